From an optimization exercise on the open Yosys and OpenROAD flow, aimed at small area; shortcuts taken in it are not production practice. RTL that was checked went through simulation tests only; none was proved equivalent to the original. The runs stand in the order in which they began. Some may have run side by side, so a run need not build on the results above it, and the first need not be the original design. Not every run is shown, and edits may drop behaviour that the tests do not exercise. No functional check of the RTL was part of runs 3 and 4. The flow treats the clock pin as an ideal source, which a real chip does not have. Power figures rest on the tool's default switching activity, not on a simulated workload.

--- design/flow/design.v ---
module window_gen #(
    parameter int DATA_W = 8,
    parameter int IMG_W  = 32
)(
    input  logic                 clk,
    input  logic                 rst_n,        
    input  logic                 pixel_vld,    
    input  logic [DATA_W-1:0]    pixel_in,     
    output logic [DATA_W-1:0]    w00, w01, w02,   
    output logic [DATA_W-1:0]    w10, w11, w12,   
    output logic [DATA_W-1:0]    w20, w21, w22    
);
    logic [DATA_W-1:0] linebuf1 [0:IMG_W-1];  
    logic [DATA_W-1:0] linebuf2 [0:IMG_W-1];  
    logic [$clog2(IMG_W)-1:0] col;
    logic [DATA_W-1:0] shift2 [0:2];  
    logic [DATA_W-1:0] shift1 [0:2];  
    logic [DATA_W-1:0] shift0 [0:2];  
    always_ff @(posedge clk or negedge rst_n) begin
        if (!rst_n) begin
            col <= '0;
            for (int i = 0; i < 3; i++) begin
                shift2[i] <= '0;
                shift1[i] <= '0;
                shift0[i] <= '0;
            end
        end else if (pixel_vld) begin
            shift2[2] <= shift2[1];
            shift2[1] <= shift2[0];
            shift2[0] <= pixel_in;
            shift1[2] <= shift1[1];
            shift1[1] <= shift1[0];
            shift1[0] <= linebuf1[col];
            shift0[2] <= shift0[1];
            shift0[1] <= shift0[0];
            shift0[0] <= linebuf2[col];
            linebuf2[col] <= linebuf1[col];
            linebuf1[col] <= pixel_in;
            /*verilator lint_off WIDTHEXPAND*/
            col <= (col == IMG_W-1) ? '0 : col + 1;
            /*verilator lint_on WIDTHEXPAND*/
        end
    end
    assign { w00, w01, w02 } = { shift0[2], shift0[1], shift0[0] };
    assign { w10, w11, w12 } = { shift1[2], shift1[1], shift1[0] };
    assign { w20, w21, w22 } = { shift2[2], shift2[1], shift2[0] };
endmodule
module gaussian_blur (
  input  logic        clk,
  input  logic        rst_n,
  input  logic [7:0]  pixel_in,
  input  logic        pixel_vld,
  output logic [7:0]  pixel_out,
  output logic        pixel_vld_out
);
  localparam int IMG_W = 32;
  localparam int IMG_H = 24;
  logic [7:0] w00, w01, w02;
  logic [7:0] w10, w11, w12;
  logic [7:0] w20, w21, w22;
  /*verilator lint_off WIDTHEXPAND*/
  window_gen #(
    .DATA_W(8),
    .IMG_W (IMG_W)
  ) win0 (
    .clk       (clk),
    .rst_n     (rst_n),
    .pixel_in  (pixel_in),
    .pixel_vld (pixel_vld),
    .w00       (w00), .w01(w01), .w02(w02),
    .w10       (w10), .w11(w11), .w12(w12),
    .w20       (w20), .w21(w21), .w22(w22)
  );
  /*verilator lint_on WIDTHEXPAND*/
  logic [15:0] mac_sum;
  always_comb begin
    mac_sum = {{8{1'b0}}, w00}       + ({{8{1'b0}}, w01} << 1) + {{8{1'b0}}, w02}
            + ({{8{1'b0}}, w10} << 1) + ({{8{1'b0}}, w11} << 2) + ({{8{1'b0}}, w12} << 1)
            + {{8{1'b0}}, w20}       + ({{8{1'b0}}, w21} << 1) + {{8{1'b0}}, w22};
  end
  logic [1:0] vld_pipe;
  always_ff @(posedge clk or negedge rst_n) begin
    if (!rst_n)
      vld_pipe <= 2'b0;
    else
      vld_pipe <= {vld_pipe[0], pixel_vld};
  end
  logic [1:0] row0_pipe;
  always_ff @(posedge clk or negedge rst_n) begin
    if (!rst_n)
      row0_pipe <= 2'b0;
    else
      row0_pipe <= {row0_pipe[0], (row_cnt == 0)};
  end
  logic [$clog2(IMG_W)-1:0] col_cnt;
  logic [$clog2(IMG_H)-1:0] row_cnt;
  always_ff @(posedge clk or negedge rst_n) begin
    if (!rst_n) begin
      col_cnt <= '0;
      row_cnt <= '0;
    end else if (pixel_vld) begin
      /*verilator lint_off WIDTHEXPAND*/
      if (col_cnt == IMG_W-1) begin
        col_cnt <= '0;
        row_cnt <= (row_cnt == IMG_H-1) ? '0 : row_cnt + 1;
      end else begin
        col_cnt <= col_cnt + 1;
      end
      /*verilator lint_on WIDTHEXPAND*/
    end
  end
  always_ff @(posedge clk or negedge rst_n) begin
    if (!rst_n) begin
      pixel_out     <= '0;
      pixel_vld_out <= 1'b0;
    end else begin
      /*verilator lint_off WIDTHTRUNC*/
      if (row0_pipe[1]) begin
        pixel_out <= mac_sum[9:2];    
      end else begin
        pixel_out <= mac_sum[11:4];   
      end
      /*verilator lint_on WIDTHTRUNC*/
      pixel_vld_out <= vld_pipe[1];
    end
  end
endmodule
--- design/flow/run.sh ---
#!/bin/bash
# synth_recipe.tcl (not shown) runs the flow's synth.tcl, then flattens the netlist and writes it again
# the make line also repeats each setting of config.mk as NAME=value (left out here)
make -C /OpenROAD-flow-scripts/flow DESIGN_CONFIG=/design/flow/config.mk WORK_HOME=/design/flow/orfs CLKGATE_MAP_FILE= SYNTH_SCRIPT=/design/flow/synth_recipe.tcl finish
--- design/flow/config.mk ---
export PLATFORM = sky130hd
export DESIGN_NAME = gaussian_blur
export DESIGN_NICKNAME = gaussian_blur
export VERILOG_FILES = /design/flow/design.v
export SDC_FILE = /design/flow/constraint.sdc
export NUM_CORES = 4
export LEC_CHECK = 0
export CAP_MARGIN = 20
export CORE_MARGIN = 2
export CORE_UTILIZATION = 40
export SLEW_MARGIN = 20
--- design/flow/constraint.sdc ---
create_clock -name core_clock -period 5.0 [get_ports {clk}]
set_input_delay 1.0000 -clock core_clock [delete_from_list [all_inputs] [get_ports {clk}]]
set_output_delay 1.0000 -clock core_clock [all_outputs]
set_load 0.01 [all_outputs]
==> metrics.cfg, run 1 <==
[outcome]
status = complete, no violations

[finish]
antenna_cells = 0
syn_to_final_growth_pct = 15.54
layout-drive-gt1-share_pct = 18.03
layout.nets = 1855

[yosys]
ys_seq_area_share_pct = 69.69
ys_types = 78
yosysWarnings = 7
ys.flop_type = edfxtp_1
synth_area_mm2 = 0.02565
async_flop_share_pct = 16.34
syn_inst = 1672
ys_ff_latch = 612
syn_area_per_cell_um2 = 15.34
synth_edf_count = 512

[timing]
fin_setup_tns_ns = 0
setup-violations-final = 0
maxSlewViolCount = 0
hold_viol_final = 0
worstMarginPinSlew_ns = 1.151
finalCritPeriodShare_pct = 89.01
skew_ns = 0.02659
rsz0062_at_grt = false
fmax_mhz = 224.7
max_slew_margin_pct = 22.90
min_period_ns = 4.450

[route]
routed.top_layer = met4
dr.pass1.iters = 6
drc = 0
wl_met2_um = 35810
num_vias = 16140
post_drt_wl_per_cell_um = 29.95
drt-total-wl_um = 79680
detail-route-antenna-nets = 0
met1Wirelength_um = 30800
viasPerCell = 6.066
wl_met3_um = 9054
first_iter_violations = 2440

[clocking]
clockBufferDepth = 3
clk_latency_ns = 0.61
ctsHtreeMaxLevel = 3
clk_pin_slew_ns = 0.06
clkSinkCount = 612
cts_buffers = 66
cts_setup_buffers = 0
cts-root-buf = clkbuf_16
cts_resized = 0
cts_tree = done
cts_hold_buf = 0

[critical_path]
crit_required_ns = 5.48
cp-start-kind = register
crit_chain = inv_1 > fa_1 > inv_1 > fa_1 > fa_1 > inv_1 > fa_1 > inv_1 > ha_1 > fa_1 > a21o_1 > a21oi_1 > nor4b_1 > a211o_1 > mux2_2
cp.arrival_ns = 4.93
path_common_cell = fa_1
crit_fanout = 3
endpoint_kind = register
reg2reg_depth = 15
critPathKind = reg2reg
worst_path_largest_cell_delay_ns = 0.54
slowest_stage = fa_1

[global_routing]
grt_first_pass_wirelength_um = 114600
antenna_found_initial = 3
overflow = 0
grt_usage_pct = 24.15
grt_pass1_vias = 15820
grt_max_degree = 66

[place]
globalplace.congestion = 0.9125
port_buffers = 19
dp_hpwl_um = 50380

[min_path]
hold_class = in2async

[floorplan]
io_pins = 20
die_h_um = 257.2
num_rows = 92
core_area_mm2 = 0.06320
fp.dieW_um = 257.2
initial_core_util_pct = 40.59
die_area_mm2 = 0.06617

[run]
maxCapViolations = 0

==> sequential cells by signal, indices dropped and copies added, names as in the netlist, 5 cells and up <==
register / flops
col_cnt: 5
win0.linebuf1: 256
row_cnt: 5
win0.shift1: 24
win0.linebuf2: 256
win0.shift2: 24
win0.col: 5
pixel_out: 8
win0.shift0: 24
==> area by class of cell <==
| cell class | instances | area, um^2 |
|---|---|---|
| Fill cell | 5428 | 33560 |
| Sequential cell | 612 | 17890 |
| Multi-Input combinational cell | 864 | 7112 |
| Clock buffer | 80 | 1782 |
| Tap cell | 846 | 1059 |
| Timing Repair Buffer | 117 | 958.4 |
| Clock inverter | 35 | 440.4 |
| Inverter | 106 | 397.9 |
==> stage by stage <==
stage / util [%] / hold slack, ns / instance area, um^2 / std cells / setup WS, ns
after CTS: 46.90 / 0.2761 / 29640 / 2660 / 0.5126
after detailed placement: 43.38 / 0.3370 / 27410 / 2545 / 0.5500
after global placement: 43.37 / 0.3321 / 27410 / 2545 / 0.6190
after global routing: 46.90 / 0.2808 / 29640 / 2660 / 0.3739
after floorplan: - / 0.3312 / 25650 / 1672 / 0.7950
final: 46.90 / 0.2984 / 29640 / 2660 / 0.5496
==> worst max-delay path: cells and delay by family (launching register included) <==
kind,cells,cell delay [ns]
compound gates,3,0.71
fa+ha+maj,6,2.71
buf+inv,4,0.21
flops,1,0.35
mux,1,0.27
simple gates,1,0.09
==> cell usage after synthesis (all sizes together) (5+ instances only) <==
cell	number	area, um^2
nand2	103	389.1
a222oi	6	60.06
nor3b	6	50.05
o32ai	5	43.79
a32oi	23	201.4
clkbuf	34	127.6
nor2	57	226.5
nand4	6	37.54
ha	25	312.8
mux2	65	735.7
nor2b	11	68.82
nor4	10	68.81
buf	56	354.1
a221oi	12	111.4
xnor2	5	43.79
a32o	11	110.1
dfrtp	100	2502
nand3	38	190.2
nand2b	9	58.81
nor3	29	145.1
o21ai	63	315.3
and2	8	50.05
a31oi	12	75.07
a21oi	26	130.1
inv	106	397.9
o22ai	34	212.7
and3	11	68.82
a22o	18	157.7
edfxtp	512	15370
a22oi	73	548.0
and4bb	5	62.56
a2111oi	9	98.84
fa	52	1041
mux2i	65	650.6
==> placed cells by master (no fill, tap or decap), drive strengths merged, types with 57 or more instances in the layout <==
master    n
inv     110
nor2     57
mux2     65
nand2   103
edfxtp  512
buf     100
clkbuf   80
a22oi    73
mux2i    65
dfrtp   100
o21ai    63
==> per-layer routing <==
layer | track usage, % | up-vias
met5 | 0 | -
met2 | 37.04 | 1146
met3 | 5.693 | 207
met4 | 10.84 | 0
met1 | 32.80 | 8165
li1 | - | 6618
==> logic make-up (layout without fill, tap and decap cells) <==
logic type | Yosys count | in the layout | share of synthesized area (%)
XOR/XNOR | 5 | 5 | 0.1707
AND/OR/NAND/NOR | 315 | 315 | 6.273
adder cells (fa/ha/maj) | 77 | 77 | 5.278
multiplexers | 134 | 134 | 5.756
flip-flops | 612 | 612 | 69.69
buffers and inverters | 196 | 338 | 3.429
AO/OA/AOI/OAI | 333 | 333 | 9.399
==> final timing paths <==
path / from / to / slack (ns)
max: win0.shift0[1][2] / pixel_out[5] / 0.55
min: rst_n / win0.shift2[2][5] / 0.30
max reg2reg: win0.shift0[1][2] / pixel_out[5] / 0.55
min reg2reg: vld_pipe[0] / vld_pipe[1] / 0.35
max in group asynchronous: rst_n / win0.shift1[1][2] / 3.70
min in group core_clock: vld_pipe[0] / vld_pipe[1] / 0.35
Power of run 1 is not shown: the default activity estimate is doubtful for this run.
==> run 2: changes to the inputs <==
==> design/flow/design.v (replaced) <==
module window_gen #(
    parameter int DATA_W = 8,
    parameter int IMG_W  = 32
)(
    input  logic              clk,
    input  logic              pixel_vld,
    input  logic [DATA_W-1:0] pixel_in,
    output logic [DATA_W-1:0] tap0,
    output logic [DATA_W-1:0] tap32,
    output logic [DATA_W-1:0] tap64
);
    logic [DATA_W-1:0] sr [0:2*IMG_W];
    always_ff @(posedge clk) begin
        if (pixel_vld) begin
            sr[0] <= pixel_in;
            for (int i = 1; i <= 2*IMG_W; i++)
                sr[i] <= sr[i-1];
        end
    end
    assign tap0  = sr[0];
    assign tap32 = sr[IMG_W];
    assign tap64 = sr[2*IMG_W];
endmodule
module gaussian_blur (
  input  logic        clk,
  input  logic        rst_n,
  input  logic [7:0]  pixel_in,
  input  logic        pixel_vld,
  output logic [7:0]  pixel_out,
  output logic        pixel_vld_out
);
  localparam int IMG_W = 32;
  localparam int IMG_H = 24;
  logic [7:0] tap0, tap32, tap64;
  logic [9:0] v0;           
  logic [9:0] v1, v2;       
  window_gen #(.DATA_W(8), .IMG_W(IMG_W)) win0 (
    .clk      (clk),
    .pixel_vld(pixel_vld),
    .pixel_in (pixel_in),
    .tap0     (tap0),
    .tap32    (tap32),
    .tap64    (tap64)
  );
  assign v0 = {2'b00, tap64} + {1'b0, tap32, 1'b0} + {2'b00, tap0};
  always_ff @(posedge clk) begin
    if (pixel_vld) begin
      v1 <= v0;
      v2 <= v1;
    end
  end
  logic [11:0] sum;
  assign sum = {2'b00, v2} + {1'b0, v1, 1'b0} + {2'b00, v0};
  logic [1:0] vld_pipe;
  always_ff @(posedge clk or negedge rst_n) begin
    if (!rst_n) begin
      vld_pipe      <= 2'b0;
      pixel_vld_out <= 1'b0;
    end else begin
      vld_pipe      <= {vld_pipe[0], pixel_vld};
      pixel_vld_out <= vld_pipe[1];
    end
  end
  logic [$clog2(IMG_W)-1:0] col_cnt;
  logic [$clog2(IMG_H)-1:0] row_cnt;
  always_ff @(posedge clk or negedge rst_n) begin
    if (!rst_n) begin
      col_cnt <= '0;
      row_cnt <= '0;
    end else if (vld_pipe[1]) begin
      col_cnt <= col_cnt + 1'b1;
      if (&col_cnt)
        row_cnt <= (row_cnt == IMG_H-1) ? '0 : row_cnt + 1'b1;
    end
  end
  always_ff @(posedge clk) begin
    if (row_cnt == 0)
      pixel_out <= sum[9:2];
    else
      pixel_out <= sum[11:4];
  end
endmodule
==> metrics.cfg, run 2 <==
[outcome]
status = complete, no violations

[route]
drt-total-wl_um = 23080
drc = 0
first_iter_violations = 580
detail-route-antenna-nets = 0
post_drt_wl_per_cell_um = 15.37
viasPerCell = 4.552
num_vias = 6833
dr.pass1.iters = 4

[floorplan]
num_rows = 78
initial_core_util_pct = 40.59
die_h_um = 218.6
fp.dieW_um = 218.6
core_area_mm2 = 0.04538
die_area_mm2 = 0.04778
io_pins = 20

[yosys]
netlist_top_cells_count = edfxtp_1 (540), inv_1 (52), ha_1 (21), fa_1 (18), o21ai_0 (15)
ys_types = 47
ys_ff_latch = 561
syn_area_per_cell_um2 = 23.53
synth_area_leaders = edfxtp_1 (88%), fa_1 (2.0%), dfrtp_1 (1.8%)
yosysWarnings = 3
synth_area_mm2 = 0.01842
ys.flop_type = edfxtp_1
synth_edf_count = 540
ys_seq_area_share_pct = 90.67
yosysTopAreaCellShare_pct = 88.03
async_flop_share_pct = 2.317
synth_most_common_cell = edfxtp_1
synth_top_cell_by_area = edfxtp_1
syn_inst = 783

[pwr]
intPower_uw = 8351
switching_share_pct = 23.44
power_frac_seq_pct = 52.1
comb_power_share_pct = 13.3
p_leak_uw = 0.007325
power.switching_uw = 2557
clockPowerShare_pct = 34.6
ir_drop_v = 0.0003057
p_per_area_mw_per_mm2 = 517.8

[finish]
seq_area_mm2 = 0.01670
layout-drive-gt1-share_pct = 10.11
reg_top3 = win0.sr x520, v1 x10, v2 x10
layout_common_cells = edfxtp_1 (540), clkbuf_16 (53), inv_1 (52)
top_register = win0.sr
fill_cells = 3718
layout.nets = 911
final_util_pct = 46.42
largest_reg_flops = 520
syn_to_final_growth_pct = 14.37
multiInputGateArea_mm2 = 0.001479
fin_cells = 1501
layout_commonest_cell = edfxtp_1
final_cell_area_mm2 = 0.02107

[clocking]
clockBufferDepth = 3
cts_setup_buffers = 0
clk_latency_ns = 0.59
cts_hold_buf = 0
clk_pin_slew_ns = 0.06
cts_tree = done
cts-root-buf = clkbuf_16
clkSinkCount = 561
cts_buffers = 53
ctsHtreeMaxLevel = 2
cts_resized = 0

[timing]
worstMarginPinSlew_ns = 0.8066
rsz0062_at_grt = false
hold_viol_final = 0
min_period_ns = 4.485
fin_ws_ns = 0.5151
finalCritPeriodShare_pct = 89.70
fmax_mhz = 223.0
skew_ns = 0.03402
maxSlewViolCount = 0
fin_setup_tns_ns = 0
setup-violations-final = 0
max_slew_margin_pct = 46.23

[critical_path]
crit_required_ns = 5.44
path_common_cell = inv_1
crit_chain = inv_1 > fa_1 > inv_1 > ha_1 > inv_1 > fa_1 > nor2b_1 > o21ai_1 > a21boi_0 > o31ai_1 > o21ai_0 > fa_1 > inv_1 > ha_1 > a21oi_1 > nand2_1 > o21ai_0 > mux2i_1 > a211oi_2
slowest_stage = fa_1
critPathKind = reg2reg
endpoint_kind = register
crit_fanout = 8
worst_path_largest_cell_delay_ns = 0.53
cp.arrival_ns = 4.92
cp-start-kind = register

[global_routing]
antenna_found_initial = 1
overflow = 0
grt_max_degree = 109
use_met2_pct = 11.95
use_met1_pct = 15.70
busiest_layer = met1
grt_first_pass_wirelength_um = 36150
grt_usage_pct = 9.770
grt_use_met3_pct = 2.477
grt_pass1_vias = 6626

[place]
port_buffers = 19
globalplace.congestion = 0.7246
pre_cts_ws_ns = 0.5130
place_inst = 1406
placed_cell_area_mm2 = 0.01943
dp_hpwl_um = 11700

[min_path]
hold_class = reg2reg

[run]
maxCapViolations = 0

## run 2: cell families (layout without fill, tap and decap cells)
kind of cell               after synthesis  count (layout)  synth area share [%]
DFF                                    561             561                 90.67
buffers and inverters                   57             174                 1.304
AOI/OAI and AO/OA                       53              53                 2.017
and+or+nand+nor                         52              52                 1.589
adders and majority gates               39              39                 3.383
xor gates and xnor gates                16              16                0.7608
muxes                                    5               5                0.2785
other                                    0               1                     0
## run 2: per-stage QoR
step                hold WS (ns)  power (uW)
floorplan                 0.3312        6820
global placement          0.3344        7194
detailed placement        0.3472        7237
CTS                       0.3597       11090
global route              0.3635       11460
finish                    0.3554       10910
## run 2: area by class of cell
cell class	instances	share of cell area (%)
well taps	600	3.563
flip-flops and latches	561	79.27
inverters	52	0.9265
diodes	1	0.01188
multi-input cells	165	7.020
clock buffers	66	6.527
clock inverters	28	1.253
repair buffers	28	1.425
## run 2: final timing paths
| check | cells past startpoint | endpoint | slack (ns) | start |
|---|---|---|---|---|
| worst max-delay path | 19 | pixel_out[6] | 0.52 | win0.sr[0][1] |
| worst min register to register | 0 | vld_pipe[1] | 0.36 | vld_pipe[0] |
| worst min-delay path | 0 | vld_pipe[1] | 0.36 | vld_pipe[0] |
| min in group asynchronous | 1 | col_cnt[4] | 0.79 | rst_n |
| max in group asynchronous | 1 | row_cnt[1] | 3.81 | rst_n |
| worst max register to register | 19 | pixel_out[6] | 0.52 | win0.sr[0][1] |
## run 2: power groups by stage
stage	clock (uW)	sequential, uW	combinational, uW
3_5_place_dp	0	5780	1460
2_1_floorplan	0	5740	1080
3_3_place_gp	0	5770	1420
6_report	3780	5680	1450
5_1_grt	4110	5710	1640
4_1_cts	3930	5690	1460
## run 2: critical path: cells and delay by family, from the launching register on
| family | cells | cell delay, ns |
|---|---|---|
| buf+inv | 4 | 0.22 |
| simple gates | 2 | 0.14 |
| fa+ha+maj | 5 | 1.83 |
| compound gates | 7 | 1.53 |
| flops | 1 | 0.35 |
| mux | 1 | 0.25 |
## run 2: layer usage
metal  wire, um  vias to the layer above
li1           -                     3175
met1      12380                     3492
met2       8866                      110
met3       1070                       56
met4        762                        0
met5          0                        -
==> run 3: changes to the inputs <==
--- a/design/flow/design.v
+++ b/design/flow/design.v
@@ -42,7 +42,26 @@
     .tap32    (tap32),
     .tap64    (tap64)
   );
-  assign v0 = {2'b00, tap64} + {1'b0, tap32, 1'b0} + {2'b00, tap0};
+  logic [8:0] cs_s;         
+  logic [9:0] cs_c;         
+  assign cs_s[0] = tap64[0] ^ tap0[0];
+  assign cs_c[0] = 1'b0;
+  assign cs_c[1] = tap64[0] & tap0[0];
+  for (genvar i = 1; i < 8; i++) begin : g_csa0
+    assign cs_s[i]   = tap64[i] ^ tap0[i] ^ tap32[i-1];
+    assign cs_c[i+1] = (tap64[i] & tap0[i]) | (tap64[i] & tap32[i-1]) | (tap0[i] & tap32[i-1]);
+  end
+  assign cs_s[8] = tap32[7];
+  assign cs_c[9] = 1'b0;
+  logic [10:0] rc0;
+  assign rc0[0] = 1'b0;
+  for (genvar i = 0; i < 10; i++) begin : g_cpa0
+    logic a, b;
+    assign a = (i < 9) ? cs_s[i] : 1'b0;
+    assign b = cs_c[i];
+    assign v0[i]    = a ^ b ^ rc0[i];
+    assign rc0[i+1] = (a & b) | (a & rc0[i]) | (b & rc0[i]);
+  end
   always_ff @(posedge clk) begin
     if (pixel_vld) begin
       v1 <= v0;
@@ -50,7 +69,26 @@
     end
   end
   logic [11:0] sum;
-  assign sum = {2'b00, v2} + {1'b0, v1, 1'b0} + {2'b00, v0};
+  logic [10:0] ss_s;
+  logic [11:0] ss_c;
+  assign ss_s[0] = v2[0] ^ v0[0];
+  assign ss_c[0] = 1'b0;
+  assign ss_c[1] = v2[0] & v0[0];
+  for (genvar i = 1; i < 10; i++) begin : g_csa1
+    assign ss_s[i]   = v2[i] ^ v0[i] ^ v1[i-1];
+    assign ss_c[i+1] = (v2[i] & v0[i]) | (v2[i] & v1[i-1]) | (v0[i] & v1[i-1]);
+  end
+  assign ss_s[10] = v1[9];
+  assign ss_c[11] = 1'b0;
+  logic [12:0] rc1;
+  assign rc1[0] = 1'b0;
+  for (genvar i = 0; i < 12; i++) begin : g_cpa1
+    logic a, b;
+    assign a = (i < 11) ? ss_s[i] : 1'b0;
+    assign b = ss_c[i];
+    assign sum[i]   = a ^ b ^ rc1[i];
+    assign rc1[i+1] = (a & b) | (a & rc1[i]) | (b & rc1[i]);
+  end
   logic [1:0] vld_pipe;
   always_ff @(posedge clk or negedge rst_n) begin
     if (!rst_n) begin
--- a/design/flow/config.mk
+++ b/design/flow/config.mk
@@ -8,4 +8,5 @@
 export CAP_MARGIN = 20
 export CORE_MARGIN = 2
 export CORE_UTILIZATION = 40
+export CTS_BUF_LIST = sky130_fd_sc_hd__clkbuf_8
 export SLEW_MARGIN = 20
==> metrics.cfg, run 3 <==
[yosys]
ys.flop_type = edfxtp_1
ys_types = 20
yosysTopAreaCellShare_pct = 90.49
synth_edf_count = 540
synth_area_leaders = edfxtp_1 (90%), fa_1 (3.6%), dfrtp_1 (1.8%)
synth_most_common_cell = edfxtp_1
yosysWarnings = 3
async_flop_share_pct = 2.317
syn_area_per_cell_um2 = 25.78
syn_inst = 695
synth_area_mm2 = 0.01792
ys_seq_area_share_pct = 93.20
ys_ff_latch = 561
netlist_top_cells_count = edfxtp_1 (540), inv_1 (61), fa_1 (32), dfrtp_1 (13), mux2_2 (9)
synth_top_cell_by_area = edfxtp_1

[route]
dr.pass1.iters = 4
detail-route-antenna-nets = 0
drc = 0
viasPerCell = 4.302
num_vias = 6303
drt-total-wl_um = 22340
first_iter_violations = 564
post_drt_wl_per_cell_um = 15.25

[finish]
reg_top3 = win0.sr x520, v1 x10, v2 x10
final_cell_area_mm2 = 0.02060
largest_reg_flops = 520
layout_commonest_cell = edfxtp_1
layout.nets = 863
syn_to_final_growth_pct = 14.95
fill_cells = 3638
layout_common_cells = edfxtp_1 (540), clkbuf_8 (88), inv_1 (80)
top_register = win0.sr
antenna_cells = 0
layout-drive-gt1-share_pct = 17.87
final_util_pct = 46.58

[floorplan]
core_area_mm2 = 0.04422
io_pins = 20
die_h_um = 215.7
die_area_mm2 = 0.04651
fp.dieW_um = 215.7
initial_core_util_pct = 40.52
num_rows = 77

[pwr]
p_leak_uw = 0.007259
total_power_uw = 10040
p_per_area_mw_per_mm2 = 487.6
ir_drop_v = 0.0002765

[timing]
hold_ws_ns = 0.3463
maxSlewViolCount = 0
max_slew_margin_pct = 30.80
worstMarginPinSlew_ns = 1.038
min_period_ns = 5.626
setup-violations-final = 3
skew_ns = 0.02843
fmax_mhz = 177.7
fin_ws_ns = -0.6262
hold_viol_final = 0
rsz0062_at_grt = true
finalCritPeriodShare_pct = 112.5

[critical_path]
reg2reg_depth = 22
r2r_start = win0.sr[0][1]
crit_fanout = 2
ff2ff_setup_slack_ns = -0.63
crit_required_ns = 5.52
cp.arrival_ns = 6.14
cp-start-kind = register
reg2reg_to = pixel_out[7]
endpoint_kind = register
startpoint = win0.sr[0][1]
crit_end = pixel_out[7]
critPathKind = reg2reg

[global_routing]
grt_max_degree = 133
overflow = 0
grt_first_pass_wirelength_um = 35280
antenna_found_initial = 1
use_met2_pct = 11.46
grt_usage_pct = 9.837
grt_pass1_vias = 6450
busiest_layer = met1
use_met1_pct = 15.59
grt_use_met3_pct = 3.749

[place]
dp_hpwl_um = 10270
pre_cts_ws_ns = -0.7373
port_buffers = 19
placed_cell_area_mm2 = 0.01902
globalplace.congestion = 0.6593

[clocking]
cts_buffers = 85
clkSinkCount = 561
clk_pin_slew_ns = 0.06
clockBufferDepth = 3
clk_latency_ns = 0.65
cts_tree = done
ctsHtreeMaxLevel = 3
cts-root-buf = clkbuf_8

[outcome]
status = complete, but fails checks
check.faults = setup timing

[run]
maxCapViolations = 0

[min_path]
hold_class = reg2reg

## run 3: changes by cell type in the layout (fill, tap and decap cells not counted), sizes merged, moves of 10 or more
cell    before  now
inv         53   94
xnor2       13    3
ha          21    5
clkbuf      66   88
o21ai       16    1
nand2       14    3
fa          18   32
a21oi       12    2
## run 3: how the worst min path moves through the flow
stage / startpoint / to / slack, ns / depth (start not counted)
after global routing: vld_pipe[0] / vld_pipe[1] / 0.36 / 0
after global placement: vld_pipe[0] / vld_pipe[1] / 0.33 / 0
after floorplan: vld_pipe[0] / vld_pipe[1] / 0.33 / 0
final: vld_pipe[0] / vld_pipe[1] / 0.35 / 0
after detailed placement: vld_pipe[0] / vld_pipe[1] / 0.34 / 0
after CTS: vld_pipe[0] / vld_pipe[1] / 0.35 / 0
## run 3: repair_timing
action	CTS	global route
buffers inserted	2	1
hold endpoints to repair	0	0
pin swaps	7	1
endpoints found under the setup margin	4	4
gates resized for setup	0	11
hold buffers	0	0
## run 3: final cells by class
class	count	area [um^2]	area share (%)
Clock buffer	88	1211	5.880
Clock inverter	57	339.1	1.646
Inverter	61	229.0	1.112
Multi-Input combinational cell	73	1027	4.987
Sequential cell	561	16700	81.08
Tap cell	592	740.7	3.596
Timing Repair Buffer	33	350.3	1.701
## run 3: logic make-up (layout without fill, tap and decap cells)
group,after synthesis,count (layout),share of synthesized area [%]
compound gates,4,4,0.1466
xor+xnor,5,5,0.2444
fa+ha+maj,37,37,3.924
buf+inv,61,239,1.278
flops,561,561,93.20
mux,11,11,0.6773
simple gates,16,16,0.5306
## run 3: metal layers
metal | vias up | part of all wire, %
li1 | 2904 | -
met1 | 3225 | 54
met2 | 117 | 38
met3 | 57 | 4.8
met4 | 0 | 2.9
met5 | - | 0
## run 3: where the power goes
group / total [uW] / internal (uW) / switching, uW / leakage [uW]
combinational: 901 / 429 / 471 / 0.000837
clock: 3460 / 1790 / 1670 / 0.000907
sequential: 5690 / 5560 / 133 / 0.00552
total: 10000 / 7770 / 2270 / 0.00726
## run 3: through the flow
| stage | TNS (ns) | cells |
|---|---|---|
| floorplan | -1.374 | 695 |
| global placement | -1.886 | 1317 |
| detailed placement | -2.105 | 1317 |
| CTS | -1.727 | 1464 |
| global route | -2.296 | 1465 |
| finish | -1.598 | 1465 |
## run 3: critical path, cell delays in order, from the launching register on
cell and delay [ns]:
edfxtp_1 0.35, inv_2 0.04, fa_1 0.53, inv_1 0.04, ha_2 0.17, inv_2 0.05, fa_2 0.18, inv_2 0.04
fa_2 0.53, inv_2 0.04, fa_1 0.49, inv_2 0.04, fa_2 0.38, fa_2 0.34, fa_2 0.35, fa_2 0.35
fa_2 0.34, inv_2 0.06, fa_2 0.18, inv_2 0.04, fa_2 0.33, fa_1 0.37, mux2_2 0.27
==> run 4: changes to the inputs <==
--- a/design/flow/config.mk
+++ b/design/flow/config.mk
@@ -8,5 +8,4 @@
 export CAP_MARGIN = 20
 export CORE_MARGIN = 2
 export CORE_UTILIZATION = 40
-export CTS_BUF_LIST = sky130_fd_sc_hd__clkbuf_8
 export SLEW_MARGIN = 20
==> metrics.cfg, run 4 <==
[critical_path]
critPathKind = reg2reg
reg2reg_to = pixel_out[7]
crit_fanout = 2
r2r_start = win0.sr[32][0]
cp.arrival_ns = 6.06
cp-start-kind = register
endpoint_kind = register
reg2reg_depth = 20
ff2ff_setup_slack_ns = -0.61
crit_required_ns = 5.45

[finish]
final_util_pct = 46.95
final_cell_area_mm2 = 0.02076
layout_commonest_cell = edfxtp_1
layout_common_cells = edfxtp_1 (540), clkbuf_16 (54), inv_1 (53)
reg_top3 = win0.sr x520, v1 x10, v2 x10
layout.nets = 830
top_register = win0.sr
fill_cells = 3595
syn_to_final_growth_pct = 15.86
largest_reg_flops = 520
antenna_cells = 0
layout-drive-gt1-share_pct = 14.95

[clocking]
clockBufferDepth = 3
ctsHtreeMaxLevel = 2
cts_buffers = 53
clk_latency_ns = 0.57
cts_hold_buf = 0
cts_tree = done
cts-root-buf = clkbuf_16
clk_pin_slew_ns = 0.06
clkSinkCount = 561

[timing]
fin_setup_tns_ns = -1.656
max_slew_margin_pct = 32.97
min_period_ns = 5.613
maxSlewViolCount = 0
skew_ns = 0.02162
finalCritPeriodShare_pct = 112.3
rsz0062_at_grt = true
setup-violations-final = 4
fin_ws_ns = -0.6127
hold_viol_final = 0
worstMarginPinSlew_ns = 1.006
fmax_mhz = 178.2

[floorplan]
core_area_mm2 = 0.04422
fp.dieW_um = 215.7
die_area_mm2 = 0.04651
io_pins = 20
num_rows = 77
die_h_um = 215.7
initial_core_util_pct = 40.52

[global_routing]
grt_pass1_vias = 6098
grt_usage_pct = 9.186
grt_max_degree = 133
antenna_found_initial = 2
grt_first_pass_wirelength_um = 33890
overflow = 0

[yosys]
synth_edf_count = 540
syn_inst = 695
ys_ff_latch = 561
yosysTopAreaCellShare_pct = 90.49
ys_types = 20
synth_most_common_cell = edfxtp_1
netlist_top_cells_count = edfxtp_1 (540), inv_1 (61), fa_1 (32), dfrtp_1 (13), mux2_2 (9)
synth_area_mm2 = 0.01792
ys_seq_area_share_pct = 93.20
synth_area_leaders = edfxtp_1 (90%), fa_1 (3.6%), dfrtp_1 (1.8%)
syn_area_per_cell_um2 = 25.78
synth_top_cell_by_area = edfxtp_1
ys.flop_type = edfxtp_1
yosysWarnings = 3
async_flop_share_pct = 2.317

[route]
first_iter_violations = 514
post_drt_wl_per_cell_um = 15.07
detail-route-antenna-nets = 0
dr.pass1.iters = 6
drc = 0
num_vias = 6178
viasPerCell = 4.366
drt-total-wl_um = 21320

[place]
dp_hpwl_um = 10270
placed_cell_area_mm2 = 0.01902
globalplace.congestion = 0.6593
pre_cts_ws_ns = -0.7373
port_buffers = 19

[min_path]
hold_class = reg2reg
hold_path_end = vld_pipe[1]
whs_path_depth = 0
hp-start = vld_pipe[0]

[run]
maxCapViolations = 0

[pwr]
total_power_uw = 10490
p_per_area_mw_per_mm2 = 505.3
p_leak_uw = 0.007193
ir_drop_v = 0.0003777

[outcome]
check.faults = setup timing
status = complete, but fails checks

## run 4: cell counts after synthesis
Identical to the previous run, type by type.
## run 4: worst max-delay path by stage
stage | from | endpoint | slack (ns) | cells past startpoint
CTS | win0.sr[32][0] | pixel_out[7] | -0.63 | 20
global placement | win0.sr[32][0] | pixel_out[7] | -0.66 | 20
finish | win0.sr[32][0] | pixel_out[7] | -0.61 | 20
global route | win0.sr[0][1] | pixel_out[7] | -0.80 | 22
floorplan | win0.sr[0][1] | pixel_out[7] | -0.52 | 20
detailed placement | win0.sr[32][0] | pixel_out[7] | -0.74 | 20
## run 4: metrics by stage
step,cells,hold slack [ns]
2_1_floorplan,695,0.3312
3_3_place_gp,1317,0.3317
3_5_place_dp,1317,0.3356
4_1_cts,1415,0.3498
5_1_grt,1415,0.3643
6_report,1415,0.3465
## run 4: layer usage
metal | up-vias | track usage (%) | part of all wire [%]
met1 | 3196 | 15.32 | 55
li1 | 2837 | - | -
met4 | 0 | 3.448 | 2.3
met5 | - | 0 | 0
met2 | 101 | 11.13 | 38
met3 | 44 | 2.565 | 4.8
## run 4: kinds of logic after synthesis
group,Yosys count,share of synthesized area [%]
flops,561,93.20
buf+inv,61,1.278
fa+ha+maj,37,3.924
simple gates,16,0.5306
mux,11,0.6773
xor+xnor,5,0.2444
compound gates,4,0.1466
## run 4: layout make-up
type                       count  area, um^2  share of cell area (%)
clock buffer                  65        1413                   6.804
clock inverter                31       316.6                   1.525
inverter                      61       229.0                   1.103
multi-input combinational     73        1020                   4.911
sequential                   561       16700                   80.44
tap                          592       740.7                   3.568
timing repair buffer          32       342.8                   1.651
## run 4: what timing repair did
item,in CTS,in global routing
setup buffers,2,0
setup endpoints to repair,4,4
pin swaps,7,2
resized for setup,1,4
## run 4: power by group
part	internal (uW)	total [uW]	switching [uW]
sequential	5550	5690	133
clock	2270	3910	1640
combinational	426	894	468
## run 4: critical path, stage by stage, from the launching register on
cell and delay, ns:
edfxtp_1 0.40, inv_2 0.07, fa_1 0.42, inv_1 0.07
ha_2 0.17, inv_2 0.03, fa_1 0.47, fa_1 0.51
inv_2 0.04, fa_2 0.33, fa_2 0.35, fa_2 0.34
fa_2 0.35, fa_2 0.35, fa_2 0.34, inv_2 0.06
fa_2 0.18, inv_2 0.04, fa_2 0.33, fa_1 0.37
mux2_2 0.26
==> run 5: changes to the inputs <==
--- a/design/flow/design.v
+++ b/design/flow/design.v
@@ -42,26 +42,7 @@
     .tap32    (tap32),
     .tap64    (tap64)
   );
-  logic [8:0] cs_s;         
-  logic [9:0] cs_c;         
-  assign cs_s[0] = tap64[0] ^ tap0[0];
-  assign cs_c[0] = 1'b0;
-  assign cs_c[1] = tap64[0] & tap0[0];
-  for (genvar i = 1; i < 8; i++) begin : g_csa0
-    assign cs_s[i]   = tap64[i] ^ tap0[i] ^ tap32[i-1];
-    assign cs_c[i+1] = (tap64[i] & tap0[i]) | (tap64[i] & tap32[i-1]) | (tap0[i] & tap32[i-1]);
-  end
-  assign cs_s[8] = tap32[7];
-  assign cs_c[9] = 1'b0;
-  logic [10:0] rc0;
-  assign rc0[0] = 1'b0;
-  for (genvar i = 0; i < 10; i++) begin : g_cpa0
-    logic a, b;
-    assign a = (i < 9) ? cs_s[i] : 1'b0;
-    assign b = cs_c[i];
-    assign v0[i]    = a ^ b ^ rc0[i];
-    assign rc0[i+1] = (a & b) | (a & rc0[i]) | (b & rc0[i]);
-  end
+  assign v0 = {2'b00, tap64} + {1'b0, tap32, 1'b0} + {2'b00, tap0};
   always_ff @(posedge clk) begin
     if (pixel_vld) begin
       v1 <= v0;
@@ -69,26 +50,7 @@
     end
   end
   logic [11:0] sum;
-  logic [10:0] ss_s;
-  logic [11:0] ss_c;
-  assign ss_s[0] = v2[0] ^ v0[0];
-  assign ss_c[0] = 1'b0;
-  assign ss_c[1] = v2[0] & v0[0];
-  for (genvar i = 1; i < 10; i++) begin : g_csa1
-    assign ss_s[i]   = v2[i] ^ v0[i] ^ v1[i-1];
-    assign ss_c[i+1] = (v2[i] & v0[i]) | (v2[i] & v1[i-1]) | (v0[i] & v1[i-1]);
-  end
-  assign ss_s[10] = v1[9];
-  assign ss_c[11] = 1'b0;
-  logic [12:0] rc1;
-  assign rc1[0] = 1'b0;
-  for (genvar i = 0; i < 12; i++) begin : g_cpa1
-    logic a, b;
-    assign a = (i < 11) ? ss_s[i] : 1'b0;
-    assign b = ss_c[i];
-    assign sum[i]   = a ^ b ^ rc1[i];
-    assign rc1[i+1] = (a & b) | (a & rc1[i]) | (b & rc1[i]);
-  end
+  assign sum = {2'b00, v2} + {1'b0, v1, 1'b0} + {2'b00, v0};
   logic [1:0] vld_pipe;
   always_ff @(posedge clk or negedge rst_n) begin
     if (!rst_n) begin
--- a/design/flow/config.mk
+++ b/design/flow/config.mk
@@ -8,4 +8,7 @@
 export CAP_MARGIN = 20
 export CORE_MARGIN = 2
 export CORE_UTILIZATION = 40
+export CTS_BUF_LIST = sky130_fd_sc_hd__clkbuf_8
+export CTS_CLUSTER_DIAMETER = 60
+export CTS_CLUSTER_SIZE = 20
 export SLEW_MARGIN = 20
==> metrics.cfg, run 5 <==
[outcome]
status = complete, no violations

[floorplan]
io_pins = 20
die_area_mm2 = 0.04778
core_area_mm2 = 0.04538
num_rows = 78
die_h_um = 218.6
initial_core_util_pct = 40.59
fp.dieW_um = 218.6

[finish]
fill_cells = 3805
layout_common_cells = edfxtp_1 (540), inv_1 (55), clkbuf_8 (38)
seq_area_mm2 = 0.01670
fin_cells = 1464
syn_to_final_growth_pct = 9.319
top_register = win0.sr
layout_commonest_cell = edfxtp_1
layout.nets = 896
largest_reg_flops = 520
layout-drive-gt1-share_pct = 8.343
reg_top3 = win0.sr x520, v1 x10, v2 x10
final_cell_area_mm2 = 0.02014
final_util_pct = 44.37
multiInputGateArea_mm2 = 0.001479

[route]
num_vias = 6706
post_drt_wl_per_cell_um = 15.45
drc = 0
dr.pass1.iters = 4
drt-total-wl_um = 22630
first_iter_violations = 703
detail-route-antenna-nets = 0
viasPerCell = 4.581

[timing]
fin_setup_tns_ns = 0
hold_ws_ns = 0.3666
max_slew_margin_pct = 44.92
setup-violations-final = 0
min_period_ns = 4.500
rsz0062_at_grt = false
finalCritPeriodShare_pct = 90.01
skew_ns = 0.03424
fmax_mhz = 222.2
hold_viol_final = 0
maxSlewViolCount = 0
worstMarginPinSlew_ns = 0.8262

[clocking]
ctsHtreeMaxLevel = 2
cts_resized = 0
cts_setup_buffers = 0
clkSinkCount = 561
clk_pin_slew_ns = 0.11
cts_hold_buf = 0
clockBufferDepth = 3
cts_buffers = 38
clk_latency_ns = 0.59
cts_tree = done
cts-root-buf = clkbuf_8

[critical_path]
crit_fanout = 8
crit_required_ns = 5.45
cp-start-kind = register
cp.arrival_ns = 4.95
critPathKind = reg2reg
endpoint_kind = register

[yosys]
ys_ff_latch = 561
synth_fa_ha_area_share_pct = 3.383
synth_area_mm2 = 0.01842
synth_top_family_by_area = adder cells
synth_edf_count = 540
syn_inst = 783
async_flop_share_pct = 2.317
yosysTopAreaCellShare_pct = 88.03
syn_area_per_cell_um2 = 23.53
synthXorXnorAreaFrac_pct = 0.7608
yosysWarnings = 3
ys_types = 47
synth_most_common_cell = edfxtp_1
synth_top_cell_by_area = edfxtp_1
synthSimpleGateAreaFrac_pct = 1.589
muxShareOfSynthArea_pct = 0.2785
ys.flop_type = edfxtp_1
synth_compound_area_share_pct = 2.017
synth_area_leaders = edfxtp_1 (88%), fa_1 (2.0%), dfrtp_1 (1.8%)
ys_seq_area_share_pct = 90.67
netlist_top_cells_count = edfxtp_1 (540), inv_1 (52), ha_1 (21), fa_1 (18), o21ai_0 (15)

[pwr]
p_leak_uw = 0.006899
p_per_area_mw_per_mm2 = 463.6
power_frac_seq_pct = 60.8
switching_share_pct = 25.08
comb_power_share_pct = 15.5
power.switching_uw = 2341
intPower_uw = 6994
ir_drop_v = 0.0002508
clockPowerShare_pct = 23.8

[global_routing]
grt_pass1_vias = 6421
grt_first_pass_wirelength_um = 35070
grt_max_degree = 109
overflow = 0
antenna_found_initial = 0
grt_usage_pct = 9.369

[place]
placed_cell_area_mm2 = 0.01943
globalplace.congestion = 0.7246
place_inst = 1406
dp_hpwl_um = 11700
port_buffers = 19

[min_path]
hold_class = reg2reg

[run]
maxCapViolations = 0

run 5: cell types whose count changed after synthesis, moves of 4 or more:
cell     previous run  this run
fa_1               32        18
xnor2_1             3        13
o21a_1              0         4
mux2_2              9         1
a21oi_1             2        12
ha_1                5        21
nor2_1              3        11
inv_1              61        52
o21ai_0             1        15
nand2_1             3        14
run 5: stage by stage:
stage / power [uW] / setup slack [ns]
global route: 9859 / 0.01765
floorplan: 6820 / 0.9196
detailed placement: 7237 / 0.5130
finish: 9335 / 0.4996
CTS: 9506 / 0.4442
global placement: 7194 / 0.6378
run 5: routing by layer:
| layer | track usage [%] | share of wire [%] | vias to the layer above |
|---|---|---|---|
| li1 | - | - | 3112 |
| met1 | 15.44 | 55 | 3474 |
| met2 | 11.90 | 39 | 79 |
| met3 | 2.450 | 4.1 | 41 |
| met4 | 2.857 | 1.9 | 0 |
| met5 | 0 | 0 | - |
run 5: layout make-up:
class | instances | area share (%)
diodes | 1 | 0.01243
repair buffers | 28 | 1.491
well taps | 600 | 3.728
clock inverters | 19 | 0.9196
flip-flops and latches | 561 | 82.94
clock buffers | 38 | 2.597
inverters | 52 | 0.9693
multi-input cells | 165 | 7.344
run 5: power by group through the flow:
stage / registers [uW] / clock network [uW] / logic [uW]
finish: 5670 / 2220 / 1450
detailed placement: 5780 / 0 / 1460
global placement: 5770 / 0 / 1420
floorplan: 5740 / 0 / 1080
CTS: 5680 / 2360 / 1470
global route: 5710 / 2520 / 1640
run 5: logic make-up after synthesis:
family,count (synthesis)
simple gates,52
buf+inv,57
mux,5
flops,561
fa+ha+maj,39
compound gates,53
xor+xnor,16
run 5: worst max-delay path, stage by stage, from the launching register on:
cell and delay (ns):
edfxtp_1 0.37, inv_1 0.06, fa_1 0.53, inv_1 0.05, ha_1 0.21, inv_1 0.07, fa_1 0.19, nor2b_1 0.05
o21ai_1 0.14, a21boi_0 0.19, o31ai_1 0.44, o21ai_0 0.21, fa_1 0.51, inv_1 0.04, ha_1 0.39, a21oi_1 0.29
nand2_1 0.09, o21ai_0 0.21, mux2i_1 0.25, a211oi_2 0.06
run 5: final timing paths:
kind                          startpoint      endpoint  slack [ns]  cells past startpoint
max                        win0.sr[0][1]  pixel_out[6]        0.50                     19
min                          vld_pipe[0]   vld_pipe[1]        0.37                      0
max reg2reg                win0.sr[0][1]  pixel_out[6]        0.50                     19
min reg2reg                  vld_pipe[0]   vld_pipe[1]        0.37                      0
max in group asynchronous          rst_n    row_cnt[1]        3.83                      1
min in group asynchronous          rst_n    col_cnt[3]        0.78                      1
==> run 6: changes to the inputs <==
--- a/design/flow/config.mk
+++ b/design/flow/config.mk
@@ -7,7 +7,7 @@
 export LEC_CHECK = 0
 export CAP_MARGIN = 20
 export CORE_MARGIN = 2
-export CORE_UTILIZATION = 40
+export CORE_UTILIZATION = 70
 export CTS_BUF_LIST = sky130_fd_sc_hd__clkbuf_8
 export CTS_CLUSTER_DIAMETER = 60
 export CTS_CLUSTER_SIZE = 20
==> metrics.cfg, run 6 <==
[route]
viasPerCell = 5.608
num_vias = 6668
drc = 0
drt-total-wl_um = 21790
dr.pass1.iters = 5
post_drt_wl_per_cell_um = 18.33
detail-route-antenna-nets = 0
first_iter_violations = 766

[outcome]
status = complete, no violations

[yosys]
ys_seq_area_share_pct = 90.67
yosysWarnings = 3
muxShareOfSynthArea_pct = 0.2785
synth_top_cell_by_area = edfxtp_1
synth_compound_area_share_pct = 2.017
syn_area_per_cell_um2 = 23.53
synth_most_common_cell = edfxtp_1
ys.flop_type = edfxtp_1
ys_types = 47
synth_top_family_by_area = adder cells
ys_ff_latch = 561
yosysTopAreaCellShare_pct = 88.03
synth_fa_ha_area_share_pct = 3.383
synthSimpleGateAreaFrac_pct = 1.589
synth_edf_count = 540
netlist_top_cells_count = edfxtp_1 (540), inv_1 (52), ha_1 (21), fa_1 (18), o21ai_0 (15)
synth_area_leaders = edfxtp_1 (88%), fa_1 (2.0%), dfrtp_1 (1.8%)
syn_inst = 783
synth_area_mm2 = 0.01842
async_flop_share_pct = 2.317
synthXorXnorAreaFrac_pct = 0.7608

[pwr]
ir_drop_v = 0.0003272
power_frac_seq_pct = 61.5
power.switching_uw = 2271
intPower_uw = 6952
comb_power_share_pct = 16.2
clockPowerShare_pct = 22.3
p_leak_uw = 0.006850
switching_share_pct = 24.63
p_per_area_mw_per_mm2 = 468.0

[clocking]
clk_pin_slew_ns = 0.11
cts_buffers = 36
clockBufferDepth = 3
cts_setup_buffers = 0
ctsHtreeMaxLevel = 2
cts_hold_buf = 0
cts_tree = done
cts-root-buf = clkbuf_8
cts_resized = 0
clkSinkCount = 561
clk_latency_ns = 0.56

[finish]
reg_top3 = win0.sr x520, v1 x10, v2 x10
top_register = win0.sr
fill_cells = 1342
layout.nets = 890
final_cell_area_mm2 = 0.01971
syn_to_final_growth_pct = 6.976
layout_commonest_cell = edfxtp_1
layout_common_cells = edfxtp_1 (540), inv_1 (56), clkbuf_8 (37)
layout-drive-gt1-share_pct = 7.494
antenna_cells = 0
largest_reg_flops = 520

[place]
placed_cell_area_mm2 = 0.01906
globalplace.congestion = 0.7838
port_buffers = 19
dp_hpwl_um = 11230

[floorplan]
fp.dieW_um = 166.2
io_pins = 20
core_area_mm2 = 0.02591
die_h_um = 166.2
num_rows = 59
die_area_mm2 = 0.02763
initial_core_util_pct = 71.09

[timing]
rsz0062_at_grt = false
maxSlewViolCount = 0
fmax_mhz = 214.7
max_slew_margin_pct = 46.67
hold_ws_ns = 0.3715
setup-violations-final = 0
finalCritPeriodShare_pct = 93.15
hold_viol_final = 0
min_period_ns = 4.658
worstMarginPinSlew_ns = 0.7999
fin_setup_tns_ns = 0
skew_ns = 0.01961

[critical_path]
crit_buf_inv = 4
crit_fanout = 8
endpoint_kind = register
slowest_stage = fa_1
crit_chain = inv_1 > fa_1 > inv_1 > ha_1 > inv_1 > fa_1 > nor2b_1 > o21ai_1 > a21boi_0 > o31ai_1 > o21ai_0 > fa_1 > inv_1 > ha_1 > a21oi_1 > nand2_1 > o21ai_0 > mux2i_1 > a211oi_2
cp-start-kind = register
worst_path_largest_cell_delay_ns = 0.54
cp_top_family = adder cells
crit_required_ns = 5.44
path_common_cell = inv_1
cp.arrival_ns = 5.10
critPathKind = reg2reg

[run]
maxCapViolations = 0

[global_routing]
grt_usage_pct = 15.91
grt_first_pass_wirelength_um = 34470
overflow = 0
grt_max_degree = 130
grt_pass1_vias = 6487
antenna_found_initial = 0

[min_path]
hold_class = reg2reg

## run 6: cell types whose count changed in the layout (fill, tap and decap cells not counted)
cell / before / now
buf_4: 6 / 2
clkinv_1: 3 / 1
inv_8: 3 / 1
clkbuf_8: 38 / 37
clkinv_8: 2 / 1
diode_2: 1 / 0
inv_1: 55 / 56
inv_16: 1 / 0
inv_6: 2 / 3
## run 6: per-layer routing
layer / up-vias / global-route usage, % / part of all wire [%]
met1: 3398 / 26.57 / 51
met2: 131 / 21.92 / 43
met4: 0 / 5.585 / 2.4
met3: 42 / 2.884 / 4.0
li1: 3097 / - / -
met5: - / 0 / 0
## run 6: worst paths after layout
path                          startpoint           end  slack (ns)  depth (start not counted)
max                        win0.sr[0][1]  pixel_out[6]        0.34                         19
min                          vld_pipe[0]   vld_pipe[1]        0.37                          0
max reg2reg                win0.sr[0][1]  pixel_out[6]        0.34                         19
min reg2reg                  vld_pipe[0]   vld_pipe[1]        0.37                          0
max in group asynchronous          rst_n    row_cnt[1]        3.80                          1
min in group asynchronous          rst_n   vld_pipe[0]        0.81                          1
## run 6: cell type report
cell class | count | area [um^2] | area share [%]
Multi-Input combinational cell | 165 | 1479 | 7.505
Timing Repair Buffer | 24 | 270.3 | 1.372
Tap cell | 335 | 419.2 | 2.127
Clock buffer | 37 | 509.2 | 2.584
Clock inverter | 15 | 131.4 | 0.6667
Inverter | 52 | 195.2 | 0.9905
Sequential cell | 561 | 16700 | 84.75
## run 6: cells by family after synthesis
kind of cell             Yosys count
XOR/XNOR                          16
multiplexers                       5
AO/OA/AOI/OAI                     53
AND/OR/NAND/NOR                   52
flip-flops                       561
adder cells (fa/ha/maj)           39
buffers and inverters             57
## run 6: through the flow
stage                     std cells  utilization [%]  worst slack [ns]  power (uW)
after floorplan                 783                -            0.9196        6820
after global placement         1137            73.58            0.6694        7137
after detailed placement       1137            73.58            0.4082        7243
after CTS                      1189            76.05            0.3909        9306
after global routing           1189            76.05           0.03482        9677
final                          1189            76.05            0.3423        9223
## run 6: power groups by stage
stage               clock network (uW)  registers, uW  logic [uW]
floorplan                            0           5740        1080
global placement                     0           5760        1370
detailed placement                   0           5770        1470
CTS                               2150           5680        1480
global route                      2320           5700        1650
finish                            2050           5670        1500
==> run 7: changes to the inputs <==
==> design/flow/design.v (replaced) <==
module window_gen #(
    parameter int DATA_W = 8,
    parameter int IMG_W  = 32
)(
    input  logic              clk,
    input  logic              pixel_vld,
    input  logic [DATA_W-1:0] pixel_in,
    output logic [DATA_W-1:0] tap32,
    output logic [DATA_W-1:0] tap64
);
    logic [DATA_W-1:0] sr [0:2*IMG_W-1];
    always_ff @(posedge clk) begin
        if (pixel_vld) begin
            sr[0] <= pixel_in;
            for (int i = 1; i < 2*IMG_W; i++)
                sr[i] <= sr[i-1];
        end
    end
    assign tap32 = sr[IMG_W-1];
    assign tap64 = sr[2*IMG_W-1];
endmodule
module gaussian_blur (
  input  logic        clk,
  input  logic        rst_n,
  input  logic [7:0]  pixel_in,
  input  logic        pixel_vld,
  output logic [7:0]  pixel_out,
  output logic        pixel_vld_out
);
  localparam int IMG_W = 32;
  localparam int IMG_H = 24;
  logic [7:0] tap32, tap64;
  window_gen #(.DATA_W(8), .IMG_W(IMG_W)) win0 (
    .clk      (clk),
    .pixel_vld(pixel_vld),
    .pixel_in (pixel_in),
    .tap32    (tap32),
    .tap64    (tap64)
  );
  logic [8:0]  cs_s;
  logic [9:0]  cs_c;
  logic [10:0] rc0;
  logic [9:0]  vin;
  assign cs_s[0] = tap64[0] ^ pixel_in[0];
  assign cs_c[0] = 1'b0;
  assign cs_c[1] = tap64[0] & pixel_in[0];
  for (genvar i = 1; i < 8; i++) begin : g_csa0
    assign {cs_c[i+1], cs_s[i]} = tap64[i] + pixel_in[i] + tap32[i-1];
  end
  assign cs_s[8] = tap32[7];
  assign cs_c[9] = 1'b0;
  assign rc0[0] = 1'b0;
  for (genvar i = 0; i < 10; i++) begin : g_cpa0
    logic a;
    assign a = (i < 9) ? cs_s[i] : 1'b0;
    assign {rc0[i+1], vin[i]} = a + cs_c[i] + rc0[i];
  end
  logic [9:0] v0, v1, v2;
  always_ff @(posedge clk) begin
    if (pixel_vld) begin
      v0 <= vin;
      v1 <= v0;
      v2 <= v1;
    end
  end
  logic [11:0] sum;
  logic [10:0] ss_s;
  logic [11:0] ss_c;
  logic [12:0] rc1;
  assign ss_s[0] = v2[0] ^ v0[0];
  assign ss_c[0] = 1'b0;
  assign ss_c[1] = v2[0] & v0[0];
  for (genvar i = 1; i < 10; i++) begin : g_csa1
    assign {ss_c[i+1], ss_s[i]} = v2[i] + v0[i] + v1[i-1];
  end
  assign ss_s[10] = v1[9];
  assign ss_c[11] = 1'b0;
  assign rc1[0] = 1'b0;
  for (genvar i = 0; i < 12; i++) begin : g_cpa1
    logic a;
    assign a = (i < 11) ? ss_s[i] : 1'b0;
    assign {rc1[i+1], sum[i]} = a + ss_c[i] + rc1[i];
  end
  logic [1:0] vld_pipe;
  always_ff @(posedge clk or negedge rst_n) begin
    if (!rst_n) begin
      vld_pipe      <= 2'b0;
      pixel_vld_out <= 1'b0;
    end else begin
      vld_pipe      <= {vld_pipe[0], pixel_vld};
      pixel_vld_out <= vld_pipe[1];
    end
  end
  logic [$clog2(IMG_W)-1:0] col_cnt;
  logic [$clog2(IMG_H)-1:0] row_cnt;
  always_ff @(posedge clk or negedge rst_n) begin
    if (!rst_n) begin
      col_cnt <= '0;
      row_cnt <= '0;
    end else if (vld_pipe[1]) begin
      col_cnt <= col_cnt + 1'b1;
      if (&col_cnt)
        row_cnt <= (row_cnt == 5'(IMG_H-1)) ? '0 : row_cnt + 1'b1;
    end
  end
  always_ff @(posedge clk) begin
    if (row_cnt == 0)
      pixel_out <= sum[9:2];
    else
      pixel_out <= sum[11:4];
  end
endmodule
--- a/design/flow/config.mk
+++ b/design/flow/config.mk
@@ -7,7 +7,7 @@
 export LEC_CHECK = 0
 export CAP_MARGIN = 20
 export CORE_MARGIN = 2
-export CORE_UTILIZATION = 70
+export CORE_UTILIZATION = 40
 export CTS_BUF_LIST = sky130_fd_sc_hd__clkbuf_8
 export CTS_CLUSTER_DIAMETER = 60
 export CTS_CLUSTER_SIZE = 20
==> metrics.cfg, run 7 <==
[outcome]
status = complete, no violations

[clocking]
clk_pin_slew_ns = 0.12
cts-root-buf = clkbuf_8
cts_buffers = 36
ctsHtreeMaxLevel = 2
clk_latency_ns = 0.59
cts_tree = done
clkSinkCount = 563
clockBufferDepth = 3

[finish]
fin_cells = 1316
layout_common_cells = edfxtp_1 (542), clkbuf_8 (37), fa_1 (23)
layout_commonest_cell = edfxtp_1
largest_reg_flops = 512
final_util_pct = 44.30
top_register = win0.sr
layout.nets = 757
layout-drive-gt1-share_pct = 10.77
antenna_cells = 0
syn_to_final_growth_pct = 9.574

[critical_path]
reg2reg_to = pixel_out[6]
slowest_stage = fa_1
path_common_cell = fa_1
cp.arrival_ns = 5.16
cp-start-kind = primary input
worst_path_largest_cell_delay_ns = 0.49
crit_required_ns = 5.32
crit_chain = clkdlybuf4s50_1 > fa_1 > ha_1 > inv_1 > fa_1 > inv_1 > fa_1 > fa_2 > fa_1 > fa_1 > fa_1 > fa_1
critPathKind = in2reg
r2r_start = v0[1]
ff2ff_setup_slack_ns = 0.19
endpoint_kind = register
cp_top_family = adder cells
reg2reg_depth = 12
crit_fanout = 2
crit_buf_inv = 3

[pwr]
p_leak_uw = 0.006408
p_per_area_mw_per_mm2 = 430.5
total_power_uw = 8397
ir_drop_v = 0.0002409

[timing]
skew_ns = 0.02286
maxSlewViolCount = 0
fin_ws_ns = 0.1601
hold_viol_final = 0
setup-violations-final = 0
rsz0062_at_grt = false
worstMarginPinSlew_ns = 0.7390
min_period_ns = 4.840
max_slew_margin_pct = 50.73
fin_setup_tns_ns = 0
finalCritPeriodShare_pct = 96.80
fmax_mhz = 206.6

[global_routing]
antenna_found_initial = 3
grt_usage_pct = 8.909
grt_max_degree = 121
grt_pass1_vias = 5743
grt_first_pass_wirelength_um = 32590
overflow = 0

[yosys]
synth_area_leaders = edfxtp_1 (91%), fa_1 (3.6%), dfrtp_1 (1.8%)
syn_inst = 646
ys_ff_latch = 563
netlist_top_cells_count = edfxtp_1 (542), fa_1 (32), dfrtp_1 (13), mux2_2 (11)
ys_seq_area_share_pct = 94.17
synth_most_common_cell = edfxtp_1
async_flop_share_pct = 2.309
yosysWarnings = 3
ys.flop_type = edfxtp_1
synth_edf_count = 542
synth_area_mm2 = 0.01780
ys_types = 20
synth_top_cell_by_area = edfxtp_1
syn_area_per_cell_um2 = 27.55
yosysTopAreaCellShare_pct = 91.44

[floorplan]
initial_core_util_pct = 40.43
num_rows = 77
die_h_um = 214.9
io_pins = 20
core_area_mm2 = 0.04403
fp.dieW_um = 214.9
die_area_mm2 = 0.04620

[route]
num_vias = 5858
viasPerCell = 4.451
post_drt_wl_per_cell_um = 15.67
detail-route-antenna-nets = 0
drt-total-wl_um = 20620
dr.pass1.iters = 4
first_iter_violations = 717
drc = 0

[place]
place_inst = 1261
port_buffers = 19
dp_hpwl_um = 9792
globalplace.congestion = 0.6632
pre_cts_ws_ns = -0.5276

[min_path]
hold_path_end = vld_pipe[1]
whs_path_depth = 0
hold_class = reg2reg
hp-start = vld_pipe[0]

[run]
maxCapViolations = 0

==> run 7: through the flow <==
| step | hold slack [ns] | area [um^2] |
|---|---|---|
| floorplan | 0.3312 | 17820 |
| CTS | 0.3733 | 19490 |
| finish | 0.3688 | 19500 |
| global route | 0.3855 | 19500 |
| detailed placement | 0.3404 | 18840 |
| global placement | 0.3329 | 18840 |
==> run 7: power by group <==
group          switching [uW]  internal (uW)  total [uW]
registers                 141           5560        5700
clock network            1340            765        2110
logic                     294            301         595
total                    1780           6620        8400
==> run 7: routing by layer <==
metal | wire length (um) | up-vias | GRT usage (%)
li1 | - | 2663 | -
met1 | 11330 | 3069 | 15.24
met2 | 7677 | 89 | 10.64
met3 | 1173 | 37 | 2.350
met4 | 441 | 0 | 2.986
met5 | 0 | - | 0
==> run 7: worst reg2reg max path: stages, from the launching register on <==
cell,delay [ns]
edfxtp_1,0.43
fa_1,0.48
and3_4,0.16
fa_2,0.39
fa_2,0.37
fa_2,0.34
fa_2,0.35
fa_2,0.38
fa_2,0.39
fa_2,0.35
fa_2,0.35
fa_1,0.44
mux2_2,0.26
==> run 7: timing repair <==
item                       in CTS  in global routing
cloned                          0                  0
buffers inserted                1                  1
pin swaps                       4                  3
gates resized for setup         1                  1
setup endpoints to repair       2                  3
hold buffers                    0                  0
==> run 7: worst max path at each step <==
| stage | from | to | slack (ns) | depth (start not counted) |
|---|---|---|---|---|
| after floorplan | v0[1] | pixel_out[6] | 0.04 | 12 |
| after global placement | pixel_in[1] | v0[8] | -0.53 | 12 |
| after detailed placement | pixel_in[1] | v0[8] | -0.53 | 12 |
| after CTS | v0[1] | pixel_out[6] | 0.05 | 12 |
| after global routing | v0[1] | pixel_out[6] | 0.02 | 12 |
| final | pixel_in[1] | v0[8] | 0.16 | 12 |
==> run 7: area by class of cell <==
cell class | count | area (um^2)
Inverter | 8 | 30.03
Timing Repair Buffer | 26 | 297.8
Multi-Input combinational cell | 74 | 1031
Clock inverter | 16 | 133.9
Fill cell | 3670 | 24520
Clock buffer | 37 | 509.2
Tap cell | 592 | 740.7
Sequential cell | 563 | 16760
==> run 7: cell families after synthesis <==
family	after synthesis	synth area share, %
buffers and inverters	9	0.1968
AO/OA/AOI/OAI	7	0.2320
adder cells (fa/ha/maj)	37	3.950
multiplexers	11	0.6959
XOR/XNOR	5	0.2461
AND/OR/NAND/NOR	14	0.5132
flip-flops	563	94.17
==> run 8: changes to the inputs <==
==> design/flow/flow/run.sh (new file) <==
#!/bin/bash
# Own layout flow: the standard ORFS flow with small port buffers and a
# lean clock tree (no dummy clock loads). Tool output goes to standard.log.
set -euo pipefail
export BUFFER_PORTS_ARGS="-buffer_cell sky130_fd_sc_hd__buf_1"
export CTS_ARGS="-sink_clustering_enable -repair_clock_nets -dont_use_dummy_load -buf_list sky130_fd_sc_hd__clkbuf_4 -sink_clustering_size 10 -sink_clustering_max_diameter 40"
bash standard.sh > standard.log 2>&1
==> design/flow/standard.sh (new file) <==
#!/bin/bash
# synth_recipe.tcl (not shown) runs the flow's synth.tcl, then flattens the netlist and writes it again
# the make line also repeats each setting of config.mk as NAME=value (left out here)
make -C /OpenROAD-flow-scripts/flow DESIGN_CONFIG=/design/flow/config.mk WORK_HOME=/design/flow/orfs CLKGATE_MAP_FILE= SYNTH_SCRIPT=/design/flow/synth_recipe.tcl "${@:-finish}"
--- a/design/flow/config.mk
+++ b/design/flow/config.mk
@@ -8,7 +8,4 @@
 export CAP_MARGIN = 20
 export CORE_MARGIN = 2
 export CORE_UTILIZATION = 40
-export CTS_BUF_LIST = sky130_fd_sc_hd__clkbuf_8
-export CTS_CLUSTER_DIAMETER = 60
-export CTS_CLUSTER_SIZE = 20
 export SLEW_MARGIN = 20
removed: design/flow/run.sh
==> metrics.cfg, run 8 <==
[yosys]
ys_ff_latch = 563
synth_area_mm2 = 0.01780
yosysWarnings = 3
synth_most_common_cell = edfxtp_1
synth_top_cell_by_area = edfxtp_1
async_flop_share_pct = 2.309
synth_area_leaders = edfxtp_1 (91%), fa_1 (3.6%), dfrtp_1 (1.8%)
ys.flop_type = edfxtp_1
syn_area_per_cell_um2 = 27.55
ys_types = 20
synth_edf_count = 542
netlist_top_cells_count = edfxtp_1 (542), fa_1 (32), dfrtp_1 (13), mux2_2 (11)
ys_seq_area_share_pct = 94.17
syn_inst = 646
yosysTopAreaCellShare_pct = 91.44

[timing]
max_slew_margin_pct = 40.60
fmax_mhz = 207.5
setup-violations-final = 0
hold_viol_final = 0
min_period_ns = 4.820
maxSlewViolCount = 0
finalCritPeriodShare_pct = 96.41
rsz0062_at_grt = false
skew_ns = 0.06731
hold_ws_ns = 0.2851
worstMarginPinSlew_ns = 0.8909

[pwr]
total_power_uw = 8187
p_per_area_mw_per_mm2 = 425.4
ir_drop_v = 0.0002434
comb_power_share_pct = 6.7
clockPowerShare_pct = 23.7
power_frac_seq_pct = 69.6
intPower_uw = 6443
switching_share_pct = 21.31
power.switching_uw = 1744
p_leak_uw = 0.006324

[finish]
layout_common_cells = edfxtp_1 (542), clkbuf_4 (69), fa_1 (24)
layout_commonest_cell = edfxtp_1
largest_reg_flops = 512
seq_area_mm2 = 0.01676
layout.nets = 788
fin_cells = 1332
fill_cells = 3712
syn_to_final_growth_pct = 8.126
layout-drive-gt1-share_pct = 13.01
top_register = win0.sr
multiInputGateArea_mm2 = 0.001028

[floorplan]
die_h_um = 214.9
num_rows = 77
io_pins = 20
core_area_mm2 = 0.04403
fp.dieW_um = 214.9
die_area_mm2 = 0.04620
initial_core_util_pct = 40.43

[route]
post_drt_wl_per_cell_um = 15.88
detail-route-antenna-nets = 0
num_vias = 5987
drt-total-wl_um = 21160
viasPerCell = 4.495
first_iter_violations = 641
dr.pass1.iters = 4
drc = 0

[global_routing]
grt_max_degree = 122
antenna_found_initial = 2
grt_first_pass_wirelength_um = 33100
overflow = 0
grt_pass1_vias = 5968
grt_usage_pct = 9.298

[run]
maxCapViolations = 0

[place]
port_buffers = 19
place_inst = 1261
dp_hpwl_um = 10110
globalplace.congestion = 0.6728

[clocking]
clkSinkCount = 563
cts_tree = done
clk_pin_slew_ns = 0.11
clockBufferDepth = 3
cts_hold_buf = 0
ctsHtreeMaxLevel = 3
cts_buffers = 68
clk_latency_ns = 0.72
cts-root-buf = clkbuf_4

[outcome]
status = complete, no violations

[critical_path]
ff2ff_setup_slack_ns = 0.18
cp.arrival_ns = 5.43
critPathKind = reg2reg
r2r_start = v1[0]
reg2reg_to = pixel_out[6]
crit_required_ns = 5.61
reg2reg_depth = 12
crit_fanout = 2
endpoint_kind = register
startpoint = v1[0]
cp-start-kind = register

[min_path]
hold_class = in2async

-- run 8: changes by cell type in the layout (fill, tap and decap cells not counted), sizes merged --
cell / delta
buf: +16
clkbuf: +32
clkinv: -7
clkdlybuf4s50: -18
clkinvlp: -2
diode: +2
bufinv: -1
inv: -6
-- run 8: cell type report --
class | instances | area share [%]
inverters | 8 | 0.1560
multi-input cells | 74 | 5.344
flip-flops and latches | 563 | 87.09
clock buffers | 68 | 2.652
repair buffers | 25 | 0.8841
well taps | 592 | 3.849
diodes | 2 | 0.02600
-- run 8: worst max-delay path by stage --
stage | end | slack (ns) | depth (start not counted)
2_1_floorplan | pixel_out[6] | 0.04 | 12
3_3_place_gp | v0[8] | -0.16 | 12
3_5_place_dp | v0[8] | -0.19 | 12
4_1_cts | pixel_out[6] | 0.05 | 12
5_1_grt | pixel_out[6] | 0.004 | 12
6_report | pixel_out[6] | 0.18 | 12
-- run 8: per-layer routing --
metal  vias to the layer above  GRT usage [%]  share of wire (%)
met5                         -              0                  0
met4                         0          4.653                3.0
met3                        55          3.015                5.3
met2                       126          10.80                 37
met1                      3063          15.15                 55
li1                       2743              -                  -
-- run 8: power groups by stage --
stage	Clock (uW)	Combinational, uW	Sequential [uW]
6_report	1940	552	5700
5_1_grt	2250	641	5740
4_1_cts	2080	574	5700
3_5_place_dp	0	574	5800
3_3_place_gp	0	554	5800
2_1_floorplan	0	335	5760
-- run 8: critical path, cell delays in order, from the launching register on --
cell and delay, ns:
edfxtp_1 0.43, fa_1 0.48, and3_4 0.17, fa_2 0.34, fa_2 0.37, fa_2 0.38, fa_2 0.39, fa_2 0.34
fa_2 0.36, fa_2 0.39, fa_2 0.35, fa_1 0.45, mux2_2 0.27
-- run 8: metrics by stage --
stage	TNS [ns]	instance area [um^2]	setup WS, ns	util (%)
after floorplan	0	17820	0.03811	-
final	0	19250	0.1797	43.71
after detailed placement	-0.4668	18720	-0.1913	42.51
after CTS	0	19240	0.04514	43.70
after global placement	-0.2785	18720	-0.1647	42.51
after global routing	0	19240	0.004219	43.71
-- run 8: cell families (layout without fill, tap and decap cells) --
family                     after synthesis  after routing  synth area share [%]
xor gates and xnor gates                 5              5                0.2461
DFF                                    563            563                 94.17
buffers and inverters                    9            101                0.1968
and+or+nand+nor                         14             14                0.5132
adders and majority gates               37             37                 3.950
muxes                                   11             11                0.6959
AOI/OAI and AO/OA                        7              7                0.2320
other                                    0              2                     0
-- run 8: what timing repair did --
action / CTS / global route
resized for setup: 1 / 0
pin swaps: 3 / 6
setup endpoints to repair: 2 / 2
cloned: 0 / 0
buffers inserted: 1 / 0
==> run 9: changes to the inputs <==
==> design/flow/flow/run.sh (replaced) <==
#!/bin/bash
# Own layout flow: the standard ORFS flow with small port buffers and a
# lean clock tree (no dummy clock loads). Tool output goes to standard.log.
set -euo pipefail
export BUFFER_PORTS_ARGS="-buffer_cell sky130_fd_sc_hd__buf_1"
export CTS_ARGS="-sink_clustering_enable -repair_clock_nets -dont_use_dummy_load -buf_list sky130_fd_sc_hd__clkbuf_8 -sink_clustering_size 24 -sink_clustering_max_diameter 60"
bash standard.sh > standard.log 2>&1
--- a/design/flow/config.mk
+++ b/design/flow/config.mk
@@ -7,5 +7,5 @@
 export LEC_CHECK = 0
 export CAP_MARGIN = 20
 export CORE_MARGIN = 2
-export CORE_UTILIZATION = 40
+export CORE_UTILIZATION = 70
 export SLEW_MARGIN = 20
==> metrics.cfg, run 9 <==
[yosys]
async_flop_share_pct = 2.309
ys_types = 20
netlist_top_cells_count = edfxtp_1 (542), fa_1 (32), dfrtp_1 (13), mux2_2 (11)
ys_ff_latch = 563
synth_edf_count = 542
synth_compound_area_share_pct = 0.2320
synth_area_leaders = edfxtp_1 (91%), fa_1 (3.6%), dfrtp_1 (1.8%)
ys.flop_type = edfxtp_1
synth_most_common_cell = edfxtp_1
synth_area_mm2 = 0.01780
synthSimpleGateAreaFrac_pct = 0.5131
yosysTopAreaCellShare_pct = 91.44
synth_top_family_by_area = adder cells
synth_top_cell_by_area = edfxtp_1
muxShareOfSynthArea_pct = 0.6959
synth_fa_ha_area_share_pct = 3.951
syn_area_per_cell_um2 = 27.55
yosysWarnings = 3
ys_seq_area_share_pct = 94.17
synthXorXnorAreaFrac_pct = 0.2460
syn_inst = 646

[critical_path]
crit_fanout = 2
cp-start-kind = register
critPathKind = reg2reg
endpoint_kind = register
cp.arrival_ns = 5.25
crit_required_ns = 5.41

[pwr]
total_power_uw = 8101
p_leak_uw = 0.006317
ir_drop_v = 0.0002817
p_per_area_mw_per_mm2 = 426.8

[clocking]
clk_pin_slew_ns = 0.09
clkSinkCount = 563
cts_tree = done
clockBufferDepth = 3
cts_setup_buffers = 0
ctsHtreeMaxLevel = 2
cts-root-buf = clkbuf_8
cts_buffers = 36
clk_latency_ns = 0.55

[timing]
setup-violations-final = 0
finalCritPeriodShare_pct = 96.74
rsz0062_at_grt = false
maxSlewViolCount = 0
max_slew_margin_pct = 38.03
min_period_ns = 4.837
fmax_mhz = 206.7
hold_viol_final = 0
hold_ws_ns = 0.3509
skew_ns = 0.04261
fin_setup_tns_ns = 0
worstMarginPinSlew_ns = 0.9295

[finish]
layout-drive-gt1-share_pct = 10.21
top_register = win0.sr
antenna_cells = 0
layout_commonest_cell = edfxtp_1
syn_to_final_growth_pct = 6.622
layout_common_cells = edfxtp_1 (542), clkbuf_8 (36), fa_1 (24)
layout.nets = 765
largest_reg_flops = 512

[global_routing]
grt_pass1_vias = 5736
grt_first_pass_wirelength_um = 31310
grt_use_met3_pct = 2.844
grt_usage_pct = 15.59
antenna_found_initial = 0
busiest_layer = met1
overflow = 0
use_met2_pct = 21.17
use_met1_pct = 26.95
grt_max_degree = 100

[floorplan]
num_rows = 58
die_h_um = 163.5
io_pins = 20
core_area_mm2 = 0.02511
initial_core_util_pct = 70.89
fp.dieW_um = 163.5
die_area_mm2 = 0.02672

[run]
maxCapViolations = 0

[route]
first_iter_violations = 552
dr.pass1.iters = 6
drt-total-wl_um = 20250
detail-route-antenna-nets = 0
drc = 0
viasPerCell = 5.646
post_drt_wl_per_cell_um = 19.38
num_vias = 5900

[place]
dp_hpwl_um = 10260
port_buffers = 19
globalplace.congestion = 0.7255

[min_path]
hold_class = reg2reg

[outcome]
status = complete, no violations

==> run 9: cell counts after synthesis <==
No cell type changed its count.
==> run 9: path summary, 6_finish.rpt <==
kind	from	endpoint	slack, ns	cells past startpoint
max	v1[0]	pixel_out[6]	0.16	12
max reg2reg	v1[0]	pixel_out[6]	0.16	12
min	vld_pipe[0]	vld_pipe[1]	0.35	0
min in group asynchronous	rst_n	col_cnt[2]	0.47	1
max in group asynchronous	rst_n	vld_pipe[1]	4.09	1
min reg2reg	vld_pipe[0]	vld_pipe[1]	0.35	0
==> run 9: logic make-up (layout without fill, tap and decap cells) <==
logic type | after synthesis | count (layout)
DFF | 563 | 563
muxes | 11 | 11
adders and majority gates | 37 | 37
AOI/OAI and AO/OA | 7 | 7
xor gates and xnor gates | 5 | 5
and+or+nand+nor | 14 | 14
buffers and inverters | 9 | 78
==> run 9: what timing repair did <==
| item | CTS | global route |
|---|---|---|
| hold buffers | 0 | 0 |
| gates resized for setup | 1 | 0 |
| pin swaps | 6 | 6 |
| endpoints found under the setup margin | 2 | 2 |
==> run 9: layout make-up <==
type	count	area, um^2
clock buffer	36	495.5
fill	1318	6131
inverter	8	30.03
multi-input combinational	74	1028
sequential	563	16760
tap	330	412.9
timing repair buffer	34	250.2
==> run 9: critical path, stage by stage (launching register included) <==
cell and delay [ns]:
edfxtp_1 0.43, fa_1 0.50, and3_4 0.17, fa_2 0.39, fa_2 0.37, fa_2 0.39, fa_2 0.34, fa_2 0.35
fa_2 0.37, fa_2 0.35, fa_2 0.35, fa_1 0.44, mux2_2 0.27
==> run 9: layer usage <==
layer / vias up / wire [um]
met5: - / 0
met4: 0 / 338
met3: 32 / 830
met2: 111 / 8585
met1: 3092 / 10490
li1: 2665 / -
==> run 9: metrics by stage <==
stage | util (%) | cells | setup slack (ns) | instance area (um^2)
after floorplan | - | 646 | 0.03811 | 17820
after global placement | 73.59 | 1009 | -0.1512 | 18480
after detailed placement | 73.59 | 1009 | -0.2044 | 18480
after CTS | 75.58 | 1045 | 0.007540 | 18980
after global routing | 75.58 | 1045 | 0.03527 | 18980
final | 75.58 | 1045 | 0.1632 | 18980
==> run 9: power breakdown <==
part | switching, uW | leakage, uW | internal [uW]
registers | 142 | 0.00553 | 5560
clock network | 1180 | 0.000259 | 654
logic | 301 | 0.000523 | 263
total | 1630 | 0.00632 | 6470
==> run 10: changes to the inputs <==
==> design/flow/flow/run.sh (replaced) <==
#!/bin/bash
# Own layout flow: the standard ORFS flow with small port buffers and a
# lean clock tree (no dummy clock loads). Tool output goes to standard.log.
set -euo pipefail
export BUFFER_PORTS_ARGS="-buffer_cell sky130_fd_sc_hd__buf_1"
export CTS_ARGS="-sink_clustering_enable -repair_clock_nets -dont_use_dummy_load -buf_list sky130_fd_sc_hd__clkbuf_16 -sink_clustering_size 32 -sink_clustering_max_diameter 60"
bash standard.sh > standard.log 2>&1
==> metrics.cfg, run 10 <==
[route]
wl_met3_um = 673
wl_met2_um = 9251
routed.top_layer = met4
first_iter_violations = 525
dr.pass1.iters = 4
drt-total-wl_um = 21010
post_drt_wl_per_cell_um = 20.11
num_vias = 5920
met1Wirelength_um = 10620
drc = 0
detail-route-antenna-nets = 0
viasPerCell = 5.665

[floorplan]
initial_core_util_pct = 70.89
num_rows = 58
io_pins = 20
fp.dieW_um = 163.5
core_area_mm2 = 0.02511
die_area_mm2 = 0.02672
die_h_um = 163.5

[critical_path]
crit_required_ns = 5.38
critPathKind = reg2reg
reg2reg_depth = 12
cp.arrival_ns = 5.21
crit_fanout = 2
endpoint_kind = register
cp-start-kind = register

[clocking]
clk_pin_slew_ns = 0.06
clkSinkCount = 563
cts-root-buf = clkbuf_16
ctsHtreeMaxLevel = 2
clk_latency_ns = 0.52
cts_buffers = 36
cts_tree = done
cts_hold_buf = 0
clockBufferDepth = 3

[run]
maxCapViolations = 0

[global_routing]
overflow = 0
grt_first_pass_wirelength_um = 32600
grt_max_degree = 100
grt_usage_pct = 16.27
antenna_found_initial = 0
grt_pass1_vias = 5884

[pwr]
p_leak_uw = 0.006502
p_per_area_mw_per_mm2 = 456.4
ir_drop_v = 0.0003226

[yosys]
ys_ff_latch = 563
muxShareOfSynthArea_pct = 0.6959
yosysTopAreaCellShare_pct = 91.44
synth_fa_ha_area_share_pct = 3.951
synth_area_leaders = edfxtp_1 (91%), fa_1 (3.6%), dfrtp_1 (1.8%)
ys_types = 20
synth_compound_area_share_pct = 0.2320
yosysWarnings = 3
syn_inst = 646
ys.flop_type = edfxtp_1
synth_edf_count = 542
async_flop_share_pct = 2.309
ys_seq_area_share_pct = 94.17
synth_top_cell_by_area = edfxtp_1
synth_area_mm2 = 0.01780
synth_top_family_by_area = adder cells
synthXorXnorAreaFrac_pct = 0.2460
netlist_top_cells_count = edfxtp_1 (542), fa_1 (32), dfrtp_1 (13), mux2_2 (11)
syn_area_per_cell_um2 = 27.55
synthSimpleGateAreaFrac_pct = 0.5131
synth_most_common_cell = edfxtp_1

[timing]
rsz0062_at_grt = false
skew_ns = 0.03068
worstMarginPinSlew_ns = 0.9243
fmax_mhz = 207.2
hold_viol_final = 0
min_period_ns = 4.827
maxSlewViolCount = 0
max_slew_margin_pct = 38.38
finalCritPeriodShare_pct = 96.54
setup-violations-final = 0
fin_setup_tns_ns = 0
hold_ws_ns = 0.3486

[finish]
layout.nets = 765
top_register = win0.sr
layout-drive-gt1-share_pct = 10.21
fin_cells = 1045
antenna_cells = 0
layout_common_cells = edfxtp_1 (542), clkbuf_16 (36), fa_1 (24)
largest_reg_flops = 512
layout_commonest_cell = edfxtp_1
final_util_pct = 77.20
syn_to_final_growth_pct = 8.899

[place]
globalplace.congestion = 0.7255
dp_hpwl_um = 10260
port_buffers = 19
place_inst = 1009

[min_path]
whs_path_depth = 0
hold_class = reg2reg

[outcome]
status = complete, no violations

[run 10: cell counts after synthesis]
Identical to the previous run, type by type.
[run 10: cell families (layout without fill, tap and decap cells)]
| logic type | count (synthesis) | count (layout) |
|---|---|---|
| flip-flops | 563 | 563 |
| adder cells (fa/ha/maj) | 37 | 37 |
| AND/OR/NAND/NOR | 14 | 14 |
| multiplexers | 11 | 11 |
| buffers and inverters | 9 | 78 |
| AO/OA/AOI/OAI | 7 | 7 |
| XOR/XNOR | 5 | 5 |
[run 10: layout make-up]
class | count | area (um^2)
Tap cell | 330 | 412.9
Sequential cell | 563 | 16760
Clock buffer | 36 | 900.9
Timing Repair Buffer | 34 | 250.2
Fill cell | 1273 | 5725
Inverter | 8 | 30.03
Multi-Input combinational cell | 74 | 1028
[run 10: final timing paths]
| check | slack [ns] | startpoint | endpoint |
|---|---|---|---|
| setup / recovery | 0.17 | v1[0] | pixel_out[6] |
| hold reg to reg | 0.35 | vld_pipe[0] | vld_pipe[1] |
| min in group asynchronous | 0.51 | rst_n | col_cnt[4] |
| setup reg to reg | 0.17 | v1[0] | pixel_out[6] |
| hold / removal | 0.35 | vld_pipe[0] | vld_pipe[1] |
| max in group asynchronous | 4.04 | rst_n | col_cnt[0] |
[run 10: worst max-delay path, stage by stage (launching register included)]
cell      delay [ns]
edfxtp_1        0.42
fa_1            0.50
and3_4          0.17
fa_2            0.39
fa_2            0.35
fa_2            0.36
fa_2            0.39
fa_2            0.35
fa_2            0.38
fa_2            0.35
fa_2            0.35
fa_1            0.44
mux2_2          0.27
[run 10: repair_timing]
action,CTS,global route
setup buffers,0,0
setup endpoints to repair,2,2
resized for setup,1,0
pin swaps,6,7
[run 10: metrics by stage]
step	total power, uW	area (um^2)	setup WS, ns
finish	8846	19380	0.1730
global placement	6337	18480	-0.1512
floorplan	6099	17820	0.03811
global route	9192	19380	0.04013
detailed placement	6381	18480	-0.2044
CTS	8961	19380	0.01338
[run 10: power breakdown]
part | switching (uW) | internal [uW]
registers | 148 | 5560
logic | 305 | 265
clock network | 1290 | 1280
total | 1740 | 7100
[run 10: metal layers]
metal | global-route usage, % | vias to the layer above
li1 | - | 2667
met1 | 26.82 | 3114
met2 | 23.42 | 102
met3 | 2.692 | 37
met4 | 4.785 | 0
met5 | 0 | -
==> run 11: changes to the inputs <==
==> design/flow/flow/run.sh (replaced) <==
#!/bin/bash
# Own layout flow: the standard ORFS flow with small port buffers and a
# lean clock tree (no dummy clock loads). Tool output goes to standard.log.
set -euo pipefail
export BUFFER_PORTS_ARGS="-buffer_cell sky130_fd_sc_hd__buf_1"
export CTS_ARGS="-sink_clustering_enable -repair_clock_nets -dont_use_dummy_load -buf_list sky130_fd_sc_hd__clkbuf_8 -sink_clustering_size 20 -sink_clustering_max_diameter 60"
bash standard.sh > standard.log 2>&1
==> design/flow/config.mk (replaced) <==
export PLATFORM = sky130hd
export DESIGN_NAME = gaussian_blur
export DESIGN_NICKNAME = gaussian_blur
export VERILOG_FILES = /design/flow/design.v
export SDC_FILE = /design/flow/constraint.sdc
export NUM_CORES = 4
export LEC_CHECK = 0
export CAP_MARGIN = 0
export CORE_MARGIN = 2
export CORE_UTILIZATION = 40
export SLEW_MARGIN = 0
==> metrics.cfg, run 11 <==
[pwr]
p_leak_uw = 0.006262
ir_drop_v = 0.0001818
p_per_area_mw_per_mm2 = 422.5

[timing]
skew_ns = 0.04069
max_slew_margin_pct = 40.74
setup-violations-final = 0
finalCritPeriodShare_pct = 96.19
worstMarginPinSlew_ns = 0.8889
hold_ws_ns = 0.3813
maxSlewViolCount = 0
fin_ws_ns = 0.1905
hold_viol_final = 0
rsz0062_at_grt = false
fmax_mhz = 207.9
min_period_ns = 4.809

[yosys]
synth_top_cell_by_area = edfxtp_1
ys.flop_type = edfxtp_1
netlist_top_cells_count = edfxtp_1 (542), fa_1 (32), dfrtp_1 (13), mux2_2 (11)
yosysTopAreaCellShare_pct = 91.44
syn_inst = 646
ys_ff_latch = 563
synth_most_common_cell = edfxtp_1
synth_area_mm2 = 0.01780
synth_area_leaders = edfxtp_1 (91%), fa_1 (3.6%), dfrtp_1 (1.8%)
syn_area_per_cell_um2 = 27.55
ys_types = 20
ys_seq_area_share_pct = 94.17
async_flop_share_pct = 2.309
yosysWarnings = 3
synth_edf_count = 542

[clocking]
clockBufferDepth = 3
cts_buffers = 35
clk_latency_ns = 0.58
ctsHtreeMaxLevel = 2
clkSinkCount = 563
cts_hold_buf = 0
clk_pin_slew_ns = 0.11
cts_tree = done
cts-root-buf = clkbuf_8

[place]
globalplace.congestion = 0.6728
dp_hpwl_um = 10110
port_buffers = 19
pre_cts_ws_ns = -0.1913

[finish]
layout_common_cells = edfxtp_1 (542), clkbuf_8 (35), fa_1 (24)
layout.nets = 755
syn_to_final_growth_pct = 7.936
layout_commonest_cell = edfxtp_1
largest_reg_flops = 512
layout-drive-gt1-share_pct = 8.936
multiInputGateArea_mm2 = 0.001028
fill_cells = 3678
seq_area_mm2 = 0.01676
antenna_cells = 0
top_register = win0.sr

[route]
num_vias = 5827
drt-total-wl_um = 20480
dr.pass1.iters = 4
wl_met2_um = 7673
viasPerCell = 4.493
first_iter_violations = 630
detail-route-antenna-nets = 0
drc = 0
routed.top_layer = met4
met1Wirelength_um = 11560
wl_met3_um = 799
post_drt_wl_per_cell_um = 15.79

[global_routing]
grt_usage_pct = 8.861
grt_first_pass_wirelength_um = 32040
grt_max_degree = 122
overflow = 0
grt_pass1_vias = 5706
antenna_found_initial = 1

[run]
maxCapViolations = 0

[floorplan]
core_area_mm2 = 0.04403
io_pins = 20
die_area_mm2 = 0.04620
die_h_um = 214.9
initial_core_util_pct = 40.43
num_rows = 77
fp.dieW_um = 214.9

[critical_path]
startpoint = v0[1]
crit_fanout = 2
crit_required_ns = 5.46
cp.arrival_ns = 5.27
cp-start-kind = register
endpoint_kind = register
critPathKind = reg2reg
r2r_start = v0[1]

[outcome]
status = complete, no violations

[min_path]
hp-start = win0.sr[44][3]
hold_class = reg2reg

[run 11: cell counts after synthesis]
No cell type changed its count.
[run 11: worst paths after layout]
kind / cells after the start / end / slack (ns)
setup / recovery: 12 / pixel_out[6] / 0.19
hold / removal: 0 / win0.sr[45][3] / 0.38
setup reg to reg: 12 / pixel_out[6] / 0.19
hold reg to reg: 0 / win0.sr[45][3] / 0.38
max in group asynchronous: 1 / col_cnt[1] / 4.09
min in group asynchronous: 1 / row_cnt[2] / 0.45
[run 11: metal layers]
metal,vias up,GRT usage [%]
li1,2635,-
met1,3069,14.98
met2,86,10.86
met3,37,2.166
met4,0,3.079
met5,-,0
[run 11: per-stage QoR]
step	instance area [um^2]	utilization, %	setup TNS (ns)	std cells	total power, uW
floorplan	17820	-	0	646	6099
global placement	18720	42.51	-0.2785	1261	6353
detailed placement	18720	42.51	-0.4668	1261	6374
CTS	19210	43.64	0	1297	8276
global route	19210	43.64	0	1297	8532
finish	19210	43.64	0	1297	8118
[run 11: layout make-up]
class	instances	area share, %
sequential	563	87.24
timing repair buffer	25	0.8857
inverter	8	0.1563
multi-input combinational	74	5.353
tap	592	3.855
clock buffer	35	2.507
[run 11: power by group]
group / switching [uW] / internal [uW]
Clock: 1240 / 637
Sequential: 141 / 5560
Combinational: 294 / 255
Total: 1670 / 6450
[run 11: cells by family (layout without fill, tap and decap cells)]
kind of cell / count (synthesis) / after routing / synth area share [%]
flops: 563 / 563 / 94.17
compound gates: 7 / 7 / 0.2320
fa+ha+maj: 37 / 37 / 3.950
mux: 11 / 11 / 0.6959
buf+inv: 9 / 68 / 0.1968
simple gates: 14 / 14 / 0.5132
xor+xnor: 5 / 5 / 0.2461
[run 11: timing repair]
| item | 4_1_cts | 5_1_grt |
|---|---|---|
| pin swaps | 3 | 6 |
| buffers inserted | 1 | 0 |
| resized for setup | 1 | 0 |
| endpoints found under the setup margin | 2 | 2 |
[run 11: worst max-delay path, cell delays in order, from the launching register on]
cell      delay (ns)
edfxtp_1        0.43
fa_1            0.50
and3_4          0.17
fa_2            0.34
fa_2            0.37
fa_2            0.38
fa_2            0.39
fa_2            0.34
fa_2            0.36
fa_2            0.39
fa_2            0.35
fa_1            0.45
mux2_2          0.27
==> run 12: changes to the inputs <==
==> design/flow/flow/run.sh (replaced) <==
#!/bin/bash
# Own layout flow: the standard ORFS flow with smaller port buffers and a
# leaner clock tree (no dummy clock loads). Each tool's output goes to its own
# log in the work folder.
set -euo pipefail
export BUFFER_PORTS_ARGS="-buffer_cell sky130_fd_sc_hd__buf_1"
export CTS_ARGS="-sink_clustering_enable -repair_clock_nets -buf_list sky130_fd_sc_hd__clkbuf_8 -sink_clustering_size 20 -sink_clustering_max_diameter 60 -dont_use_dummy_load"
bash standard.sh > standard.log 2>&1
--- a/design/flow/config.mk
+++ b/design/flow/config.mk
@@ -5,7 +5,10 @@
 export SDC_FILE = /design/flow/constraint.sdc
 export NUM_CORES = 4
 export LEC_CHECK = 0
-export CAP_MARGIN = 0
+export CAP_MARGIN = 20
 export CORE_MARGIN = 2
 export CORE_UTILIZATION = 40
-export SLEW_MARGIN = 0
+export CTS_BUF_LIST = sky130_fd_sc_hd__clkbuf_8
+export CTS_CLUSTER_DIAMETER = 60
+export CTS_CLUSTER_SIZE = 20
+export SLEW_MARGIN = 20
==> metrics.cfg, run 12 <==
[critical_path]
ff2ff_setup_slack_ns = 0.19
reg2reg_to = pixel_out[6]
r2r_start = v0[1]
endpoint_kind = register
critPathKind = reg2reg
reg2reg_depth = 12
cp.arrival_ns = 5.27
crit_fanout = 2
crit_required_ns = 5.46
cp-start-kind = register

[clocking]
clk_latency_ns = 0.58
clkSinkCount = 563
cts_buffers = 35
ctsHtreeMaxLevel = 2
cts-root-buf = clkbuf_8
clockBufferDepth = 3
clk_pin_slew_ns = 0.11
cts_tree = done

[yosys]
synth_area_mm2 = 0.01780
syn_inst = 646
synth_edf_count = 542
ys.flop_type = edfxtp_1
ys_types = 20
synth_most_common_cell = edfxtp_1
muxShareOfSynthArea_pct = 0.6959
async_flop_share_pct = 2.309
ys_seq_area_share_pct = 94.17
synth_top_family_by_area = adder cells
synth_compound_area_share_pct = 0.2320
yosysTopAreaCellShare_pct = 91.44
netlist_top_cells_count = edfxtp_1 (542), fa_1 (32), dfrtp_1 (13), mux2_2 (11)
yosysWarnings = 3
synth_fa_ha_area_share_pct = 3.951
synth_top_cell_by_area = edfxtp_1
ys_ff_latch = 563
synthXorXnorAreaFrac_pct = 0.2460
syn_area_per_cell_um2 = 27.55
synth_area_leaders = edfxtp_1 (91%), fa_1 (3.6%), dfrtp_1 (1.8%)
synthSimpleGateAreaFrac_pct = 0.5131

[global_routing]
grt_max_degree = 122
antenna_found_initial = 1
grt_pass1_vias = 5706
grt_first_pass_wirelength_um = 32040
overflow = 0
grt_usage_pct = 8.861

[place]
dp_hpwl_um = 10110
globalplace.congestion = 0.6728
port_buffers = 19
place_inst = 1261

[finish]
syn_to_final_growth_pct = 7.936
layout.nets = 755
top_register = win0.sr
layout_common_cells = edfxtp_1 (542), clkbuf_8 (35), fa_1 (24)
layout-drive-gt1-share_pct = 8.936
largest_reg_flops = 512
layout_commonest_cell = edfxtp_1
antenna_cells = 0
fin_cells = 1297

[route]
dr.pass1.iters = 4
drc = 0
detail-route-antenna-nets = 0
drt-total-wl_um = 20480
post_drt_wl_per_cell_um = 15.79
viasPerCell = 4.493
first_iter_violations = 630
num_vias = 5827

[timing]
hold_viol_final = 0
finalCritPeriodShare_pct = 96.19
min_period_ns = 4.809
hold_ws_ns = 0.3813
skew_ns = 0.04069
rsz0062_at_grt = false
max_slew_margin_pct = 40.74
worstMarginPinSlew_ns = 0.8889
fmax_mhz = 207.9
maxSlewViolCount = 0
setup-violations-final = 0

[floorplan]
fp.dieW_um = 214.9
die_h_um = 214.9
num_rows = 77
io_pins = 20
initial_core_util_pct = 40.43
die_area_mm2 = 0.04620
core_area_mm2 = 0.04403

[pwr]
p_leak_uw = 0.006262
ir_drop_v = 0.0001818
p_per_area_mw_per_mm2 = 422.5
total_power_uw = 8118

[min_path]
hold_class = reg2reg
whs_path_depth = 0
hold_path_end = win0.sr[45][3]
hp-start = win0.sr[44][3]

[outcome]
status = complete, no violations

[run]
maxCapViolations = 0

[run 12: area by class of cell]
class / count / area, um^2
clock buffers: 35 / 481.7
repair buffers: 25 / 170.2
well taps: 592 / 740.7
fillers: 3678 / 24820
multi-input cells: 74 / 1028
inverters: 8 / 30.03
flip-flops and latches: 563 / 16760
[run 12: power by group]
group / leakage (uW) / internal [uW] / switching, uW
clock: 0.000252 / 637 / 1240
combinational: 0.000476 / 255 / 294
sequential: 0.00553 / 5560 / 141
[run 12: critical path, cell delays in order (launching register included)]
cell and delay (ns):
edfxtp_1 0.43, fa_1 0.50, and3_4 0.17, fa_2 0.34, fa_2 0.37, fa_2 0.38
fa_2 0.39, fa_2 0.34, fa_2 0.36, fa_2 0.39, fa_2 0.35, fa_1 0.45
mux2_2 0.27
[run 12: how the worst max path moves through the flow]
stage	to	cells past startpoint	start	slack [ns]
6_report	pixel_out[6]	12	v0[1]	0.19
5_1_grt	pixel_out[6]	12	v0[1]	0.03
4_1_cts	pixel_out[6]	12	v1[0]	0.05
3_5_place_dp	v0[8]	12	pixel_in[1]	-0.19
3_3_place_gp	v0[8]	12	pixel_in[1]	-0.16
2_1_floorplan	pixel_out[6]	12	v0[1]	0.04
[run 12: what timing repair did]
item,CTS,global route
pin swaps,3,6
hold buffers,0,0
endpoints found under the setup margin,2,2
buffers inserted,1,0
gates resized for setup,1,0
[run 12: stage by stage]
stage                     utilization, %  setup slack (ns)  area (um^2)  setup TNS, ns
after floorplan                        -           0.03811        17820              0
after global placement             42.51           -0.1647        18720        -0.2785
after detailed placement           42.51           -0.1913        18720        -0.4668
after CTS                          43.64           0.04785        19210              0
after global routing               43.64           0.02544        19210              0
final                              43.64            0.1905        19210              0
[run 12: logic make-up after synthesis]
| kind of cell | Yosys count |
|---|---|
| compound gates | 7 |
| xor+xnor | 5 |
| fa+ha+maj | 37 |
| buf+inv | 9 |
| flops | 563 |
| mux | 11 |
| simple gates | 14 |
[run 12: per-layer routing]
layer / GRT usage [%] / wire length [um] / share of wire (%)
met5: 0 / 0 / 0
met3: 2.166 / 799 / 3.9
met1: 14.98 / 11560 / 56
met4: 3.079 / 449 / 2.2
met2: 10.86 / 7673 / 37
==> run 13: changes to the inputs <==
==> design/flow/flow/run.sh (replaced) <==
#!/bin/bash
# Own layout flow: the standard ORFS flow with small port buffers and a
# lean clock tree (no dummy clock loads). Tool output goes to standard.log.
set -euo pipefail
export BUFFER_PORTS_ARGS="-buffer_cell sky130_fd_sc_hd__buf_1"
export CTS_ARGS="-sink_clustering_enable -repair_clock_nets -dont_use_dummy_load -buf_list sky130_fd_sc_hd__clkbuf_16 -sink_clustering_size 30 -sink_clustering_max_diameter 70"
bash standard.sh > standard.log 2>&1
--- a/design/flow/config.mk
+++ b/design/flow/config.mk
@@ -8,7 +8,4 @@
 export CAP_MARGIN = 20
 export CORE_MARGIN = 2
 export CORE_UTILIZATION = 40
-export CTS_BUF_LIST = sky130_fd_sc_hd__clkbuf_8
-export CTS_CLUSTER_DIAMETER = 60
-export CTS_CLUSTER_SIZE = 20
 export SLEW_MARGIN = 20
==> metrics.cfg, run 13 <==
[outcome]
status = complete, no violations

[clocking]
clk_latency_ns = 0.55
cts_tree = done
clkSinkCount = 563
cts-root-buf = clkbuf_16
clockBufferDepth = 3
clk_pin_slew_ns = 0.10
cts_buffers = 26
cts_hold_buf = 0
ctsHtreeMaxLevel = 1

[critical_path]
path_common_cell = fa_2
cp_top_family = adder cells
slowest_stage = fa_1
crit_chain = fa_1 > and3_4 > fa_2 > fa_2 > fa_2 > fa_2 > fa_2 > fa_2 > fa_2 > fa_2 > fa_1 > mux2_2
cp.arrival_ns = 5.29
crit_required_ns = 5.48
ff2ff_setup_slack_ns = 0.19
worst_path_largest_cell_delay_ns = 0.50
crit_fanout = 2
cp-start-kind = register
endpoint_kind = register
crit_buf_inv = 0
critPathKind = reg2reg

[yosys]
ys_ff_latch = 563
synth_area_mm2 = 0.01780
syn_inst = 646
synth_top_cell_by_area = edfxtp_1
ys_types = 20
yosysWarnings = 3
async_flop_share_pct = 2.309
synth_edf_count = 542
syn_area_per_cell_um2 = 27.55
synth_most_common_cell = edfxtp_1
synth_area_leaders = edfxtp_1 (91%), fa_1 (3.6%), dfrtp_1 (1.8%)
netlist_top_cells_count = edfxtp_1 (542), fa_1 (32), dfrtp_1 (13), mux2_2 (11)
ys_seq_area_share_pct = 94.17
yosysTopAreaCellShare_pct = 91.44
ys.flop_type = edfxtp_1

[timing]
min_period_ns = 4.814
finalCritPeriodShare_pct = 96.28
rsz0062_at_grt = false
setup-violations-final = 0
hold_viol_final = 0
hold_ws_ns = 0.3615
fmax_mhz = 207.7
fin_ws_ns = 0.1862
skew_ns = 0.04051
max_slew_margin_pct = 40.42
worstMarginPinSlew_ns = 0.8937
maxSlewViolCount = 0

[finish]
layout_commonest_cell = edfxtp_1
fin_cells = 1289
layout-drive-gt1-share_pct = 7.759
layout.nets = 746
layout_common_cells = edfxtp_1 (542), clkbuf_16 (26), fa_1 (24)
largest_reg_flops = 512
syn_to_final_growth_pct = 8.899
top_register = win0.sr

[place]
place_inst = 1261
globalplace.congestion = 0.6728
port_buffers = 19
dp_hpwl_um = 10110
pre_cts_ws_ns = -0.1913

[floorplan]
die_h_um = 214.9
core_area_mm2 = 0.04403
io_pins = 20
num_rows = 77
initial_core_util_pct = 40.43
fp.dieW_um = 214.9
die_area_mm2 = 0.04620

[min_path]
hold_class = reg2reg

[route]
first_iter_violations = 722
dr.pass1.iters = 5
drc = 0
num_vias = 5775
viasPerCell = 4.480
detail-route-antenna-nets = 0
post_drt_wl_per_cell_um = 15.82
drt-total-wl_um = 20390

[global_routing]
antenna_found_initial = 1
grt_pass1_vias = 5610
grt_first_pass_wirelength_um = 31820
grt_usage_pct = 8.681
overflow = 0
grt_max_degree = 122

[pwr]
total_power_uw = 8440
p_leak_uw = 0.006331
p_per_area_mw_per_mm2 = 435.4
ir_drop_v = 0.0002941

[run]
maxCapViolations = 0

[run 13: cell types whose count changed in the layout (fill, tap and decap cells not counted), sizes merged]
cell | previous run | this run
clkbuf | 36 | 27
diode | 0 | 1
[run 13: layout make-up]
class	count	area [um^2]
inverters	8	30.03
repair buffers	25	170.2
well taps	592	740.7
clock buffers	26	650.6
fillers	3667	24640
diodes	1	2.502
flip-flops and latches	563	16760
multi-input cells	74	1028
[run 13: layer usage]
| metal | wire [um] | track usage (%) | share of wire (%) | up-vias |
|---|---|---|---|---|
| met5 | 0 | 0 | 0 | - |
| met4 | 422 | 2.222 | 2.1 | 0 |
| met3 | 1029 | 2.067 | 5.0 | 32 |
| met2 | 7724 | 10.94 | 38 | 88 |
| met1 | 11210 | 14.78 | 55 | 3025 |
| li1 | - | - | - | 2630 |
[run 13: final timing paths]
| path | from | endpoint | cells past startpoint |
|---|---|---|---|
| min in group asynchronous | rst_n | row_cnt[3] | 1 |
| worst min-delay path | vld_pipe[0] | vld_pipe[1] | 0 |
| worst max-delay path | v0[1] | pixel_out[6] | 12 |
| max in group asynchronous | rst_n | col_cnt[1] | 1 |
| worst min register to register | vld_pipe[0] | vld_pipe[1] | 0 |
| worst max register to register | v0[1] | pixel_out[6] | 12 |
[run 13: kinds of logic after synthesis]
family	count (synthesis)	share of synthesized area [%]
xor+xnor	5	0.2461
compound gates	7	0.2320
fa+ha+maj	37	3.950
mux	11	0.6959
flops	563	94.17
simple gates	14	0.5132
buf+inv	9	0.1968
[run 13: report_power, final]
group          leakage, uW  internal (uW)  switching (uW)  total [uW]
registers          0.00553           5560             140        5700
clock network     0.000320            930            1260        2190
logic             0.000476            256             296         552
total              0.00633           6740            1700        8440
[run 13: worst reg2reg max path, delay by kind of cell, from the launching register on]
| kind | cells | cell delay [ns] |
|---|---|---|
| adders and majority gates | 10 | 3.87 |
| DFF | 1 | 0.43 |
| muxes | 1 | 0.27 |
| and+or+nand+nor | 1 | 0.17 |
[run 13: through the flow]
step | TNS, ns | utilization [%] | cell area [um^2]
5_1_grt | 0 | 44.02 | 19380
2_1_floorplan | 0 | - | 17820
3_5_place_dp | -0.4668 | 42.51 | 18720
6_report | 0 | 44.03 | 19380
4_1_cts | 0 | 44.02 | 19380
3_3_place_gp | -0.2785 | 42.51 | 18720
[run 13: what timing repair did]
action                                 4_1_cts  5_1_grt
setup endpoints to repair                    2        2
endpoints found under the hold margin        0        0
pin swaps                                    3        6
resized for setup                            1        0
buffers inserted                             1        0
==> run 14: changes to the inputs <==
==> design/flow/flow/run.sh (replaced) <==
#!/bin/bash
# Own layout flow: the standard ORFS flow with small port buffers and a
# lean clock tree (no dummy clock loads). Tool output goes to standard.log.
set -euo pipefail
export BUFFER_PORTS_ARGS="-buffer_cell sky130_fd_sc_hd__buf_1"
export CTS_ARGS="-sink_clustering_enable -repair_clock_nets -dont_use_dummy_load -buf_list sky130_fd_sc_hd__clkbuf_8 -sink_clustering_size 22 -sink_clustering_max_diameter 60"
bash standard.sh > standard.log 2>&1
==> metrics.cfg, run 14 <==
[outcome]
status = complete, no violations

[yosys]
netlist_top_cells_count = edfxtp_1 (542), fa_1 (32), dfrtp_1 (13), mux2_2 (11)
synth_area_leaders = edfxtp_1 (91%), fa_1 (3.6%), dfrtp_1 (1.8%)
syn_inst = 646
synth_fa_ha_area_share_pct = 3.951
synth_top_family_by_area = adder cells
async_flop_share_pct = 2.309
synthXorXnorAreaFrac_pct = 0.2460
synth_most_common_cell = edfxtp_1
muxShareOfSynthArea_pct = 0.6959
ys_types = 20
synth_area_mm2 = 0.01780
ys.flop_type = edfxtp_1
synthSimpleGateAreaFrac_pct = 0.5131
synth_compound_area_share_pct = 0.2320
synth_top_cell_by_area = edfxtp_1
ys_ff_latch = 563
synth_edf_count = 542
syn_area_per_cell_um2 = 27.55
yosysWarnings = 3
ys_seq_area_share_pct = 94.17
yosysTopAreaCellShare_pct = 91.44

[pwr]
ir_drop_v = 0.0002156
power.switching_uw = 1655
p_per_area_mw_per_mm2 = 418.8
intPower_uw = 6369
p_leak_uw = 0.006234
power_frac_seq_pct = 71.0
clockPowerShare_pct = 22.1
comb_power_share_pct = 6.9
switching_share_pct = 20.63

[critical_path]
endpoint_kind = register
crit_fanout = 2
cp.arrival_ns = 5.28
critPathKind = reg2reg
crit_required_ns = 5.50
cp-start-kind = register

[timing]
worstMarginPinSlew_ns = 0.8830
skew_ns = 0.03900
fin_ws_ns = 0.2199
rsz0062_at_grt = false
finalCritPeriodShare_pct = 95.60
hold_viol_final = 0
maxSlewViolCount = 0
fmax_mhz = 209.2
max_slew_margin_pct = 41.13
setup-violations-final = 0
min_period_ns = 4.780
hold_ws_ns = 0.3830

[floorplan]
io_pins = 20
initial_core_util_pct = 40.43
die_area_mm2 = 0.04620
core_area_mm2 = 0.04403
fp.dieW_um = 214.9
die_h_um = 214.9
num_rows = 77

[finish]
fill_cells = 3681
top_register = win0.sr
syn_to_final_growth_pct = 7.641
final_util_pct = 43.52
layout.nets = 751
layout_common_cells = edfxtp_1 (542), clkbuf_8 (31), fa_1 (24)
largest_reg_flops = 512
layout-drive-gt1-share_pct = 8.417
layout_commonest_cell = edfxtp_1

[clocking]
clkSinkCount = 563
cts_buffers = 31
cts_hold_buf = 0
cts-root-buf = clkbuf_8
clockBufferDepth = 3
cts_tree = done
ctsHtreeMaxLevel = 1
clk_pin_slew_ns = 0.10
clk_latency_ns = 0.64

[global_routing]
grt_max_degree = 122
grt_usage_pct = 8.703
overflow = 0
antenna_found_initial = 1
grt_first_pass_wirelength_um = 31850
grt_pass1_vias = 5622

[route]
first_iter_violations = 731
viasPerCell = 4.486
drt-total-wl_um = 20250
dr.pass1.iters = 5
detail-route-antenna-nets = 0
post_drt_wl_per_cell_um = 15.65
drc = 0
num_vias = 5805

[place]
dp_hpwl_um = 10110
pre_cts_ws_ns = -0.1913
port_buffers = 19
globalplace.congestion = 0.6728

[run]
maxCapViolations = 0

[min_path]
hold_class = reg2reg

## run 14: cell counts after synthesis
Identical to the previous run, type by type.
## run 14: power by group through the flow
stage	clock network, uW	registers (uW)	logic, uW
after detailed placement	0	5800	574
after global routing	2050	5740	639
final	1780	5700	550
after floorplan	0	5760	335
after global placement	0	5800	554
after CTS	1890	5700	574
## run 14: final cells by class
cell class	count	area, um^2	share of cell area (%)
Sequential cell	563	16760	87.48
Multi-Input combinational cell	74	1028	5.368
Tap cell	592	740.7	3.866
Clock buffer	31	426.7	2.227
Timing Repair Buffer	25	170.2	0.8881
Inverter	8	30.03	0.1567
Antenna cell	1	2.502	0.01306
## run 14: timing repair
item                                    in CTS  in global routing
setup buffers                                1                  0
resized for setup                            1                  0
pin swaps                                    3                  7
endpoints found under the setup margin       2                  2
## run 14: cells by family (layout without fill, tap and decap cells)
logic type / count (synthesis) / after routing
adders and majority gates: 37 / 37
xor gates and xnor gates: 5 / 5
other: 0 / 1
buffers and inverters: 9 / 64
DFF: 563 / 563
and+or+nand+nor: 14 / 14
AOI/OAI and AO/OA: 7 / 7
muxes: 11 / 11
## run 14: through the flow
step	instance area [um^2]	power [uW]	TNS, ns	instances
after floorplan	17820	6099	0	646
after global placement	18720	6353	-0.2785	1261
after detailed placement	18720	6374	-0.4668	1261
after CTS	19160	8171	0	1293
after global routing	19160	8420	0	1293
final	19160	8024	0	1294
## run 14: worst max-delay path, cell delays in order, from the launching register on
cell and delay [ns]:
edfxtp_1 0.43, fa_1 0.50, and3_4 0.17, fa_2 0.34
fa_2 0.37, fa_2 0.36, fa_2 0.34, fa_2 0.34
fa_2 0.36, fa_2 0.39, fa_2 0.35, fa_1 0.45
mux2_2 0.27
## run 14: routing by layer
layer	track usage (%)	up-vias	share of wire, %
met4	2.546	0	2.5
met1	14.90	3045	55
met2	10.76	92	38
met5	0	-	0
met3	2.038	40	4.8
li1	-	2628	-
## run 14: path summary, 6_finish.rpt
kind | from | end | slack (ns) | cells past startpoint
worst max-delay path | v0[1] | pixel_out[6] | 0.22 | 12
worst min-delay path | vld_pipe[0] | vld_pipe[1] | 0.38 | 0
worst max register to register | v0[1] | pixel_out[6] | 0.22 | 12
worst min register to register | vld_pipe[0] | vld_pipe[1] | 0.38 | 0
max in group asynchronous | rst_n | col_cnt[3] | 4.16 | 1
min in group asynchronous | rst_n | row_cnt[4] | 0.39 | 1
==> run 15: changes to the inputs <==
==> design/flow/flow/run.sh (replaced) <==
#!/bin/bash
# Own layout flow: the standard ORFS flow with small port buffers and a
# lean clock tree (no dummy clock loads, a clock slew target for CTS repair).
# Tool output goes to standard.log.
set -euo pipefail
export BUFFER_PORTS_ARGS="-buffer_cell sky130_fd_sc_hd__buf_1"
export CTS_ARGS="-sink_clustering_enable -repair_clock_nets -dont_use_dummy_load -buf_list sky130_fd_sc_hd__clkbuf_16 -sink_clustering_size 36 -sink_clustering_max_diameter 90"
export PRE_CTS_TCL="$PWD/flow/pre_cts.tcl"
bash standard.sh > standard.log 2>&1
==> design/flow/flow/pre_cts.tcl (new file) <==
set_max_transition 0.100 -clock_path [all_clocks]
==> metrics.cfg, run 15 <==
[outcome]
status = complete, no violations

[timing]
fin_setup_tns_ns = 0
max_slew_margin_pct = 40.19
setup-violations-final = 0
hold_viol_final = 0
finalCritPeriodShare_pct = 96.67
skew_ns = 0.02374
rsz0062_at_grt = false
fmax_mhz = 206.9
min_period_ns = 4.834
worstMarginPinSlew_ns = 0.8971
hold_ws_ns = 0.3705
maxSlewViolCount = 0

[critical_path]
startpoint = v0[1]
crit_required_ns = 5.44
cp.arrival_ns = 5.27
endpoint_kind = register
critPathKind = reg2reg
crit_fanout = 2
r2r_start = v0[1]
cp-start-kind = register

[finish]
final_util_pct = 43.62
layout_common_cells = edfxtp_1 (542), fa_1 (24), clkbuf_16 (19)
layout.nets = 739
largest_reg_flops = 512
syn_to_final_growth_pct = 7.901
antenna_cells = 0
layout-drive-gt1-share_pct = 6.821
layout_commonest_cell = edfxtp_1
final_cell_area_mm2 = 0.01921
top_register = win0.sr

[clocking]
clkSinkCount = 563
clk_latency_ns = 0.54
cts_tree = done
cts_hold_buf = 0
clk_pin_slew_ns = 0.12
cts_buffers = 19

[yosys]
syn_inst = 646
ys_ff_latch = 563
async_flop_share_pct = 2.309
synth_area_leaders = edfxtp_1 (91%), fa_1 (3.6%), dfrtp_1 (1.8%)
synth_most_common_cell = edfxtp_1
ys_types = 20
ys_seq_area_share_pct = 94.17
synth_top_cell_by_area = edfxtp_1
synth_edf_count = 542
yosysTopAreaCellShare_pct = 91.44
ys.flop_type = edfxtp_1
netlist_top_cells_count = edfxtp_1 (542), fa_1 (32), dfrtp_1 (13), mux2_2 (11)
yosysWarnings = 3
synth_area_mm2 = 0.01780
syn_area_per_cell_um2 = 27.55

[floorplan]
initial_core_util_pct = 40.43
fp.dieW_um = 214.9
die_h_um = 214.9
die_area_mm2 = 0.04620
core_area_mm2 = 0.04403
io_pins = 20
num_rows = 77

[pwr]
p_leak_uw = 0.006245
p_per_area_mw_per_mm2 = 424.3
total_power_uw = 8149
ir_drop_v = 0.0002794

[global_routing]
antenna_found_initial = 1
use_met1_pct = 14.79
use_met2_pct = 10.78
grt_first_pass_wirelength_um = 31330
grt_usage_pct = 8.496
grt_pass1_vias = 5515
busiest_layer = met1
grt_use_met3_pct = 1.472
overflow = 0
grt_max_degree = 122

[route]
drc = 0
viasPerCell = 4.507
detail-route-antenna-nets = 0
post_drt_wl_per_cell_um = 15.73
drt-total-wl_um = 20150
num_vias = 5773
dr.pass1.iters = 4
first_iter_violations = 693

[place]
placed_cell_area_mm2 = 0.01872
port_buffers = 19
dp_hpwl_um = 10110
globalplace.congestion = 0.6728

[min_path]
hp-start = vld_pipe[0]
hold_class = reg2reg

[run]
maxCapViolations = 0

==> run 15: worst max-delay path, stage by stage (launching register included) <==
cell and delay [ns]:
edfxtp_1 0.44, fa_1 0.50, and3_4 0.17, fa_2 0.34, fa_2 0.37, fa_2 0.38, fa_2 0.39, fa_2 0.34
fa_2 0.36, fa_2 0.39, fa_2 0.35, fa_1 0.45, mux2_2 0.27
==> run 15: final timing paths <==
check                      depth (start not counted)            to  slack (ns)
max                                               12  pixel_out[6]        0.17
min                                                0   vld_pipe[1]        0.37
max reg2reg                                       12  pixel_out[6]        0.17
min reg2reg                                        0   vld_pipe[1]        0.37
max in group asynchronous                          1    col_cnt[1]        4.10
min in group asynchronous                          1    row_cnt[4]        0.46
==> run 15: cells by family after synthesis <==
logic type / share of synthesized area, %
adder cells (fa/ha/maj): 3.950
AND/OR/NAND/NOR: 0.5132
flip-flops: 94.17
buffers and inverters: 0.1968
AO/OA/AOI/OAI: 0.2320
multiplexers: 0.6959
XOR/XNOR: 0.2461
==> run 15: final cells by class <==
cell class	count	area (um^2)
Clock buffer	19	475.5
Timing Repair Buffer	25	170.2
Tap cell	592	740.7
Multi-Input combinational cell	74	1028
Inverter	8	30.03
Sequential cell	563	16760
Fill cell	3681	24820
==> run 15: report_power, final <==
| part | switching [uW] | internal [uW] | leakage [uW] | total (uW) |
|---|---|---|---|---|
| registers | 143 | 5560 | 0.00553 | 5700 |
| logic | 296 | 256 | 0.000476 | 553 |
| clock network | 1200 | 696 | 0.000234 | 1900 |
| total | 1640 | 6510 | 0.00624 | 8150 |
==> run 15: what timing repair did <==
action	4_1_cts	5_1_grt
cloned	0	0
buffers inserted	1	0
pin swaps	3	6
setup endpoints to repair	2	2
gates resized for setup	1	0
==> run 15: metrics by stage <==
stage,worst slack (ns),std cells
CTS,0.04641,1281
global route,0.003181,1281
global placement,-0.1647,1261
finish,0.1664,1281
detailed placement,-0.1913,1261
floorplan,0.03811,646
==> run 15: routing by layer <==
layer  vias up  part of all wire, %
li1       2610                    -
met1      3073                   57
met2        62                   38
met3        28                  3.0
met4         0                  2.1
met5         -                    0
==> run 16: changes to the inputs <==
==> design/flow/flow/run.sh (replaced) <==
#!/bin/bash
# Own layout flow: the standard ORFS flow with small port buffers and a
# lean clock tree (no dummy clock loads). Tool output goes to standard.log.
set -euo pipefail
export BUFFER_PORTS_ARGS="-buffer_cell sky130_fd_sc_hd__buf_1"
export CTS_ARGS="-sink_clustering_enable -repair_clock_nets -dont_use_dummy_load -buf_list sky130_fd_sc_hd__clkbuf_8 -sink_clustering_size 22 -sink_clustering_max_diameter 45"
bash standard.sh > standard.log 2>&1
removed: design/flow/flow/pre_cts.tcl
==> metrics.cfg, run 16 <==
[global_routing]
overflow = 0
antenna_found_initial = 1
grt_max_degree = 122
grt_usage_pct = 8.989
grt_first_pass_wirelength_um = 32460
grt_pass1_vias = 5733

[place]
globalplace.congestion = 0.6728
port_buffers = 19
dp_hpwl_um = 10110

[clocking]
cts_hold_buf = 0
cts_tree = done
ctsHtreeMaxLevel = 2
clkSinkCount = 563
clockBufferDepth = 3
cts-root-buf = clkbuf_8
cts_buffers = 44
clk_pin_slew_ns = 0.08
clk_latency_ns = 0.59

[pwr]
switching_share_pct = 20.74
clockPowerShare_pct = 25.0
power.switching_uw = 1728
ir_drop_v = 0.0002434
p_leak_uw = 0.006327
comb_power_share_pct = 6.6
p_per_area_mw_per_mm2 = 430.8
intPower_uw = 6603
total_power_uw = 8331
power_frac_seq_pct = 68.4

[finish]
syn_to_final_growth_pct = 8.646
layout_common_cells = edfxtp_1 (542), clkbuf_8 (44), fa_1 (24)
layout-drive-gt1-share_pct = 10.08
top_register = win0.sr
layout.nets = 764
largest_reg_flops = 512
layout_commonest_cell = edfxtp_1

[yosys]
synth_area_leaders = edfxtp_1 (91%), fa_1 (3.6%), dfrtp_1 (1.8%)
netlist_top_cells_count = edfxtp_1 (542), fa_1 (32), dfrtp_1 (13), mux2_2 (11)
synth_area_mm2 = 0.01780
syn_area_per_cell_um2 = 27.55
async_flop_share_pct = 2.309
ys_ff_latch = 563
ys.flop_type = edfxtp_1
yosysWarnings = 3
synth_edf_count = 542
synth_top_cell_by_area = edfxtp_1
ys_seq_area_share_pct = 94.17
yosysTopAreaCellShare_pct = 91.44
syn_inst = 646
synth_most_common_cell = edfxtp_1
ys_types = 20

[critical_path]
crit_fanout = 2
r2r_start = v0[1]
cp.arrival_ns = 5.27
startpoint = v0[1]
critPathKind = reg2reg
crit_required_ns = 5.47
endpoint_kind = register
cp-start-kind = register

[route]
viasPerCell = 4.516
detail-route-antenna-nets = 0
first_iter_violations = 752
post_drt_wl_per_cell_um = 15.93
dr.pass1.iters = 5
num_vias = 5902
drc = 0
drt-total-wl_um = 20820

[timing]
worstMarginPinSlew_ns = 0.9055
finalCritPeriodShare_pct = 95.89
fin_setup_tns_ns = 0
maxSlewViolCount = 0
max_slew_margin_pct = 39.64
fmax_mhz = 208.6
rsz0062_at_grt = false
skew_ns = 0.06580
setup-violations-final = 0
hold_viol_final = 0
min_period_ns = 4.794

[floorplan]
fp.dieW_um = 214.9
core_area_mm2 = 0.04403
num_rows = 77
io_pins = 20
die_h_um = 214.9
die_area_mm2 = 0.04620
initial_core_util_pct = 40.43

[min_path]
hold_class = reg2reg
hp-start = vld_pipe[0]

[run]
maxCapViolations = 0

[outcome]
status = complete, no violations

run 16: cell types whose count changed in the layout (fill, tap and decap cells not counted):
| cell | before | now |
|---|---|---|
| diode_2 | 0 | 1 |
| clkbuf_16 | 19 | 0 |
| clkbuf_8 | 0 | 44 |
run 16: cell type report:
class                      instances  area, um^2
fill                            3674       24690
sequential                       563       16760
multi-input combinational         74        1028
tap                              592       740.7
clock buffer                      44       605.6
timing repair buffer              25       170.2
inverter                           8       30.03
antenna                            1       2.502
run 16: metal layers:
| metal | global-route usage [%] | routed length [um] | up-vias |
|---|---|---|---|
| met5 | 0 | 0 | - |
| met4 | 3.565 | 564 | 0 |
| met2 | 10.73 | 7828 | 102 |
| li1 | - | - | 2656 |
| met1 | 15.06 | 11340 | 3097 |
| met3 | 2.505 | 1082 | 47 |
run 16: cells by family after synthesis:
group	Yosys count	synth area share [%]
and+or+nand+nor	14	0.5132
buffers and inverters	9	0.1968
muxes	11	0.6959
xor gates and xnor gates	5	0.2461
AOI/OAI and AO/OA	7	0.2320
adders and majority gates	37	3.950
DFF	563	94.17
run 16: path summary, 6_finish.rpt:
path	depth (start not counted)	slack (ns)	end
max in group asynchronous	1	4.13	vld_pipe[0]
max reg2reg	12	0.21	pixel_out[6]
min	0	0.35	vld_pipe[1]
max	12	0.21	pixel_out[6]
min reg2reg	0	0.35	vld_pipe[1]
min in group asynchronous	1	0.43	row_cnt[3]
run 16: power groups by stage:
stage | clock network, uW | registers [uW] | logic [uW]
5_1_grt | 2380 | 5740 | 641
3_3_place_gp | 0 | 5800 | 554
2_1_floorplan | 0 | 5760 | 335
4_1_cts | 2200 | 5700 | 574
3_5_place_dp | 0 | 5800 | 574
6_report | 2080 | 5700 | 552
run 16: timing repair:
| item | 4_1_cts | 5_1_grt |
|---|---|---|
| pin swaps | 3 | 6 |
| gates resized for setup | 1 | 0 |
| buffers inserted | 1 | 0 |
| setup endpoints to repair | 2 | 2 |
run 16: per-stage QoR:
step	utilization, %	cells	setup WS [ns]	hold slack [ns]	area (um^2)
floorplan	-	646	0.03811	0.3312	17820
global placement	42.51	1261	-0.1647	0.3324	18720
detailed placement	42.51	1261	-0.1913	0.3456	18720
CTS	43.92	1306	0.05905	0.3616	19340
global route	43.92	1306	0.01985	0.3700	19340
finish	43.92	1307	0.2056	0.3546	19340
run 16: critical path, stage by stage (launching register included):
cell	delay, ns
edfxtp_1	0.42
fa_1	0.50
and3_4	0.17
fa_2	0.34
fa_2	0.37
fa_2	0.37
fa_2	0.39
fa_2	0.34
fa_2	0.36
fa_2	0.39
fa_2	0.34
fa_1	0.45
mux2_2	0.27
==> run 17: changes to the inputs <==
==> design/flow/flow/run.sh (replaced) <==
#!/bin/bash
# Own layout flow: the standard ORFS flow with small port buffers and a
# lean clock tree (no dummy clock loads). Tool output goes to standard.log.
set -euo pipefail
export BUFFER_PORTS_ARGS="-buffer_cell sky130_fd_sc_hd__buf_1"
export CTS_ARGS="-sink_clustering_enable -repair_clock_nets -dont_use_dummy_load -buf_list sky130_fd_sc_hd__clkbuf_8 -sink_clustering_size 22 -sink_clustering_max_diameter 60"
bash standard.sh > standard.log 2>&1
--- a/design/flow/config.mk
+++ b/design/flow/config.mk
@@ -8,4 +8,5 @@
 export CAP_MARGIN = 20
 export CORE_MARGIN = 2
 export CORE_UTILIZATION = 40
+export PLACE_DENSITY = 0.75
 export SLEW_MARGIN = 20
==> metrics.cfg, run 17 <==
[pwr]
total_power_uw = 8042
power_frac_seq_pct = 70.9
clockPowerShare_pct = 21.8
power.switching_uw = 1661
comb_power_share_pct = 7.3
p_leak_uw = 0.006262
ir_drop_v = 0.0002423
switching_share_pct = 20.65
p_per_area_mw_per_mm2 = 418.8
intPower_uw = 6381

[global_routing]
grt_max_degree = 89
antenna_found_initial = 0
overflow = 0
grt_first_pass_wirelength_um = 31170
grt_usage_pct = 8.530
grt_pass1_vias = 5606

[yosys]
synth_edf_count = 542
ys_ff_latch = 563
ys.flop_type = edfxtp_1
async_flop_share_pct = 2.309
yosysWarnings = 3
ys_seq_area_share_pct = 94.17
netlist_top_cells_count = edfxtp_1 (542), fa_1 (32), dfrtp_1 (13), mux2_2 (11)
synth_top_cell_by_area = edfxtp_1
synth_area_leaders = edfxtp_1 (91%), fa_1 (3.6%), dfrtp_1 (1.8%)
syn_area_per_cell_um2 = 27.55
yosysTopAreaCellShare_pct = 91.44
syn_inst = 646
synth_area_mm2 = 0.01780
ys_types = 20
synth_most_common_cell = edfxtp_1

[critical_path]
worst_path_largest_cell_delay_ns = 0.50
cp-start-kind = register
crit_required_ns = 5.50
path_common_cell = fa_2
crit_chain = fa_1 > and3_4 > fa_2 > fa_2 > fa_2 > fa_2 > fa_2 > fa_2 > fa_2 > fa_2 > fa_1 > mux2_4
slowest_stage = fa_1
crit_fanout = 2
ff2ff_setup_slack_ns = 0.15
cp.arrival_ns = 5.35
critPathKind = reg2reg
endpoint_kind = register

[timing]
maxSlewViolCount = 0
min_period_ns = 4.846
skew_ns = 0.1041
max_slew_margin_pct = 31.67
hold_viol_final = 0
fin_setup_tns_ns = 0
fmax_mhz = 206.3
hold_ws_ns = 0.3703
rsz0062_at_grt = false
worstMarginPinSlew_ns = 1.025
setup-violations-final = 0
finalCritPeriodShare_pct = 96.92

[floorplan]
fp.dieW_um = 214.9
core_area_mm2 = 0.04403
initial_core_util_pct = 40.43
io_pins = 20
die_area_mm2 = 0.04620
die_h_um = 214.9
num_rows = 77

[finish]
seq_area_mm2 = 0.01676
syn_to_final_growth_pct = 7.887
fill_cells = 3619
layout_common_cells = edfxtp_1 (542), clkbuf_8 (31), fa_1 (24)
multiInputGateArea_mm2 = 0.001032
antenna_cells = 0
layout_commonest_cell = edfxtp_1
top_register = win0.sr
layout-drive-gt1-share_pct = 8.936
largest_reg_flops = 512
fin_cells = 1297
final_util_pct = 43.62
layout.nets = 755

[route]
detail-route-antenna-nets = 0
dr.pass1.iters = 4
num_vias = 5801
viasPerCell = 4.473
post_drt_wl_per_cell_um = 15.51
first_iter_violations = 563
drt-total-wl_um = 20120
drc = 0

[clocking]
cts_buffers = 31
cts_tree = done
clockBufferDepth = 3
clk_latency_ns = 0.66
clkSinkCount = 563
clk_pin_slew_ns = 0.12
cts-root-buf = clkbuf_8
ctsHtreeMaxLevel = 1

[run]
maxCapViolations = 0

[place]
globalplace.congestion = 0.6915
port_buffers = 19
dp_hpwl_um = 10470
place_inst = 1266

[min_path]
hold_class = reg2reg

[outcome]
status = complete, no violations

-- run 17: cell count changes in the layout (fill, tap and decap cells not counted) --
cell      change
clkbuf_8     -13
mux2_2        -1
buf_4         +3
mux2_4        +1
buf_12        +1
diode_2       -1
-- run 17: stage by stage --
stage / setup slack (ns) / area (um^2)
after floorplan: 0.03811 / 17820
after global placement: -0.1909 / 18770
after detailed placement: -0.1811 / 18770
after CTS: 0.02407 / 19200
after global routing: 0.0005222 / 19200
final: 0.1538 / 19200
-- run 17: power by group through the flow --
stage | clock (uW) | combinational [uW] | sequential [uW]
3_3_place_gp | 0 | 568 | 5800
6_report | 1750 | 588 | 5700
4_1_cts | 1850 | 599 | 5700
2_1_floorplan | 0 | 335 | 5760
3_5_place_dp | 0 | 599 | 5800
5_1_grt | 2000 | 675 | 5730
-- run 17: critical path, delay by kind of cell, from the launching register on --
| family | cells | cell delay, ns |
|---|---|---|
| muxes | 1 | 0.29 |
| adders and majority gates | 10 | 3.86 |
| DFF | 1 | 0.44 |
| and+or+nand+nor | 1 | 0.16 |
-- run 17: timing repair --
| action | in CTS | in global routing |
|---|---|---|
| pin swaps | 4 | 8 |
| hold endpoints to repair | 0 | 0 |
| setup buffers | 0 | 0 |
| setup endpoints to repair | 2 | 1 |
| hold buffers | 0 | 0 |
| gates resized for setup | 1 | 1 |
-- run 17: cell type report --
class                           instances  area share, %
Tap cell                              592          3.857
Inverter                                8         0.1564
Timing Repair Buffer                   29          1.108
Sequential cell                       563          87.28
Multi-Input combinational cell         74          5.375
Clock buffer                           31          2.222
-- run 17: final timing paths --
kind / end / depth (start not counted) / from
worst max-delay path: pixel_out[6] / 12 / v0[1]
worst min-delay path: vld_pipe[1] / 0 / vld_pipe[0]
worst max register to register: pixel_out[6] / 12 / v0[1]
worst min register to register: vld_pipe[1] / 0 / vld_pipe[0]
max in group asynchronous: col_cnt[2] / 1 / rst_n
min in group asynchronous: row_cnt[4] / 1 / rst_n
-- run 17: kinds of logic after synthesis --
group                    Yosys count  synth area share (%)
buffers and inverters              9                0.1968
multiplexers                      11                0.6959
AO/OA/AOI/OAI                      7                0.2320
flip-flops                       563                 94.17
adder cells (fa/ha/maj)           37                 3.950
AND/OR/NAND/NOR                   14                0.5132
XOR/XNOR                           5                0.2461
-- run 17: layer usage --
metal / GRT usage [%] / vias up / wire length, um
met5: 0 / - / 0
met4: 2.639 / 0 / 506
met3: 2.038 / 35 / 1017
met2: 10.88 / 97 / 7706
met1: 14.21 / 3034 / 10890
li1: - / 2635 / -
==> run 18: changes to the inputs <==
==> design/flow/flow/run.sh (replaced) <==
#!/bin/bash
# Own layout flow: the standard ORFS flow with small port buffers and a
# lean clock tree (no dummy clock loads). Tool output goes to standard.log.
set -euo pipefail
export BUFFER_PORTS_ARGS="-buffer_cell sky130_fd_sc_hd__buf_1"
export CTS_ARGS="-sink_clustering_enable -repair_clock_nets -dont_use_dummy_load -buf_list {sky130_fd_sc_hd__clkbuf_8 sky130_fd_sc_hd__clkbuf_16} -sink_clustering_size 22 -sink_clustering_max_diameter 60"
bash standard.sh > standard.log 2>&1
--- a/design/flow/config.mk
+++ b/design/flow/config.mk
@@ -8,5 +8,4 @@
 export CAP_MARGIN = 20
 export CORE_MARGIN = 2
 export CORE_UTILIZATION = 40
-export PLACE_DENSITY = 0.75
 export SLEW_MARGIN = 20
==> metrics.cfg, run 18 <==
[outcome]
status = complete, no violations

[timing]
finalCritPeriodShare_pct = 95.39
max_slew_margin_pct = 40.06
hold_viol_final = 0
fin_ws_ns = 0.2304
rsz0062_at_grt = false
fmax_mhz = 209.7
worstMarginPinSlew_ns = 0.8991
hold_ws_ns = 0.3724
maxSlewViolCount = 0
skew_ns = 0.02572
setup-violations-final = 0
min_period_ns = 4.770

[clocking]
clockBufferDepth = 3
clkSinkCount = 563
cts_tree = done
cts_hold_buf = 0
clk_latency_ns = 0.58
ctsHtreeMaxLevel = 1
clk_pin_slew_ns = 0.07
cts_buffers = 31
cts-root-buf = clkbuf_16

[min_path]
hold_class = reg2reg
whs_path_depth = 0

[critical_path]
ff2ff_setup_slack_ns = 0.23
cp.arrival_ns = 5.21
worst_path_largest_cell_delay_ns = 0.50
path_common_cell = fa_2
endpoint_kind = register
reg2reg_depth = 12
critPathKind = reg2reg
crit_fanout = 2
cp-start-kind = register
crit_required_ns = 5.45
slowest_stage = fa_1
crit_chain = fa_1 > and3_4 > fa_2 > fa_2 > fa_2 > fa_2 > fa_2 > fa_2 > fa_2 > fa_2 > fa_1 > mux2_2

[floorplan]
core_area_mm2 = 0.04403
die_h_um = 214.9
initial_core_util_pct = 40.43
num_rows = 77
fp.dieW_um = 214.9
die_area_mm2 = 0.04620
io_pins = 20

[yosys]
syn_inst = 646
ys_seq_area_share_pct = 94.17
yosysTopAreaCellShare_pct = 91.44
synth_area_leaders = edfxtp_1 (91%), fa_1 (3.6%), dfrtp_1 (1.8%)
ys_ff_latch = 563
synth_edf_count = 542
async_flop_share_pct = 2.309
synth_top_cell_by_area = edfxtp_1
syn_area_per_cell_um2 = 27.55
ys_types = 20
synth_most_common_cell = edfxtp_1
ys.flop_type = edfxtp_1
synth_area_mm2 = 0.01780
netlist_top_cells_count = edfxtp_1 (542), fa_1 (32), dfrtp_1 (13), mux2_2 (11)
yosysWarnings = 3

[finish]
final_cell_area_mm2 = 0.01951
top_register = win0.sr
syn_to_final_growth_pct = 9.602
fin_cells = 1294
largest_reg_flops = 512
layout.nets = 751
layout-drive-gt1-share_pct = 8.417
fill_cells = 3644
seq_area_mm2 = 0.01676
final_util_pct = 44.31
layout_common_cells = edfxtp_1 (542), clkbuf_16 (31), fa_1 (24)
multiInputGateArea_mm2 = 0.001028
layout_commonest_cell = edfxtp_1

[run]
maxCapViolations = 0

[pwr]
p_per_area_mw_per_mm2 = 442.8
ir_drop_v = 0.0002427
p_leak_uw = 0.006393

[place]
pre_cts_ws_ns = -0.1913
place_inst = 1261
port_buffers = 19
dp_hpwl_um = 10110
placed_cell_area_mm2 = 0.01872
globalplace.congestion = 0.6728

[route]
detail-route-antenna-nets = 0
drc = 0
dr.pass1.iters = 4
first_iter_violations = 758
viasPerCell = 4.511
num_vias = 5837
post_drt_wl_per_cell_um = 15.86
drt-total-wl_um = 20520

[global_routing]
antenna_found_initial = 1
overflow = 0
grt_usage_pct = 8.782
grt_first_pass_wirelength_um = 32060
grt_max_degree = 122
grt_pass1_vias = 5607

==> run 18: what timing repair did <==
action,4_1_cts,5_1_grt
pin swaps,3,7
endpoints found under the setup margin,2,2
gates resized for setup,1,0
endpoints found under the hold margin,0,0
buffers inserted,1,0
==> run 18: final cells by class <==
class | count | share of cell area (%)
Clock buffer | 31 | 3.976
Inverter | 8 | 0.1539
Timing Repair Buffer | 25 | 0.8722
Antenna cell | 1 | 0.01283
Sequential cell | 563 | 85.92
Tap cell | 592 | 3.797
Multi-Input combinational cell | 74 | 5.272
==> run 18: metrics by stage <==
step                      TNS, ns  total power [uW]
after floorplan                 0              6099
after global placement    -0.2785              6353
after detailed placement  -0.4668              6374
after CTS                       0              8782
after global routing            0              9044
final                           0              8639
==> run 18: final timing paths <==
kind	from	endpoint
max	v0[1]	pixel_out[6]
min in group asynchronous	rst_n	row_cnt[4]
max in group asynchronous	rst_n	col_cnt[4]
max reg2reg	v0[1]	pixel_out[6]
min	vld_pipe[0]	vld_pipe[1]
min reg2reg	vld_pipe[0]	vld_pipe[1]
==> run 18: kinds of logic after synthesis <==
family | Yosys count | synth area share, %
xor gates and xnor gates | 5 | 0.2461
muxes | 11 | 0.6959
buffers and inverters | 9 | 0.1968
DFF | 563 | 94.17
adders and majority gates | 37 | 3.950
AOI/OAI and AO/OA | 7 | 0.2320
and+or+nand+nor | 14 | 0.5132
==> run 18: power breakdown <==
group          total, uW  internal (uW)  switching [uW]
logic                551            255             296
clock network       2390           1100            1290
registers           5700           5560             142
==> run 18: routing by layer <==
layer | routed length [um] | vias up | track usage (%)
li1 | - | 2643 | -
met1 | 11180 | 3075 | 15.11
met2 | 7821 | 88 | 10.88
met3 | 1050 | 31 | 2.067
met4 | 471 | 0 | 2.315
met5 | 0 | - | 0
==> run 18: worst max-delay path, delay by kind of cell (launching register included) <==
| family | cells | cell delay, ns |
|---|---|---|
| mux | 1 | 0.27 |
| fa+ha+maj | 10 | 3.80 |
| simple gates | 1 | 0.17 |
| flops | 1 | 0.42 |
==> run 19: changes to the inputs <==
==> design/flow/flow/run.sh (replaced) <==
#!/bin/bash
# Own layout flow: the standard ORFS flow with small port buffers and a
# lean clock tree (no dummy clock loads). Tool output goes to standard.log.
set -euo pipefail
export BUFFER_PORTS_ARGS="-buffer_cell sky130_fd_sc_hd__buf_1"
export CTS_ARGS="-sink_clustering_enable -repair_clock_nets -dont_use_dummy_load -buf_list sky130_fd_sc_hd__clkbuf_8 -sink_clustering_size 21 -sink_clustering_max_diameter 60"
bash standard.sh > standard.log 2>&1
==> metrics.cfg, run 19 <==
[min_path]
whs_path_depth = 0
hold_class = reg2reg
hp-start = win0.sr[23][0]

[critical_path]
crit_fanout = 2
cp_top_family = adder cells
endpoint_kind = register
crit_buf_inv = 0
slowest_stage = fa_1
worst_path_largest_cell_delay_ns = 0.50
reg2reg_depth = 12
startpoint = v0[1]
crit_chain = fa_1 > and3_4 > fa_2 > fa_2 > fa_2 > fa_2 > fa_2 > fa_2 > fa_2 > fa_2 > fa_1 > mux2_2
path_depth = 12
r2r_start = v0[1]
critPathKind = reg2reg
ff2ff_setup_slack_ns = 0.19
crit_required_ns = 5.45
path_common_cell = fa_2
cp.arrival_ns = 5.26
cp-start-kind = register

[floorplan]
num_rows = 77
core_area_mm2 = 0.04403
fp.dieW_um = 214.9
die_h_um = 214.9
io_pins = 20
initial_core_util_pct = 40.43
die_area_mm2 = 0.04620

[global_routing]
grt_first_pass_wirelength_um = 32090
grt_max_degree = 122
antenna_found_initial = 1
grt_pass1_vias = 5664
grt_usage_pct = 8.880
overflow = 0

[yosys]
ys_seq_area_share_pct = 94.17
synth_top_family_by_area = adder cells
yosysWarnings = 3
synth_edf_count = 542
yosysTopAreaCellShare_pct = 91.44
synth_fa_ha_area_share_pct = 3.951
syn_inst = 646
synth_area_leaders = edfxtp_1 (91%), fa_1 (3.6%), dfrtp_1 (1.8%)
synth_compound_area_share_pct = 0.2320
syn_area_per_cell_um2 = 27.55
synth_area_mm2 = 0.01780
synthXorXnorAreaFrac_pct = 0.2460
ys.flop_type = edfxtp_1
muxShareOfSynthArea_pct = 0.6959
netlist_top_cells_count = edfxtp_1 (542), fa_1 (32), dfrtp_1 (13), mux2_2 (11)
synthSimpleGateAreaFrac_pct = 0.5131
ys_types = 20
synth_most_common_cell = edfxtp_1
async_flop_share_pct = 2.309
ys_ff_latch = 563
synth_top_cell_by_area = edfxtp_1

[finish]
fill_cells = 3680
final_util_pct = 43.61
fin_cells = 1297
top_register = win0.sr
layout_commonest_cell = edfxtp_1
layout-drive-gt1-share_pct = 8.807
layout_common_cells = edfxtp_1 (542), clkbuf_8 (34), fa_1 (24)
largest_reg_flops = 512
syn_to_final_growth_pct = 7.873
layout.nets = 754
final_cell_area_mm2 = 0.01920

[pwr]
power.switching_uw = 1671
p_leak_uw = 0.006255
comb_power_share_pct = 6.8
ir_drop_v = 0.0001842
power_frac_seq_pct = 70.3
p_per_area_mw_per_mm2 = 421.9
switching_share_pct = 20.62
clockPowerShare_pct = 22.9
intPower_uw = 6430

[route]
drc = 0
detail-route-antenna-nets = 0
viasPerCell = 4.467
drt-total-wl_um = 20360
first_iter_violations = 663
num_vias = 5794
post_drt_wl_per_cell_um = 15.70
dr.pass1.iters = 4

[timing]
hold_viol_final = 0
skew_ns = 0.05291
min_period_ns = 4.813
rsz0062_at_grt = false
setup-violations-final = 0
max_slew_margin_pct = 40.78
worstMarginPinSlew_ns = 0.8883
hold_ws_ns = 0.3806
fmax_mhz = 207.8
maxSlewViolCount = 0
fin_setup_tns_ns = 0
finalCritPeriodShare_pct = 96.25

[outcome]
status = complete, no violations

[clocking]
cts_hold_buf = 0
clk_pin_slew_ns = 0.11
cts_tree = done
cts_buffers = 34
clkSinkCount = 563
cts-root-buf = clkbuf_8
clk_latency_ns = 0.57
clockBufferDepth = 3
ctsHtreeMaxLevel = 2

[place]
placed_cell_area_mm2 = 0.01872
dp_hpwl_um = 10110
place_inst = 1261
port_buffers = 19
globalplace.congestion = 0.6728

[run]
maxCapViolations = 0

-- run 19: cell counts after synthesis --
No cell type changed its count.
-- run 19: metal layers --
metal	vias up	global-route usage [%]	share of wire [%]
li1	2639	-	-
met1	3015	15.00	54
met2	94	10.78	37
met3	46	2.293	5.8
met4	0	3.148	2.5
met5	-	0	0
-- run 19: what timing repair did --
item,CTS,global route
resized for setup,1,0
buffers inserted,1,0
pin swaps,3,6
setup endpoints to repair,2,2
-- run 19: final cells by class --
class	count	area, um^2	area share [%]
inverters	8	30.03	0.1564
well taps	592	740.7	3.858
multi-input cells	74	1028	5.356
diodes	1	2.502	0.01303
flip-flops and latches	563	16760	87.29
repair buffers	25	170.2	0.8862
clock buffers	34	467.9	2.437
-- run 19: metrics by stage --
step           power, uW  setup WS [ns]
6_report            8101         0.1874
5_1_grt             8518        0.01140
4_1_cts             8258        0.04834
3_5_place_dp        6374        -0.1913
3_3_place_gp        6353        -0.1647
2_1_floorplan       6099        0.03811
-- run 19: worst paths after layout --
kind,endpoint
setup / recovery,pixel_out[6]
hold / removal,win0.sr[24][0]
setup reg to reg,pixel_out[6]
hold reg to reg,win0.sr[24][0]
max in group asynchronous,col_cnt[0]
min in group asynchronous,row_cnt[3]
-- run 19: power groups by stage --
stage	clock [uW]	sequential, uW	combinational (uW)
2_1_floorplan	0	5760	335
3_3_place_gp	0	5800	554
3_5_place_dp	0	5800	574
4_1_cts	1980	5700	572
5_1_grt	2140	5740	640
6_report	1860	5700	548
-- run 19: cells by family after synthesis --
group / Yosys count
buffers and inverters: 9
adder cells (fa/ha/maj): 37
AND/OR/NAND/NOR: 14
flip-flops: 563
multiplexers: 11
AO/OA/AOI/OAI: 7
XOR/XNOR: 5
-- run 19: worst reg2reg max path, cell delays in order (launching register included) --
cell and delay [ns]:
edfxtp_1 0.43, fa_1 0.50, and3_4 0.17, fa_2 0.34
fa_2 0.37, fa_2 0.38, fa_2 0.39, fa_2 0.34
fa_2 0.36, fa_2 0.39, fa_2 0.35, fa_1 0.45
mux2_2 0.27
==> run 20: changes to the inputs <==
==> design/flow/flow/run.sh (replaced) <==
#!/bin/bash
# Own layout flow: the standard ORFS flow with small port buffers and a
# lean clock tree (no dummy clock loads). Tool output goes to standard.log.
set -euo pipefail
export BUFFER_PORTS_ARGS="-buffer_cell sky130_fd_sc_hd__buf_1"
export CTS_ARGS="-sink_clustering_enable -repair_clock_nets -dont_use_dummy_load -buf_list sky130_fd_sc_hd__clkbuf_8 -sink_clustering_size 20 -sink_clustering_max_diameter 60"
bash standard.sh > standard.log 2>&1
--- a/design/flow/config.mk
+++ b/design/flow/config.mk
@@ -8,4 +8,6 @@
 export CAP_MARGIN = 20
 export CORE_MARGIN = 2
 export CORE_UTILIZATION = 40
+export GPL_ROUTABILITY_DRIVEN = 0
+export GPL_TIMING_DRIVEN = 0
 export SLEW_MARGIN = 20
==> metrics.cfg, run 20 <==
[pwr]
ir_drop_v = 0.0002718
p_per_area_mw_per_mm2 = 419.0
total_power_uw = 8162
p_leak_uw = 0.006390

[route]
drc = 0
viasPerCell = 4.517
detail-route-antenna-nets = 0
drt-total-wl_um = 21030
num_vias = 5917
post_drt_wl_per_cell_um = 16.05
dr.pass1.iters = 4
first_iter_violations = 620

[finish]
fill_cells = 3645
layout_commonest_cell = edfxtp_1
largest_reg_flops = 512
layout-drive-gt1-share_pct = 10.58
syn_to_final_growth_pct = 9.454
top_register = win0.sr
layout.nets = 768
antenna_cells = 0
final_cell_area_mm2 = 0.01948
layout_common_cells = edfxtp_1 (542), clkbuf_8 (35), fa_1 (24)

[yosys]
synth_top_cell_by_area = edfxtp_1
ys_seq_area_share_pct = 94.17
ys_ff_latch = 563
netlist_top_cells_count = edfxtp_1 (542), fa_1 (32), dfrtp_1 (13), mux2_2 (11)
ys_types = 20
yosysTopAreaCellShare_pct = 91.44
syn_area_per_cell_um2 = 27.55
synth_most_common_cell = edfxtp_1
async_flop_share_pct = 2.309
synth_area_mm2 = 0.01780
synth_area_leaders = edfxtp_1 (91%), fa_1 (3.6%), dfrtp_1 (1.8%)
ys.flop_type = edfxtp_1
syn_inst = 646
synth_edf_count = 542
yosysWarnings = 3

[critical_path]
r2r_start = v1[0]
endpoint_kind = register
ff2ff_setup_slack_ns = 0.17
crit_required_ns = 5.46
reg2reg_depth = 12
cp.arrival_ns = 5.29
critPathKind = reg2reg
reg2reg_to = pixel_out[6]
cp-start-kind = register
crit_fanout = 2

[floorplan]
io_pins = 20
core_area_mm2 = 0.04403
initial_core_util_pct = 40.43
fp.dieW_um = 214.9
die_h_um = 214.9
num_rows = 77
die_area_mm2 = 0.04620

[global_routing]
grt_pass1_vias = 5913
grt_usage_pct = 9.185
overflow = 0
grt_max_degree = 38
grt_first_pass_wirelength_um = 33180
antenna_found_initial = 3

[clocking]
clk_latency_ns = 0.59
clkSinkCount = 563
cts_buffers = 35
cts_tree = done
cts-root-buf = clkbuf_8
cts_hold_buf = 0
clockBufferDepth = 3
clk_pin_slew_ns = 0.11
ctsHtreeMaxLevel = 2

[timing]
rsz0062_at_grt = false
finalCritPeriodShare_pct = 96.65
max_slew_margin_pct = 53.67
min_period_ns = 4.832
fin_setup_tns_ns = 0
maxSlewViolCount = 0
skew_ns = 0.06181
fmax_mhz = 206.9
worstMarginPinSlew_ns = 0.6949
hold_viol_final = 0
setup-violations-final = 0

[run]
maxCapViolations = 0

[min_path]
hp-start = vld_pipe[0]
hold_class = reg2reg
hold_path_end = vld_pipe[1]
whs_path_depth = 0

[place]
port_buffers = 19
dp_hpwl_um = 11890
placed_cell_area_mm2 = 0.01899

[outcome]
status = complete, no violations

-- run 20: cell count changes in the layout (fill, tap and decap cells not counted), sizes merged --
cell | previous run | this run
diode | 1 | 0
buf | 24 | 37
clkbuf | 35 | 36
-- run 20: metrics by stage --
step | setup WS (ns) | instances | hold WS [ns] | utilization (%)
after detailed placement | -0.2282 | 1274 | 0.3358 | 43.13
after CTS | 0.04551 | 1310 | 0.3624 | 44.24
after global routing | 0.0009472 | 1310 | 0.3824 | 44.25
after global placement | -17.01 | 1257 | 0.3318 | 42.32
final | 0.1677 | 1310 | 0.3587 | 44.25
after floorplan | 0.03811 | 646 | 0.3312 | -
-- run 20: report_power, final --
group / leakage (uW) / total [uW] / internal (uW) / switching [uW]
sequential: 0.00553 / 5690 / 5550 / 133
clock: 0.000252 / 1880 / 637 / 1240
combinational: 0.000604 / 598 / 279 / 319
-- run 20: per-layer routing --
| layer | up-vias | share of wire [%] | track usage, % |
|---|---|---|---|
| met5 | - | 0 | 0 |
| met4 | 0 | 3.2 | 3.819 |
| met3 | 47 | 4.5 | 2.052 |
| met2 | 92 | 37 | 11.04 |
| met1 | 3103 | 55 | 15.59 |
| li1 | 2675 | - | - |
-- run 20: worst max path at each step --
stage | start | to | cells after the start
floorplan | v0[1] | pixel_out[6] | 12
global placement | pixel_vld | vld_pipe[0] | 1
detailed placement | pixel_in[1] | v0[8] | 12
CTS | v0[1] | pixel_out[6] | 12
global route | v1[0] | pixel_out[6] | 12
finish | v1[0] | pixel_out[6] | 12
-- run 20: critical path, stage by stage, from the launching register on --
cell      delay (ns)
edfxtp_1        0.43
fa_1            0.46
and3_4          0.16
fa_2            0.38
fa_2            0.34
fa_2            0.36
fa_2            0.40
fa_2            0.35
fa_2            0.35
fa_2            0.38
fa_2            0.39
fa_1            0.44
mux2_2          0.28
-- run 20: layout make-up --
type	count	area (um^2)	share of cell area, %
Clock buffer	35	481.7	2.473
Timing Repair Buffer	37	435.4	2.235
Tap cell	592	740.7	3.802
Buffer	1	5.005	0.02569
Multi-Input combinational cell	74	1028	5.279
Sequential cell	563	16760	86.03
Inverter	8	30.03	0.1541
-- run 20: kinds of logic after synthesis --
group,Yosys count,synth area share (%)
multiplexers,11,0.6959
AO/OA/AOI/OAI,7,0.2320
adder cells (fa/ha/maj),37,3.950
buffers and inverters,9,0.1968
AND/OR/NAND/NOR,14,0.5132
flip-flops,563,94.17
XOR/XNOR,5,0.2461
-- run 20: repair_timing --
action                                  4_1_cts  5_1_grt
setup buffers                                 1        0
endpoints found under the setup margin        2        2
resized for setup                             0        1
pin swaps                                     3        4
hold endpoints to repair                      0        0
==> run 21: changes to the inputs <==
--- a/design/flow/config.mk
+++ b/design/flow/config.mk
@@ -7,7 +7,5 @@
 export LEC_CHECK = 0
 export CAP_MARGIN = 20
 export CORE_MARGIN = 2
-export CORE_UTILIZATION = 40
-export GPL_ROUTABILITY_DRIVEN = 0
-export GPL_TIMING_DRIVEN = 0
+export CORE_UTILIZATION = 55
 export SLEW_MARGIN = 20
==> metrics.cfg, run 21 <==
[clocking]
clk_pin_slew_ns = 0.11
clkSinkCount = 563
clockBufferDepth = 3
ctsHtreeMaxLevel = 2
cts-root-buf = clkbuf_8
clk_latency_ns = 0.57
cts_setup_buffers = 0
cts_buffers = 35
cts_tree = done

[yosys]
muxShareOfSynthArea_pct = 0.6959
ys_ff_latch = 563
synth_area_mm2 = 0.01780
yosysWarnings = 3
syn_area_per_cell_um2 = 27.55
yosysTopAreaCellShare_pct = 91.44
syn_inst = 646
async_flop_share_pct = 2.309
synth_compound_area_share_pct = 0.2320
synth_most_common_cell = edfxtp_1
netlist_top_cells_count = edfxtp_1 (542), fa_1 (32), dfrtp_1 (13), mux2_2 (11)
synth_fa_ha_area_share_pct = 3.951
synth_area_leaders = edfxtp_1 (91%), fa_1 (3.6%), dfrtp_1 (1.8%)
synth_top_family_by_area = adder cells
synth_top_cell_by_area = edfxtp_1
synth_edf_count = 542
ys.flop_type = edfxtp_1
synthXorXnorAreaFrac_pct = 0.2460
ys_seq_area_share_pct = 94.17
ys_types = 20
synthSimpleGateAreaFrac_pct = 0.5131

[timing]
hold_viol_final = 0
maxSlewViolCount = 0
finalCritPeriodShare_pct = 97.28
setup-violations-final = 0
worstMarginPinSlew_ns = 0.9022
max_slew_margin_pct = 39.85
rsz0062_at_grt = false
fmax_mhz = 205.6
min_period_ns = 4.864
skew_ns = 0.06368

[min_path]
hold_class = reg2reg
whs_path_depth = 0

[run]
maxCapViolations = 0

[route]
post_drt_wl_per_cell_um = 18.18
dr.pass1.iters = 4
num_vias = 5806
viasPerCell = 5.221
drc = 0
first_iter_violations = 455
drt-total-wl_um = 20220
detail-route-antenna-nets = 0

[global_routing]
grt_first_pass_wirelength_um = 32040
grt_max_degree = 107
grt_pass1_vias = 5817
overflow = 0
antenna_found_initial = 1
grt_usage_pct = 12.37

[critical_path]
path_common_cell = fa_2
worst_path_largest_cell_delay_ns = 0.50
crit_required_ns = 5.42
endpoint_kind = register
slowest_stage = fa_1
critPathKind = reg2reg
cp-start-kind = register
crit_chain = fa_1 > and3_4 > fa_2 > fa_2 > fa_2 > fa_2 > fa_2 > fa_2 > fa_2 > fa_2 > fa_1 > mux2_2
crit_fanout = 2
cp.arrival_ns = 5.29
reg2reg_depth = 12

[place]
globalplace.congestion = 0.7282
placed_cell_area_mm2 = 0.01854
dp_hpwl_um = 10240
port_buffers = 19
place_inst = 1077

[floorplan]
io_pins = 20
core_area_mm2 = 0.03172
num_rows = 65
die_area_mm2 = 0.03382
die_h_um = 183.9
fp.dieW_um = 183.9
initial_core_util_pct = 56.12

[finish]
fill_cells = 2160
layout_common_cells = edfxtp_1 (542), clkbuf_8 (35), fa_1 (24)
fin_cells = 1112
layout_commonest_cell = edfxtp_1
multiInputGateArea_mm2 = 0.001028
layout.nets = 760
antenna_cells = 0
seq_area_mm2 = 0.01676
largest_reg_flops = 512
final_cell_area_mm2 = 0.01902
syn_to_final_growth_pct = 6.882
layout-drive-gt1-share_pct = 9.577
top_register = win0.sr

[pwr]
p_leak_uw = 0.006291
p_per_area_mw_per_mm2 = 426.4
ir_drop_v = 0.0003171

[outcome]
status = complete, no violations

## run 21: cell counts after synthesis
Identical to the previous run, type by type.
## run 21: cells by family after synthesis
family | after synthesis
DFF | 563
adders and majority gates | 37
and+or+nand+nor | 14
muxes | 11
buffers and inverters | 9
AOI/OAI and AO/OA | 7
xor gates and xnor gates | 5
## run 21: cell type report
class / count / share of cell area, %
clock buffer: 35 / 2.532
inverter: 8 / 0.1578
multi-input combinational: 74 / 5.406
sequential: 563 / 88.10
tap: 402 / 2.644
timing repair buffer: 30 / 1.158
## run 21: through the flow
stage	hold WS [ns]	TNS, ns	util (%)	power (uW)	setup WS [ns]
2_1_floorplan	0.3312	0	-	6099	0.03811
3_3_place_gp	0.3343	-0.2620	58.45	6356	-0.1521
4_1_cts	0.3716	0	59.98	8258	0.04006
3_5_place_dp	0.3465	-0.5164	58.45	6390	-0.1864
6_report	0.3654	0	59.98	8112	0.1359
5_1_grt	0.3886	0	59.98	8523	0.01252
## run 21: where the power goes
part | total, uW | internal, uW | switching [uW]
clock network | 1850 | 637 | 1210
logic | 565 | 262 | 304
registers | 5700 | 5560 | 143
## run 21: critical path, delay by kind of cell, from the launching register on
| family | cells | cell delay, ns |
|---|---|---|
| adders and majority gates | 10 | 3.89 |
| DFF | 1 | 0.43 |
| muxes | 1 | 0.26 |
| and+or+nand+nor | 1 | 0.17 |
## run 21: timing repair
action | CTS | global route
resized for setup | 1 | 0
setup endpoints to repair | 2 | 1
pin swaps | 4 | 2
hold buffers | 0 | 0
## run 21: final timing paths
path	from	endpoint	slack, ns
setup / recovery	v1[0]	pixel_out[6]	0.14
hold / removal	vld_pipe[0]	vld_pipe[1]	0.37
setup reg to reg	v1[0]	pixel_out[6]	0.14
hold reg to reg	vld_pipe[0]	vld_pipe[1]	0.37
max in group asynchronous	rst_n	col_cnt[2]	4.06
min in group asynchronous	rst_n	col_cnt[4]	0.49
## run 21: metal layers
| metal | GRT usage (%) | part of all wire, % | up-vias |
|---|---|---|---|
| met2 | 16.60 | 41 | 86 |
| met3 | 2.516 | 4.3 | 34 |
| met4 | 4.416 | 2.4 | 0 |
| li1 | - | - | 2647 |
| met1 | 20.34 | 52 | 3039 |
| met5 | 0 | 0 | - |
==> run 22: changes to the inputs <==
==> design/flow/flow/run.sh (replaced) <==
#!/bin/bash
# Own layout flow: the standard ORFS flow with small port buffers and a
# lean clock tree (no dummy clock loads). Tool output goes to standard.log.
set -euo pipefail
export BUFFER_PORTS_ARGS="-buffer_cell sky130_fd_sc_hd__buf_1"
export CTS_ARGS="-sink_clustering_enable -repair_clock_nets -dont_use_dummy_load -buf_list sky130_fd_sc_hd__clkbuf_8 -sink_clustering_size 22 -sink_clustering_max_diameter 50 -balance_levels"
bash standard.sh > standard.log 2>&1
--- a/design/flow/config.mk
+++ b/design/flow/config.mk
@@ -7,5 +7,5 @@
 export LEC_CHECK = 0
 export CAP_MARGIN = 20
 export CORE_MARGIN = 2
-export CORE_UTILIZATION = 55
+export CORE_UTILIZATION = 40
 export SLEW_MARGIN = 20
==> metrics.cfg, run 22 <==
[timing]
max_slew_margin_pct = 40.84
min_period_ns = 4.767
maxSlewViolCount = 0
rsz0062_at_grt = false
skew_ns = 0.05989
fin_setup_tns_ns = 0
hold_viol_final = 0
fmax_mhz = 209.8
finalCritPeriodShare_pct = 95.34
setup-violations-final = 0
worstMarginPinSlew_ns = 0.8875

[finish]
final_util_pct = 43.76
largest_reg_flops = 512
syn_to_final_growth_pct = 8.245
fin_cells = 1301
top_register = win0.sr
layout.nets = 759
antenna_cells = 0
layout_common_cells = edfxtp_1 (542), clkbuf_8 (39), fa_1 (24)
layout_commonest_cell = edfxtp_1
layout-drive-gt1-share_pct = 9.450

[critical_path]
crit_end = pixel_out[6]
cp_top_family = adder cells
crit_chain = fa_1 > and3_4 > fa_2 > fa_2 > fa_2 > fa_2 > fa_2 > fa_2 > fa_2 > fa_2 > fa_1 > mux2_2
slowest_stage = fa_1
critPathKind = reg2reg
startpoint = v0[1]
reg2reg_depth = 12
reg2reg_to = pixel_out[6]
crit_required_ns = 5.44
path_common_cell = fa_2
cp.arrival_ns = 5.20
endpoint_kind = register
cp-start-kind = register
crit_fanout = 2
path_depth = 12
worst_path_largest_cell_delay_ns = 0.50
ff2ff_setup_slack_ns = 0.23
crit_buf_inv = 0
r2r_start = v0[1]

[global_routing]
grt_max_degree = 122
antenna_found_initial = 1
grt_usage_pct = 8.918
overflow = 0
grt_pass1_vias = 5739
grt_first_pass_wirelength_um = 32310

[run]
maxCapViolations = 0

[yosys]
syn_area_per_cell_um2 = 27.55
ys_types = 20
synth_area_leaders = edfxtp_1 (91%), fa_1 (3.6%), dfrtp_1 (1.8%)
synth_most_common_cell = edfxtp_1
syn_inst = 646
synth_top_cell_by_area = edfxtp_1
yosysTopAreaCellShare_pct = 91.44
async_flop_share_pct = 2.309
ys.flop_type = edfxtp_1
synth_area_mm2 = 0.01780
ys_ff_latch = 563
ys_seq_area_share_pct = 94.17
synth_edf_count = 542
yosysWarnings = 3
netlist_top_cells_count = edfxtp_1 (542), fa_1 (32), dfrtp_1 (13), mux2_2 (11)

[min_path]
hp-start = win0.sr[13][6]
hold_class = reg2reg

[clocking]
cts_buffers = 39
clockBufferDepth = 3
cts_tree = done
cts_hold_buf = 0
clk_latency_ns = 0.58
cts-root-buf = clkbuf_8
clkSinkCount = 563
clk_pin_slew_ns = 0.11
ctsHtreeMaxLevel = 2

[floorplan]
initial_core_util_pct = 40.43
num_rows = 77
fp.dieW_um = 214.9
io_pins = 20
core_area_mm2 = 0.04403
die_area_mm2 = 0.04620
die_h_um = 214.9

[route]
dr.pass1.iters = 4
drc = 0
viasPerCell = 4.513
first_iter_violations = 796
post_drt_wl_per_cell_um = 15.89
detail-route-antenna-nets = 0
num_vias = 5871
drt-total-wl_um = 20680

[pwr]
ir_drop_v = 0.0002173
p_leak_uw = 0.006291
p_per_area_mw_per_mm2 = 426.1

[place]
port_buffers = 19
dp_hpwl_um = 10110
place_inst = 1261
globalplace.congestion = 0.6728

[outcome]
status = complete, no violations

==> run 22: cell counts after synthesis <==
Identical to the previous run, type by type.
==> run 22: area by class of cell <==
cell class / count / area [um^2]
Sequential cell: 563 / 16760
Clock buffer: 39 / 536.8
Inverter: 8 / 30.03
Tap cell: 592 / 740.7
Fill cell: 3678 / 24760
Multi-Input combinational cell: 74 / 1028
Timing Repair Buffer: 25 / 170.2
==> run 22: worst register-to-register path, delay by kind of cell, from the launching register on <==
family / cells / cell delay, ns
AND/OR/NAND/NOR: 1 / 0.17
adder cells (fa/ha/maj): 10 / 3.79
flip-flops: 1 / 0.42
multiplexers: 1 / 0.27
==> run 22: report_power, final <==
group	leakage [uW]	switching [uW]	internal (uW)	total, uW
combinational	0.000476	295	255	550
clock	0.000280	1260	705	1960
sequential	0.00553	141	5560	5700
total	0.00629	1690	6520	8210
==> run 22: how the worst min path moves through the flow <==
| stage | to | slack (ns) | cells after the start |
|---|---|---|---|
| 3_5_place_dp | vld_pipe[1] | 0.35 | 0 |
| 3_3_place_gp | vld_pipe[1] | 0.33 | 0 |
| 5_1_grt | win0.sr[14][6] | 0.36 | 0 |
| 4_1_cts | win0.sr[16][6] | 0.36 | 0 |
| 6_report | win0.sr[14][6] | 0.36 | 0 |
| 2_1_floorplan | vld_pipe[1] | 0.33 | 0 |
==> run 22: metal layers <==
metal	global-route usage (%)	share of wire, %
met1	14.81	55
met5	0	0
met2	10.99	38
met3	2.279	5.0
met4	3.449	2.7
==> run 22: logic make-up (layout without fill, tap and decap cells) <==
group | Yosys count | in the layout | share of synthesized area, %
compound gates | 7 | 7 | 0.2320
xor+xnor | 5 | 5 | 0.2461
fa+ha+maj | 37 | 37 | 3.950
buf+inv | 9 | 72 | 0.1968
flops | 563 | 563 | 94.17
mux | 11 | 11 | 0.6959
simple gates | 14 | 14 | 0.5132
==> run 22: stage by stage <==
| stage | cell area, um^2 | power, uW | worst slack, ns | hold slack (ns) |
|---|---|---|---|---|
| after floorplan | 17820 | 6099 | 0.03811 | 0.3312 |
| after global placement | 18720 | 6353 | -0.1647 | 0.3324 |
| after detailed placement | 18720 | 6374 | -0.1913 | 0.3456 |
| after CTS | 19270 | 8375 | 0.03456 | 0.3572 |
| after global routing | 19270 | 8623 | 0.06343 | 0.3576 |
| final | 19270 | 8209 | 0.2331 | 0.3564 |
==> run 22: repair_timing <==
action | CTS | global route
pin swaps | 3 | 7
resized for setup | 1 | 0
setup buffers | 1 | 0
endpoints found under the setup margin | 2 | 2
==> run 23: changes to the inputs <==
==> design/flow/flow/run.sh (replaced) <==
#!/bin/bash
# Own layout flow: the standard ORFS flow with small port buffers and a
# lean clock tree (no dummy clock loads). Tool output goes to standard.log.
set -euo pipefail
export BUFFER_PORTS_ARGS="-buffer_cell sky130_fd_sc_hd__buf_1"
export CTS_ARGS="-sink_clustering_enable -repair_clock_nets -dont_use_dummy_load -buf_list sky130_fd_sc_hd__clkbuf_8 -sink_clustering_size 22 -sink_clustering_max_diameter 55"
bash standard.sh > standard.log 2>&1
==> metrics.cfg, run 23 <==
[timing]
setup-violations-final = 0
fin_setup_tns_ns = 0
finalCritPeriodShare_pct = 96.02
max_slew_margin_pct = 40.33
skew_ns = 0.03929
rsz0062_at_grt = false
worstMarginPinSlew_ns = 0.8951
hold_viol_final = 0
min_period_ns = 4.801
maxSlewViolCount = 0
fmax_mhz = 208.3
fin_ws_ns = 0.1989

[clocking]
clk_latency_ns = 0.58
cts_buffers = 36
cts_tree = done
cts_hold_buf = 0
clkSinkCount = 563
clk_pin_slew_ns = 0.11
clockBufferDepth = 3
cts-root-buf = clkbuf_8
ctsHtreeMaxLevel = 2

[pwr]
switching_share_pct = 20.60
intPower_uw = 6465
power_frac_seq_pct = 70.0
power.switching_uw = 1678
total_power_uw = 8143
p_per_area_mw_per_mm2 = 423.6
clockPowerShare_pct = 23.3
ir_drop_v = 0.0001775
comb_power_share_pct = 6.8
p_leak_uw = 0.006270

[global_routing]
overflow = 0
grt_use_met3_pct = 2.208
grt_first_pass_wirelength_um = 32130
use_met2_pct = 10.72
grt_pass1_vias = 5676
use_met1_pct = 15.06
busiest_layer = met1
grt_max_degree = 122
antenna_found_initial = 1
grt_usage_pct = 8.898

[finish]
layout.nets = 756
fill_cells = 3682
layout-drive-gt1-share_pct = 9.065
top_register = win0.sr
syn_to_final_growth_pct = 8.013
largest_reg_flops = 512
layout_commonest_cell = edfxtp_1
fin_cells = 1298
layout_common_cells = edfxtp_1 (542), clkbuf_8 (36), fa_1 (24)
antenna_cells = 0
final_cell_area_mm2 = 0.01923

[yosys]
synth_area_leaders = edfxtp_1 (91%), fa_1 (3.6%), dfrtp_1 (1.8%)
yosysTopAreaCellShare_pct = 91.44
ys_ff_latch = 563
syn_area_per_cell_um2 = 27.55
synth_edf_count = 542
ys_types = 20
netlist_top_cells_count = edfxtp_1 (542), fa_1 (32), dfrtp_1 (13), mux2_2 (11)
synth_area_mm2 = 0.01780
ys_seq_area_share_pct = 94.17
ys.flop_type = edfxtp_1
synth_top_cell_by_area = edfxtp_1
async_flop_share_pct = 2.309
syn_inst = 646
yosysWarnings = 3
synth_most_common_cell = edfxtp_1

[critical_path]
ff2ff_setup_slack_ns = 0.20
crit_fanout = 1
cp-start-kind = register
crit_chain = fa_1 > and3_4 > fa_2 > fa_2 > fa_2 > fa_2 > fa_2 > fa_2 > fa_2 > fa_2 > fa_1 > mux2_2
endpoint_kind = register
worst_path_largest_cell_delay_ns = 0.49
slowest_stage = fa_1
path_common_cell = fa_2
cp.arrival_ns = 5.27
critPathKind = reg2reg
crit_required_ns = 5.47

[route]
first_iter_violations = 736
detail-route-antenna-nets = 0
viasPerCell = 4.498
drc = 0
drt-total-wl_um = 20500
dr.pass1.iters = 4
num_vias = 5838
post_drt_wl_per_cell_um = 15.80

[place]
pre_cts_ws_ns = -0.1913
placed_cell_area_mm2 = 0.01872
place_inst = 1261
port_buffers = 19
dp_hpwl_um = 10110
globalplace.congestion = 0.6728

[floorplan]
die_area_mm2 = 0.04620
die_h_um = 214.9
initial_core_util_pct = 40.43
io_pins = 20
num_rows = 77
core_area_mm2 = 0.04403
fp.dieW_um = 214.9

[min_path]
hold_class = reg2reg

[outcome]
status = complete, no violations

[run]
maxCapViolations = 0

-- run 23: cell counts after synthesis --
Identical to the previous run, type by type.
-- run 23: repair_timing --
action / CTS / global route
endpoints found under the setup margin: 2 / 2
hold endpoints to repair: 0 / 0
buffers inserted: 1 / 0
resized for setup: 1 / 0
pin swaps: 3 / 6
-- run 23: cell families after synthesis --
group / count (synthesis) / synth area share [%]
DFF: 563 / 94.17
and+or+nand+nor: 14 / 0.5132
adders and majority gates: 37 / 3.950
xor gates and xnor gates: 5 / 0.2461
AOI/OAI and AO/OA: 7 / 0.2320
buffers and inverters: 9 / 0.1968
muxes: 11 / 0.6959
-- run 23: power by group through the flow --
stage	combinational (uW)	clock, uW	sequential, uW
floorplan	335	0	5760
global placement	554	0	5800
detailed placement	574	0	5800
CTS	574	2020	5700
global route	641	2180	5740
finish	551	1900	5700
-- run 23: worst max-delay path: cells and delay by family, from the launching register on --
family | cells | cell delay [ns]
adder cells (fa/ha/maj) | 10 | 3.86
flip-flops | 1 | 0.41
multiplexers | 1 | 0.27
AND/OR/NAND/NOR | 1 | 0.17
-- run 23: layer usage --
| metal | vias to the layer above | share of wire (%) |
|---|---|---|
| met3 | 40 | 4.5 |
| met5 | - | 0 |
| li1 | 2637 | - |
| met1 | 3075 | 56 |
| met2 | 86 | 37 |
| met4 | 0 | 2.4 |
-- run 23: cell type report --
type                       count  area, um^2  share of cell area, %
clock buffer                  36       495.5                  2.577
inverter                       8       30.03                 0.1562
multi-input combinational     74        1028                  5.350
sequential                   563       16760                  87.18
tap                          592       740.7                  3.853
timing repair buffer          25       170.2                 0.8851
-- run 23: metrics by stage --
| stage | util [%] | hold WS, ns |
|---|---|---|
| 6_report | 43.67 | 0.3796 |
| 2_1_floorplan | - | 0.3312 |
| 4_1_cts | 43.67 | 0.3858 |
| 5_1_grt | 43.67 | 0.3951 |
| 3_5_place_dp | 42.51 | 0.3456 |
| 3_3_place_gp | 42.51 | 0.3324 |
-- run 23: worst paths after layout --
kind                             start            to  cells past startpoint
max                              v2[1]  pixel_out[6]                     12
min                        vld_pipe[0]   vld_pipe[1]                      0
max reg2reg                      v2[1]  pixel_out[6]                     12
min reg2reg                vld_pipe[0]   vld_pipe[1]                      0
max in group asynchronous        rst_n    col_cnt[4]                      1
min in group asynchronous        rst_n    col_cnt[1]                      1
==> run 24: changes to the inputs <==
==> design/flow/flow/run.sh (replaced) <==
#!/bin/bash
# Own layout flow: the standard ORFS flow with small port buffers and a
# lean clock tree (no dummy clock loads). Tool output goes to standard.log.
set -euo pipefail
export BUFFER_PORTS_ARGS="-buffer_cell sky130_fd_sc_hd__buf_1"
export CTS_ARGS="-sink_clustering_enable -repair_clock_nets -dont_use_dummy_load -buf_list sky130_fd_sc_hd__clkbuf_8 -sink_clustering_size 22 -sink_clustering_max_diameter 50"
bash standard.sh > standard.log 2>&1
==> metrics.cfg, run 24 <==
[yosys]
syn_area_per_cell_um2 = 27.55
synth_edf_count = 542
synth_area_leaders = edfxtp_1 (91%), fa_1 (3.6%), dfrtp_1 (1.8%)
ys_types = 20
yosysTopAreaCellShare_pct = 91.44
synth_most_common_cell = edfxtp_1
syn_inst = 646
synth_area_mm2 = 0.01780
ys.flop_type = edfxtp_1
async_flop_share_pct = 2.309
yosysWarnings = 3
ys_ff_latch = 563
synth_top_cell_by_area = edfxtp_1
ys_seq_area_share_pct = 94.17
netlist_top_cells_count = edfxtp_1 (542), fa_1 (32), dfrtp_1 (13), mux2_2 (11)

[critical_path]
cp_top_family = adder cells
worst_path_largest_cell_delay_ns = 0.50
crit_chain = fa_1 > and3_4 > fa_2 > fa_2 > fa_2 > fa_2 > fa_2 > fa_2 > fa_2 > fa_2 > fa_1 > mux2_2
crit_end = pixel_out[6]
reg2reg_to = pixel_out[6]
cp.arrival_ns = 5.20
crit_required_ns = 5.44
startpoint = v0[1]
slowest_stage = fa_1
endpoint_kind = register
reg2reg_depth = 12
cp-start-kind = register
path_common_cell = fa_2
crit_buf_inv = 0
r2r_start = v0[1]
critPathKind = reg2reg
path_depth = 12
crit_fanout = 2
ff2ff_setup_slack_ns = 0.23

[finish]
layout_commonest_cell = edfxtp_1
fin_cells = 1301
layout_common_cells = edfxtp_1 (542), clkbuf_8 (39), fa_1 (24)
syn_to_final_growth_pct = 8.245
layout-drive-gt1-share_pct = 9.450
antenna_cells = 0
top_register = win0.sr
layout.nets = 759
largest_reg_flops = 512

[timing]
skew_ns = 0.05989
setup-violations-final = 0
max_slew_margin_pct = 40.84
finalCritPeriodShare_pct = 95.34
rsz0062_at_grt = false
fin_ws_ns = 0.2331
min_period_ns = 4.767
fmax_mhz = 209.8
hold_viol_final = 0
worstMarginPinSlew_ns = 0.8875
maxSlewViolCount = 0

[clocking]
clk_latency_ns = 0.58
ctsHtreeMaxLevel = 2
clkSinkCount = 563
cts-root-buf = clkbuf_8
cts_buffers = 39
cts_hold_buf = 0
clk_pin_slew_ns = 0.11
cts_tree = done
clockBufferDepth = 3

[floorplan]
core_area_mm2 = 0.04403
num_rows = 77
fp.dieW_um = 214.9
io_pins = 20
initial_core_util_pct = 40.43
die_area_mm2 = 0.04620
die_h_um = 214.9

[route]
num_vias = 5871
detail-route-antenna-nets = 0
drc = 0
viasPerCell = 4.513
drt-total-wl_um = 20680
dr.pass1.iters = 4
first_iter_violations = 796
post_drt_wl_per_cell_um = 15.89

[global_routing]
grt_max_degree = 122
overflow = 0
grt_usage_pct = 8.918
antenna_found_initial = 1
grt_first_pass_wirelength_um = 32310
grt_pass1_vias = 5739

[pwr]
total_power_uw = 8209
p_leak_uw = 0.006291
ir_drop_v = 0.0002173
p_per_area_mw_per_mm2 = 426.1

[place]
globalplace.congestion = 0.6728
dp_hpwl_um = 10110
place_inst = 1261
pre_cts_ws_ns = -0.1913
port_buffers = 19

[min_path]
hold_class = reg2reg

[outcome]
status = complete, no violations

[run]
maxCapViolations = 0

-- run 24: worst min-delay path by stage --
stage / startpoint / slack (ns) / to / cells past startpoint
finish: win0.sr[13][6] / 0.36 / win0.sr[14][6] / 0
detailed placement: vld_pipe[0] / 0.35 / vld_pipe[1] / 0
global placement: vld_pipe[0] / 0.33 / vld_pipe[1] / 0
CTS: win0.sr[15][6] / 0.36 / win0.sr[16][6] / 0
floorplan: vld_pipe[0] / 0.33 / vld_pipe[1] / 0
global route: win0.sr[13][6] / 0.36 / win0.sr[14][6] / 0
-- run 24: cells by family (layout without fill, tap and decap cells) --
group	Yosys count	in the layout	share of synthesized area, %
XOR/XNOR	5	5	0.2461
AO/OA/AOI/OAI	7	7	0.2320
multiplexers	11	11	0.6959
buffers and inverters	9	72	0.1968
flip-flops	563	563	94.17
adder cells (fa/ha/maj)	37	37	3.950
AND/OR/NAND/NOR	14	14	0.5132
-- run 24: power breakdown --
part           internal (uW)  total [uW]  switching, uW
logic                    255         550            295
registers               5560        5700            141
clock network            705        1960           1260
-- run 24: stage by stage --
stage	util, %	setup TNS (ns)	hold slack [ns]	cell area (um^2)
6_report	43.76	0	0.3564	19270
5_1_grt	43.76	0	0.3576	19270
4_1_cts	43.76	0	0.3572	19270
3_5_place_dp	42.51	-0.4668	0.3456	18720
3_3_place_gp	42.51	-0.2785	0.3324	18720
2_1_floorplan	-	0	0.3312	17820
-- run 24: final cells by class --
cell class	count	area (um^2)
Fill cell	3678	24760
Multi-Input combinational cell	74	1028
Tap cell	592	740.7
Inverter	8	30.03
Sequential cell	563	16760
Timing Repair Buffer	25	170.2
Clock buffer	39	536.8
-- run 24: worst register-to-register path, stage by stage (launching register included) --
cell and delay [ns]:
edfxtp_1 0.42, fa_1 0.50, and3_4 0.17, fa_2 0.34
fa_2 0.37, fa_2 0.36, fa_2 0.34, fa_2 0.34
fa_2 0.36, fa_2 0.39, fa_2 0.34, fa_1 0.45
mux2_2 0.27
-- run 24: repair_timing --
item | in CTS | in global routing
resized for setup | 1 | 0
pin swaps | 3 | 7
buffers inserted | 1 | 0
setup endpoints to repair | 2 | 2
-- run 24: layer usage --
metal	vias up	wire, um	GRT usage (%)
met5	-	0	0
met4	0	559	3.449
met2	94	7769	10.99
met3	45	1039	2.279
li1	2644	-	-
met1	3088	11310	14.81
==> run 25: changes to the inputs <==
==> design/flow/flow/run.sh (replaced) <==
#!/bin/bash
# Own layout flow: the standard ORFS flow with small port buffers and a
# lean clock tree (no dummy clock loads). Tool output goes to standard.log.
set -euo pipefail
export BUFFER_PORTS_ARGS="-buffer_cell sky130_fd_sc_hd__buf_1"
export CTS_ARGS="-sink_clustering_enable -repair_clock_nets -dont_use_dummy_load -buf_list sky130_fd_sc_hd__clkbuf_8 -sink_clustering_size 20 -sink_clustering_max_diameter 60"
export REMOVE_ABC_BUFFERS=1
bash standard.sh > standard.log 2>&1
==> metrics.cfg, run 25 <==
[outcome]
status = complete, no violations

[pwr]
ir_drop_v = 0.0002297
p_per_area_mw_per_mm2 = 424.2
total_power_uw = 8164
p_leak_uw = 0.006279

[min_path]
hold_class = reg2reg
hp-start = win0.sr[12][3]
whs_path_depth = 0

[timing]
rsz0062_at_grt = false
worstMarginPinSlew_ns = 0.8678
fmax_mhz = 208.4
finalCritPeriodShare_pct = 95.95
maxSlewViolCount = 0
fin_setup_tns_ns = 0
max_slew_margin_pct = 42.15
skew_ns = 0.05545
min_period_ns = 4.798
hold_viol_final = 0
setup-violations-final = 0
fin_ws_ns = 0.2025

[yosys]
netlist_top_cells_count = edfxtp_1 (542), fa_1 (32), dfrtp_1 (13), mux2_2 (11)
synth_top_cell_by_area = edfxtp_1
synth_area_mm2 = 0.01780
ys.flop_type = edfxtp_1
synth_edf_count = 542
synth_area_leaders = edfxtp_1 (91%), fa_1 (3.6%), dfrtp_1 (1.8%)
yosysWarnings = 3
ys_ff_latch = 563
async_flop_share_pct = 2.309
synth_most_common_cell = edfxtp_1
ys_types = 20
ys_seq_area_share_pct = 94.17
syn_inst = 646
yosysTopAreaCellShare_pct = 91.44
syn_area_per_cell_um2 = 27.55

[route]
post_drt_wl_per_cell_um = 15.92
viasPerCell = 4.504
drc = 0
drt-total-wl_um = 20680
num_vias = 5851
dr.pass1.iters = 4
detail-route-antenna-nets = 0
first_iter_violations = 573

[clocking]
clk_latency_ns = 0.58
cts-root-buf = clkbuf_8
clockBufferDepth = 3
cts_buffers = 36
cts_tree = done
cts_hold_buf = 0
clkSinkCount = 563
clk_pin_slew_ns = 0.12
ctsHtreeMaxLevel = 2

[place]
port_buffers = 19
dp_hpwl_um = 10080
pre_cts_ws_ns = -0.6211
globalplace.congestion = 0.6652
placed_cell_area_mm2 = 0.01873

[critical_path]
cp-start-kind = register
crit_fanout = 2
crit_required_ns = 5.45
critPathKind = reg2reg
cp.arrival_ns = 5.25
startpoint = v1[0]
reg2reg_depth = 12
r2r_start = v1[0]
endpoint_kind = register

[global_routing]
grt_usage_pct = 8.972
grt_first_pass_wirelength_um = 32710
grt_max_degree = 112
grt_pass1_vias = 5729
antenna_found_initial = 0
overflow = 0

[floorplan]
die_area_mm2 = 0.04620
num_rows = 77
fp.dieW_um = 214.9
core_area_mm2 = 0.04403
initial_core_util_pct = 40.43
die_h_um = 214.9
io_pins = 20

[finish]
final_util_pct = 43.71
layout_commonest_cell = edfxtp_1
antenna_cells = 0
layout_common_cells = edfxtp_1 (542), clkbuf_8 (36), fa_1 (24)
top_register = win0.sr
final_cell_area_mm2 = 0.01925
layout-drive-gt1-share_pct = 9.194
syn_to_final_growth_pct = 8.126
layout.nets = 757
largest_reg_flops = 512

[run]
maxCapViolations = 0

run 25: cell types whose count changed in the layout (fill, tap and decap cells not counted), sizes merged:
cell    change
buf         +1
clkbuf      -3
run 25: stage by stage:
| step | hold WS, ns | cells |
|---|---|---|
| 6_report | 0.3587 | 1299 |
| 3_5_place_dp | 0.3602 | 1263 |
| 4_1_cts | 0.3592 | 1299 |
| 5_1_grt | 0.3642 | 1299 |
| 3_3_place_gp | 0.3314 | 1263 |
| 2_1_floorplan | 0.3312 | 645 |
run 25: report_power, final:
group / leakage, uW / internal (uW) / total (uW) / switching, uW
Clock: 0.000259 / 654 / 1900 / 1250
Combinational: 0.000485 / 256 / 563 / 306
Sequential: 0.00553 / 5560 / 5700 / 144
Total: 0.00628 / 6470 / 8160 / 1700
run 25: final timing paths:
check,end,slack (ns)
worst max-delay path,pixel_out[6],0.20
worst min-delay path,win0.sr[13][3],0.36
worst max register to register,pixel_out[6],0.20
worst min register to register,win0.sr[13][3],0.36
max in group asynchronous,col_cnt[4],4.08
min in group asynchronous,vld_pipe[0],0.45
run 25: repair_timing:
action	CTS	global route
pin swaps	3	4
buffers inserted	0	0
gates resized for setup	9	0
hold endpoints to repair	0	0
setup endpoints to repair	3	1
run 25: cells by family (layout without fill, tap and decap cells):
kind of cell	after synthesis	in the layout	synth area share, %
simple gates	14	14	0.5132
mux	11	11	0.6959
fa+ha+maj	37	37	3.950
xor+xnor	5	5	0.2461
flops	563	563	94.17
compound gates	7	7	0.2320
buf+inv	9	70	0.1968
run 25: critical path: stages, from the launching register on:
cell and delay (ns):
edfxtp_1 0.42, fa_1 0.47, and3_4 0.17, fa_2 0.38
fa_2 0.34, fa_2 0.35, fa_2 0.40, fa_2 0.39
fa_2 0.35, fa_2 0.37, fa_2 0.35, fa_1 0.44
mux2_2 0.26
run 25: cell type report:
cell class	count	area [um^2]
inverter	8	30.03
clock buffer	36	495.5
multi-input combinational	74	1028
tap	592	740.7
fill	3658	24780
timing repair buffer	26	190.2
sequential	563	16760
run 25: metal layers:
metal	track usage, %	share of wire [%]
met5	0	0
met1	15.15	55
met3	2.010	4.3
met4	3.333	2.6
met2	11.06	38
==> run 26: changes to the inputs <==
==> design/flow/flow/run.sh (replaced) <==
#!/bin/bash
# Own layout flow: the standard ORFS flow with small port buffers and a
# lean clock tree (no dummy clock loads). Tool output goes to standard.log.
set -euo pipefail
export BUFFER_PORTS_ARGS="-buffer_cell sky130_fd_sc_hd__buf_1"
export CTS_ARGS="-sink_clustering_enable -repair_clock_nets -dont_use_dummy_load -buf_list sky130_fd_sc_hd__clkbuf_8 -root_buf sky130_fd_sc_hd__clkbuf_4 -tree_buf sky130_fd_sc_hd__clkbuf_4 -sink_clustering_buffer sky130_fd_sc_hd__clkbuf_8 -sink_clustering_size 20 -sink_clustering_max_diameter 60"
bash standard.sh > standard.log 2>&1
==> metrics.cfg, run 26 <==
[floorplan]
core_area_mm2 = 0.04403
fp.dieW_um = 214.9
num_rows = 77
initial_core_util_pct = 40.43
die_h_um = 214.9
io_pins = 20
die_area_mm2 = 0.04620

[timing]
setup-violations-final = 0
worstMarginPinSlew_ns = 0.8881
finalCritPeriodShare_pct = 96.06
maxSlewViolCount = 0
max_slew_margin_pct = 40.80
skew_ns = 0.04818
hold_viol_final = 0
hold_ws_ns = 0.3387
min_period_ns = 4.803
fin_ws_ns = 0.1968
fmax_mhz = 208.2
rsz0062_at_grt = false

[outcome]
status = complete, no violations

[yosys]
muxShareOfSynthArea_pct = 0.6959
netlist_top_cells_count = edfxtp_1 (542), fa_1 (32), dfrtp_1 (13), mux2_2 (11)
synthSimpleGateAreaFrac_pct = 0.5131
synth_top_family_by_area = adder cells
synth_edf_count = 542
ys.flop_type = edfxtp_1
syn_inst = 646
ys_ff_latch = 563
synth_compound_area_share_pct = 0.2320
syn_area_per_cell_um2 = 27.55
ys_seq_area_share_pct = 94.17
ys_types = 20
synth_area_mm2 = 0.01780
synth_area_leaders = edfxtp_1 (91%), fa_1 (3.6%), dfrtp_1 (1.8%)
async_flop_share_pct = 2.309
synthXorXnorAreaFrac_pct = 0.2460
synth_most_common_cell = edfxtp_1
yosysWarnings = 3
synth_top_cell_by_area = edfxtp_1
synth_fa_ha_area_share_pct = 3.951
yosysTopAreaCellShare_pct = 91.44

[pwr]
switching_share_pct = 20.63
p_per_area_mw_per_mm2 = 420.2
ir_drop_v = 0.0001818
p_leak_uw = 0.006249
power.switching_uw = 1663
total_power_uw = 8060
power_frac_seq_pct = 70.7
clockPowerShare_pct = 22.5
comb_power_share_pct = 6.8
intPower_uw = 6397

[route]
num_vias = 5825
detail-route-antenna-nets = 0
wl_met2_um = 7636
drc = 0
drt-total-wl_um = 20450
viasPerCell = 4.488
met1Wirelength_um = 11390
first_iter_violations = 630
dr.pass1.iters = 4
post_drt_wl_per_cell_um = 15.75
wl_met3_um = 961
routed.top_layer = met4

[critical_path]
endpoint_kind = register
cp.arrival_ns = 5.37
cp_top_family = adder cells
path_common_cell = fa_2
r2r_start = v2[1]
critPathKind = reg2reg
crit_required_ns = 5.57
reg2reg_to = pixel_out[6]
ff2ff_setup_slack_ns = 0.20
worst_path_largest_cell_delay_ns = 0.49
crit_buf_inv = 0
reg2reg_depth = 12
crit_fanout = 1
slowest_stage = fa_1
cp-start-kind = register
crit_chain = fa_1 > and3_4 > fa_2 > fa_2 > fa_2 > fa_2 > fa_2 > fa_2 > fa_2 > fa_2 > fa_1 > mux2_2

[place]
place_inst = 1261
globalplace.congestion = 0.6728
placed_cell_area_mm2 = 0.01872
port_buffers = 19
dp_hpwl_um = 10110
pre_cts_ws_ns = -0.1913

[clocking]
clockBufferDepth = 3
ctsHtreeMaxLevel = 2
clkSinkCount = 563
cts_tree = done
cts_hold_buf = 0
cts-root-buf = clkbuf_4
clk_latency_ns = 0.68
clk_pin_slew_ns = 0.11
cts_buffers = 35

[global_routing]
overflow = 0
antenna_found_initial = 2
grt_pass1_vias = 5708
grt_usage_pct = 8.854
grt_first_pass_wirelength_um = 32040
grt_max_degree = 122

[finish]
layout_commonest_cell = edfxtp_1
final_cell_area_mm2 = 0.01918
largest_reg_flops = 512
layout-drive-gt1-share_pct = 8.936
syn_to_final_growth_pct = 7.775
layout_common_cells = edfxtp_1 (542), clkbuf_8 (30), fa_1 (24)
top_register = win0.sr
fill_cells = 3683
layout.nets = 755
fin_cells = 1298

[min_path]
hold_class = in2async

[run]
maxCapViolations = 0

-- run 26: cell counts after synthesis --
Identical to the previous run, type by type.
-- run 26: worst max-delay path by stage --
stage                 from  cells after the start            to  slack (ns)
2_1_floorplan        v0[1]                     12  pixel_out[6]        0.04
3_3_place_gp   pixel_in[1]                     12         v0[8]       -0.16
3_5_place_dp   pixel_in[1]                     12         v0[8]       -0.19
4_1_cts              v0[1]                     12  pixel_out[6]        0.05
5_1_grt              v2[1]                     12  pixel_out[6]        0.03
6_report             v2[1]                     12  pixel_out[6]        0.20
-- run 26: metal layers --
layer	up-vias	GRT usage, %
met1	3064	15.01
met2	87	10.85
met3	38	2.151
li1	2636	-
met5	-	0
met4	0	3.009
-- run 26: power groups by stage --
stage                     logic (uW)  clock network [uW]  registers (uW)
after floorplan                  335                   0            5760
after global placement           554                   0            5800
after detailed placement         574                   0            5800
after CTS                        572                1940            5700
after global routing             640                2100            5740
final                            549                1810            5700
-- run 26: through the flow --
step | utilization, % | setup TNS [ns]
after floorplan | - | 0
after global placement | 42.51 | -0.2785
after detailed placement | 42.51 | -0.4668
after CTS | 43.56 | 0
after global routing | 43.57 | 0
final | 43.57 | 0
-- run 26: final cells by class --
| class | count | area [um^2] | area share (%) |
|---|---|---|---|
| tap | 592 | 740.7 | 3.861 |
| sequential | 563 | 16760 | 87.37 |
| multi-input combinational | 74 | 1028 | 5.361 |
| timing repair buffer | 25 | 170.2 | 0.8870 |
| clock buffer | 35 | 450.4 | 2.348 |
| antenna | 1 | 2.502 | 0.01304 |
| inverter | 8 | 30.03 | 0.1565 |
-- run 26: cells by family (layout without fill, tap and decap cells) --
logic type	after synthesis	count (layout)
adder cells (fa/ha/maj)	37	37
multiplexers	11	11
flip-flops	563	563
AO/OA/AOI/OAI	7	7
XOR/XNOR	5	5
buffers and inverters	9	68
AND/OR/NAND/NOR	14	14
other	0	1
-- run 26: timing repair --
item | CTS | global route
setup endpoints to repair | 2 | 2
setup buffers | 1 | 0
resized for setup | 1 | 0
pin swaps | 3 | 6
==> run 27: changes to the inputs <==
==> design/flow/flow/run.sh (replaced) <==
#!/bin/bash
# Own layout flow: the standard ORFS flow with small port buffers and a
# lean clock tree (no dummy clock loads). Tool output goes to standard.log.
set -euo pipefail
export BUFFER_PORTS_ARGS="-buffer_cell sky130_fd_sc_hd__buf_1"
export CTS_ARGS="-sink_clustering_enable -repair_clock_nets -dont_use_dummy_load -buf_list sky130_fd_sc_hd__clkbuf_8 -root_buf sky130_fd_sc_hd__clkbuf_4 -tree_buf sky130_fd_sc_hd__clkbuf_4 -sink_clustering_buffer sky130_fd_sc_hd__clkbuf_8 -sink_clustering_size 21 -sink_clustering_max_diameter 60"
bash standard.sh > standard.log 2>&1
==> metrics.cfg, run 27 <==
[outcome]
status = complete, no violations

[floorplan]
initial_core_util_pct = 40.43
num_rows = 77
fp.dieW_um = 214.9
core_area_mm2 = 0.04403
io_pins = 20
die_area_mm2 = 0.04620
die_h_um = 214.9

[route]
detail-route-antenna-nets = 0
num_vias = 5806
wl_met3_um = 944
wl_met2_um = 7585
routed.top_layer = met4
viasPerCell = 4.476
dr.pass1.iters = 5
met1Wirelength_um = 11440
drc = 0
post_drt_wl_per_cell_um = 15.76
first_iter_violations = 703
drt-total-wl_um = 20450

[timing]
min_period_ns = 4.813
fin_ws_ns = 0.1873
maxSlewViolCount = 0
max_slew_margin_pct = 40.25
setup-violations-final = 0
finalCritPeriodShare_pct = 96.25
skew_ns = 0.07473
hold_ws_ns = 0.3302
worstMarginPinSlew_ns = 0.8962
hold_viol_final = 0
fmax_mhz = 207.8
rsz0062_at_grt = false

[global_routing]
overflow = 0
grt_usage_pct = 8.864
grt_first_pass_wirelength_um = 32070
grt_pass1_vias = 5671
grt_max_degree = 122
antenna_found_initial = 2

[yosys]
synth_area_leaders = edfxtp_1 (91%), fa_1 (3.6%), dfrtp_1 (1.8%)
ys_ff_latch = 563
syn_inst = 646
yosysWarnings = 3
synth_most_common_cell = edfxtp_1
ys_types = 20
async_flop_share_pct = 2.309
yosysTopAreaCellShare_pct = 91.44
syn_area_per_cell_um2 = 27.55
synth_area_mm2 = 0.01780
synth_top_cell_by_area = edfxtp_1
synth_edf_count = 542
netlist_top_cells_count = edfxtp_1 (542), fa_1 (32), dfrtp_1 (13), mux2_2 (11)
ys.flop_type = edfxtp_1
ys_seq_area_share_pct = 94.17

[clocking]
clk_pin_slew_ns = 0.11
cts_hold_buf = 0
clkSinkCount = 563
clockBufferDepth = 3
cts_tree = done
cts-root-buf = clkbuf_4
clk_latency_ns = 0.71
ctsHtreeMaxLevel = 2
cts_buffers = 34

[run]
maxCapViolations = 0

[finish]
layout_common_cells = edfxtp_1 (542), clkbuf_8 (29), fa_1 (24)
top_register = win0.sr
layout.nets = 754
seq_area_mm2 = 0.01676
layout-drive-gt1-share_pct = 8.807
multiInputGateArea_mm2 = 0.001028
layout_commonest_cell = edfxtp_1
syn_to_final_growth_pct = 7.697
largest_reg_flops = 512
fill_cells = 3684

[critical_path]
path_common_cell = fa_2
cp.arrival_ns = 5.38
endpoint_kind = register
critPathKind = reg2reg
cp-start-kind = register
crit_fanout = 2
worst_path_largest_cell_delay_ns = 0.50
crit_chain = fa_1 > and3_4 > fa_2 > fa_2 > fa_2 > fa_2 > fa_2 > fa_2 > fa_2 > fa_2 > fa_1 > mux2_2
slowest_stage = fa_1
crit_required_ns = 5.57

[place]
globalplace.congestion = 0.6728
dp_hpwl_um = 10110
port_buffers = 19
pre_cts_ws_ns = -0.1913

[min_path]
hold_class = in2async

[pwr]
total_power_uw = 8044
p_leak_uw = 0.006242
p_per_area_mw_per_mm2 = 419.6
ir_drop_v = 0.0001831

## run 27: cell types whose count changed in the layout (fill, tap and decap cells not counted)
| cell | before | now |
|---|---|---|
| clkbuf_8 | 30 | 29 |
## run 27: layout make-up
type                            instances  area share, %
Antenna cell                            1        0.01305
Clock buffer                           34          2.278
Inverter                                8         0.1566
Multi-Input combinational cell         74          5.365
Sequential cell                       563          87.44
Tap cell                              592          3.864
Timing Repair Buffer                   25         0.8877
## run 27: metrics by stage
stage                     cell area, um^2  util, %  cells  setup TNS, ns
after floorplan                     17820        -    646              0
after global placement              18720    42.51   1261        -0.2785
after detailed placement            18720    42.51   1261        -0.4668
after CTS                           19170    43.53   1296              0
after global routing                19170    43.54   1297              0
final                               19170    43.54   1297              0
## run 27: repair_timing
action,4_1_cts,5_1_grt
setup buffers,1,0
resized for setup,1,0
setup endpoints to repair,2,2
pin swaps,3,6
## run 27: path summary, 6_finish.rpt
kind                           startpoint        endpoint  slack, ns  depth (start not counted)
setup reg to reg                    v0[1]    pixel_out[6]       0.19                         12
hold reg to reg            win0.sr[23][0]  win0.sr[24][0]       0.38                          0
max in group asynchronous           rst_n      col_cnt[0]       4.19                          1
setup / recovery                    v0[1]    pixel_out[6]       0.19                         12
min in group core_clock    win0.sr[23][0]  win0.sr[24][0]       0.38                          0
hold / removal                      rst_n      row_cnt[3]       0.33                          1
## run 27: logic make-up after synthesis
family / after synthesis / synth area share, %
AO/OA/AOI/OAI: 7 / 0.2320
AND/OR/NAND/NOR: 14 / 0.5132
flip-flops: 563 / 94.17
adder cells (fa/ha/maj): 37 / 3.950
buffers and inverters: 9 / 0.1968
XOR/XNOR: 5 / 0.2461
multiplexers: 11 / 0.6959
## run 27: critical path, delay by kind of cell, from the launching register on
family | cells | cell delay [ns]
fa+ha+maj | 10 | 3.87
flops | 1 | 0.43
mux | 1 | 0.27
simple gates | 1 | 0.17
## run 27: per-layer routing
metal / vias to the layer above / GRT usage [%]
met5: - / 0
met4: 0 / 2.986
met3: 42 / 2.321
met2: 89 / 10.78
met1: 3039 / 15.00
li1: 2636 / -
## run 27: power breakdown
group | switching, uW | leakage (uW) | internal, uW
registers | 140 | 0.00553 | 5560
logic | 294 | 0.000476 | 254
clock network | 1230 | 0.000232 | 568
==> run 28: changes to the inputs <==
==> design/flow/flow/run.sh (replaced) <==
#!/bin/bash
# Own layout flow: the standard ORFS flow with small port buffers and a
# lean clock tree (no dummy clock loads). Tool output goes to standard.log.
set -euo pipefail
export BUFFER_PORTS_ARGS="-buffer_cell sky130_fd_sc_hd__buf_1"
export CTS_ARGS="-sink_clustering_enable -repair_clock_nets -dont_use_dummy_load -buf_list sky130_fd_sc_hd__clkbuf_8 -root_buf sky130_fd_sc_hd__clkbuf_1 -tree_buf sky130_fd_sc_hd__clkbuf_1 -sink_clustering_buffer sky130_fd_sc_hd__clkbuf_8 -sink_clustering_size 20 -sink_clustering_max_diameter 60"
bash standard.sh > standard.log 2>&1
==> metrics.cfg, run 28 <==
[outcome]
status = complete, no violations

[global_routing]
antenna_found_initial = 2
overflow = 0
grt_first_pass_wirelength_um = 32210
grt_pass1_vias = 5748
grt_usage_pct = 8.889
grt_max_degree = 122

[yosys]
yosysWarnings = 3
ys_types = 20
syn_inst = 646
synth_edf_count = 542
synth_area_mm2 = 0.01780
synth_most_common_cell = edfxtp_1
synth_top_cell_by_area = edfxtp_1
yosysTopAreaCellShare_pct = 91.44
synth_area_leaders = edfxtp_1 (91%), fa_1 (3.6%), dfrtp_1 (1.8%)
syn_area_per_cell_um2 = 27.55
ys_ff_latch = 563
ys_seq_area_share_pct = 94.17
async_flop_share_pct = 2.309
ys.flop_type = edfxtp_1
netlist_top_cells_count = edfxtp_1 (542), fa_1 (32), dfrtp_1 (13), mux2_2 (11)

[place]
place_inst = 1261
pre_cts_ws_ns = -0.1913
port_buffers = 19
placed_cell_area_mm2 = 0.01872
globalplace.congestion = 0.6728
dp_hpwl_um = 10110

[finish]
layout-drive-gt1-share_pct = 8.123
syn_to_final_growth_pct = 8.175
layout_commonest_cell = edfxtp_1
layout.nets = 764
final_cell_area_mm2 = 0.01925
top_register = win0.sr
largest_reg_flops = 512
layout_common_cells = edfxtp_1 (542), clkbuf_8 (30), fa_1 (24)
fin_cells = 1307

[timing]
setup-violations-final = 0
skew_ns = 0.1135
min_period_ns = 4.840
max_slew_margin_pct = 41.33
finalCritPeriodShare_pct = 96.81
fmax_mhz = 206.6
maxSlewViolCount = 0
rsz0062_at_grt = false
fin_ws_ns = 0.1596
worstMarginPinSlew_ns = 0.8801
hold_viol_final = 0

[critical_path]
critPathKind = reg2reg
crit_required_ns = 6.16
crit_fanout = 2
crit_chain = fa_1 > and3_4 > fa_2 > fa_2 > fa_2 > fa_2 > fa_2 > fa_2 > fa_2 > fa_2 > fa_1 > mux2_2
endpoint_kind = register
cp.arrival_ns = 6.00
crit_buf_inv = 0
slowest_stage = fa_1
cp-start-kind = register
worst_path_largest_cell_delay_ns = 0.50
cp_top_family = adder cells
path_common_cell = fa_2

[route]
drc = 0
post_drt_wl_per_cell_um = 15.71
detail-route-antenna-nets = 0
dr.pass1.iters = 4
num_vias = 5874
viasPerCell = 4.494
first_iter_violations = 598
drt-total-wl_um = 20540

[min_path]
hold_class = in2async

[pwr]
power_frac_seq_pct = 71.0
comb_power_share_pct = 6.9
clockPowerShare_pct = 22.1
switching_share_pct = 20.71
ir_drop_v = 0.0001808
power.switching_uw = 1662
intPower_uw = 6363
p_per_area_mw_per_mm2 = 416.8
p_leak_uw = 0.006270

[clocking]
clk_latency_ns = 1.33
cts_buffers = 35
clkSinkCount = 563
clockBufferDepth = 3
clk_pin_slew_ns = 0.12
cts-root-buf = clkbuf_1
ctsHtreeMaxLevel = 2
cts_tree = done

[floorplan]
core_area_mm2 = 0.04403
die_h_um = 214.9
initial_core_util_pct = 40.43
num_rows = 77
die_area_mm2 = 0.04620
fp.dieW_um = 214.9
io_pins = 20

[run]
maxCapViolations = 0

[run 28: path summary, 6_finish.rpt]
| check | from | end | slack [ns] | depth (start not counted) |
|---|---|---|---|---|
| max in group asynchronous | rst_n | col_cnt[1] | 4.25 | 2 |
| worst min-delay path | rst_n | vld_pipe[0] | 0.28 | 2 |
| worst min register to register | win0.sr[38][1] | win0.sr[39][1] | 0.34 | 0 |
| worst max-delay path | v0[1] | pixel_out[6] | 0.16 | 12 |
| worst max register to register | v0[1] | pixel_out[6] | 0.16 | 12 |
| min in group core_clock | win0.sr[38][1] | win0.sr[39][1] | 0.34 | 0 |
[run 28: per-stage QoR]
stage	util, %	power [uW]	hold WS (ns)	setup TNS (ns)
after floorplan	-	6099	0.3312	0
after global placement	42.51	6353	0.3324	-0.2785
after detailed placement	42.51	6374	0.3456	-0.4668
after CTS	43.73	8193	0.07761	0
after global routing	43.73	8446	0.1628	0
final	43.73	8025	0.2831	0
[run 28: cell type report]
type / count / area, um^2
Fill cell: 3674 / 24770
Sequential cell: 563 / 16760
Multi-Input combinational cell: 74 / 1028
Tap cell: 592 / 740.7
Clock buffer: 35 / 431.7
Timing Repair Buffer: 34 / 260.3
Inverter: 8 / 30.03
Antenna cell: 1 / 2.502
[run 28: timing repair]
item	in CTS	in global routing
setup endpoints to repair	2	2
hold endpoints to repair	22	0
cloned	0	0
hold buffers	9	0
setup buffers	1	0
resized for setup	1	0
pin swaps	2	2
[run 28: worst reg2reg max path: stages (launching register included)]
cell and delay (ns):
edfxtp_1 0.44, fa_1 0.50, and3_4 0.17, fa_2 0.38, fa_2 0.34, fa_2 0.34
fa_2 0.35, fa_2 0.39, fa_2 0.36, fa_2 0.40, fa_2 0.39, fa_1 0.45
mux2_2 0.27
[run 28: cell families after synthesis]
group | count (synthesis) | share of synthesized area [%]
mux | 11 | 0.6959
flops | 563 | 94.17
fa+ha+maj | 37 | 3.950
buf+inv | 9 | 0.1968
xor+xnor | 5 | 0.2461
compound gates | 7 | 0.2320
simple gates | 14 | 0.5132
[run 28: per-layer routing]
metal  part of all wire, %  wire length [um]  vias to the layer above  global-route usage (%)
met2                    38              7736                       93                   10.98
li1                      -                 -                     2655                       -
met4                   2.3               468                        0                   2.963
met1                    55             11260                     3089                   15.03
met3                   5.2              1070                       37                   2.137
met5                     0                 0                        -                       0
[run 28: power by group through the flow]
stage	combinational (uW)	sequential, uW	clock, uW
6_report	554	5700	1770
2_1_floorplan	335	5760	0
3_5_place_dp	574	5800	0
3_3_place_gp	554	5800	0
4_1_cts	579	5700	1910
5_1_grt	648	5740	2060
==> run 29: changes to the inputs <==
==> design/flow/flow/run.sh (replaced) <==
#!/bin/bash
# Own layout flow: the standard ORFS flow with small port buffers and a
# lean clock tree (no dummy clock loads). Tool output goes to standard.log.
set -euo pipefail
export BUFFER_PORTS_ARGS="-buffer_cell sky130_fd_sc_hd__buf_1"
export CTS_ARGS="-sink_clustering_enable -repair_clock_nets -dont_use_dummy_load -buf_list sky130_fd_sc_hd__clkbuf_8 -root_buf sky130_fd_sc_hd__clkbuf_2 -tree_buf sky130_fd_sc_hd__clkbuf_2 -sink_clustering_buffer sky130_fd_sc_hd__clkbuf_8 -sink_clustering_size 21 -sink_clustering_max_diameter 60"
bash standard.sh > standard.log 2>&1
==> metrics.cfg, run 29 <==
[yosys]
synth_top_cell_by_area = edfxtp_1
syn_area_per_cell_um2 = 27.55
synth_area_mm2 = 0.01780
yosysWarnings = 3
synth_edf_count = 542
async_flop_share_pct = 2.309
synth_most_common_cell = edfxtp_1
ys_types = 20
ys_ff_latch = 563
netlist_top_cells_count = edfxtp_1 (542), fa_1 (32), dfrtp_1 (13), mux2_2 (11)
syn_inst = 646
ys_seq_area_share_pct = 94.17
yosysTopAreaCellShare_pct = 91.44
synth_area_leaders = edfxtp_1 (91%), fa_1 (3.6%), dfrtp_1 (1.8%)
ys.flop_type = edfxtp_1

[critical_path]
worst_path_largest_cell_delay_ns = 0.49
endpoint_kind = register
critPathKind = reg2reg
reg2reg_to = pixel_out[6]
crit_fanout = 1
cp.arrival_ns = 5.51
r2r_start = v2[1]
crit_chain = fa_1 > and3_4 > fa_2 > fa_2 > fa_2 > fa_2 > fa_2 > fa_2 > fa_2 > fa_2 > fa_1 > mux2_2
cp-start-kind = register
ff2ff_setup_slack_ns = 0.20
crit_required_ns = 5.71
path_common_cell = fa_2
slowest_stage = fa_1
reg2reg_depth = 12

[timing]
hold_viol_final = 0
setup-violations-final = 0
max_slew_margin_pct = 40.33
rsz0062_at_grt = false
worstMarginPinSlew_ns = 0.8950
fin_setup_tns_ns = 0
skew_ns = 0.1046
finalCritPeriodShare_pct = 96.06
min_period_ns = 4.803
fmax_mhz = 208.2
maxSlewViolCount = 0

[finish]
layout.nets = 754
layout_common_cells = edfxtp_1 (542), clkbuf_8 (29), fa_1 (24)
final_util_pct = 43.51
top_register = win0.sr
layout-drive-gt1-share_pct = 8.807
syn_to_final_growth_pct = 7.627
final_cell_area_mm2 = 0.01916
layout_commonest_cell = edfxtp_1
fin_cells = 1297
largest_reg_flops = 512

[pwr]
p_per_area_mw_per_mm2 = 418.3
ir_drop_v = 0.0001831
total_power_uw = 8014
p_leak_uw = 0.006240

[place]
placed_cell_area_mm2 = 0.01872
dp_hpwl_um = 10110
globalplace.congestion = 0.6728
port_buffers = 19
place_inst = 1261

[global_routing]
grt_usage_pct = 8.864
antenna_found_initial = 2
grt_max_degree = 122
overflow = 0
grt_first_pass_wirelength_um = 32070
grt_pass1_vias = 5671

[route]
dr.pass1.iters = 6
post_drt_wl_per_cell_um = 15.77
drt-total-wl_um = 20460
viasPerCell = 4.456
detail-route-antenna-nets = 0
num_vias = 5779
first_iter_violations = 718
drc = 0

[run]
maxCapViolations = 0

[floorplan]
fp.dieW_um = 214.9
num_rows = 77
die_h_um = 214.9
io_pins = 20
core_area_mm2 = 0.04403
initial_core_util_pct = 40.43
die_area_mm2 = 0.04620

[clocking]
clockBufferDepth = 3
clk_latency_ns = 0.88
cts_buffers = 34
clk_pin_slew_ns = 0.11
cts_tree = done
clkSinkCount = 563
cts-root-buf = clkbuf_2
ctsHtreeMaxLevel = 2

[min_path]
hold_class = in2async

[outcome]
status = complete, no violations

## run 29: cell families after synthesis
group	after synthesis	share of synthesized area, %
muxes	11	0.6959
adders and majority gates	37	3.950
xor gates and xnor gates	5	0.2461
and+or+nand+nor	14	0.5132
DFF	563	94.17
buffers and inverters	9	0.1968
AOI/OAI and AO/OA	7	0.2320
## run 29: worst max path at each step
stage / start / endpoint / depth (start not counted)
after detailed placement: pixel_in[1] / v0[8] / 12
after CTS: v0[1] / pixel_out[6] / 12
final: v2[1] / pixel_out[6] / 12
after floorplan: v0[1] / pixel_out[6] / 12
after global routing: v2[1] / pixel_out[6] / 12
after global placement: pixel_in[1] / v0[8] / 12
## run 29: what timing repair did
action | 4_1_cts | 5_1_grt
setup endpoints to repair | 2 | 2
hold buffers | 0 | 0
setup buffers | 1 | 0
resized for setup | 1 | 0
pin swaps | 3 | 6
## run 29: final cells by class
cell class                 count  area [um^2]
antenna                        1        2.502
clock buffer                  34        424.2
fill                        3688        24870
inverter                       8        30.03
multi-input combinational     74         1028
sequential                   563        16760
tap                          592        740.7
timing repair buffer          25        170.2
## run 29: metrics by stage
step / worst slack, ns / hold slack, ns
after floorplan: 0.03811 / 0.3312
after global placement: -0.1647 / 0.3324
after detailed placement: -0.1913 / 0.3456
after CTS: 0.04919 / 0.07861
after global routing: 0.02700 / 0.1301
final: 0.1970 / 0.1882
## run 29: worst max-delay path, delay by kind of cell, from the launching register on
kind          cells  cell delay, ns
simple gates      1            0.17
flops             1            0.41
mux               1            0.27
fa+ha+maj        10            3.86
## run 29: power breakdown
group          switching [uW]  internal, uW
clock                    1230           540
sequential                141          5560
combinational             293           254
total                    1660          6350
## run 29: layer usage
metal / routed length, um / part of all wire [%] / GRT usage [%] / up-vias
li1: - / - / - / 2636
met4: 471 / 2.3 / 2.986 / 0
met3: 1188 / 5.8 / 2.321 / 41
met5: 0 / 0 / 0 / -
met1: 11220 / 55 / 15.00 / 3015
met2: 7576 / 37 / 10.78 / 87
==> run 30: changes to the inputs <==
==> design/flow/flow/run.sh (replaced) <==
#!/bin/bash
# Own layout flow: the standard ORFS flow with small port buffers and a
# lean clock tree (no dummy clock loads). Tool output goes to standard.log.
set -euo pipefail
export BUFFER_PORTS_ARGS="-buffer_cell sky130_fd_sc_hd__buf_1"
export CTS_ARGS="-sink_clustering_enable -repair_clock_nets -dont_use_dummy_load -buf_list sky130_fd_sc_hd__clkbuf_8 -root_buf sky130_fd_sc_hd__clkbuf_2 -tree_buf sky130_fd_sc_hd__clkbuf_2 -sink_clustering_buffer sky130_fd_sc_hd__clkbuf_8 -sink_clustering_size 20 -sink_clustering_max_diameter 60"
bash standard.sh > standard.log 2>&1
==> metrics.cfg, run 30 <==
[critical_path]
crit_required_ns = 5.71
slowest_stage = fa_1
endpoint_kind = register
crit_fanout = 1
cp-start-kind = register
path_common_cell = fa_2
ff2ff_setup_slack_ns = 0.20
crit_chain = fa_1 > and3_4 > fa_2 > fa_2 > fa_2 > fa_2 > fa_2 > fa_2 > fa_2 > fa_2 > fa_1 > mux2_2
critPathKind = reg2reg
worst_path_largest_cell_delay_ns = 0.49
cp.arrival_ns = 5.52

[place]
place_inst = 1261
port_buffers = 19
placed_cell_area_mm2 = 0.01872
dp_hpwl_um = 10110
globalplace.congestion = 0.6728
pre_cts_ws_ns = -0.1913

[run]
maxCapViolations = 0

[clocking]
cts_hold_buf = 0
clk_pin_slew_ns = 0.11
ctsHtreeMaxLevel = 2
cts-root-buf = clkbuf_2
cts_tree = done
clockBufferDepth = 3
clk_latency_ns = 0.85
cts_buffers = 35
clkSinkCount = 563

[finish]
layout_commonest_cell = edfxtp_1
syn_to_final_growth_pct = 7.704
top_register = win0.sr
layout-drive-gt1-share_pct = 8.936
final_cell_area_mm2 = 0.01917
fin_cells = 1298
layout_common_cells = edfxtp_1 (542), clkbuf_8 (30), fa_1 (24)
layout.nets = 755
largest_reg_flops = 512

[timing]
fin_setup_tns_ns = 0
hold_viol_final = 0
rsz0062_at_grt = false
min_period_ns = 4.804
worstMarginPinSlew_ns = 0.8849
fmax_mhz = 208.2
setup-violations-final = 0
max_slew_margin_pct = 41.01
fin_ws_ns = 0.1964
finalCritPeriodShare_pct = 96.07
maxSlewViolCount = 0
skew_ns = 0.07823

[floorplan]
num_rows = 77
core_area_mm2 = 0.04403
io_pins = 20
initial_core_util_pct = 40.43
die_area_mm2 = 0.04620
fp.dieW_um = 214.9
die_h_um = 214.9

[yosys]
synth_area_leaders = edfxtp_1 (91%), fa_1 (3.6%), dfrtp_1 (1.8%)
syn_area_per_cell_um2 = 27.55
synthXorXnorAreaFrac_pct = 0.2460
yosysWarnings = 3
yosysTopAreaCellShare_pct = 91.44
syn_inst = 646
synthSimpleGateAreaFrac_pct = 0.5131
synth_edf_count = 542
ys_ff_latch = 563
synth_fa_ha_area_share_pct = 3.951
synth_area_mm2 = 0.01780
netlist_top_cells_count = edfxtp_1 (542), fa_1 (32), dfrtp_1 (13), mux2_2 (11)
synth_most_common_cell = edfxtp_1
ys.flop_type = edfxtp_1
synth_top_family_by_area = adder cells
ys_seq_area_share_pct = 94.17
ys_types = 20
async_flop_share_pct = 2.309
muxShareOfSynthArea_pct = 0.6959
synth_top_cell_by_area = edfxtp_1
synth_compound_area_share_pct = 0.2320

[pwr]
ir_drop_v = 0.0001770
p_leak_uw = 0.006247
p_per_area_mw_per_mm2 = 419.1
total_power_uw = 8034

[route]
detail-route-antenna-nets = 0
drc = 0
viasPerCell = 4.489
num_vias = 5827
post_drt_wl_per_cell_um = 15.79
dr.pass1.iters = 4
first_iter_violations = 635
drt-total-wl_um = 20490

[outcome]
status = complete, no violations

[global_routing]
overflow = 0
antenna_found_initial = 2
grt_max_degree = 122
grt_first_pass_wirelength_um = 32040
grt_pass1_vias = 5691
grt_usage_pct = 8.857

[min_path]
hold_class = in2async

run 30: cell count changes in the layout (fill, tap and decap cells not counted):
cell	delta
clkbuf_8	+1
run 30: final timing paths:
path | from | end | cells past startpoint
hold reg to reg | win0.sr[44][3] | win0.sr[45][3] | 0
setup / recovery | v2[1] | pixel_out[6] | 12
max in group asynchronous | rst_n | col_cnt[1] | 1
setup reg to reg | v2[1] | pixel_out[6] | 12
hold / removal | rst_n | vld_pipe[0] | 1
min in group core_clock | win0.sr[44][3] | win0.sr[45][3] | 0
run 30: per-stage QoR:
stage                     util (%)  hold slack (ns)
after floorplan                  -           0.3312
after global placement       42.51           0.3324
after detailed placement     42.51           0.3456
after CTS                    43.54          0.09144
after global routing         43.54           0.1364
final                        43.54           0.1954
run 30: power breakdown:
group | switching (uW) | internal (uW) | total [uW]
combinational | 294 | 255 | 548
sequential | 141 | 5560 | 5700
clock | 1230 | 557 | 1790
total | 1670 | 6370 | 8030
run 30: final cells by class:
| type | instances | area [um^2] |
|---|---|---|
| fillers | 3684 | 24860 |
| flip-flops and latches | 563 | 16760 |
| multi-input cells | 74 | 1028 |
| well taps | 592 | 740.7 |
| clock buffers | 35 | 437.9 |
| repair buffers | 25 | 170.2 |
| inverters | 8 | 30.03 |
| diodes | 1 | 2.502 |
run 30: layer usage:
layer,up-vias,share of wire (%),global-route usage [%]
met5,-,0,0
met3,38,4.9,2.222
li1,2634,-,-
met1,3055,56,15.01
met2,100,37,10.85
met4,0,2.1,2.917
run 30: kinds of logic after synthesis:
family | count (synthesis)
buffers and inverters | 9
adder cells (fa/ha/maj) | 37
multiplexers | 11
AND/OR/NAND/NOR | 14
XOR/XNOR | 5
flip-flops | 563
AO/OA/AOI/OAI | 7
run 30: worst max-delay path: cells and delay by family (launching register included):
kind          cells  cell delay [ns]
simple gates      1             0.17
flops             1             0.42
fa+ha+maj        10             3.86
mux               1             0.27
run 30: what timing repair did:
item,4_1_cts,5_1_grt
gates resized for setup,1,0
pin swaps,3,6
setup endpoints to repair,2,2
cloned,0,0
buffers inserted,1,0
==> run 31: changes to the inputs <==
--- a/design/flow/design.v
+++ b/design/flow/design.v
@@ -91,20 +91,20 @@
       pixel_vld_out <= vld_pipe[1];
     end
   end
-  logic [$clog2(IMG_W)-1:0] col_cnt;
-  logic [$clog2(IMG_H)-1:0] row_cnt;
+  logic [7:0] pos;
+  logic [1:0] third;
   always_ff @(posedge clk or negedge rst_n) begin
     if (!rst_n) begin
-      col_cnt <= '0;
-      row_cnt <= '0;
+      pos   <= '0;
+      third <= '0;
     end else if (vld_pipe[1]) begin
-      col_cnt <= col_cnt + 1'b1;
-      if (&col_cnt)
-        row_cnt <= (row_cnt == 5'(IMG_H-1)) ? '0 : row_cnt + 1'b1;
+      pos <= pos + 1'b1;
+      if (&pos)
+        third <= (third == 2'd2) ? 2'd0 : third + 1'b1;
     end
   end
   always_ff @(posedge clk) begin
-    if (row_cnt == 0)
+    if (pos[7:5] == 3'd0 && third == 2'd0)
       pixel_out <= sum[9:2];
     else
       pixel_out <= sum[11:4];
==> metrics.cfg, run 31 <==
[critical_path]
startpoint = v0[1]
endpoint_kind = register
r2r_start = v0[1]
crit_fanout = 2
cp-start-kind = register
cp.arrival_ns = 5.53
crit_required_ns = 5.74
critPathKind = reg2reg

[route]
drc = 0
post_drt_wl_per_cell_um = 16.16
first_iter_violations = 600
dr.pass1.iters = 4
viasPerCell = 4.464
drt-total-wl_um = 20900
num_vias = 5772
detail-route-antenna-nets = 0

[finish]
layout_common_cells = edfxtp_1 (542), clkbuf_8 (31), fa_1 (24)
final_util_pct = 43.53
layout_commonest_cell = edfxtp_1
fill_cells = 3650
largest_reg_flops = 512
layout.nets = 748
layout-drive-gt1-share_pct = 9.857
syn_to_final_growth_pct = 8.049
top_register = win0.sr

[floorplan]
die_h_um = 214.6
die_area_mm2 = 0.04604
initial_core_util_pct = 40.28
io_pins = 20
core_area_mm2 = 0.04403
num_rows = 77
fp.dieW_um = 214.6

[pwr]
p_leak_uw = 0.006259
power_frac_seq_pct = 70.7
p_per_area_mw_per_mm2 = 420.9
ir_drop_v = 0.0002398
switching_share_pct = 20.84
comb_power_share_pct = 6.8
intPower_uw = 6385
total_power_uw = 8067
clockPowerShare_pct = 22.5
power.switching_uw = 1681

[global_routing]
overflow = 0
grt_max_degree = 161
grt_first_pass_wirelength_um = 33250
antenna_found_initial = 1
grt_pass1_vias = 5863
grt_usage_pct = 9.145

[clocking]
cts_hold_buf = 0
cts_buffers = 36
ctsHtreeMaxLevel = 2
clockBufferDepth = 3
clkSinkCount = 563
cts_tree = done
cts-root-buf = clkbuf_2
clk_latency_ns = 0.90
clk_pin_slew_ns = 0.11

[timing]
skew_ns = 0.08457
fmax_mhz = 208.7
max_slew_margin_pct = 42.40
hold_viol_final = 0
rsz0062_at_grt = false
finalCritPeriodShare_pct = 95.85
worstMarginPinSlew_ns = 0.8640
fin_setup_tns_ns = 0
hold_ws_ns = 0.1617
setup-violations-final = 0
maxSlewViolCount = 0
min_period_ns = 4.793

[place]
port_buffers = 19
globalplace.congestion = 0.7376
dp_hpwl_um = 10210

[yosys]
synth_edf_count = 542
yosysWarnings = 3
syn_area_per_cell_um2 = 27.97
ys_ff_latch = 563
async_flop_share_pct = 2.309
ys_types = 17
syn_inst = 634
synth_top_cell_by_area = edfxtp_1
netlist_top_cells_count = edfxtp_1 (542), fa_1 (32), dfrtp_1 (13), mux2_2 (11), dfxtp_1 (8)
synth_most_common_cell = edfxtp_1
ys_seq_area_share_pct = 94.50
ys.flop_type = edfxtp_1
synth_area_leaders = edfxtp_1 (92%), fa_1 (3.6%), dfrtp_1 (1.8%)
synth_area_mm2 = 0.01774
yosysTopAreaCellShare_pct = 91.77

[min_path]
hold_class = in2async

[outcome]
status = complete, no violations

[run]
maxCapViolations = 0

run 31: kinds of logic (layout without fill, tap and decap cells):
| group | count (synthesis) | in the layout | synth area share (%) |
|---|---|---|---|
| mux | 11 | 11 | 0.6984 |
| fa+ha+maj | 35 | 35 | 3.824 |
| xor+xnor | 7 | 7 | 0.3457 |
| simple gates | 13 | 13 | 0.5220 |
| buf+inv | 5 | 71 | 0.1058 |
| other cells | 0 | 1 | 0 |
| flops | 563 | 563 | 94.50 |
run 31: routing by layer:
layer / track usage [%] / vias up / wire length (um)
li1: - / 2615 / -
met1: 14.56 / 3024 / 10960
met2: 12.15 / 82 / 8551
met3: 2.128 / 51 / 816
met4: 3.472 / 0 / 571
met5: 0 / - / 0
run 31: critical path, stage by stage, from the launching register on:
cell and delay (ns):
edfxtp_1 0.45, fa_1 0.51, and3_4 0.17, fa_2 0.38, fa_2 0.34, fa_2 0.34
fa_2 0.35, fa_2 0.39, fa_2 0.34, fa_2 0.35, fa_2 0.35, fa_1 0.43
mux2_2 0.26
run 31: power by group through the flow:
stage	combinational (uW)	clock (uW)	sequential [uW]
global route	629	2080	5750
detailed placement	574	0	5810
finish	547	1810	5710
floorplan	323	0	5770
global placement	546	0	5800
CTS	572	1930	5720
run 31: worst paths after layout:
kind                             endpoint  slack [ns]  depth (start not counted)
hold / removal                     pos[5]        0.16                          1
setup reg to reg             pixel_out[6]        0.21                         12
hold reg to reg            win0.sr[52][5]        0.35                          0
setup / recovery             pixel_out[6]        0.21                         12
min in group core_clock    win0.sr[52][5]        0.35                          0
max in group asynchronous          pos[3]        4.36                          1
run 31: final cells by class:
type                            count  area [um^2]  area share [%]
Inverter                            5        18.77         0.09794
Clock buffer                       36        451.7           2.357
Sequential cell                   563        16760           87.46
Multi-Input combinational cell     66        980.9           5.119
Tap cell                          592        740.7           3.865
Timing Repair Buffer               30        207.7           1.084
Antenna cell                        1        2.502         0.01306
run 31: timing repair:
item,4_1_cts,5_1_grt
gates resized for setup,1,0
pin swaps,4,6
setup buffers,0,0
setup endpoints to repair,2,2
run 31: per-stage QoR:
stage | cells | instance area (um^2) | setup WS, ns
floorplan | 634 | 17760 | 0.03812
global placement | 1256 | 18700 | -0.1891
detailed placement | 1256 | 18700 | -0.1915
CTS | 1292 | 19160 | 0.03393
global route | 1293 | 19160 | 0.04554
finish | 1293 | 19160 | 0.2074
==> run 32: changes to the inputs <==
==> design/flow/flow/run.sh (replaced) <==
#!/bin/bash
# Own layout flow: the standard ORFS flow (standard.sh) with
#  - small port buffers,
#  - the pixel_vld fanout driven by a few location-clustered buffers
#    (flow/vld_tree.tcl, run before global placement),
#  - a lean clock tree: no dummy clock loads, small root/branch buffers.
# make and the ORFS step logs (orfs/logs/...) hold each tool's output;
# standard.log holds what standard.sh prints.
set -euo pipefail
export BUFFER_PORTS_ARGS="-buffer_cell sky130_fd_sc_hd__buf_1"
export CTS_ARGS="-sink_clustering_enable -repair_clock_nets -dont_use_dummy_load -buf_list sky130_fd_sc_hd__clkbuf_8 -root_buf sky130_fd_sc_hd__clkbuf_2 -tree_buf sky130_fd_sc_hd__clkbuf_2 -sink_clustering_buffer sky130_fd_sc_hd__clkbuf_8 -sink_clustering_size 20 -sink_clustering_max_diameter 60"
export PRE_GLOBAL_PLACE_TCL="$PWD/flow/vld_tree.tcl"
export VLD_TREE_K=6
export VLD_TREE_CELL=sky130_fd_sc_hd__buf_4
bash standard.sh > standard.log 2>&1
==> design/flow/flow/vld_tree.tcl (new file) <==
# Pre-global-placement hook: drive the pixel_vld loads (the shift-register
# enables) from a few strong buffers, one per location cluster, instead of
# leaving the high-fanout net to repair_design. buffer_ports then puts the
# usual port buffer in front of them.
set block [ord::get_db_block]
set dbu [$block getDbUnitsPerMicron]
set onet [[$block findBTerm pixel_vld] getNet]
set loads {}
foreach it [$onet getITerms] {
  if { [$it isInputSignal] } {
    set bb [[$it getInst] getBBox]
    lappend loads [list [expr {([$bb xMin] + [$bb xMax]) / 2}] \
      [expr {([$bb yMin] + [$bb yMax]) / 2}] \
      "[[$it getInst] getName]/[[$it getMTerm] getName]"]
  }
}
set n [llength $loads]
set k $::env(VLD_TREE_K)
# k groups: columns of equal size by x, each split into rows by y
set cols [expr {int(ceil(sqrt($k)))}]
set rows [expr {int(ceil(double($k) / $cols))}]
set byx [lsort -integer -index 0 $loads]
set per_col [expr {int(ceil(double($n) / $cols))}]
set g 0
for {set c 0} {$c < $cols} {incr c} {
  set colset [lsort -integer -index 1 \
    [lrange $byx [expr {$c * $per_col}] [expr {($c + 1) * $per_col - 1}]]]
  set m [llength $colset]
  if { $m == 0 } { continue }
  set per_row [expr {int(ceil(double($m) / $rows))}]
  for {set r 0} {$r < $rows} {incr r} {
    set grp [lrange $colset [expr {$r * $per_row}] [expr {($r + 1) * $per_row - 1}]]
    if { [llength $grp] == 0 } { continue }
    set sx 0
    set sy 0
    set pins {}
    foreach l $grp {
      set sx [expr {$sx + [lindex $l 0]}]
      set sy [expr {$sy + [lindex $l 1]}]
      lappend pins [get_pins [lindex $l 2]]
    }
    set x [expr {double($sx) / [llength $grp] / $dbu}]
    set y [expr {double($sy) / [llength $grp] / $dbu}]
    insert_buffer -buffer_cell $::env(VLD_TREE_CELL) -net [get_nets [$onet getName]] \
      -load_pins $pins -location [list $x $y] -buffer_name vldbuf_$g
    incr g
  }
}
puts "vld_tree: $n loads of pixel_vld split over $g $::env(VLD_TREE_CELL) buffers"
==> metrics.cfg, run 32 <==
[timing]
max_slew_margin_pct = 31.78
hold_viol_final = 0
rsz0062_at_grt = true
fmax_mhz = 204.3
worstMarginPinSlew_ns = 1.023
min_period_ns = 4.895
skew_ns = 0.1735
setup-violations-final = 0
hold_ws_ns = 0.1876
finalCritPeriodShare_pct = 97.91
maxSlewViolCount = 0

[clocking]
cts-root-buf = clkbuf_2
clk_pin_slew_ns = 0.11
cts_tree = done
cts_buffers = 37
cts_setup_buffers = 0
clkSinkCount = 563
ctsHtreeMaxLevel = 2
clk_latency_ns = 0.93
clockBufferDepth = 3

[min_path]
hold_class = in2async

[route]
detail-route-antenna-nets = 0
viasPerCell = 4.492
drt-total-wl_um = 20990
num_vias = 5831
post_drt_wl_per_cell_um = 16.17
dr.pass1.iters = 4
first_iter_violations = 571
drc = 0

[pwr]
intPower_uw = 6411
p_leak_uw = 0.006290
comb_power_share_pct = 7.0
switching_share_pct = 20.76
p_per_area_mw_per_mm2 = 421.0
ir_drop_v = 0.0002265
clockPowerShare_pct = 22.5
power_frac_seq_pct = 70.5
power.switching_uw = 1680

[yosys]
synth_most_common_cell = edfxtp_1
syn_area_per_cell_um2 = 27.97
ys.flop_type = edfxtp_1
synth_top_cell_by_area = edfxtp_1
synth_area_leaders = edfxtp_1 (92%), fa_1 (3.6%), dfrtp_1 (1.8%)
yosysWarnings = 3
synth_edf_count = 542
ys_seq_area_share_pct = 94.50
ys_types = 17
netlist_top_cells_count = edfxtp_1 (542), fa_1 (32), dfrtp_1 (13), mux2_2 (11), dfxtp_1 (8)
synth_area_mm2 = 0.01774
syn_inst = 634
yosysTopAreaCellShare_pct = 91.77
async_flop_share_pct = 2.309
ys_ff_latch = 563

[finish]
layout_common_cells = edfxtp_1 (542), clkbuf_8 (32), fa_1 (24)
layout_commonest_cell = edfxtp_1
layout-drive-gt1-share_pct = 10.50
largest_reg_flops = 512
top_register = win0.sr
syn_to_final_growth_pct = 8.367
final_cell_area_mm2 = 0.01922
layout.nets = 753

[critical_path]
path_common_cell = fa_2
cp-start-kind = register
crit_required_ns = 5.71
endpoint_kind = register
critPathKind = reg2reg
cp_top_family = adder cells
crit_buf_inv = 0
r2r_start = v2[1]
cp.arrival_ns = 5.60
crit_chain = fa_1 > and3_4 > fa_2 > fa_2 > fa_2 > fa_2 > fa_2 > fa_2 > fa_2 > fa_2 > fa_1 > mux2_2
crit_fanout = 1
slowest_stage = fa_1
startpoint = v2[1]
worst_path_largest_cell_delay_ns = 0.48

[floorplan]
io_pins = 20
fp.dieW_um = 214.6
die_area_mm2 = 0.04604
core_area_mm2 = 0.04403
initial_core_util_pct = 40.28
num_rows = 77
die_h_um = 214.6

[place]
globalplace.congestion = 0.7194
dp_hpwl_um = 10760
placed_cell_area_mm2 = 0.01875
port_buffers = 19

[run]
maxCapViolations = 0

[global_routing]
antenna_found_initial = 1
grt_max_degree = 83
grt_first_pass_wirelength_um = 32830
grt_usage_pct = 9.019
overflow = 0
grt_pass1_vias = 5870

[outcome]
status = complete, no violations

## run 32: layer usage
| metal | track usage [%] | vias to the layer above | part of all wire (%) |
|---|---|---|---|
| met5 | 0 | - | 0 |
| met4 | 3.079 | 0 | 2.3 |
| met3 | 2.241 | 43 | 3.9 |
| met2 | 12.37 | 84 | 42 |
| met1 | 14.06 | 3081 | 52 |
| li1 | - | 2623 | - |
## run 32: metrics by stage
stage               total power [uW]  worst slack [ns]  setup TNS, ns  instances  util (%)
global route                    8472          -0.05265       -0.05265       1298     43.65
floorplan                       6091           0.03812              0        634         -
detailed placement              6404           -0.1823        -0.5751       1260     42.58
global placement                6351           -0.1796        -0.3185       1260     42.58
CTS                             8255           0.01782              0       1297     43.65
finish                          8091            0.1047              0       1298     43.65
## run 32: final timing paths
kind	end	slack [ns]	cells past startpoint
max in group asynchronous	third[1]	4.37	1
hold / removal	pos[5]	0.19	1
setup / recovery	pixel_out[6]	0.10	12
hold reg to reg	win0.sr[5][2]	0.24	0
min in group core_clock	win0.sr[5][2]	0.24	0
setup reg to reg	pixel_out[6]	0.10	12
## run 32: area by class of cell
| type | count | area (um^2) |
|---|---|---|
| Multi-Input combinational cell | 66 | 980.9 |
| Antenna cell | 1 | 2.502 |
| Clock buffer | 37 | 465.4 |
| Inverter | 5 | 18.77 |
| Timing Repair Buffer | 34 | 250.2 |
| Fill cell | 3647 | 24810 |
| Sequential cell | 563 | 16760 |
| Tap cell | 592 | 740.7 |
## run 32: power by group through the flow
stage	registers, uW	clock network, uW	logic [uW]
floorplan	5770	0	323
global placement	5800	0	551
detailed placement	5810	0	592
CTS	5720	1950	590
global route	5740	2080	645
finish	5710	1820	567
## run 32: repair_timing
| action | in CTS | in global routing |
|---|---|---|
| endpoints found under the hold margin | 0 | 0 |
| resized for setup | 1 | 0 |
| pin swaps | 8 | 1 |
| hold buffers | 0 | 0 |
| setup endpoints to repair | 2 | 2 |
## run 32: logic make-up after synthesis
| kind of cell | synth area share (%) |
|---|---|
| xor gates and xnor gates | 0.3457 |
| adders and majority gates | 3.824 |
| muxes | 0.6984 |
| DFF | 94.50 |
| and+or+nand+nor | 0.5220 |
| buffers and inverters | 0.1058 |
==> run 33: changes to the inputs <==
--- a/design/flow/flow/run.sh
+++ b/design/flow/flow/run.sh
@@ -10,6 +10,6 @@
 export BUFFER_PORTS_ARGS="-buffer_cell sky130_fd_sc_hd__buf_1"
 export CTS_ARGS="-sink_clustering_enable -repair_clock_nets -dont_use_dummy_load -buf_list sky130_fd_sc_hd__clkbuf_8 -root_buf sky130_fd_sc_hd__clkbuf_2 -tree_buf sky130_fd_sc_hd__clkbuf_2 -sink_clustering_buffer sky130_fd_sc_hd__clkbuf_8 -sink_clustering_size 20 -sink_clustering_max_diameter 60"
 export PRE_GLOBAL_PLACE_TCL="$PWD/flow/vld_tree.tcl"
-export VLD_TREE_K=6
-export VLD_TREE_CELL=sky130_fd_sc_hd__buf_4
+export VLD_TREE_K=4
+export VLD_TREE_CELL=sky130_fd_sc_hd__buf_6
 bash standard.sh > standard.log 2>&1
==> metrics.cfg, run 33 <==
[critical_path]
critPathKind = reg2reg
ff2ff_setup_slack_ns = 0.12
r2r_start = v0[1]
crit_required_ns = 5.74
crit_fanout = 2
reg2reg_depth = 12
reg2reg_to = pixel_out[6]
endpoint_kind = register
cp-start-kind = register
cp.arrival_ns = 5.62

[yosys]
synth_most_common_cell = edfxtp_1
ys.flop_type = edfxtp_1
synth_area_leaders = edfxtp_1 (92%), fa_1 (3.6%), dfrtp_1 (1.8%)
async_flop_share_pct = 2.309
syn_inst = 634
synth_edf_count = 542
synth_area_mm2 = 0.01774
yosysTopAreaCellShare_pct = 91.77
ys_types = 17
ys_seq_area_share_pct = 94.50
netlist_top_cells_count = edfxtp_1 (542), fa_1 (32), dfrtp_1 (13), mux2_2 (11), dfxtp_1 (8)
yosysWarnings = 3
synth_top_cell_by_area = edfxtp_1
ys_ff_latch = 563
syn_area_per_cell_um2 = 27.97

[finish]
largest_reg_flops = 512
layout.nets = 745
layout_common_cells = edfxtp_1 (542), clkbuf_8 (29), fa_1 (24)
multiInputGateArea_um2 = 980.9
layout-drive-gt1-share_pct = 9.469
final_cell_area_mm2 = 0.01914
top_register = win0.sr
final_util_pct = 43.47
seq_area_mm2 = 0.01676
syn_to_final_growth_pct = 7.923
fill_cells = 3676
layout_commonest_cell = edfxtp_1

[floorplan]
io_pins = 20
num_rows = 77
initial_core_util_pct = 40.28
die_h_um = 214.6
die_area_mm2 = 0.04604
core_area_mm2 = 0.04403
fp.dieW_um = 214.6

[route]
first_iter_violations = 532
num_vias = 5790
viasPerCell = 4.488
drt-total-wl_um = 20790
dr.pass1.iters = 4
drc = 0
detail-route-antenna-nets = 0
post_drt_wl_per_cell_um = 16.12

[clocking]
cts_setup_buffers = 0
cts-root-buf = clkbuf_2
clk_pin_slew_ns = 0.11
clkSinkCount = 563
clockBufferDepth = 3
ctsHtreeMaxLevel = 2
clk_latency_ns = 0.87
cts_tree = done
cts_hold_buf = 0
cts_buffers = 34

[outcome]
status = complete, no violations

[global_routing]
overflow = 0
grt_pass1_vias = 5805
grt_first_pass_wirelength_um = 32810
grt_usage_pct = 8.985
grt_max_degree = 149
antenna_found_initial = 2

[pwr]
ir_drop_v = 0.0002106
p_per_area_mw_per_mm2 = 419.1
p_leak_uw = 0.006245

[timing]
skew_ns = 0.07940
setup-violations-final = 0
min_period_ns = 4.882
worstMarginPinSlew_ns = 0.7343
finalCritPeriodShare_pct = 97.63
hold_viol_final = 0
maxSlewViolCount = 0
fin_setup_tns_ns = 0
max_slew_margin_pct = 51.05
fmax_mhz = 204.9
rsz0062_at_grt = false

[run]
maxCapViolations = 0

[place]
dp_hpwl_um = 10200
placed_cell_area_mm2 = 0.01871
port_buffers = 19
globalplace.congestion = 0.7144

[min_path]
hold_class = in2async

## run 33: logic make-up (layout without fill, tap and decap cells)
logic type / count (synthesis) / after routing / share of synthesized area, %
flip-flops: 563 / 563 / 94.50
adder cells (fa/ha/maj): 35 / 35 / 3.824
AND/OR/NAND/NOR: 13 / 13 / 0.5220
multiplexers: 11 / 11 / 0.6984
XOR/XNOR: 7 / 7 / 0.3457
buffers and inverters: 5 / 68 / 0.1058
other: 0 / 1 / 0
## run 33: area by class of cell
type                    count  share of cell area, %
flip-flops and latches    563                  87.57
multi-input cells          66                  5.125
well taps                 592                  3.870
clock buffers              34                  2.216
repair buffers             29                  1.111
inverters                   5                0.09805
diodes                      1                0.01307
## run 33: timing repair
action	in CTS	in global routing
pin swaps	3	1
setup endpoints to repair	2	1
resized for setup	1	0
## run 33: worst max path at each step
stage / end / slack (ns) / start / cells past startpoint
3_3_place_gp: v0[8] / -0.18 / pixel_in[1] / 12
5_1_grt: pixel_out[6] / 0.009 / v1[0] / 12
6_report: pixel_out[6] / 0.12 / v0[1] / 12
4_1_cts: pixel_out[6] / 0.02 / v0[1] / 12
3_5_place_dp: v0[8] / -0.17 / pixel_in[1] / 12
2_1_floorplan: pixel_out[6] / 0.04 / v0[1] / 12
## run 33: through the flow
| step | setup WS (ns) | total power (uW) | hold slack [ns] | cells |
|---|---|---|---|---|
| 6_report | 0.1185 | 8022 | 0.1668 | 1290 |
| 5_1_grt | 0.008764 | 8403 | 0.1552 | 1290 |
| 4_1_cts | 0.02349 | 8168 | 0.03811 | 1289 |
| 3_5_place_dp | -0.1723 | 6390 | 0.3570 | 1255 |
| 3_3_place_gp | -0.1840 | 6345 | 0.3323 | 1255 |
| 2_1_floorplan | 0.03812 | 6091 | 0.3312 | 634 |
## run 33: layer usage
layer / GRT usage, % / vias up / wire, um
li1: - / 2604 / -
met1: 14.09 / 3055 / 10810
met2: 12.31 / 97 / 8587
met3: 2.241 / 34 / 983
met4: 2.894 / 0 / 418
met5: 0 / - / 0
## run 33: where the power goes
group          internal [uW]  leakage [uW]  switching (uW)  total [uW]
sequential              5560       0.00553             152        5710
clock                    540      0.000229            1220        1760
combinational            260      0.000481             294         555
## run 33: critical path: stages, from the launching register on
cell	delay, ns
edfxtp_1	0.44
fa_1	0.50
and3_4	0.17
fa_2	0.38
fa_2	0.35
fa_2	0.39
fa_2	0.34
fa_2	0.35
fa_2	0.39
fa_2	0.36
fa_2	0.40
fa_1	0.45
mux2_2	0.26
==> run 34: changes to the inputs <==
==> design/flow/flow/run.sh (replaced) <==
#!/bin/bash
# Own layout flow: the standard ORFS flow (standard.sh) with
#  - small port buffers,
#  - the pixel_vld fanout driven by a few location-clustered buffers
#    (flow/vld_tree.tcl, run after global placement),
#  - a lean clock tree: no dummy clock loads, small root/branch buffers.
# make and the ORFS step logs (orfs/logs/...) hold each tool's output;
# standard.log holds what standard.sh prints.
set -euo pipefail
export BUFFER_PORTS_ARGS="-buffer_cell sky130_fd_sc_hd__buf_1"
export CTS_ARGS="-sink_clustering_enable -repair_clock_nets -dont_use_dummy_load -buf_list sky130_fd_sc_hd__clkbuf_8 -root_buf sky130_fd_sc_hd__clkbuf_2 -tree_buf sky130_fd_sc_hd__clkbuf_2 -sink_clustering_buffer sky130_fd_sc_hd__clkbuf_8 -sink_clustering_size 20 -sink_clustering_max_diameter 60"
export POST_GLOBAL_PLACE_TCL="$PWD/flow/vld_tree.tcl"
export VLD_TREE_K=6
export VLD_TREE_CELL=sky130_fd_sc_hd__buf_4
bash standard.sh > standard.log 2>&1
--- a/design/flow/flow/vld_tree.tcl
+++ b/design/flow/flow/vld_tree.tcl
@@ -1,10 +1,37 @@
-# Pre-global-placement hook: drive the pixel_vld loads (the shift-register
-# enables) from a few strong buffers, one per location cluster, instead of
-# leaving the high-fanout net to repair_design. buffer_ports then puts the
-# usual port buffer in front of them.
+# Post-global-placement hook: rebuild the buffer tree on pixel_vld (the
+# shift-register enables). The buffers that placement's timing repair put on
+# the net are removed, the port buffer is sized back down, and the loads are
+# split by location over a few buffers placed at their clusters' centres.
 set block [ord::get_db_block]
 set dbu [$block getDbUnitsPerMicron]
-set onet [[$block findBTerm pixel_vld] getNet]
+set pnet [[$block findBTerm pixel_vld] getNet]
+set pbuf ""
+foreach it [$pnet getITerms] {
+  if { [$it isInputSignal] } { set pbuf [$it getInst] }
+}
+# buffers below the port buffer
+set tree {}
+set front [list [[$pbuf findITerm X] getNet]]
+while { [llength $front] > 0 } {
+  set next {}
+  foreach net $front {
+    foreach it [$net getITerms] {
+      if { ![$it isInputSignal] } { continue }
+      set inst [$it getInst]
+      set lc [get_lib_cells -of_objects [get_cells [$inst getName]]]
+      if { [get_property $lc is_buffer] } {
+        lappend tree [$inst getName]
+        lappend next [[$inst findITerm X] getNet]
+      }
+    }
+  }
+  set front $next
+}
+if { [llength $tree] > 0 } {
+  remove_buffers {*}$tree
+}
+replace_cell [get_cells [$pbuf getName]] sky130_fd_sc_hd__buf_1
+set onet [[$pbuf findITerm X] getNet]
 set loads {}
 foreach it [$onet getITerms] {
   if { [$it isInputSignal] } {
@@ -16,7 +43,6 @@
 }
 set n [llength $loads]
 set k $::env(VLD_TREE_K)
-# k groups: columns of equal size by x, each split into rows by y
 set cols [expr {int(ceil(sqrt($k)))}]
 set rows [expr {int(ceil(double($k) / $cols))}]
 set byx [lsort -integer -index 0 $loads]
@@ -46,4 +72,4 @@
     incr g
   }
 }
-puts "vld_tree: $n loads of pixel_vld split over $g $::env(VLD_TREE_CELL) buffers"
+puts "vld_tree: removed [llength $tree] buffers; $n loads of pixel_vld split over $g $::env(VLD_TREE_CELL) buffers"
==> metrics.cfg, run 34 <==
[clocking]
cts-root-buf = clkbuf_2
clk_pin_slew_ns = 0.11
cts_hold_buf = 0
clk_latency_ns = 0.86
clockBufferDepth = 3
cts_tree = done
clkSinkCount = 563
cts_buffers = 35
ctsHtreeMaxLevel = 2
cts_setup_buffers = 0

[min_path]
hold_class = in2async

[yosys]
ys_types = 17
ys_ff_latch = 563
synth_compound_area_share_pct = 0
ys_seq_area_share_pct = 94.50
synth_edf_count = 542
async_flop_share_pct = 2.309
synth_top_family_by_area = adder cells
synth_fa_ha_area_share_pct = 3.824
synthXorXnorAreaFrac_pct = 0.3457
synth_top_cell_by_area = edfxtp_1
synth_area_leaders = edfxtp_1 (92%), fa_1 (3.6%), dfrtp_1 (1.8%)
yosysTopAreaCellShare_pct = 91.77
yosysWarnings = 3
muxShareOfSynthArea_pct = 0.6984
syn_area_per_cell_um2 = 27.97
netlist_top_cells_count = edfxtp_1 (542), fa_1 (32), dfrtp_1 (13), mux2_2 (11), dfxtp_1 (8)
synth_area_mm2 = 0.01774
synth_most_common_cell = edfxtp_1
syn_inst = 634
synthSimpleGateAreaFrac_pct = 0.5220
ys.flop_type = edfxtp_1

[floorplan]
die_h_um = 214.6
num_rows = 77
initial_core_util_pct = 40.28
io_pins = 20
core_area_mm2 = 0.04403
die_area_mm2 = 0.04604
fp.dieW_um = 214.6

[finish]
largest_reg_flops = 512
fill_cells = 3663
syn_to_final_growth_pct = 7.676
final_util_pct = 43.37
layout_common_cells = edfxtp_1 (542), clkbuf_8 (30), fa_1 (24)
layout.nets = 743
top_register = win0.sr
layout-drive-gt1-share_pct = 9.065
layout_commonest_cell = edfxtp_1
fin_cells = 1288

[timing]
worstMarginPinSlew_ns = 1.048
hold_ws_ns = 0.2146
maxSlewViolCount = 0
rsz0062_at_grt = false
fin_setup_tns_ns = 0
fmax_mhz = 205.7
max_slew_margin_pct = 30.15
setup-violations-final = 0
finalCritPeriodShare_pct = 97.21
skew_ns = 0.09124
hold_viol_final = 0
min_period_ns = 4.861

[pwr]
p_per_area_mw_per_mm2 = 420.8
total_power_uw = 8036
ir_drop_v = 0.0002347
p_leak_uw = 0.006223

[critical_path]
critPathKind = reg2reg
endpoint_kind = register
cp-start-kind = register
cp.arrival_ns = 5.55
crit_fanout = 2
crit_required_ns = 5.69

[global_routing]
overflow = 0
grt_first_pass_wirelength_um = 33490
antenna_found_initial = 1
grt_usage_pct = 9.188
grt_pass1_vias = 5891
grt_max_degree = 92

[route]
drc = 0
drt-total-wl_um = 20970
num_vias = 5728
viasPerCell = 4.447
post_drt_wl_per_cell_um = 16.28
first_iter_violations = 670
detail-route-antenna-nets = 0
dr.pass1.iters = 4

[place]
place_inst = 1251
dp_hpwl_um = 10200
port_buffers = 19

[run]
maxCapViolations = 0

[outcome]
status = complete, no violations

## run 34: cell counts after synthesis
Identical to the previous run, type by type.
## run 34: final timing paths
kind | from | end | slack (ns) | depth (start not counted)
min | rst_n | pixel_vld_out | 0.21 | 1
min reg2reg | vld_pipe[0] | vld_pipe[1] | 0.36 | 0
min in group core_clock | vld_pipe[0] | vld_pipe[1] | 0.36 | 0
max | v0[1] | pixel_out[6] | 0.14 | 12
max in group asynchronous | rst_n | pos[0] | 4.32 | 1
max reg2reg | v0[1] | pixel_out[6] | 0.14 | 12
## run 34: worst max-delay path: stages, from the launching register on
cell	delay [ns]
edfxtp_1	0.46
fa_1	0.50
and3_4	0.17
fa_2	0.37
fa_2	0.37
fa_2	0.36
fa_2	0.34
fa_2	0.35
fa_2	0.38
fa_2	0.39
fa_2	0.34
fa_1	0.42
mux2_2	0.26
## run 34: cell families after synthesis
logic type | Yosys count
and+or+nand+nor | 13
xor gates and xnor gates | 7
adders and majority gates | 35
DFF | 563
buffers and inverters | 5
muxes | 11
## run 34: layout make-up
cell class / instances / area (um^2) / share of cell area (%)
inverters: 5 / 18.77 / 0.09828
well taps: 592 / 740.7 / 3.879
flip-flops and latches: 563 / 16760 / 87.77
diodes: 1 / 2.502 / 0.01310
clock buffers: 35 / 437.9 / 2.293
multi-input cells: 66 / 980.9 / 5.137
repair buffers: 26 / 155.1 / 0.8124
## run 34: power breakdown
part           total [uW]  switching [uW]  internal, uW  leakage, uW
Sequential           5710             150          5560      0.00553
Combinational         540             290           251     0.000451
Clock                1790            1230           557     0.000236
## run 34: layer usage
metal	wire (um)	share of wire (%)	up-vias	GRT usage, %
met1	11180	53	3006	14.58
met2	8578	41	80	12.50
met4	424	2.0	0	3.009
met3	787	3.8	35	2.113
met5	0	0	-	0
li1	-	-	2607	-
## run 34: timing repair
item,CTS,global route
setup endpoints to repair,2,1
hold endpoints to repair,0,0
pin swaps,4,10
resized for setup,1,0
## run 34: stage by stage
stage               worst slack (ns)  instance area [um^2]
global placement             -0.1891                 18700
finish                        0.1393                 19100
floorplan                    0.03812                 17760
global route                 0.01340                 19100
detailed placement           -0.1708                 18610
CTS                          0.04505                 19060
==> run 35: changes to the inputs <==
--- a/design/flow/flow/run.sh
+++ b/design/flow/flow/run.sh
@@ -10,6 +10,6 @@
 export BUFFER_PORTS_ARGS="-buffer_cell sky130_fd_sc_hd__buf_1"
 export CTS_ARGS="-sink_clustering_enable -repair_clock_nets -dont_use_dummy_load -buf_list sky130_fd_sc_hd__clkbuf_8 -root_buf sky130_fd_sc_hd__clkbuf_2 -tree_buf sky130_fd_sc_hd__clkbuf_2 -sink_clustering_buffer sky130_fd_sc_hd__clkbuf_8 -sink_clustering_size 20 -sink_clustering_max_diameter 60"
 export POST_GLOBAL_PLACE_TCL="$PWD/flow/vld_tree.tcl"
-export VLD_TREE_K=6
-export VLD_TREE_CELL=sky130_fd_sc_hd__buf_4
+export VLD_TREE_K=4
+export VLD_TREE_CELL=sky130_fd_sc_hd__buf_6
 bash standard.sh > standard.log 2>&1
==> metrics.cfg, run 35 <==
[outcome]
status = complete, no violations

[timing]
rsz0062_at_grt = true
fmax_mhz = 206.4
max_slew_margin_pct = 32.38
maxSlewViolCount = 0
skew_ns = 0.1363
fin_setup_tns_ns = 0
setup-violations-final = 0
hold_viol_final = 0
hold_ws_ns = 0.2250
min_period_ns = 4.844
finalCritPeriodShare_pct = 96.88
worstMarginPinSlew_ns = 1.014

[yosys]
netlist_top_cells_count = edfxtp_1 (542), fa_1 (32), dfrtp_1 (13), mux2_2 (11), dfxtp_1 (8)
synth_edf_count = 542
ys.flop_type = edfxtp_1
ys_seq_area_share_pct = 94.50
ys_ff_latch = 563
yosysWarnings = 3
ys_types = 17
async_flop_share_pct = 2.309
synth_top_cell_by_area = edfxtp_1
yosysTopAreaCellShare_pct = 91.77
syn_area_per_cell_um2 = 27.97
synth_area_mm2 = 0.01774
synth_most_common_cell = edfxtp_1
synth_area_leaders = edfxtp_1 (92%), fa_1 (3.6%), dfrtp_1 (1.8%)
syn_inst = 634

[route]
drc = 0
first_iter_violations = 606
viasPerCell = 4.462
drt-total-wl_um = 20940
detail-route-antenna-nets = 0
dr.pass1.iters = 5
num_vias = 5734
post_drt_wl_per_cell_um = 16.30

[pwr]
p_per_area_mw_per_mm2 = 421.1
p_leak_uw = 0.006206
ir_drop_v = 0.0002299

[critical_path]
crit_chain = fa_1 > and3_4 > fa_2 > fa_2 > fa_2 > fa_2 > fa_2 > fa_2 > fa_2 > fa_2 > fa_1 > mux2_2
endpoint_kind = register
cp-start-kind = register
cp.arrival_ns = 5.53
crit_fanout = 2
slowest_stage = fa_1
crit_buf_inv = 0
crit_required_ns = 5.69
worst_path_largest_cell_delay_ns = 0.50
critPathKind = reg2reg
path_common_cell = fa_2
cp_top_family = adder cells

[global_routing]
grt_usage_pct = 9.122
grt_pass1_vias = 5912
antenna_found_initial = 1
grt_first_pass_wirelength_um = 33180
overflow = 0
grt_max_degree = 137

[finish]
syn_to_final_growth_pct = 7.513
layout_common_cells = edfxtp_1 (542), clkbuf_8 (34), fa_1 (24)
layout-drive-gt1-share_pct = 8.671
layout.nets = 740
final_util_pct = 43.31
largest_reg_flops = 512
top_register = win0.sr
layout_commonest_cell = edfxtp_1

[clocking]
clk_latency_ns = 0.91
cts_hold_buf = 0
ctsHtreeMaxLevel = 2
cts-root-buf = clkbuf_2
clk_pin_slew_ns = 0.11
cts_tree = done
cts_setup_buffers = 0
clockBufferDepth = 3
clkSinkCount = 563
cts_buffers = 35

[floorplan]
fp.dieW_um = 214.6
core_area_mm2 = 0.04403
io_pins = 20
initial_core_util_pct = 40.28
num_rows = 77
die_area_mm2 = 0.04604
die_h_um = 214.6

[place]
port_buffers = 19
dp_hpwl_um = 9976

[run]
maxCapViolations = 0

[min_path]
hold_class = in2async

[run 35: timing repair]
item,in CTS,in global routing
setup endpoints to repair,2,2
gates resized for setup,1,0
pin swaps,5,8
endpoints found under the hold margin,0,0
[run 35: worst register-to-register path: cells and delay by family (launching register included)]
family,cells,cell delay (ns)
fa+ha+maj,10,3.74
flops,1,0.45
mux,1,0.26
simple gates,1,0.16
[run 35: worst paths after layout]
| kind | from | end | slack (ns) | depth (start not counted) |
|---|---|---|---|---|
| max in group asynchronous | rst_n | third[1] | 4.31 | 1 |
| min in group core_clock | win0.sr[60][0] | win0.sr[61][0] | 0.32 | 0 |
| max reg2reg | v0[1] | pixel_out[6] | 0.16 | 12 |
| min | rst_n | pos[4] | 0.22 | 1 |
| min reg2reg | win0.sr[60][0] | win0.sr[61][0] | 0.32 | 0 |
| max | v0[1] | pixel_out[6] | 0.16 | 12 |
[run 35: cells by family after synthesis]
group | synth area share [%]
flops | 94.50
fa+ha+maj | 3.824
simple gates | 0.5220
mux | 0.6984
xor+xnor | 0.3457
buf+inv | 0.1058
[run 35: metal layers]
layer | wire [um] | up-vias | track usage (%)
li1 | - | 2589 | -
met1 | 11080 | 3028 | 14.37
met4 | 422 | 0 | 3.032
met5 | 0 | - | 0
met3 | 823 | 35 | 2.284
met2 | 8621 | 82 | 12.37
[run 35: stage by stage]
step	setup WS (ns)	total power, uW	cells	instance area (um^2)
3_3_place_gp	-0.1891	6347	1256	18700
5_1_grt	-0.02222	8440	1285	19070
2_1_floorplan	0.03812	6091	634	17760
6_report	0.1562	8029	1285	19070
4_1_cts	0.02073	8190	1284	19060
3_5_place_dp	-0.1988	6376	1249	18610
[run 35: final cells by class]
type / count / area [um^2]
fill: 3646 / 24960
sequential: 563 / 16760
multi-input combinational: 66 / 980.9
tap: 592 / 740.7
clock buffer: 35 / 437.9
timing repair buffer: 23 / 126.4
inverter: 5 / 18.77
antenna: 1 / 2.502
[run 35: power by group]
part	internal [uW]	total (uW)	switching, uW
clock	557	1780	1230
sequential	5560	5710	150
combinational	248	536	289
total	6360	8030	1660
==> run 36: changes to the inputs <==
--- a/design/flow/flow/run.sh
+++ b/design/flow/flow/run.sh
@@ -8,7 +8,7 @@
 # standard.log holds what standard.sh prints.
 set -euo pipefail
 export BUFFER_PORTS_ARGS="-buffer_cell sky130_fd_sc_hd__buf_1"
-export CTS_ARGS="-sink_clustering_enable -repair_clock_nets -dont_use_dummy_load -buf_list sky130_fd_sc_hd__clkbuf_8 -root_buf sky130_fd_sc_hd__clkbuf_2 -tree_buf sky130_fd_sc_hd__clkbuf_2 -sink_clustering_buffer sky130_fd_sc_hd__clkbuf_8 -sink_clustering_size 20 -sink_clustering_max_diameter 60"
+export CTS_ARGS="-sink_clustering_enable -repair_clock_nets -dont_use_dummy_load -buf_list sky130_fd_sc_hd__clkbuf_8 -root_buf sky130_fd_sc_hd__clkbuf_2 -tree_buf sky130_fd_sc_hd__clkbuf_2 -sink_clustering_buffer sky130_fd_sc_hd__clkbuf_8 -sink_clustering_size 21 -sink_clustering_max_diameter 60"
 export POST_GLOBAL_PLACE_TCL="$PWD/flow/vld_tree.tcl"
 export VLD_TREE_K=4
 export VLD_TREE_CELL=sky130_fd_sc_hd__buf_6
==> metrics.cfg, run 36 <==
[outcome]
status = complete, no violations

[global_routing]
antenna_found_initial = 1
grt_first_pass_wirelength_um = 33050
overflow = 0
grt_usage_pct = 9.063
grt_pass1_vias = 5907
grt_max_degree = 137

[floorplan]
initial_core_util_pct = 40.28
num_rows = 77
die_h_um = 214.6
fp.dieW_um = 214.6
die_area_mm2 = 0.04604
core_area_mm2 = 0.04403
io_pins = 20

[route]
viasPerCell = 4.477
dr.pass1.iters = 5
drc = 0
drt-total-wl_um = 20830
post_drt_wl_per_cell_um = 16.22
first_iter_violations = 632
detail-route-antenna-nets = 0
num_vias = 5748

[finish]
final_cell_area_mm2 = 0.01905
fill_cells = 3647
syn_to_final_growth_pct = 7.435
layout_commonest_cell = edfxtp_1
layout-drive-gt1-share_pct = 8.538
top_register = win0.sr
largest_reg_flops = 512
layout.nets = 739
layout_common_cells = edfxtp_1 (542), clkbuf_8 (33), fa_1 (24)

[place]
port_buffers = 19
dp_hpwl_um = 9976
pre_cts_ws_ns = -0.1988
placed_cell_area_mm2 = 0.01861

[clocking]
ctsHtreeMaxLevel = 2
clk_latency_ns = 0.88
clockBufferDepth = 3
cts-root-buf = clkbuf_2
clk_pin_slew_ns = 0.12
cts_setup_buffers = 0
cts_tree = done
cts_buffers = 34
clkSinkCount = 563

[yosys]
synth_top_cell_by_area = edfxtp_1
ys_types = 17
yosysWarnings = 3
synth_edf_count = 542
yosysTopAreaCellShare_pct = 91.77
async_flop_share_pct = 2.309
synth_top_family_by_area = adder cells
synth_area_leaders = edfxtp_1 (92%), fa_1 (3.6%), dfrtp_1 (1.8%)
synth_fa_ha_area_share_pct = 3.824
syn_inst = 634
netlist_top_cells_count = edfxtp_1 (542), fa_1 (32), dfrtp_1 (13), mux2_2 (11), dfxtp_1 (8)
ys_ff_latch = 563
ys_seq_area_share_pct = 94.50
synth_area_mm2 = 0.01774
synthXorXnorAreaFrac_pct = 0.3457
syn_area_per_cell_um2 = 27.97
ys.flop_type = edfxtp_1
synth_compound_area_share_pct = 0
synthSimpleGateAreaFrac_pct = 0.5220
muxShareOfSynthArea_pct = 0.6984
synth_most_common_cell = edfxtp_1

[timing]
min_period_ns = 4.830
hold_viol_final = 0
worstMarginPinSlew_ns = 1.010
fin_ws_ns = 0.1697
finalCritPeriodShare_pct = 96.61
skew_ns = 0.07067
maxSlewViolCount = 0
fin_setup_tns_ns = 0
setup-violations-final = 0
fmax_mhz = 207.0
rsz0062_at_grt = false
max_slew_margin_pct = 32.67

[critical_path]
crit_fanout = 2
critPathKind = reg2reg
cp.arrival_ns = 5.59
cp-start-kind = register
endpoint_kind = register
crit_required_ns = 5.76

[pwr]
switching_share_pct = 20.77
p_leak_uw = 0.006199
ir_drop_v = 0.0002303
p_per_area_mw_per_mm2 = 420.4
comb_power_share_pct = 6.7
power.switching_uw = 1664
power_frac_seq_pct = 71.3
intPower_uw = 6347
total_power_uw = 8011
clockPowerShare_pct = 22.1

[run]
maxCapViolations = 0

[min_path]
hold_class = in2async

==> run 36: changes by cell type in the layout (fill, tap and decap cells not counted) <==
cell	delta
clkbuf_8	-1
==> run 36: cells by family (layout without fill, tap and decap cells) <==
| logic type | after synthesis | count (layout) |
|---|---|---|
| flops | 563 | 563 |
| fa+ha+maj | 35 | 35 |
| simple gates | 13 | 13 |
| mux | 11 | 11 |
| xor+xnor | 7 | 7 |
| buf+inv | 5 | 62 |
| other cells | 0 | 1 |
==> run 36: final timing paths <==
path / from / slack (ns) / depth (start not counted) / end
hold / removal: rst_n / 0.15 / 1 / pos[2]
min in group core_clock: pixel_in[0] / 0.34 / 1 / win0.sr[0][0]
setup reg to reg: v0[1] / 0.17 / 12 / pixel_out[6]
hold reg to reg: win0.sr[38][2] / 0.36 / 0 / win0.sr[39][2]
max in group asynchronous: rst_n / 4.37 / 1 / pos[0]
setup / recovery: v0[1] / 0.17 / 12 / pixel_out[6]
==> run 36: metrics by stage <==
stage | std cells | util, % | hold slack [ns]
2_1_floorplan | 634 | - | 0.3312
3_3_place_gp | 1256 | 42.48 | 0.3345
3_5_place_dp | 1249 | 42.27 | 0.3347
4_1_cts | 1283 | 43.25 | 0.05507
5_1_grt | 1284 | 43.28 | 0.1431
6_report | 1284 | 43.28 | 0.1547
==> run 36: area by class of cell <==
cell class                      instances  area [um^2]  area share [%]
Sequential cell                       563        16760           87.96
Multi-Input combinational cell         66        980.9           5.148
Tap cell                              592        740.7           3.887
Clock buffer                           34        424.2           2.226
Timing Repair Buffer                   23        126.4          0.6632
Inverter                                5        18.77         0.09850
Antenna cell                            1        2.502         0.01313
==> run 36: power by group through the flow <==
stage                     Clock (uW)  Combinational (uW)  Sequential [uW]
after floorplan                    0                 323             5770
after global placement             0                 546             5800
after detailed placement           0                 561             5810
after CTS                       1870                 561             5720
after global routing            2030                 624             5750
final                           1770                 535             5710
==> run 36: what timing repair did <==
item / CTS / global route
endpoints found under the setup margin: 2 / 2
gates cloned: 0 / 0
pin swaps: 4 / 4
gates resized for setup: 1 / 0
hold buffers: 0 / 0
==> run 36: layer usage <==
layer | vias up | global-route usage (%) | part of all wire [%]
met1 | 3037 | 14.33 | 53
met2 | 78 | 12.32 | 41
li1 | 2593 | - | -
met3 | 40 | 2.156 | 3.6
met4 | 0 | 3.032 | 2.1
met5 | - | 0 | 0
==> run 36: critical path, stage by stage (launching register included) <==
cell and delay, ns:
edfxtp_1 0.45, fa_1 0.50, and3_4 0.17, fa_2 0.38, fa_2 0.34, fa_2 0.34
fa_2 0.34, fa_2 0.35, fa_2 0.37, fa_2 0.35, fa_2 0.40, fa_1 0.45
mux2_2 0.26
==> run 37: changes to the inputs <==
--- a/design/flow/flow/run.sh
+++ b/design/flow/flow/run.sh
@@ -8,7 +8,7 @@
 # standard.log holds what standard.sh prints.
 set -euo pipefail
 export BUFFER_PORTS_ARGS="-buffer_cell sky130_fd_sc_hd__buf_1"
-export CTS_ARGS="-sink_clustering_enable -repair_clock_nets -dont_use_dummy_load -buf_list sky130_fd_sc_hd__clkbuf_8 -root_buf sky130_fd_sc_hd__clkbuf_2 -tree_buf sky130_fd_sc_hd__clkbuf_2 -sink_clustering_buffer sky130_fd_sc_hd__clkbuf_8 -sink_clustering_size 21 -sink_clustering_max_diameter 60"
+export CTS_ARGS="-sink_clustering_enable -repair_clock_nets -dont_use_dummy_load -buf_list sky130_fd_sc_hd__clkbuf_8 -root_buf sky130_fd_sc_hd__clkbuf_2 -tree_buf sky130_fd_sc_hd__clkbuf_2 -sink_clustering_buffer sky130_fd_sc_hd__clkbuf_8 -sink_clustering_size 20 -sink_clustering_max_diameter 80"
 export POST_GLOBAL_PLACE_TCL="$PWD/flow/vld_tree.tcl"
 export VLD_TREE_K=4
 export VLD_TREE_CELL=sky130_fd_sc_hd__buf_6
==> metrics.cfg, run 37 <==
[timing]
setup-violations-final = 0
finalCritPeriodShare_pct = 97.22
hold_viol_final = 0
skew_ns = 0.08718
rsz0062_at_grt = false
max_slew_margin_pct = 32.25
fin_ws_ns = 0.1391
hold_ws_ns = 0.2171
fmax_mhz = 205.7
min_period_ns = 4.861
maxSlewViolCount = 0
worstMarginPinSlew_ns = 1.016

[floorplan]
num_rows = 77
initial_core_util_pct = 40.28
die_h_um = 214.6
core_area_mm2 = 0.04403
fp.dieW_um = 214.6
io_pins = 20
die_area_mm2 = 0.04604

[finish]
seq_area_mm2 = 0.01676
layout_commonest_cell = edfxtp_1
largest_reg_flops = 512
final_cell_area_mm2 = 0.01905
layout.nets = 739
fin_cells = 1284
top_register = win0.sr
layout-drive-gt1-share_pct = 8.538
multiInputGateArea_um2 = 980.9
layout_common_cells = edfxtp_1 (542), clkbuf_8 (33), fa_1 (24)
fill_cells = 3645
syn_to_final_growth_pct = 7.435

[yosys]
yosysTopAreaCellShare_pct = 91.77
syn_area_per_cell_um2 = 27.97
ys_types = 17
ys.flop_type = edfxtp_1
netlist_top_cells_count = edfxtp_1 (542), fa_1 (32), dfrtp_1 (13), mux2_2 (11), dfxtp_1 (8)
synth_most_common_cell = edfxtp_1
synth_area_leaders = edfxtp_1 (92%), fa_1 (3.6%), dfrtp_1 (1.8%)
async_flop_share_pct = 2.309
synth_top_cell_by_area = edfxtp_1
yosysWarnings = 3
ys_ff_latch = 563
synth_edf_count = 542
ys_seq_area_share_pct = 94.50
syn_inst = 634
synth_area_mm2 = 0.01774

[critical_path]
cp_top_family = adder cells
critPathKind = reg2reg
path_depth = 12
endpoint_kind = register
slowest_stage = fa_1
crit_required_ns = 5.68
crit_buf_inv = 0
path_common_cell = fa_2
crit_chain = fa_1 > and3_4 > fa_2 > fa_2 > fa_2 > fa_2 > fa_2 > fa_2 > fa_2 > fa_2 > fa_1 > mux2_2
crit_fanout = 2
cp-start-kind = register
worst_path_largest_cell_delay_ns = 0.50
cp.arrival_ns = 5.55
reg2reg_depth = 12

[place]
placed_cell_area_mm2 = 0.01861
place_inst = 1249
pre_cts_ws_ns = -0.1988
port_buffers = 19
dp_hpwl_um = 9976

[route]
post_drt_wl_per_cell_um = 16.26
first_iter_violations = 640
drc = 0
num_vias = 5728
dr.pass1.iters = 4
drt-total-wl_um = 20880
detail-route-antenna-nets = 0
viasPerCell = 4.461

[global_routing]
grt_max_degree = 137
grt_first_pass_wirelength_um = 33020
grt_usage_pct = 9.069
overflow = 0
antenna_found_initial = 1
grt_pass1_vias = 5926

[clocking]
cts-root-buf = clkbuf_2
clk_pin_slew_ns = 0.12
cts_buffers = 34
clkSinkCount = 563
clockBufferDepth = 3
ctsHtreeMaxLevel = 2
cts_tree = done
clk_latency_ns = 0.87
cts_hold_buf = 0

[pwr]
power_frac_seq_pct = 71.3
p_per_area_mw_per_mm2 = 420.4
intPower_uw = 6348
p_leak_uw = 0.006199
switching_share_pct = 20.76
power.switching_uw = 1663
ir_drop_v = 0.0002397
clockPowerShare_pct = 22.0
comb_power_share_pct = 6.7

[outcome]
status = complete, no violations

[min_path]
hold_class = in2async

[run]
maxCapViolations = 0

run 37: kinds of logic after synthesis:
logic type / count (synthesis) / share of synthesized area, %
flip-flops: 563 / 94.50
adder cells (fa/ha/maj): 35 / 3.824
AND/OR/NAND/NOR: 13 / 0.5220
multiplexers: 11 / 0.6984
XOR/XNOR: 7 / 0.3457
buffers and inverters: 5 / 0.1058
run 37: final cells by class:
cell class / count / share of cell area, %
flip-flops and latches: 563 / 87.96
multi-input cells: 66 / 5.148
well taps: 592 / 3.887
clock buffers: 34 / 2.226
repair buffers: 23 / 0.6632
inverters: 5 / 0.09850
diodes: 1 / 0.01313
run 37: timing repair:
| action | in CTS | in global routing |
|---|---|---|
| resized for setup | 1 | 0 |
| buffers inserted | 0 | 0 |
| pin swaps | 4 | 4 |
| setup endpoints to repair | 2 | 2 |
run 37: path summary, 6_finish.rpt:
path                             start            to  slack, ns
max in group asynchronous        rst_n        pos[1]       4.34
max reg2reg                      v0[1]  pixel_out[6]       0.14
max                              v0[1]  pixel_out[6]       0.14
min in group core_clock    vld_pipe[0]   vld_pipe[1]       0.36
min                              rst_n        pos[5]       0.22
min reg2reg                vld_pipe[0]   vld_pipe[1]       0.36
run 37: power groups by stage:
stage	clock network, uW	registers (uW)	logic, uW
global route	2030	5750	624
detailed placement	0	5810	561
floorplan	0	5770	323
global placement	0	5800	546
finish	1770	5710	536
CTS	1880	5720	561
run 37: routing by layer:
metal,share of wire (%),GRT usage (%),wire [um]
met4,2.5,3.148,524
met3,3.5,2.071,730
met1,53,14.25,11130
met5,0,0,0
met2,41,12.44,8495
run 37: per-stage QoR:
| stage | util (%) | TNS [ns] | power (uW) |
|---|---|---|---|
| 4_1_cts | 43.25 | 0 | 8161 |
| 5_1_grt | 43.28 | 0 | 8402 |
| 3_3_place_gp | 42.48 | -0.3427 | 6347 |
| 6_report | 43.28 | 0 | 8010 |
| 3_5_place_dp | 42.27 | -0.5396 | 6376 |
| 2_1_floorplan | - | 0 | 6091 |
==> run 38: changes to the inputs <==
--- a/design/flow/config.mk
+++ b/design/flow/config.mk
@@ -7,5 +7,5 @@
 export LEC_CHECK = 0
 export CAP_MARGIN = 20
 export CORE_MARGIN = 2
-export CORE_UTILIZATION = 40
+export CORE_UTILIZATION = 60
 export SLEW_MARGIN = 20
==> metrics.cfg, run 38 <==
[outcome]
status = complete, no violations

[clocking]
clk_latency_ns = 0.78
cts_setup_buffers = 0
cts_tree = done
clockBufferDepth = 3
cts_hold_buf = 0
cts_buffers = 34
cts-root-buf = clkbuf_2
ctsHtreeMaxLevel = 2
clk_pin_slew_ns = 0.11
clkSinkCount = 563

[finish]
layout-drive-gt1-share_pct = 8.802
largest_reg_flops = 512
final_util_pct = 65.00
layout_common_cells = edfxtp_1 (542), clkbuf_8 (33), fa_1 (24)
fin_cells = 1078
final_cell_area_mm2 = 0.01881
layout.nets = 741
layout_commonest_cell = edfxtp_1
top_register = win0.sr
syn_to_final_growth_pct = 6.053

[critical_path]
crit_required_ns = 5.66
critPathKind = reg2reg
crit_fanout = 1
cp-start-kind = register
crit_buf_inv = 0
cp.arrival_ns = 5.50
path_common_cell = fa_2
cp_top_family = adder cells
slowest_stage = fa_1
endpoint_kind = register
crit_chain = fa_1 > and3_4 > fa_2 > fa_2 > fa_2 > fa_2 > fa_2 > fa_2 > fa_2 > fa_2 > fa_1 > mux2_2
worst_path_largest_cell_delay_ns = 0.49

[route]
routed.top_layer = met4
drc = 0
detail-route-antenna-nets = 0
drt-total-wl_um = 19790
post_drt_wl_per_cell_um = 18.35
met1Wirelength_um = 10580
wl_met3_um = 592
first_iter_violations = 584
viasPerCell = 5.283
dr.pass1.iters = 6
num_vias = 5695
wl_met2_um = 8083

[global_routing]
grt_pass1_vias = 5615
overflow = 0
antenna_found_initial = 1
grt_usage_pct = 13.03
grt_max_degree = 137
grt_first_pass_wirelength_um = 31020

[floorplan]
fp.dieW_um = 175.9
num_rows = 62
core_area_mm2 = 0.02894
io_pins = 20
die_h_um = 175.9
initial_core_util_pct = 61.29
die_area_mm2 = 0.03095

[timing]
maxSlewViolCount = 0
fmax_mhz = 206.4
max_slew_margin_pct = 31.59
fin_setup_tns_ns = 0
finalCritPeriodShare_pct = 96.88
rsz0062_at_grt = false
hold_viol_final = 0
worstMarginPinSlew_ns = 1.026
fin_ws_ns = 0.1558
setup-violations-final = 0
min_period_ns = 4.844
skew_ns = 0.06176

[yosys]
netlist_top_cells_count = edfxtp_1 (542), fa_1 (32), dfrtp_1 (13), mux2_2 (11), dfxtp_1 (8)
synth_top_family_by_area = adder cells
synthSimpleGateAreaFrac_pct = 0.5220
synth_compound_area_share_pct = 0
async_flop_share_pct = 2.309
muxShareOfSynthArea_pct = 0.6984
synth_edf_count = 542
yosysTopAreaCellShare_pct = 91.77
yosysWarnings = 3
ys_seq_area_share_pct = 94.50
ys.flop_type = edfxtp_1
ys_ff_latch = 563
synth_most_common_cell = edfxtp_1
syn_inst = 634
synth_area_leaders = edfxtp_1 (92%), fa_1 (3.6%), dfrtp_1 (1.8%)
syn_area_per_cell_um2 = 27.97
synth_top_cell_by_area = edfxtp_1
ys_types = 17
synth_area_mm2 = 0.01774
synth_fa_ha_area_share_pct = 3.824
synthXorXnorAreaFrac_pct = 0.3457

[place]
dp_hpwl_um = 9295
placed_cell_area_mm2 = 0.01837
pre_cts_ws_ns = -0.1906
port_buffers = 19
place_inst = 1043

[pwr]
ir_drop_v = 0.0002857
p_leak_uw = 0.006209
p_per_area_mw_per_mm2 = 424.0

[run]
maxCapViolations = 0

[min_path]
hold_class = in2async

==> run 38: cell counts after synthesis <==
Identical to the previous run, type by type.
==> run 38: what timing repair did <==
action | 4_1_cts | 5_1_grt
gates cloned | 0 | 0
setup endpoints to repair | 2 | 1
resized for setup | 0 | 1
pin swaps | 3 | 2
==> run 38: cell type report <==
class | instances | area [um^2]
Antenna cell | 1 | 2.502
Clock buffer | 34 | 424.2
Fill cell | 1850 | 10130
Inverter | 5 | 18.77
Multi-Input combinational cell | 66 | 980.9
Sequential cell | 563 | 16760
Tap cell | 384 | 480.5
Timing Repair Buffer | 25 | 141.4
==> run 38: cells by family (layout without fill, tap and decap cells) <==
family / count (synthesis) / count (layout)
flip-flops: 563 / 563
adder cells (fa/ha/maj): 35 / 35
AND/OR/NAND/NOR: 13 / 13
multiplexers: 11 / 11
XOR/XNOR: 7 / 7
buffers and inverters: 5 / 64
other: 0 / 1
==> run 38: final timing paths <==
check	cells past startpoint	end	start	slack (ns)
max	12	pixel_out[6]	v2[1]	0.16
min reg2reg	0	win0.sr[14][2]	win0.sr[13][2]	0.35
min	1	pos[5]	rst_n	0.24
max reg2reg	12	pixel_out[6]	v2[1]	0.16
max in group asynchronous	1	pos[0]	rst_n	4.34
min in group core_clock	0	win0.sr[14][2]	win0.sr[13][2]	0.35
==> run 38: layer usage <==
metal	up-vias	global-route usage, %
li1	2597	-
met1	2994	22.21
met2	67	17.26
met3	37	2.412
met4	0	4.511
met5	-	0
==> run 38: stage by stage <==
step,hold slack (ns),total power [uW]
floorplan,0.3312,6091
global placement,0.3345,6349
detailed placement,0.3450,6374
CTS,0.1429,8118
global route,0.2182,8363
finish,0.2353,7975
==> run 38: where the power goes <==
part / internal (uW) / switching, uW / leakage (uW)
combinational: 253 / 294 / 0.000445
sequential: 5560 / 144 / 0.00553
clock: 539 / 1190 / 0.000229
total: 6350 / 1620 / 0.00621

==> port drivers added, routing unchanged <==
No port has a modelled driver above. Below, the same layouts with a new extraction and two added sets of constraints.
Step 1, drivers: a clkbuf_16 drives clk and a buf_2 each remaining input, both assumed.
Step 2 also shifts input and output timing later by t, the mid clock arrival at the registers, as if the neighbouring blocks saw the same clock.
Three values: ideal ports, drivers, drivers and shift; two values: the first two.
run | shift t [ns] | slack for setup (ns) | worst hold slack (ns) | latest minus earliest clock arrival (ns) | worst register clock-pin slew, ns
run 1 | 0.657 | 0.550 / 0.550 / 0.550 | 0.298 / 0.273 / 0.349 | 0.027 / 0.027 | 0.07 / 0.07
run 2 | 0.629 | 0.515 / 0.515 / 0.515 | 0.355 / 0.355 / 0.355 | 0.038 / 0.037 | 0.06 / 0.06
run 3 | 0.679 | -0.626 / -0.626 / -0.626 | 0.346 / 0.346 / 0.346 | 0.032 / 0.032 | 0.06 / 0.06
run 4 | 0.611 | -0.613 / -0.613 / -0.613 | 0.346 / 0.346 / 0.346 | 0.022 / 0.023 | 0.06 / 0.06
run 5 | 0.620 | 0.500 / 0.500 / 0.500 | 0.367 / 0.367 / 0.367 | 0.040 / 0.040 | 0.12 / 0.12
run 6 | 0.596 | 0.342 / 0.342 / 0.342 | 0.371 / 0.371 / 0.371 | 0.022 / 0.022 | 0.12 / 0.12
run 7 | 0.622 | 0.160 / 0.177 / -0.445 | 0.369 / 0.369 / 0.369 | 0.038 / 0.038 | 0.12 / 0.12
run 8 | 0.734 | 0.180 / 0.180 / -0.098 | 0.285 / 0.264 / 0.353 | 0.093 / 0.094 | 0.11 / 0.11
run 9 | 0.568 | 0.163 / 0.163 / -0.161 | 0.351 / 0.351 / 0.351 | 0.045 / 0.044 | 0.12 / 0.12
run 10 | 0.553 | 0.173 / 0.173 / -0.186 | 0.349 / 0.349 / 0.349 | 0.039 / 0.039 | 0.10 / 0.10
run 11 | 0.595 | 0.191 / 0.191 / -0.140 | 0.381 / 0.381 / 0.381 | 0.053 / 0.053 | 0.11 / 0.11
run 12 | 0.595 | 0.191 / 0.191 / -0.140 | 0.381 / 0.381 / 0.381 | 0.053 / 0.053 | 0.11 / 0.11
run 13 | 0.597 | 0.186 / 0.186 / -0.110 | 0.361 / 0.361 / 0.361 | 0.070 / 0.069 | 0.10 / 0.10
run 14 | 0.666 | 0.220 / 0.220 / -0.150 | 0.383 / 0.369 / 0.383 | 0.042 / 0.042 | 0.12 / 0.12
run 15 | 0.577 | 0.166 / 0.166 / -0.132 | 0.370 / 0.370 / 0.370 | 0.024 / 0.024 | 0.12 / 0.12
run 16 | 0.615 | 0.206 / 0.206 / -0.089 | 0.355 / 0.355 / 0.355 | 0.092 / 0.091 | 0.12 / 0.12
run 17 | 0.650 | 0.154 / 0.154 / -0.071 | 0.370 / 0.362 / 0.370 | 0.128 / 0.129 | 0.13 / 0.13
run 18 | 0.613 | 0.230 / 0.230 / -0.142 | 0.372 / 0.372 / 0.372 | 0.028 / 0.027 | 0.09 / 0.09
run 19 | 0.595 | 0.187 / 0.187 / -0.141 | 0.381 / 0.381 / 0.381 | 0.058 / 0.057 | 0.12 / 0.12
run 20 | 0.605 | 0.168 / 0.168 / -0.185 | 0.359 / 0.359 / 0.359 | 0.062 / 0.063 | 0.11 / 0.11
run 21 | 0.581 | 0.136 / 0.136 / -0.145 | 0.365 / 0.365 / 0.365 | 0.072 / 0.071 | 0.11 / 0.11
run 22 | 0.600 | 0.233 / 0.233 / -0.111 | 0.356 / 0.356 / 0.356 | 0.072 / 0.072 | 0.12 / 0.12
run 23 | 0.593 | 0.199 / 0.199 / -0.126 | 0.380 / 0.380 / 0.380 | 0.078 / 0.078 | 0.12 / 0.12
run 24 | 0.600 | 0.233 / 0.233 / -0.111 | 0.356 / 0.356 / 0.356 | 0.072 / 0.072 | 0.12 / 0.12
run 25 | 0.597 | 0.202 / 0.202 / -0.113 | 0.359 / 0.359 / 0.359 | 0.056 / 0.056 | 0.12 / 0.12
run 26 | 0.704 | 0.197 / 0.197 / -0.149 | 0.339 / 0.320 / 0.377 | 0.059 / 0.060 | 0.12 / 0.12
run 27 | 0.716 | 0.187 / 0.187 / -0.151 | 0.330 / 0.312 / 0.379 | 0.081 / 0.080 | 0.12 / 0.12
run 28 | 1.311 | 0.160 / 0.160 / -0.703 | 0.283 / 0.262 / 0.337 | 0.127 / 0.127 | 0.12 / 0.12
run 29 | 0.874 | 0.197 / 0.197 / -0.161 | 0.188 / 0.167 / 0.377 | 0.106 / 0.106 | 0.12 / 0.12
run 30 | 0.853 | 0.196 / 0.196 / -0.147 | 0.195 / 0.177 / 0.377 | 0.081 / 0.081 | 0.12 / 0.12
run 31 | 0.887 | 0.207 / 0.207 / -0.085 | 0.162 / 0.157 / 0.346 | 0.125 / 0.126 | 0.12 / 0.12
run 32 | 0.887 | 0.105 / 0.105 / -0.180 | 0.188 / 0.188 / 0.244 | 0.176 / 0.176 | 0.11 / 0.11
run 33 | 0.874 | 0.118 / 0.118 / -0.128 | 0.167 / 0.152 / 0.357 | 0.086 / 0.086 | 0.12 / 0.12
run 34 | 0.854 | 0.139 / 0.139 / -0.070 | 0.215 / 0.215 / 0.357 | 0.122 / 0.122 | 0.12 / 0.12
run 35 | 0.873 | 0.156 / 0.156 / -0.102 | 0.225 / 0.211 / 0.316 | 0.154 / 0.153 | 0.12 / 0.12
run 36 | 0.877 | 0.170 / 0.170 / -0.118 | 0.155 / 0.145 / 0.359 | 0.090 / 0.091 | 0.12 / 0.12
run 37 | 0.865 | 0.139 / 0.139 / -0.089 | 0.217 / 0.205 / 0.356 | 0.091 / 0.091 | 0.12 / 0.12
run 38 | 0.801 | 0.156 / 0.156 / -0.090 | 0.235 / 0.216 / 0.346 | 0.075 / 0.075 | 0.12 / 0.12
With both steps, setup timing fails in 32 of these runs, where it was met with ideal ports. The setup slack of run 28, which loses most, moves by 0.000 ns with the drivers and by -0.863 ns with both steps.
